Background: an optimization exercise with open tools, aiming at small area. Do not read the settings as production practice. Function was checked by simulation only, so behaviour that the tests miss may differ from the original. The runs stand in the order in which they began. Some may have run side by side, so a run need not build on the results above it, and the first need not be the original design. The series may have gaps, and a smaller design here may also do less where the tests do not look. Power is estimated from default activity; no workload was simulated.

$ cat design/flow/config.mk
export PLATFORM = sky130hd
export DESIGN_NAME = dsp
export DESIGN_NICKNAME = dsp
export VERILOG_FILES = /design/flow/design.v
export SDC_FILE = /design/flow/constraint.sdc
export NUM_CORES = 4
export LEC_CHECK = 0
export CAP_MARGIN = 20
export CORE_MARGIN = 2
export CORE_UTILIZATION = 40
export SLEW_MARGIN = 20
$ cat design/flow/constraint.sdc
create_clock -name core_clock -period 12.0 [get_ports {clk}]
set_input_delay 2.4000 -clock core_clock [delete_from_list [all_inputs] [get_ports {clk}]]
set_output_delay 2.4000 -clock core_clock [all_outputs]
set_load 0.01 [all_outputs]
$ cat design/flow/design.v
`timescale 1ns/1ps
module control
  #(
    parameter N = 4  
  )
  (
    output  o_valid,  
    input   i_rst  ,  
    input   clk       
  );
  localparam NB_COUNTER = $clog2(N);
  reg  [NB_COUNTER-1:0]     counter;  
  reg                   inter_valid;  
  always @(posedge clk) begin : counter_calc
    if(i_rst) begin
      counter <= {NB_COUNTER{1'b0}};
    end
    else begin
      if (counter == (N-1)) begin
        counter <= {NB_COUNTER{1'b0}};
      end
      else begin
        counter <= counter + 1'b1;
      end
    end
  end
  always @(posedge clk) begin : inter_valid_calc
    if(i_rst) begin
      inter_valid <= 1'b0;
    end else begin
      if (counter == (N-1)) begin
        inter_valid <= 1'b1;
      end
      else begin
        inter_valid <= 1'b0;
      end
    end
  end
  assign o_valid = inter_valid;
endmodule
`timescale 1ns/1ps
module prbs9
  #(
    parameter SEED = 9'h1AA  
  )
  (
    output  o_data   ,  
    input   i_valid  ,  
    input   i_en     ,  
    input   i_rst    ,  
    input   clk         
  );
  reg  [8:0] register;  
  always @(posedge clk) begin : ShiftRegister
    if(i_rst) begin
      register <= SEED;
    end
    else begin
      if (i_en && i_valid) begin
          register <= {register[7:0], register[8]^register[4]};
      end
      else begin
        register <= register;
      end
    end
  end
  assign o_data = register[8];
endmodule
`timescale 1ns/1ps
module poly_fir_filter
  #(
    parameter NB_OUTPUT  = 8,  
    parameter NBF_OUTPUT = 7,  
    parameter NB_COEFF   = 8,  
    parameter NBF_COEFF  = 7   
  ) 
  (
    output signed [NB_OUTPUT-1:0] o_data ,    
    input                         i_data ,    
    input                         i_en   ,    
    input                         i_valid,    
    input                         i_rst  ,    
    input                         clk         
  );
  localparam NB_ADD     = NB_COEFF + 5;
  localparam NBF_ADD    = NBF_COEFF;
  localparam NBI_ADD    = NB_ADD - NBF_ADD;
  localparam NBI_OUTPUT = NB_OUTPUT - NBF_OUTPUT;
  localparam NB_SAT     = (NBI_ADD) - (NBI_OUTPUT);
  reg                  [1:0] counter             ;  
  reg                  [5:1] register            ;  
  wire signed [NB_COEFF-1:0] coeff         [23:0];  
  wire signed [NB_COEFF-1:0] set_coeff [3:0][5:0];  
  assign coeff [0] = 8'b0000_0000; assign coeff [1] = 8'b0000_0010;
  assign coeff [2] = 8'b0000_0010; assign coeff [3] = 8'b0000_0000;
  assign coeff [4] = 8'b1111_1000; assign coeff [5] = 8'b1111_0000;
  assign coeff [6] = 8'b1111_0000; assign coeff [7] = 8'b1111_1111;
  assign coeff [8] = 8'b0010_0001; assign coeff [9] = 8'b0100_1100;
  assign coeff[10] = 8'b0111_0001; assign coeff[11] = 8'b0111_1111;
  assign coeff[12] = 8'b0111_0001; assign coeff[13] = 8'b0100_1100;
  assign coeff[14] = 8'b0010_0001; assign coeff[15] = 8'b0000_0000;
  assign coeff[16] = 8'b1111_0000; assign coeff[17] = 8'b1111_0000;
  assign coeff[18] = 8'b1111_1000; assign coeff[19] = 8'b1111_1111;
  assign coeff[20] = 8'b0000_0010; assign coeff[21] = 8'b0000_0010;
  assign coeff[22] = 8'b0000_0000; assign coeff[23] = 8'b0000_0000;
  generate
    genvar ptr1, ptr2;
    for(ptr1=0;ptr1<4;ptr1=ptr1+1) begin
      for (ptr2=0;ptr2<6;ptr2=ptr2+1) begin
        assign set_coeff[ptr1][ptr2] = coeff[ptr1+ptr2*4];
      end
    end    
  endgenerate
  always @(posedge clk) begin:Counter
    if (i_rst == 1'b1) begin
      counter <= 2'b00;
    end
    else begin
      if (i_en) begin
        if (counter != 2'b00) begin
          if (counter == 2'b11) begin
            counter <= 2'b00;
          end
          else begin
            counter <= counter + 1'b1;
          end
        end
        else
          if (i_valid) begin
            counter <= counter + 1'b1;
        end
      end
    end
  end
  integer ptr3;
  integer ptr4;
  always @(posedge clk) begin:shiftRegister
    if (i_rst == 1'b1) begin
      for(ptr3=1;ptr3<6;ptr3=ptr3+1) begin:init
        register[ptr3] <= 1'b0;
      end
    end else begin
      if (counter == 2'b11 && i_en) begin
        for(ptr4=1;ptr4<6;ptr4=ptr4+1) begin:srmove
          if(ptr4==1)
            register[ptr4] <= i_data;
          else
            register[ptr4] <= register[ptr4-1];
         end   
      end
    end
  end
  reg signed [NB_COEFF-1:0] prod     [5:0];  
  integer ptr;
  always @(*) begin
    for (ptr = 0; ptr < 6; ptr=ptr+1) begin
      if (ptr==0) 
        prod[ptr] =        (i_data) ? -set_coeff[counter][ptr]
                                    :  set_coeff[counter][ptr];
      else
        prod[ptr] = (register[ptr]) ? -set_coeff[counter][ptr]
                                    :  set_coeff[counter][ptr];
    end
  end
  reg signed [NB_ADD-1:0] sum;
  always @(*) begin:accum
    sum = {NB_ADD{1'b0}};
    for(ptr3=0;ptr3<6;ptr3=ptr3+1) begin:adder 
      sum = sum + prod[ptr3];
    end
  end
  assign o_data = ( ~|sum[NB_ADD-1 -: NB_SAT+1] || &sum[NB_ADD-1 -: NB_SAT+1]) ? sum[NB_ADD-(NB_SAT) - 1 -: NB_OUTPUT] :
                    (sum[NB_ADD-1]) ? {{1'b1},{NB_OUTPUT-1{1'b0}}} : {{1'b0},{NB_OUTPUT-1{1'b1}}};
endmodule
`timescale 1ns/1ps
module BER
  #(
    parameter NB_INPUT   = 8,       
    parameter NBF_INPUT  = 7,       
    parameter N_SAMPLES  = 511,     
    parameter N_POS      = 511,     
    parameter N_PHASES   = 4,       
    parameter SEED       = 9'h1AA,  
    parameter NB_BER_CNT = 64       
  ) 
  (
    output                        o_ber_zero ,    
    output       [NB_BER_CNT-1:0] o_ber_samp ,    
    output       [NB_BER_CNT-1:0] o_ber_error,    
    input          [NB_INPUT-1:0] i_data     ,    
    input                         i_en       ,    
    input                         i_valid    ,    
    input          [N_PHASES-1:0] i_phase_sel,    
    input                         i_rst      ,    
    input                         clk             
  );
  localparam NB_STATE    = 2;
  localparam RESET_MODE  = 2'b00;
  localparam SYNCH_MODE  = 2'b01;
  localparam COUNT_MODE  = 2'b10;
  localparam STOP_MODE   = 2'b11;
  localparam NB_PHASES   = $clog2(N_PHASES);
  localparam NB_SAMPLES  = $clog2(N_SAMPLES);
  localparam NB_POS      = $clog2(N_POS);
  reg    [NB_INPUT-1:0]            phase       ;  
  reg    [NB_INPUT-1:0]   phase_register  [3:0];  
  reg   [NB_PHASES-1:0]        phase_cnt       ;  
  wire                       slice_value       ;  
  wire                   prbs9_rx_o_data       ;  
  reg       [N_POS-1:0]     dly_register       ;  
  reg  [NB_SAMPLES-1:0]      min_cnt_pos       ;  
  reg  [NB_SAMPLES-1:0]      min_err_cnt       ;  
  reg  [NB_BER_CNT-1:0]          err_cnt       ;  
  reg  [NB_BER_CNT-1:0]         samp_cnt       ;  
  reg      [NB_POS-1:0]          pos_cnt       ;  
  reg    [NB_STATE-1:0]            state       ;  
  reg    [NB_STATE-1:0]       next_state       ;  
  reg                     inter_ber_zero       ;  
  assign o_ber_samp  = samp_cnt;
  assign o_ber_error = err_cnt;
  prbs9
  #(
    .SEED(SEED)
  )
  prbs9_rx
  (
    .o_data(prbs9_rx_o_data),
    .i_valid(i_valid), 
    .i_en(i_en), 
    .i_rst(i_rst), 
    .clk(clk)      
  );
  always @(posedge clk) begin : phase_cnt_cal
    if(i_rst) begin
      phase_cnt <= {NB_POS{1'b0}};
    end
    else begin
      if (i_en) begin
        if (phase_cnt == (N_PHASES-1))
          phase_cnt <= {NB_POS{1'b0}};
        else
          phase_cnt <= phase_cnt + 1'b1;
      end
    end
  end
  integer ptr1;
  always @(posedge clk) begin : proc_phase_register
    if(i_rst) begin
      for (ptr1 = 0; ptr1 < N_PHASES; ptr1=ptr1+1) begin
        phase_register[ptr1] <= {NB_INPUT{1'b0}};
      end
    end
    else begin
      if (i_en) begin
        if (phase_cnt == 0) 
          phase_register[0] <= i_data;
        else if (phase_cnt == 1) 
          phase_register[1] <= i_data;
        else if (phase_cnt == 2) 
          phase_register[2] <= i_data;
        else
          phase_register[3] <= i_data;
      end
    end
  end
  always @(*) begin : downsampling
    case (i_phase_sel)
      2'b00:
      begin
        phase = phase_register[0];
      end
      2'b01:
      begin
        phase = phase_register[1];
      end
      2'b10:
      begin
        phase = phase_register[2];
      end
      2'b11:
      begin
        phase = phase_register[3];
      end
      default:
      begin
        phase = phase_register[0];
      end
    endcase
  end
  assign slice_value = phase[NB_INPUT-1];
  integer ptr2;
  always @(posedge clk) begin:delayShiftRegister
    if (i_rst == 1'b1) begin:init
      for (ptr2 = 0; ptr2 < N_POS; ptr2=ptr2+1)
        dly_register[ptr2] <= 1'b0;
    end
    else if (i_en && i_valid) begin :dsrmove
      dly_register <= {dly_register[N_POS-2:0],prbs9_rx_o_data}; 
    end
  end
  always @(posedge clk) begin : samp_cnt_cal
    if(i_rst) begin
      samp_cnt <= {NB_BER_CNT{1'b0}};
    end
    else if (state == RESET_MODE) begin
      samp_cnt <= {NB_BER_CNT{1'b0}};
    end
    else if(state == SYNCH_MODE) begin
      if (i_en && i_valid) begin
        if (samp_cnt == (N_SAMPLES-1))
          samp_cnt <= {NB_BER_CNT{1'b0}};
        else
          samp_cnt <= samp_cnt + 1'b1;
      end
    end
    else if(state == COUNT_MODE) begin
      if (i_en && i_valid) begin
        if (samp_cnt < (64'hFFFF_FFFF_FFFF_FFFF))  
          samp_cnt <= samp_cnt + 1'b1;
      end
    end
  end
  always @(posedge clk) begin : pos_cnt_cal
    if(i_rst) begin
      pos_cnt <= {NB_POS{1'b0}};
    end
    else if (state == RESET_MODE) begin
      pos_cnt <= {NB_POS{1'b0}};
    end
    else if(state == SYNCH_MODE) begin
      if (i_en && i_valid && (samp_cnt == (N_SAMPLES-1))) begin
        if (pos_cnt == (N_SAMPLES-1)) begin
          if (err_cnt > min_err_cnt)            
            pos_cnt <= min_cnt_pos;
        end
        else
          pos_cnt <= pos_cnt + 1'b1;
      end
    end
  end
  always @(posedge clk) begin : err_cnt_cal
    if(i_rst) begin
      err_cnt <= {NB_BER_CNT{1'b0}};
    end
    else if (state == RESET_MODE) begin
      err_cnt <= {NB_BER_CNT{1'b0}};
    end
    else if(state == SYNCH_MODE) begin
      if (i_en && i_valid) begin
        if (samp_cnt == (N_SAMPLES-1))
          err_cnt <= {NB_BER_CNT{1'b0}};
        else
          err_cnt <= err_cnt + (dly_register[pos_cnt] ^ slice_value);
      end
    end
    else if(state == COUNT_MODE) begin
      if (i_en && i_valid) begin
        if (err_cnt < (64'hFFFF_FFFF_FFFF_FFFF))  
          err_cnt <= err_cnt + (dly_register[pos_cnt] ^ slice_value);
      end
    end
  end
  always @(posedge clk) begin : min_err_cnt_cal
    if(i_rst) begin
      min_err_cnt <= {NB_SAMPLES{1'b1}};
    end
    else if (state == RESET_MODE) begin
      min_err_cnt <= {NB_SAMPLES{1'b1}};
    end
    else if(state == SYNCH_MODE) begin
      if (i_en && i_valid && samp_cnt == (N_SAMPLES-1)) begin
        if (err_cnt < min_err_cnt)
          min_err_cnt <= err_cnt;
      end
    end
  end
  always @(posedge clk) begin : min_cnt_pos_cal
    if(i_rst) begin
      min_cnt_pos <= {NB_SAMPLES{1'b0}};
    end
    else if (state == RESET_MODE) begin
      min_cnt_pos <= {NB_SAMPLES{1'b0}};
    end
    else if(state == SYNCH_MODE) begin
      if (i_en && i_valid && samp_cnt == (N_SAMPLES-1)) begin
        if (err_cnt < min_err_cnt)
          min_cnt_pos <= pos_cnt;
      end
    end
  end
  always @(posedge clk) begin : state_calc
    if(i_rst) begin
      state <= RESET_MODE;
    end else begin
      state <= next_state;
    end
  end
  always @(*) begin : next_state_calc
    case(state)
      RESET_MODE:
      begin
        if (i_en == 1)
          next_state = SYNCH_MODE;
        else
          next_state = RESET_MODE;
      end
      SYNCH_MODE:
      begin
        if ((i_en == 1) && (i_valid==1) && (pos_cnt == N_SAMPLES-1) && (samp_cnt == N_SAMPLES-1))
          next_state = COUNT_MODE;
        else
          next_state = state;
      end
      COUNT_MODE:
      begin
        if ((!i_en) || ((pos_cnt == 64'hFFFF_FFFF_FFFF_FFFE) && (samp_cnt == 64'hFFFF_FFFF_FFFF_FFFE) && i_en && i_valid))  
          next_state = STOP_MODE;
        else
          next_state = state;
      end
      STOP_MODE:
      begin
        if (i_en) 
          next_state = RESET_MODE;
        else
          next_state = state;
      end
      default:
      begin
        next_state = RESET_MODE;
      end
    endcase  
  end
  always @(posedge clk) begin : proc_inter_ber_zero
    if(i_rst) begin
      inter_ber_zero <= 1'b0;
    end else begin
      if (i_en && err_cnt == {NB_BER_CNT{1'b0}}) begin
        inter_ber_zero <= 1'b1;
      end
      else
        inter_ber_zero <= 1'b0;
    end
  end
  assign o_ber_zero = inter_ber_zero;
endmodule
`timescale 1ns/1ps
module dsp
  #(
    parameter SEED_I        = 9'h1AA,  
    parameter SEED_Q        = 9'h1FE,  
    parameter N_SAMPLES     = 511,    
    parameter N_POS         = 511,    
    parameter N_PHASES      = 4,      
    parameter NB_OUTPUT_TX  = 8,  
    parameter NBF_OUTPUT_TX = 7,  
    parameter NB_COEFF      = 8,  
    parameter NBF_COEFF     = 7,   
    parameter NB_SWITCH     = 4,   
    parameter NB_LEDS       = 4,   
    parameter NB_BER_CNT    = 64
  ) 
  (
    output [2*NB_OUTPUT_TX-1:0] o_filter_data,  
    output        [NB_LEDS-1:0] o_led        ,  
    output     [NB_BER_CNT-1:0] o_ber_samp_I ,  
    output     [NB_BER_CNT-1:0] o_ber_samp_Q ,  
    output     [NB_BER_CNT-1:0] o_ber_error_I,  
    output     [NB_BER_CNT-1:0] o_ber_error_Q,  
    input       [NB_SWITCH-1:0] i_sw         ,  
    input                       i_rstn       ,  
    input                       clk             
  );
  wire                    control_o_valid;           
  wire                    data_prbs9I_tx_to_RC_TxI;  
  wire                    data_prbs9Q_tx_to_RC_TxQ;  
  wire [NB_OUTPUT_TX-1:0] data_RC_TxI_to_BER_I;      
  wire [NB_OUTPUT_TX-1:0] data_RC_TxQ_to_BER_Q;      
  wire                    o_ber_zero_I;              
  wire                    o_ber_zero_Q;              
  wire    [NB_SWITCH-1:0] sw_from_vio;
  wire                    reset_from_vio;
  wire                    sel_mux;
  wire    [NB_SWITCH-1:0] sw_w;
  wire                    reset;
  assign  sw_w = i_sw;
  assign reset = ~i_rstn;
  assign o_filter_data = {data_RC_TxI_to_BER_I, data_RC_TxQ_to_BER_Q};
  assign o_led[0]      = reset; 
  assign o_led[1]      = sw_w[0]; 
  assign o_led[2]      = sw_w[1]; 
  assign o_led[3]      = o_ber_zero_I & o_ber_zero_Q; 
  control
  #(
    .N(N_PHASES)
  )
  u_control
  (
    .o_valid(control_o_valid),
    .i_rst(reset), 
    .clk(clk)      
  );
  prbs9
  #(
    .SEED(SEED_I)
  )
  u_prbs9I_tx
  (
    .o_data(data_prbs9I_tx_to_RC_TxI),
    .i_valid(control_o_valid), 
    .i_en(sw_w[0]), 
    .i_rst(reset), 
    .clk(clk)      
  );
  prbs9
  #(
    .SEED(SEED_Q)
  )
  u_prbs9Q_tx
  (
    .o_data(data_prbs9Q_tx_to_RC_TxQ),
    .i_valid(control_o_valid), 
    .i_en(sw_w[0]), 
    .i_rst(reset), 
    .clk(clk)      
  );
  poly_fir_filter
    #(
      .NB_OUTPUT  (NB_OUTPUT_TX),  
      .NBF_OUTPUT (NBF_OUTPUT_TX),  
      .NB_COEFF   (NB_COEFF),  
      .NBF_COEFF  (NBF_COEFF)   
    )
    u_RC_TxI
      (
        .o_data  (data_RC_TxI_to_BER_I),
        .i_data  (data_prbs9I_tx_to_RC_TxI),
        .i_en        (sw_w[0]),
        .i_valid  (control_o_valid),
        .i_rst      (reset),
        .clk        (clk)
      );
  poly_fir_filter
    #(
      .NB_OUTPUT  (NB_OUTPUT_TX),  
      .NBF_OUTPUT (NBF_OUTPUT_TX),  
      .NB_COEFF   (NB_COEFF),  
      .NBF_COEFF  (NBF_COEFF)   
    )
    u_RC_TxQ
      (
        .o_data  (data_RC_TxQ_to_BER_Q),
        .i_data  (data_prbs9Q_tx_to_RC_TxQ),
        .i_en        (sw_w[0]),
        .i_valid  (control_o_valid),
        .i_rst      (reset),
        .clk        (clk)
      );
  BER
    #(
      .NB_INPUT  (NB_OUTPUT_TX),
      .NBF_INPUT (NBF_OUTPUT_TX), 
      .N_SAMPLES   (N_SAMPLES),
      .N_POS  (N_POS),
      .N_PHASES  (N_PHASES),
      .SEED  (SEED_I)
    )
    u_BER_I 
      (
        .o_ber_zero (o_ber_zero_I),
        .o_ber_samp(o_ber_samp_I),
        .o_ber_error(o_ber_error_I),
        .i_data (data_RC_TxI_to_BER_I),
        .i_en   (sw_w[1]),
        .i_valid(control_o_valid),
        .i_phase_sel(sw_w[3:2]),
        .i_rst  (reset),
        .clk    (clk)
      );
  BER
    #(
      .NB_INPUT  (NB_OUTPUT_TX),
      .NBF_INPUT (NBF_OUTPUT_TX), 
      .N_SAMPLES   (N_SAMPLES),
      .N_POS  (N_POS),
      .N_PHASES  (N_PHASES),
      .SEED  (SEED_Q)
    )
    u_BER_Q 
      (
        .o_ber_zero (o_ber_zero_Q),
        .o_ber_samp(o_ber_samp_Q),
        .o_ber_error(o_ber_error_Q),
        .i_data (data_RC_TxQ_to_BER_Q),
        .i_en   (sw_w[1]),
        .i_valid(control_o_valid),
        .i_phase_sel(sw_w[3:2]),
        .i_rst  (reset),
        .clk    (clk)
      );
endmodule
$ cat design/flow/run.sh
#!/bin/bash
# synth_recipe.tcl (not shown) runs the flow's synth.tcl, then flattens the netlist and writes it again
# the make line also repeats each setting of config.mk as NAME=value (left out here)
make -C /OpenROAD-flow-scripts/flow DESIGN_CONFIG=/design/flow/config.mk WORK_HOME=/design/flow/orfs CLKGATE_MAP_FILE= SYNTH_SCRIPT=/design/flow/synth_recipe.tcl finish
==> results of run 1 <==
==> kinds of logic after synthesis <==
group                    share of synthesized area
buffers and inverters                      0.04293
flip-flops                                  0.4270
AO/OA/AOI/OAI                               0.1283
multiplexers                                0.1025
XOR/XNOR                                   0.03722
AND/OR/NAND/NOR                             0.2240
adder cells (fa/ha/maj)                    0.03815
==> sequential cells by signal, indices dropped and copies added, names as in the netlist, 64 cells and up <==
signal / count
u_BER_I.dly_register: 511
u_BER_I.err_cnt: 64
u_BER_Q.dly_register: 511
u_BER_I.samp_cnt: 64
u_BER_Q.err_cnt: 64
u_BER_Q.samp_cnt: 64
==> cell type report <==
| cell class | count | area share |
|---|---|---|
| sequential | 1403 | 0.3756 |
| tap | 2175 | 0.03636 |
| multi-input combinational | 5818 | 0.4668 |
| inverter | 167 | 0.008477 |
| timing repair buffer | 340 | 0.04504 |
| clock buffer | 221 | 0.05900 |
| clock inverter | 49 | 0.008778 |
==> final timing paths <==
kind / startpoint / to / slack [ns] / depth (start not counted)
max: u_RC_TxQ.counter[0]$_SDFFE_PN0P_ / o_filter_data[5] / 0.94 / 27
min: u_control.counter[0]$_SDFF_PP0_ / u_control.counter[0]$_SDFF_PP0_ / 0.43 / 1
max reg2reg: u_RC_TxI.counter[1]$_SDFFE_PN0P_ / u_BER_I.phase_register[1][7]$_SDFFE_PN0P_ / 5.20 / 26
min reg2reg: u_control.counter[0]$_SDFF_PP0_ / u_control.counter[0]$_SDFF_PP0_ / 0.43 / 1
==> routing by layer <==
layer / wire, µm / GRT usage / vias to the layer above
li1: - / - / 26960
met1: 79310 / 0.2749 / 26290
met2: 79680 / 0.3201 / 1259
met3: 8239 / 0.02976 / 211
met4: 3842 / 0.05572 / 0
met5: 0 / 0 / -
==> through the flow <==
stage	total power, mW	setup WS, ns	util	instances	cell area, µm²
floorplan	6.127	3.000	-	7939	65780
global placement	6.837	1.536	0.4279	9902	69720
detailed placement	6.864	1.452	0.4279	9902	69730
CTS	11.64	0.6125	0.4590	10170	74800
global route	12.05	0.1870	0.4592	10170	74840
finish	11.50	0.9414	0.4592	10170	74840
==> cells in the mapped netlist (21+ instances only) <==
| library cell | number |
|---|---|
| nand4_1 | 79 |
| and4_1 | 39 |
| and3_1 | 56 |
| buf_2 | 44 |
| mux4_2 | 253 |
| and2_1 | 25 |
| nor4_1 | 87 |
| mux2i_1 | 90 |
| nor3_1 | 91 |
| xor2_1 | 143 |
| xnor2_1 | 131 |
| fa_1 | 56 |
| ha_1 | 111 |
| dfxtp_1 | 1403 |
| inv_1 | 161 |
| a22oi_1 | 39 |
| nand2_1 | 2372 |
| clkbuf_1 | 468 |
| or3_1 | 33 |
| nor2_1 | 418 |
| nand3_1 | 170 |
| buf_1 | 21 |
| o21ai_0 | 109 |
| o21a_1 | 24 |
| a21oi_1 | 1163 |
| nor2b_1 | 32 |
==> where the power goes <==
part,switching (mW),internal [mW],total [mW]
sequential,0.0159,4.67,4.69
clock,1.95,2.78,4.73
combinational,1.14,0.929,2.07
total,3.11,8.38,11.5
==> timing repair <==
action                                  CTS  global route
endpoints found under the hold margin     0             0
hold buffers                              0             0
gates resized for setup                   0             1
endpoints found under the setup margin    0             2
==> worst register-to-register path: stages (launching register included) <==
cell and delay, ns:
dfxtp_1 0.42, inv_1 0.14, ha_1 0.42, ha_1 0.34, a211oi_1 0.51, a21oi_1 0.14, ha_1 0.34, o21ai_0 0.13
a21oi_1 0.12, o21ai_0 0.16, nand2b_1 0.10, a2111oi_0 0.40, a21oi_1 0.11, fa_1 0.61, inv_1 0.08, fa_1 0.53
inv_1 0.05, fa_1 0.49, inv_1 0.04, ha_1 0.30, a21oi_1 0.11, nand2b_1 0.20, nor2b_1 0.16, a211o_1 0.22
a31o_2 0.32, mux2i_1 0.16, nor2_1 0.05
==> metrics.yaml, run 1 <==
clock_tree:
  cts.clk_slew.worst_paths_ns: 0.06
  cts_root_buffer: "clkbuf_16"
  cts_sinks: 1403
  numCtsBuffers: 150
  cts_setup_buffers: 0
  tritoncts: "done"
  clock_path_buffers: 3
  clk_latency_ns: 0.79
  h-tree-depth: 4
synthesis:
  async_flop_share: 0
  yosys-top-cells-area: "dfxtp_1 (43%), nand2_1 (14%), a21oi_1 (8.8%)"
  synth_largest_area_cell: "dfxtp_1"
  synth-edff-count: 0
  ys_seq_area_frac: 0.4270
  synth_flop_cell: "dfxtp_1"
  avgSynthCellArea_um2: 8.286
  ys_ff_latch: 1403
  yosysTopAreaCellShare: 0.4270
  synth_fp_nets: 8112
  syn_inst: 7939
  syn-cell-area_um2: 65780
  synth.distinct_cells: 86
  yosysWarningCount: 11
global_routing:
  antenna_found_initial: 1
  grt_max_degree: 244
  gr-total-overflow: 0
  grt_pass1_wl_um: 277300
  grtUsageTotal: 0.1983
  first_global_vias: 51220
final_layout:
  multiInputGateArea_um2: 34930
  mostFrequentLayoutCell: "nand2_1"
  final_cell_mix: "nand2_1 (2371), dfxtp_1 (1397), a21oi_1 (1163)"
  drive_gt1_frac: 0.07702
  fillers: 15740
  n_antenna_cell: 0
  area_delta_synth_final_pct: 13.76
  seq_area_um2: 28100
  final_nets: 8053
worst_setup_path:
  cp.required_ns: 9.60
  crit_path_start_kind: "register"
  slowest_stage: "o31ai_1"
  cpMostUsedCell: "inv_1"
  path_buf_inv: 6
  slowest_delay_ns: 0.73
  crit_family: "adder cells"
  end_kind: "output pin"
  arrival_ns: 8.66
  crit_fanout: 9
  path_class: "reg -> out"
floorplan:
  die_x_um: 409.5
  initial_core_util: 0.4037
  die-area_um2: 167700
  ios: 282
  num_rows: 148
  chipHeight_um: 409.5
  core_area_um2: 163000
sta:
  timing.fmax_ghz: 0.09043
  hold_viol_final: 0
  drv_slew: 0
  slew_headroom: 0.1787
  worst_pin_slew_ns: 1.232
  hold_slack_ns: 0.4307
  rsz0062_at_grt: "no"
  tns_ns: 0
  setup_violations: 0
  finClkSkew_ns: 0.04227
  period_share: 0.9216
  fin_crit_ns: 11.06
min_path:
  hold_path_class: "reg -> reg"
place:
  io_buffer_count: 281
  routabilityCongestion: 0.8558
  dp_hpwl_um: 108300
route:
  wirelength_um: 171100
  drt_pre_antenna_iters: 5
  ant_nets: 0
  drc: 0
  vias: 54720
  routedWlPerCell_um: 16.82
  viasPerCell: 5.379
  drt_iter0_drc: 5143
power_and_ir_drop:
  leakage_nw: 24.30
  power_density_nw_per_um2: 153.6
  vdd_drop_max_v: 0.0005172
status:
  status: "no timing/DRC/antenna violations"
job:
  max-cap-violations: 0
==> inputs of run 2 (changes only) <==
==> design/flow/design.v (replaced) <==
`timescale 1ns/1ps
module control
  #(
    parameter N = 4
  )
  (
    output  o_valid,
    input   i_rst  ,
    input   clk
  );
  localparam NB_COUNTER = $clog2(N);
  reg  [NB_COUNTER-1:0] counter;
  reg                   inter_valid;
  always @(posedge clk) begin
    if (i_rst) begin
      counter     <= {NB_COUNTER{1'b0}};
      inter_valid <= 1'b0;
    end
    else begin
      counter     <= (counter == (N-1)) ? {NB_COUNTER{1'b0}} : counter + 1'b1;
      inter_valid <= (counter == (N-1));
    end
  end
  assign o_valid = inter_valid;
endmodule
`timescale 1ns/1ps
module prbs9
  #(
    parameter SEED = 9'h1AA
  )
  (
    output  o_data_I ,
    output  o_data_Q ,
    input   i_valid  ,
    input   i_en     ,
    input   i_rst    ,
    input   clk
  );
  reg [8:0] register;
  always @(posedge clk) begin
    if (i_rst)
      register <= SEED;
    else if (i_en && i_valid)
      register <= {register[7:0], register[8]^register[4]};
  end
  assign o_data_I = register[8];
  assign o_data_Q = register[5] ^ register[6];
endmodule
`timescale 1ns/1ps
module poly_fir_filter
  (
    output [7:0] o_data_I,
    output [7:0] o_data_Q,
    input        i_data_I,
    input        i_data_Q,
    input        i_en    ,
    input        i_valid ,
    input        i_rst   ,
    input        clk
  );
  reg [1:0] counter;
  reg [5:1] reg_I;
  reg [5:1] reg_Q;
  always @(posedge clk) begin
    if (i_rst)
      counter <= 2'b00;
    else if (i_en && (counter != 2'b00 || i_valid))
      counter <= counter + 1'b1;
  end
  always @(posedge clk) begin
    if (i_rst) begin
      reg_I <= 5'b0;
      reg_Q <= 5'b0;
    end
    else if (counter == 2'b11 && i_en) begin
      reg_I <= {reg_I[4:1], i_data_I};
      reg_Q <= {reg_Q[4:1], i_data_Q};
    end
  end
  fir_phase u_I (.o_data(o_data_I), .i_bits({reg_I, i_data_I}), .i_phase(counter));
  fir_phase u_Q (.o_data(o_data_Q), .i_bits({reg_Q, i_data_Q}), .i_phase(counter));
endmodule
module fir_phase
  (
    output [7:0] o_data ,
    input  [5:0] i_bits ,  
    input  [1:0] i_phase
  );
  wire signed [7:0] coeff [23:0];
  assign coeff [0] = 8'b0000_0000; assign coeff [1] = 8'b0000_0010;
  assign coeff [2] = 8'b0000_0010; assign coeff [3] = 8'b0000_0000;
  assign coeff [4] = 8'b1111_1000; assign coeff [5] = 8'b1111_0000;
  assign coeff [6] = 8'b1111_0000; assign coeff [7] = 8'b1111_1111;
  assign coeff [8] = 8'b0010_0001; assign coeff [9] = 8'b0100_1100;
  assign coeff[10] = 8'b0111_0001; assign coeff[11] = 8'b0111_1111;
  assign coeff[12] = 8'b0111_0001; assign coeff[13] = 8'b0100_1100;
  assign coeff[14] = 8'b0010_0001; assign coeff[15] = 8'b0000_0000;
  assign coeff[16] = 8'b1111_0000; assign coeff[17] = 8'b1111_0000;
  assign coeff[18] = 8'b1111_1000; assign coeff[19] = 8'b1111_1111;
  assign coeff[20] = 8'b0000_0010; assign coeff[21] = 8'b0000_0010;
  assign coeff[22] = 8'b0000_0000; assign coeff[23] = 8'b0000_0000;
  reg signed [12:0] sum;
  integer k;
  always @(*) begin
    sum = 13'sd0;
    for (k = 0; k < 6; k = k + 1)
      sum = sum + (i_bits[k] ? -coeff[i_phase + 4*k] : coeff[i_phase + 4*k]);
  end
  assign o_data = (~|sum[12:7] || &sum[12:7]) ? sum[7:0] :
                  (sum[12] ? 8'h80 : 8'h7F);
endmodule
`timescale 1ns/1ps
module BER
  (
    output        o_ber_zero   ,  
    output [63:0] o_ber_samp   ,  
    output [63:0] o_ber_error_I,  
    output [63:0] o_ber_error_Q,  
    input         i_sign_I     ,  
    input         i_sign_Q     ,  
    input         i_en         ,
    input         i_valid      ,
    input   [1:0] i_phase_sel  ,
    input         i_rst        ,
    input         clk
  );
  localparam [8:0] SEED = 9'h1AA;
  localparam [1:0] RESET_MODE = 2'b00;
  localparam [1:0] SYNCH_MODE = 2'b01;
  localparam [1:0] COUNT_MODE = 2'b10;
  localparam [1:0] STOP_MODE  = 2'b11;
  function [8:0] adv;
    input [8:0] x;
    adv = {x[7:0], x[8] ^ x[4]};
  endfunction
  reg  [1:0] state;
  reg  [1:0] phase_cnt;
  reg  [3:0] ph_I, ph_Q;
  reg  [8:0] prbs_st;          
  reg  [8:0] dly_st;           
  reg  [8:0] min_st_I, min_st_Q;  
  reg  [8:0] min_err_I, min_err_Q;
  reg        shifted;          
  reg        first_blk;        
  reg        zero_I, zero_Q;   
  reg        ber_zero;
  reg [63:0] samp_cnt, err_I, err_Q;
  wire adv_e  = i_en & i_valid;
  wire s_rst  = (state == RESET_MODE);
  wire s_sync = (state == SYNCH_MODE);
  wire s_cnt  = (state == COUNT_MODE);
  wire clr    = i_rst | s_rst;
  wire blk    = &samp_cnt[8:1];             
  wire last   = (dly_st == adv(prbs_st));   
  wire blk_end = s_sync & adv_e & blk;
  wire slice_I = ph_I[i_phase_sel];
  wire slice_Q = ph_Q[i_phase_sel];
  wire [8:0] d_st  = state[1] ? min_st_I : dly_st;
  wire [8:0] dq_st = state[1] ? min_st_Q : dly_st;
  wire dly_I = shifted & (d_st[0]  ^ d_st[5]);
  wire dly_Q = shifted & (dq_st[6] ^ dq_st[7]);
  wire e_I = dly_I ^ slice_I;
  wire e_Q = dly_Q ^ slice_Q;
  wire [8:0] prbs_nx = i_rst ? SEED : (adv_e ? adv(prbs_st) : prbs_st);
  always @(posedge clk) begin
    if (i_rst) begin
      phase_cnt <= 2'b00;
      ph_I <= 4'b0;
      ph_Q <= 4'b0;
    end
    else if (i_en) begin
      phase_cnt <= phase_cnt + 1'b1;
      ph_I[phase_cnt] <= i_sign_I;
      ph_Q[phase_cnt] <= i_sign_Q;
    end
  end
  always @(posedge clk) begin
    if (i_rst)
      state <= RESET_MODE;
    else case (state)
      RESET_MODE: if (i_en) state <= SYNCH_MODE;
      SYNCH_MODE: if (adv_e & blk & last) state <= COUNT_MODE;
      COUNT_MODE: if (!i_en) state <= STOP_MODE;
      default:    if (i_en) state <= RESET_MODE;
    endcase
  end
  always @(posedge clk) begin
    prbs_st <= prbs_nx;
    if (clr)
      dly_st <= prbs_nx;
    else if (adv_e & ~blk)
      dly_st <= adv(dly_st);
    if (i_rst)
      shifted <= 1'b0;
    else if (adv_e)
      shifted <= 1'b1;
    if (clr)
      first_blk <= 1'b1;
    else if (blk_end)
      first_blk <= 1'b0;
  end
  wire lt_I = err_I[8:0] < min_err_I;
  wire gt_I = err_I[8:0] > min_err_I;
  wire lt_Q = err_Q[8:0] < min_err_Q;
  wire gt_Q = err_Q[8:0] > min_err_Q;
  wire upd_I = first_blk | lt_I;
  wire upd_Q = first_blk | lt_Q;
  wire ld_I  = last ? ~gt_I : upd_I;
  wire ld_Q  = last ? ~gt_Q : upd_Q;
  always @(posedge clk) begin
    if (blk_end & upd_I) min_err_I <= err_I[8:0];
    if (blk_end & upd_Q) min_err_Q <= err_Q[8:0];
    if (blk_end & ld_I)  min_st_I <= adv(dly_st);
    else if (adv_e)      min_st_I <= adv(min_st_I);
    if (blk_end & ld_Q)  min_st_Q <= adv(dly_st);
    else if (adv_e)      min_st_Q <= adv(min_st_Q);
  end
  wire run = adv_e & (s_sync | s_cnt);
  always @(posedge clk) begin
    if (clr)
      samp_cnt <= 64'd0;
    else if (blk_end)
      samp_cnt <= 64'd0;
    else if (run & ~&samp_cnt)
      samp_cnt <= samp_cnt + 1'b1;
    if (clr)
      err_I <= 64'd0;
    else if (blk_end)
      err_I <= 64'd0;
    else if (run & ~&err_I)
      err_I <= err_I + e_I;
    if (clr)
      err_Q <= 64'd0;
    else if (blk_end)
      err_Q <= 64'd0;
    else if (run & ~&err_Q)
      err_Q <= err_Q + e_Q;
    if (clr | blk_end)
      zero_I <= 1'b1;
    else if (run & e_I)
      zero_I <= 1'b0;
    if (clr | blk_end)
      zero_Q <= 1'b1;
    else if (run & e_Q)
      zero_Q <= 1'b0;
    if (i_rst)
      ber_zero <= 1'b0;
    else
      ber_zero <= i_en & zero_I & zero_Q;
  end
  assign o_ber_zero    = ber_zero;
  assign o_ber_samp    = samp_cnt;
  assign o_ber_error_I = err_I;
  assign o_ber_error_Q = err_Q;
endmodule
`timescale 1ns/1ps
module dsp
  (
    output [15:0] o_filter_data,  
    output  [3:0] o_led        ,  
    output [63:0] o_ber_samp_I ,
    output [63:0] o_ber_samp_Q ,
    output [63:0] o_ber_error_I,
    output [63:0] o_ber_error_Q,
    input   [3:0] i_sw         ,  
    input         i_rstn       ,
    input         clk
  );
  wire        reset = ~i_rstn;
  wire        valid;
  wire        tx_I, tx_Q;
  wire  [7:0] fir_I, fir_Q;
  wire        ber_zero;
  wire [63:0] samp;
  assign o_filter_data = {fir_I, fir_Q};
  assign o_led         = {ber_zero, i_sw[1], i_sw[0], reset};
  assign o_ber_samp_I  = samp;
  assign o_ber_samp_Q  = samp;
  control #(.N(4)) u_control (.o_valid(valid), .i_rst(reset), .clk(clk));
  prbs9 #(.SEED(9'h1AA)) u_prbs9_tx
    (.o_data_I(tx_I), .o_data_Q(tx_Q), .i_valid(valid), .i_en(i_sw[0]), .i_rst(reset), .clk(clk));
  poly_fir_filter u_RC_Tx
    (.o_data_I(fir_I), .o_data_Q(fir_Q), .i_data_I(tx_I), .i_data_Q(tx_Q),
     .i_en(i_sw[0]), .i_valid(valid), .i_rst(reset), .clk(clk));
  BER u_BER
    (.o_ber_zero(ber_zero), .o_ber_samp(samp), .o_ber_error_I(o_ber_error_I), .o_ber_error_Q(o_ber_error_Q),
     .i_sign_I(fir_I[7]), .i_sign_Q(fir_Q[7]), .i_en(i_sw[1]), .i_valid(valid),
     .i_phase_sel(i_sw[3:2]), .i_rst(reset), .clk(clk));
endmodule
==> run 2 against run 1 <==
  * Total power decreased by 73%
  * Largest power group unchanged
  * First-iteration DRC count decreased by 85%
  * Global-route usage grew 0.094 points
  * Highest routed layer unchanged
  * Fmax is 10% higher
  * Final cell count down 72%
  * Combinational power decreased by 53%
  * Worst setup slack better by 1.0 ns
==> metrics.yaml, run 2 <==
route:
  routedWlPerCell_um: 16.56  # -1.5%
  vias: 14920  # -73%
  drt_pre_antenna_iters: 5  # unchanged
  drc: 0  # unchanged
  drt_iter0_drc: 769  # -85%
  ant_nets: 0  # unchanged
  wirelength_um: 47570  # -72%
  viasPerCell: 5.194  # -3.4%
synthesis:
  async_flop_share: 0  # unchanged
  synth-edff-count: 45  # +45
  synth_fp_nets: 2207  # -73%
  synth.distinct_cells: 72  # -16%
  ys_seq_area_frac: 0.3464  # -0.08054
  synth_flop_cell: "dfxtp_1"
  syn_inst: 2066  # -74%
  syn-cell-area_um2: 17890  # -73%
  yosysWarningCount: 5  # -6
  yosysMostFrequentCell: "dfxtp_1"
  avgSynthCellArea_um2: 8.657  # +4.5%
  synth_largest_area_cell: "dfxtp_1"
  yosys-top-cells-area: "dfxtp_1 (27%), fa_1 (8.1%), edfxtp_1 (7.6%)"
  synth_common_cells: "dfxtp_1 (242), nor2_1 (240), nand2_1 (187)"
  ys_ff_latch: 287  # -80%
  yosysTopAreaCellShare: 0.2709  # -0.1561
worst_setup_path:
  crit_fanout: 13  # +4
  path_class: "reg -> out"
  r2r_slack_ns: 5.66  # +0.46 ns
  crit_path_start_kind: "register"
  cp.required_ns: 9.60  # about the same
  end_kind: "output pin"
  arrival_ns: 7.62  # -1.04 ns
min_path:
  hold_path_class: "reg -> reg"
sta:
  rsz0062_at_grt: "no"
  finClkSkew_ns: 0.02770  # -0.01456 ns
  setup_violations: 0  # unchanged
  period_share: 0.8351  # -0.08641
  tns_ns: 0  # unchanged
  slew_headroom: 0.2603  # +0.08157
  worst_pin_slew_ns: 1.108  # -0.1235 ns
  timing.fmax_ghz: 0.09978  # +10%
  hold_viol_final: 0  # unchanged
  drv_slew: 0  # unchanged
  hold_slack_ns: 0.4373  # +0.006564 ns
  fin_crit_ns: 10.02  # -1.037 ns
global_routing:
  first_global_vias: 14340  # -72%
  antenna_found_initial: 0  # -1
  gr-total-overflow: 0  # unchanged
  grtUsageTotal: 0.1992  # +0.0009396
  grt_pass1_wl_um: 76310  # -72%
  grt_max_degree: 89  # -64%
clock_tree:
  cts_hold_buf: 0  # unchanged
  post_cts_resized: 0  # unchanged
  cts.clk_slew.worst_paths_ns: 0.06  # about the same
  cts_root_buffer: "clkbuf_16"
  cts_setup_buffers: 0  # unchanged
  cts_sinks: 287  # -80%
  numCtsBuffers: 34  # -77%
  h-tree-depth: 2  # -2
  clk_latency_ns: 0.52  # -0.27 ns
  clock_path_buffers: 3  # unchanged
  tritoncts: "done"
final_layout:
  mostFrequentLayoutCell: "clkdlybuf4s50_1"
  final_nets: 2396  # -70%
  area_delta_synth_final_pct: 22.53
  drive_gt1_frac: 0.04737  # -0.02965
  n_antenna_cell: 0  # unchanged
  final_cell_mix: "clkdlybuf4s50_1 (281), dfxtp_1 (242), nor2_1 (240)"
  top_regs: "u_BER.err_I x64, u_BER.err_Q x64, u_BER.samp_cnt x64"
  finalNonFillerCells: 2872  # -72%
power_and_ir_drop:
  power_density_nw_per_um2: 140.7  # -8.4%
  leakage_nw: 7.491  # -69%
  vdd_drop_max_v: 0.0002121  # -59%
floorplan:
  ios: 282  # unchanged
  core_area_um2: 44220  # -73%
  chipHeight_um: 215.5  # -47%
  num_rows: 77  # -48%
  initial_core_util: 0.4045  # +0.0007716
  die-area_um2: 46420  # -72%
  die_x_um: 215.5  # -47%
status:
  status: "no timing/DRC/antenna violations"
job:
  max-cap-violations: 0  # unchanged
place:
  dp_hpwl_um: 35140  # -68%
  routabilityCongestion: 0.8824  # +3.1%
  io_buffer_count: 281  # unchanged
  dp.cells: 2811  # -72%
-- run 2: cell type report --
class,instances,area (µm²)
Fill cell,4208,22310
Multi-Input combinational cell,1458,10220
Tap cell,592,740.7
Timing Repair Buffer,292,2895
Sequential cell,287,6196
Clock buffer,46,947.2
Clock inverter,15,227.7
Inverter,182,683.2
-- run 2: power by group --
part / leakage (nW) / internal [mW] / switching, mW
sequential: 2.40 / 1.00 / 0.0259
clock: 0.572 / 0.683 / 0.410
combinational: 4.52 / 0.434 / 0.531
-- run 2: kinds of logic after synthesis --
kind of cell,Yosys count,share of synthesized area
AO/OA/AOI/OAI,233,0.08332
XOR/XNOR,213,0.1043
adder cells (fa/ha/maj),139,0.1269
buffers and inverters,321,0.08255
flip-flops,287,0.3464
multiplexers,39,0.02462
AND/OR/NAND/NOR,834,0.2319
-- run 2: worst max-delay path, stage by stage (launching register included) --
cell             delay [ns]
dfxtp_1                0.41
inv_1                  0.19
ha_1                   0.41
nor2_1                 0.29
nand2_1                0.25
o21ai_0                0.50
inv_1                  0.22
fa_1                   0.52
inv_1                  0.05
fa_1                   0.47
inv_1                  0.06
fa_1                   0.54
inv_1                  0.05
ha_1                   0.20
inv_1                  0.07
fa_1                   0.22
nor2b_1                0.07
o31a_1                 0.28
o31a_1                 0.30
o41ai_2                0.27
xnor2_1                0.31
a41oi_1                0.68
o21a_1                 0.22
clkdlybuf4s50_1        0.53
-- run 2: path summary, 6_finish.rpt --
check / from / to / cells past startpoint
worst min register to register: u_control.counter[0]$_SDFF_PP0_ / u_control.counter[0]$_SDFF_PP0_ / 1
worst min-delay path: u_control.counter[0]$_SDFF_PP0_ / u_control.counter[0]$_SDFF_PP0_ / 1
worst max register to register: u_RC_Tx.counter[0]$_SDFFE_PN0P_ / u_BER.ph_I[1]$_SDFFE_PN0P_ / 22
worst max-delay path: u_RC_Tx.counter[0]$_SDFFE_PN0P_ / o_filter_data[4] / 23
-- run 2: metal layers --
metal | global-route usage | share of wire
met1 | 0.2618 | 0.45
met2 | 0.3398 | 0.48
met3 | 0.03763 | 0.050
met4 | 0.04414 | 0.016
met5 | 0 | 0
-- run 2: per-stage QoR --
step	total power, mW	utilization	cell area (µm²)	setup slack (ns)
6_report	3.083	0.4956	21910	1.978
2_1_floorplan	1.667	-	17890	3.742
3_5_place_dp	2.010	0.4690	20740	2.530
4_1_cts	3.115	0.4956	21910	1.972
3_3_place_gp	1.981	0.4690	20740	2.896
5_1_grt	3.247	0.4956	21910	1.412
==> inputs of run 3 (changes only) <==
--- a/design/flow/design.v
+++ b/design/flow/design.v
@@ -81,32 +81,207 @@
   fir_phase u_Q (.o_data(o_data_Q), .i_bits({reg_Q, i_data_Q}), .i_phase(counter));
 endmodule
-module fir_phase
-  (
-    output [7:0] o_data ,
-    input  [5:0] i_bits ,  
-    input  [1:0] i_phase
-  );
-  wire signed [7:0] coeff [23:0];
-  assign coeff [0] = 8'b0000_0000; assign coeff [1] = 8'b0000_0010;
-  assign coeff [2] = 8'b0000_0010; assign coeff [3] = 8'b0000_0000;
-  assign coeff [4] = 8'b1111_1000; assign coeff [5] = 8'b1111_0000;
-  assign coeff [6] = 8'b1111_0000; assign coeff [7] = 8'b1111_1111;
-  assign coeff [8] = 8'b0010_0001; assign coeff [9] = 8'b0100_1100;
-  assign coeff[10] = 8'b0111_0001; assign coeff[11] = 8'b0111_1111;
-  assign coeff[12] = 8'b0111_0001; assign coeff[13] = 8'b0100_1100;
-  assign coeff[14] = 8'b0010_0001; assign coeff[15] = 8'b0000_0000;
-  assign coeff[16] = 8'b1111_0000; assign coeff[17] = 8'b1111_0000;
-  assign coeff[18] = 8'b1111_1000; assign coeff[19] = 8'b1111_1111;
-  assign coeff[20] = 8'b0000_0010; assign coeff[21] = 8'b0000_0010;
-  assign coeff[22] = 8'b0000_0000; assign coeff[23] = 8'b0000_0000;
-  reg signed [12:0] sum;
-  integer k;
-  always @(*) begin
-    sum = 13'sd0;
-    for (k = 0; k < 6; k = k + 1)
-      sum = sum + (i_bits[k] ? -coeff[i_phase + 4*k] : coeff[i_phase + 4*k]);
-  end
-  assign o_data = (~|sum[12:7] || &sum[12:7]) ? sum[7:0] :
-                  (sum[12] ? 8'h80 : 8'h7F);
+module fir_phase(o_data, i_bits, i_phase);
+  output [7:0] o_data;
+  wire [7:0] o_data;
+  input [5:0] i_bits;
+  wire [5:0] i_bits;
+  input [1:0] i_phase;
+  wire [1:0] i_phase;
+  wire _000_;
+  wire _001_;
+  wire _002_;
+  wire _003_;
+  wire _004_;
+  wire _005_;
+  wire _006_;
+  wire _007_;
+  wire _008_;
+  wire _009_;
+  wire _010_;
+  wire _011_;
+  wire _012_;
+  wire _013_;
+  wire _014_;
+  wire _015_;
+  wire _016_;
+  wire _017_;
+  wire _018_;
+  wire _019_;
+  wire _020_;
+  wire _021_;
+  wire _022_;
+  wire _023_;
+  wire _024_;
+  wire _025_;
+  wire _026_;
+  wire _027_;
+  wire _028_;
+  wire _029_;
+  wire _030_;
+  wire _031_;
+  wire _032_;
+  wire _033_;
+  wire _034_;
+  wire _035_;
+  wire _036_;
+  wire _037_;
+  wire _038_;
+  wire _039_;
+  wire _040_;
+  wire _041_;
+  wire _042_;
+  wire _043_;
+  wire _044_;
+  wire _045_;
+  wire _046_;
+  wire _047_;
+  wire _048_;
+  wire _049_;
+  wire _050_;
+  wire _051_;
+  wire _052_;
+  wire _053_;
+  wire _054_;
+  wire _055_;
+  wire _056_;
+  wire _057_;
+  wire _058_;
+  wire _059_;
+  wire _060_;
+  wire _061_;
+  wire _062_;
+  wire _063_;
+  wire _064_;
+  wire _065_;
+  wire _066_;
+  wire _067_;
+  wire _068_;
+  wire _069_;
+  wire _070_;
+  wire _071_;
+  wire _072_;
+  wire _073_;
+  wire _074_;
+  wire _075_;
+  wire _076_;
+  wire _077_;
+  wire _078_;
+  wire _079_;
+  wire _080_;
+  wire _081_;
+  wire _082_;
+  wire _083_;
+  wire _084_;
+  wire _085_;
+  wire _086_;
+  wire _087_;
+  wire _088_;
+  wire _089_;
+  wire _090_;
+  wire _091_;
+  wire _092_;
+  wire _093_;
+  assign _015_ = ~i_phase[0];
+  assign _016_ = ~i_bits[2];
+  assign _017_ = ~i_bits[3];
+  assign _018_ = _017_ & _016_;
+  assign _019_ = ~_018_;
+  assign _020_ = _019_ & _015_;
+  assign _021_ = ~_020_;
+  assign _022_ = ~i_phase[1];
+  assign _023_ = _022_ & _017_;
+  assign _024_ = ~_023_;
+  assign _025_ = _024_ & i_bits[2];
+  assign _026_ = ~_025_;
+  assign _027_ = _026_ & _021_;
+  assign _028_ = i_phase[1] ? _016_ : _017_;
+  assign _029_ = i_phase[0] & i_bits[2];
+  assign _030_ = ~_029_;
+  assign _031_ = _030_ & _028_;
+  assign _032_ = ~_031_;
+  assign _033_ = i_phase[0] ? i_bits[0] : _019_;
+  assign _034_ = i_phase[1] ? i_bits[0] : i_bits[5];
+  assign _035_ = _034_ & _033_;
+  assign _036_ = ~_035_;
+  assign _037_ = _036_ & _027_;
+  assign _038_ = ~_037_;
+  assign _039_ = _038_ & _032_;
+  assign _040_ = i_bits[4] & i_bits[1];
+  assign _041_ = ~_040_;
+  assign _042_ = _041_ & _039_;
+  assign _043_ = ~_042_;
+  assign _044_ = _019_ & _022_;
+  assign _045_ = ~_044_;
+  assign _046_ = _045_ & _021_;
+  assign _047_ = ~_046_;
+  assign _048_ = i_bits[3] & i_bits[2];
+  assign _049_ = ~_048_;
+  assign _050_ = ~i_bits[1];
+  assign _051_ = ~i_bits[4];
+  assign _052_ = _051_ & _050_;
+  assign _053_ = ~_052_;
+  assign _054_ = _053_ & _049_;
+  assign _055_ = _054_ & _047_;
+  assign _056_ = _055_ & _043_;
+  assign o_data[6] = _056_ ^ _027_;
+  assign _057_ = _056_ & _041_;
+  assign _058_ = ~_057_;
+  assign _059_ = _048_ & _041_;
+  assign _060_ = ~_059_;
+  assign _061_ = _048_ & _022_;
+  assign _062_ = ~_061_;
+  assign _063_ = _062_ & i_phase[0];
+  assign _064_ = ~_063_;
+  assign _065_ = _064_ & _060_;
+  assign _066_ = ~_065_;
+  assign _067_ = _066_ & _025_;
+  assign _068_ = ~_067_;
+  assign _069_ = _053_ & _041_;
+  assign _070_ = _069_ & _068_;
+  assign _071_ = ~_070_;
+  assign _072_ = _071_ & _039_;
+  assign _073_ = ~_072_;
+  assign o_data[5] = _073_ & _058_;
+  assign _074_ = ~_039_;
+  assign _075_ = _053_ & _046_;
+  assign _076_ = ~_075_;
+  assign _077_ = i_phase[1] & _016_;
+  assign _078_ = _077_ & i_phase[0];
+  assign _079_ = ~_078_;
+  assign _080_ = _079_ & _076_;
+  assign _081_ = _080_ & _074_;
+  assign _082_ = ~_081_;
+  assign _083_ = _082_ & _027_;
+  assign _084_ = ~_083_;
+  assign _085_ = _066_ & _019_;
+  assign _086_ = ~_085_;
+  assign _087_ = _022_ ? _050_ : _051_;
+  assign _088_ = _087_ & _086_;
+  assign _089_ = ~_088_;
+  assign _090_ = _089_ & _084_;
+  assign o_data[4] = ~_090_;
+  assign _091_ = _086_ & _036_;
+  assign _092_ = ~_091_;
+  assign _093_ = _092_ & _084_;
+  assign o_data[3] = ~_093_;
+  assign _000_ = ~_033_;
+  assign _001_ = ~_034_;
+  assign _002_ = _001_ & _000_;
+  assign _003_ = ~_002_;
+  assign _004_ = _076_ & _036_;
+  assign _005_ = _004_ & _003_;
+  assign _006_ = ~_005_;
+  assign o_data[2] = _006_ & _068_;
+  assign _007_ = _041_ & _029_;
+  assign _008_ = ~_007_;
+  assign _009_ = _049_ & _020_;
+  assign _010_ = ~_009_;
+  assign _011_ = _010_ & _076_;
+  assign _012_ = ~_011_;
+  assign o_data[1] = _012_ & _008_;
+  assign o_data[0] = ~_080_;
+  assign _013_ = _056_ & _027_;
+  assign _014_ = ~_013_;
+  assign o_data[7] = _014_ & _032_;
 endmodule
 `timescale 1ns/1ps
@@ -145,5 +320,5 @@
   reg        zero_I, zero_Q;   
   reg        ber_zero;
-  reg [63:0] samp_cnt, err_I, err_Q;
+  wire [63:0] samp_cnt, err_I, err_Q;
   wire adv_e  = i_en & i_valid;
   wire s_rst  = (state == RESET_MODE);
@@ -200,15 +375,19 @@
       first_blk <= 1'b0;
   end
-  wire lt_I = err_I[8:0] < min_err_I;
-  wire gt_I = err_I[8:0] > min_err_I;
-  wire lt_Q = err_Q[8:0] < min_err_Q;
-  wire gt_Q = err_Q[8:0] > min_err_Q;
-  wire upd_I = first_blk | lt_I;
-  wire upd_Q = first_blk | lt_Q;
-  wire ld_I  = last ? ~gt_I : upd_I;
-  wire ld_Q  = last ? ~gt_Q : upd_Q;
+  function borrow;
+    input [8:0] a, b;
+    input       bin;
+    integer k;
+    begin
+      borrow = bin;
+      for (k = 0; k < 9; k = k + 1)
+        borrow = (~a[k] & b[k]) | (~(a[k] ^ b[k]) & borrow);
+    end
+  endfunction
+  wire ld_I = first_blk | ~borrow(min_err_I, err_I[8:0], ~last);
+  wire ld_Q = first_blk | ~borrow(min_err_Q, err_Q[8:0], ~last);
   always @(posedge clk) begin
-    if (blk_end & upd_I) min_err_I <= err_I[8:0];
-    if (blk_end & upd_Q) min_err_Q <= err_Q[8:0];
+    if (blk_end & ld_I) min_err_I <= err_I[8:0];
+    if (blk_end & ld_Q) min_err_Q <= err_Q[8:0];
     if (blk_end & ld_I)  min_st_I <= adv(dly_st);
     else if (adv_e)      min_st_I <= adv(min_st_I);
@@ -217,23 +396,9 @@
   end
   wire run = adv_e & (s_sync | s_cnt);
+  wire clr_cnt = clr | blk_end;
+  sat_cnt64 u_samp  (.q(samp_cnt), .i_clr(clr_cnt), .i_inc(run),       .clk(clk));
+  sat_cnt64 u_err_I (.q(err_I),    .i_clr(clr_cnt), .i_inc(run & e_I), .clk(clk));
+  sat_cnt64 u_err_Q (.q(err_Q),    .i_clr(clr_cnt), .i_inc(run & e_Q), .clk(clk));
   always @(posedge clk) begin
-    if (clr)
-      samp_cnt <= 64'd0;
-    else if (blk_end)
-      samp_cnt <= 64'd0;
-    else if (run & ~&samp_cnt)
-      samp_cnt <= samp_cnt + 1'b1;
-    if (clr)
-      err_I <= 64'd0;
-    else if (blk_end)
-      err_I <= 64'd0;
-    else if (run & ~&err_I)
-      err_I <= err_I + e_I;
-    if (clr)
-      err_Q <= 64'd0;
-    else if (blk_end)
-      err_Q <= 64'd0;
-    else if (run & ~&err_Q)
-      err_Q <= err_Q + e_Q;
     if (clr | blk_end)
       zero_I <= 1'b1;
@@ -254,4 +419,29 @@
   assign o_ber_error_Q = err_Q;
 endmodule
+module sat_cnt64
+  (
+    output reg [63:0] q    ,
+    input             i_clr,
+    input             i_inc,
+    input             clk
+  );
+  wire [7:0] ones;   
+  wire [8:0] bc;     
+  wire [63:0] t;     
+  genvar b, i;
+  generate
+    for (b = 0; b < 8; b = b + 1) begin : g_blk
+      assign ones[b] = &q[8*b+7:8*b];
+      assign bc[b+1] = bc[b] & ones[b];
+      assign t[8*b] = bc[b];
+      for (i = 1; i < 8; i = i + 1) begin : g_bit
+        assign t[8*b+i] = t[8*b+i-1] & q[8*b+i-1];
+      end
+    end
+  endgenerate
+  assign bc[0] = i_inc & ~&ones;
+  always @(posedge clk)
+    q <= i_clr ? 64'd0 : (q ^ t);
+endmodule
 `timescale 1ns/1ps
 module dsp
==> run 3 against run 2 <==
  * Largest power group is now sequential cells
  * Clock skew shrank 0.0028 ns
  * Combinational power is 86% lower
  * Largest cell class unchanged
  * Synthesized area is 20% lower
  * Synthesized cell count fell by 32%
  * Sequential share of layout area up 6.1 points
  * Worst setup slack improved by 3.0 ns
  * Utilization up 1.4 points
  * Die area shrank 20%
  * Final cell count decreased by 27%
  * Fmax increased by 43%
  * Sequential power hardly changed
  * Critical endpoint is now o_led[0]
  * Via count down 29%
  * Highest routed layer unchanged
==> metrics.yaml, run 3 <==
worst_setup_path:
  path_cells: "clkdlybuf4s50_1 > inv_2 > clkdlybuf4s50_1"
  crit_path_start_kind: "primary input"
  crit_fanout: 37  # +24
  cpMostUsedCell: "clkdlybuf4s50_1"
  cp.required_ns: 9.60  # about the same
  arrival_ns: 4.60  # -3.02 ns
  path_class: "in -> out"
  slowest_stage: "clkdlybuf4s50_1"
  slowest_delay_ns: 0.81  # +0.13 ns
  end_kind: "output pin"
power_and_ir_drop:
  swShare: 0.2441  # -0.06928
  internal_power_mw: 1.627  # -23%
  p_sw_mw: 0.5255  # -46%
  leakage_nw: 7.795  # +4.1%
  p_seq_frac: 0.477  # +0.144
  vdd_drop_max_v: 0.0001232  # -42%
  power_density_nw_per_um2: 119.3  # -15%
  power_frac_comb: 0.064  # -0.249
  clkPwrFrac: 0.460  # +0.106
sta:
  drv_slew: 0  # unchanged
  hold_slack_ns: 0.4271  # -0.01021 ns
  period_share: 0.5836  # -0.2516
  tns_ns: 0  # unchanged
  timing.fmax_ghz: 0.1428  # +43%
  worst_pin_slew_ns: 0.9107  # -0.1978 ns
  setup_violations: 0  # unchanged
  slew_headroom: 0.3929  # +0.1326
  finClkSkew_ns: 0.02493  # -0.002773 ns
  layout_setup_ws_ns: 4.997  # +3.019 ns
  hold_viol_final: 0  # unchanged
  fin_crit_ns: 7.003  # -3.019 ns
  rsz0062_at_grt: "no"
place:
  dp_hpwl_um: 26000  # -26%
  routabilityCongestion: 0.8258  # -6.4%
  io_buffer_count: 281  # unchanged
  dpl_cell_area_um2: 16970  # -18%
  pre_cts_slack_ns: 4.978  # +2.448 ns
  dp.cells: 2026  # -28%
synthesis:
  yosys.area_share.simple: 0.2023  # -0.02961
  synth-edff-count: 45  # unchanged
  yosysWarningCount: 5  # unchanged
  yosys-top-cells-area: "dfxtp_1 (34%), ha_1 (18%), edfxtp_1 (9.4%)"
  synth_common_cells: "dfxtp_1 (242), ha_1 (203), and2_1 (190)"
  yosysMostFrequentCell: "dfxtp_1"
  syn_inst: 1409  # -32%
  async_flop_share: 0  # unchanged
  muxShareOfSynthArea: 0.009433  # -0.01519
  synth_largest_area_cell: "dfxtp_1"
  synth_flop_cell: "dfxtp_1"
  synth_xor_area_frac: 0.02935  # -0.07495
  avgSynthCellArea_um2: 10.17  # +17%
  synth-compound-area-share: 0.08018  # -0.003134
  ys_ff_latch: 287  # unchanged
  synth_fp_nets: 1618  # -27%
  synth_top_family_by_area: "simple AND/OR/NAND/NOR gates"
  synth_fa_ha_area_frac: 0.1773  # +0.05041
  synth.distinct_cells: 71  # -1.4%
  ys_seq_area_frac: 0.4325  # +0.08611
  syn-cell-area_um2: 14320  # -20%
  yosysTopAreaCellShare: 0.3382  # +0.06733
route:
  ant_nets: 0  # unchanged
  wirelength_um: 35890  # -25%
  viasPerCell: 5.109  # -1.6%
  routedWlPerCell_um: 17.20  # +3.8%
  drc: 0  # unchanged
  drt_iter0_drc: 585  # -24%
  vias: 10660  # -29%
  drt_pre_antenna_iters: 5  # unchanged
final_layout:
  drive_gt1_frac: 0.04920  # +0.001832
  n_antenna_cell: 0  # unchanged
  finalNonFillerCells: 2087  # -27%
  fin_area_um2: 18050  # -18%
  final_nets: 1810  # -24%
  top_regs: "u_BER.u_err_I.q x64, u_BER.u_err_Q.q x64, u_BER.u_samp.q x64"
  area_delta_synth_final_pct: 26.00
  mostFrequentLayoutCell: "clkdlybuf4s50_1"
  final_cell_mix: "clkdlybuf4s50_1 (281), dfxtp_1 (242), ha_1 (203)"
clock_tree:
  cts_hold_buf: 0  # unchanged
  post_cts_resized: 0  # unchanged
  cts.clk_slew.worst_paths_ns: 0.05  # about the same
  h-tree-depth: 2  # unchanged
  numCtsBuffers: 34  # unchanged
  tritoncts: "done"
  clock_path_buffers: 3  # unchanged
  cts_root_buffer: "clkbuf_16"
  clk_latency_ns: 0.52  # about the same
  cts_setup_buffers: 0  # unchanged
  cts_sinks: 287  # unchanged
global_routing:
  first_global_vias: 10450  # -27%
  antenna_found_initial: 0  # unchanged
  grt_pass1_wl_um: 57080  # -25%
  gr-total-overflow: 0  # unchanged
  grt_max_degree: 140  # +57%
  grtUsageTotal: 0.1862  # -0.01304
floorplan:
  ios: 282  # unchanged
  core_area_um2: 35400  # -20%
  die-area_um2: 37340  # -20%
  die_x_um: 193.2  # -10%
  chipHeight_um: 193.2  # -10%
  num_rows: 69  # -10%
  initial_core_util: 0.4047  # about the same
min_path:
  hold_path_class: "reg -> reg"
job:
  max-cap-violations: 0  # unchanged
status:
  status: "no timing/DRC/antenna violations"
-- run 3: logic make-up after synthesis --
group	after synthesis
AND/OR/NAND/NOR	522
adder cells (fa/ha/maj)	203
multiplexers	11
flip-flops	287
XOR/XNOR	48
AO/OA/AOI/OAI	163
buffers and inverters	175
-- run 3: layer usage --
| metal | routed length, µm | vias to the layer above | track usage | part of all wire |
|---|---|---|---|---|
| met3 | 2150 | 45 | 0.04393 | 0.060 |
| met5 | 0 | - | 0 | 0 |
| met2 | 17080 | 252 | 0.3114 | 0.48 |
| li1 | - | 5302 | - | - |
| met4 | 685 | 0 | 0.04835 | 0.019 |
| met1 | 15970 | 5063 | 0.2416 | 0.45 |
-- run 3: worst max-delay path, delay by kind of cell --
kind                   cells  cell delay (ns)
buffers and inverters      3             2.19
-- run 3: metrics by stage --
| stage | power [mW] | util |
|---|---|---|
| after detailed placement | 1.186 | 0.4793 |
| after global placement | 1.184 | 0.4792 |
| after global routing | 2.235 | 0.5099 |
| after CTS | 2.181 | 0.5098 |
| after floorplan | 1.143 | - |
| final | 2.153 | 0.5099 |
-- run 3: layout make-up --
type / count / area, µm²
inverter: 45 / 182.7
sequential: 287 / 6196
tap: 461 / 576.8
clock buffer: 54 / 1037
timing repair buffer: 286 / 2854
fill: 3283 / 17350
clock inverter: 7 / 42.54
multi-input combinational: 947 / 7161
-- run 3: worst paths after layout --
path	from	endpoint	slack, ns	depth (start not counted)
worst max-delay path	i_rstn	o_led[0]	5.00	3
worst min-delay path	u_control.counter[0]$_SDFF_PP0_	u_control.counter[0]$_SDFF_PP0_	0.43	1
worst max register to register	u_control.inter_valid$_SDFF_PN0_	u_BER.u_samp.q[62]$_SDFF_PP0_	8.34	13
worst min register to register	u_control.counter[0]$_SDFF_PP0_	u_control.counter[0]$_SDFF_PP0_	0.43	1
-- run 3: power by group through the flow --
stage	combinational [mW]	clock [mW]	sequential, mW
after floorplan	0.119	0	1.02
after global routing	0.155	1.05	1.03
after global placement	0.138	0	1.05
after CTS	0.140	1.02	1.03
after detailed placement	0.139	0	1.05
final	0.137	0.989	1.03
==> inputs of run 4 (changes only) <==
==> design/flow/flow/run.sh (new file) <==
#!/bin/bash
# Standard ORFS layout with two changes: ports are buffered with the smallest
# buffer (buf_1) instead of the default choice, and clock tree synthesis uses
# small clock buffers without dummy loads.
set -e
export BUFFER_PORTS_ARGS="-buffer_cell sky130_fd_sc_hd__buf_1"
export CTS_ARGS="-sink_clustering_enable -repair_clock_nets -dont_use_dummy_load -buf_list sky130_fd_sc_hd__clkbuf_4"
bash standard.sh finish > standard_flow.log 2>&1
==> design/flow/standard.sh (new file) <==
#!/bin/bash
# synth_recipe.tcl (not shown) runs the flow's synth.tcl, then flattens the netlist and writes it again
# the make line also repeats each setting of config.mk as NAME=value (left out here)
make -C /OpenROAD-flow-scripts/flow DESIGN_CONFIG=/design/flow/config.mk WORK_HOME=/design/flow/orfs CLKGATE_MAP_FILE= SYNTH_SCRIPT=/design/flow/synth_recipe.tcl "${@:-finish}"
removed: design/flow/run.sh
==> run 4 against run 3 <==
  * Fmax grew 11%
  * Count of clock-buffer cells in the layout grew 25
  * Clock power is 35% lower
  * Worst hold slack better by 0.0084 ns
  * Via count grew 1.7%
  * Synthesized area unchanged
  * Register-to-register slack improved by 0.03 ns
  * Clock skew grew 0.060 ns
  * Sequential power about the same
  * Final cell count up 0.96%
  * Die area is the same
==> metrics.yaml, run 4 <==
synthesis:
  synth_top_family_by_area: "simple AND/OR/NAND/NOR gates"
  synth_fa_ha_area_frac: 0.1773  # unchanged
  syn-cell-area_um2: 14320  # unchanged
  yosysTopAreaCellShare: 0.3382  # unchanged
  yosysMostFrequentCell: "dfxtp_1"
  avgSynthCellArea_um2: 10.17  # unchanged
  synth-edff-count: 45  # unchanged
  ys_seq_area_frac: 0.4325  # unchanged
  synth_common_cells: "dfxtp_1 (242), ha_1 (203), and2_1 (190)"
  muxShareOfSynthArea: 0.009433  # unchanged
  synth_flop_cell: "dfxtp_1"
  synth-compound-area-share: 0.08018  # unchanged
  synth_largest_area_cell: "dfxtp_1"
  syn_inst: 1409  # unchanged
  synth.distinct_cells: 71  # unchanged
  yosys.area_share.simple: 0.2023  # unchanged
  yosysWarningCount: 5  # unchanged
  synth_fp_nets: 1618  # unchanged
  synth_xor_area_frac: 0.02935  # unchanged
  async_flop_share: 0  # unchanged
  ys_ff_latch: 287  # unchanged
  yosys-top-cells-area: "dfxtp_1 (34%), ha_1 (18%), edfxtp_1 (9.4%)"
place:
  dp_hpwl_um: 24810  # -4.6%
  pre_cts_slack_ns: 5.713  # +0.7356 ns
  routabilityCongestion: 0.8511  # +3.1%
  io_buffer_count: 281  # unchanged
  dpl_cell_area_um2: 15210  # -10%
sta:
  finClkSkew_ns: 0.08457  # +0.05964 ns
  fin_crit_ns: 6.307  # -0.6959 ns
  setup_violations: 0  # unchanged
  hold_viol_final: 0  # unchanged
  tns_ns: 0  # unchanged
  timing.fmax_ghz: 0.1586  # +11%
  rsz0062_at_grt: "no"
  layout_setup_ws_ns: 5.693  # +0.6959 ns
  period_share: 0.5256  # -0.05799
  worst_pin_slew_ns: 0.9705  # +0.05982 ns
  slew_headroom: 0.3530  # -0.03988
  drv_slew: 0  # unchanged
worst_setup_path:
  crit_path_start_kind: "primary input"
  cp.required_ns: 9.60  # about the same
  arrival_ns: 3.91  # -0.69 ns
  end_kind: "output pin"
  path_class: "in -> out"
  crit_fanout: 37  # unchanged
global_routing:
  gr-max-usage-layer: "met2"
  grt_max_degree: 135  # -3.6%
  met3_usage: 0.05248  # +0.008543
  use_met2: 0.2937  # -0.01772
  first_global_vias: 10360  # -0.83%
  antenna_found_initial: 1  # +1
  grt_pass1_wl_um: 55030  # -3.6%
  gr-total-overflow: 0  # unchanged
  grtUsageTotal: 0.1795  # -0.006679
  use_met1: 0.2254  # -0.01616
clock_tree:
  numCtsBuffers: 79  # +130%
  cts.clk_slew.worst_paths_ns: 0.05  # about the same
  post_cts_resized: 0  # unchanged
  cts_setup_buffers: 0  # unchanged
  clock_path_buffers: 3  # unchanged
  cts_root_buffer: "clkbuf_4"
  cts_sinks: 287  # unchanged
  tritoncts: "done"
  cts_hold_buf: 0  # unchanged
  clk_latency_ns: 0.70  # +0.18 ns
  h-tree-depth: 3  # +1
route:
  ant_nets: 0  # unchanged
  viasPerCell: 5.148  # +0.76%
  wirelength_um: 34210  # -4.7%
  vias: 10850  # +1.7%
  drt_pre_antenna_iters: 5  # unchanged
  routedWlPerCell_um: 16.24  # -5.6%
  drt_iter0_drc: 586  # +0.17%
  drc: 0  # unchanged
final_layout:
  utilization: 0.4467  # -0.06327
  final_nets: 1856  # +2.5%
  mostFrequentLayoutCell: "buf_1"
  fin_area_um2: 15810  # -12%
  top_regs: "u_BER.u_err_I.q x64, u_BER.u_err_Q.q x64, u_BER.u_samp.q x64"
  area_delta_synth_final_pct: 10.37
  final_cell_mix: "buf_1 (281), dfxtp_1 (242), ha_1 (203)"
  drive_gt1_frac: 0.06565  # +0.01645
floorplan:
  die-area_um2: 37340  # unchanged
  num_rows: 69  # unchanged
  chipHeight_um: 193.2  # unchanged
  ios: 282  # unchanged
  die_x_um: 193.2  # unchanged
  initial_core_util: 0.4047  # unchanged
  core_area_um2: 35400  # unchanged
job:
  max-cap-violations: 0  # unchanged
power_and_ir_drop:
  vdd_drop_max_v: 0.00005125  # -58%
  leakage_nw: 6.994  # -10%
  power_density_nw_per_um2: 114.4  # -4.1%
min_path:
  hold_path_class: "reg -> reg"
status:
  status: "no timing/DRC/antenna violations"
[run 4: cell counts after synthesis]
No cell type changed its count.
[run 4: routing by layer]
metal / share of wire / wire length (µm)
met4: 0.022 / 742
met3: 0.066 / 2245
met1: 0.44 / 14980
met2: 0.47 / 16240
met5: 0 / 0
[run 4: final timing paths]
kind / startpoint / to / slack [ns] / depth (start not counted)
hold reg to reg: u_control.counter[0]$_SDFF_PP0_ / u_control.counter[0]$_SDFF_PP0_ / 0.44 / 1
setup reg to reg: u_BER.u_samp.q[4]$_SDFF_PP0_ / u_BER.u_samp.q[6]$_SDFF_PP0_ / 8.37 / 13
hold / removal: u_control.counter[0]$_SDFF_PP0_ / u_control.counter[0]$_SDFF_PP0_ / 0.44 / 1
setup / recovery: i_rstn / o_led[0] / 5.69 / 3
[run 4: through the flow]
stage                     hold WS [ns]  power (mW)  std cells
after floorplan                 0.4043       1.143       1409
after global placement          0.4126       1.183       2027
after detailed placement        0.4285       1.184       2027
after CTS                       0.4360       1.845       2106
after global routing            0.4529       1.909       2107
final                           0.4355       1.809       2107
[run 4: final cells by class]
cell class | count | area, µm²
Multi-Input combinational cell | 947 | 7156
Inverter | 45 | 182.7
Tap cell | 461 | 576.8
Sequential cell | 287 | 6196
Timing Repair Buffer | 287 | 1104
Antenna cell | 1 | 2.502
Clock buffer | 79 | 593.1
Fill cell | 3454 | 19590
[run 4: power breakdown]
part           internal, mW  total (mW)  switching (mW)
Sequential            0.995        1.03          0.0326
Combinational        0.0372       0.136          0.0985
Clock                 0.298       0.645           0.347
[run 4: critical path: stages]
cell and delay [ns]:
buf_1 0.70, inv_2 0.54, buf_1 0.25
[run 4: logic make-up (layout without fill, tap and decap cells)]
logic type	Yosys count	count (layout)
simple gates	522	522
mux	11	11
other cells	0	1
flops	287	287
buf+inv	175	411
compound gates	163	163
xor+xnor	48	48
fa+ha+maj	203	203
==> inputs of run 5 (changes only) <==
==> design/flow/flow/run.sh (replaced) <==
#!/bin/bash
# Standard ORFS layout (standard.sh, unchanged synthesis, floorplan,
# power grid, placement and routing) with two settings changed:
#  - every port is buffered with the smallest buffer, buf_1, instead of the
#    default clkdlybuf4s50_1;
#  - clock tree synthesis uses clkbuf_8 leaf buffers on clusters of up to 15
#    flip-flops and inserts no dummy loads.
# All output goes to standard_flow.log (ORFS keeps per-step logs in orfs/logs).
set -e
export BUFFER_PORTS_ARGS="-buffer_cell sky130_fd_sc_hd__buf_1"
export CTS_ARGS="-sink_clustering_enable -repair_clock_nets -dont_use_dummy_load -buf_list sky130_fd_sc_hd__clkbuf_8 -sink_clustering_size 15 -sink_clustering_max_diameter 60"
bash standard.sh finish > standard_flow.log 2>&1
==> run 5 against run 4 <==
  * Design area down 1.5%
  * Still clean
  * Critical endpoint unchanged
  * Critical path type unchanged
  * Sequential power about the same
  * Largest cell class unchanged
  * Die area unchanged
  * Combinational power about the same
==> metrics.yaml, run 5 <==
synthesis:
  synth.distinct_cells: 71  # unchanged
  yosysWarningCount: 5  # unchanged
  synth_largest_area_cell: "dfxtp_1"
  synth-compound-area-share: 0.08018  # unchanged
  syn_inst: 1409  # unchanged
  yosysMostFrequentCell: "dfxtp_1"
  synth_xor_area_frac: 0.02935  # unchanged
  synth_top_family_by_area: "simple AND/OR/NAND/NOR gates"
  yosys-top-cells-area: "dfxtp_1 (34%), ha_1 (18%), edfxtp_1 (9.4%)"
  ys_seq_area_frac: 0.4325  # unchanged
  synth_fp_nets: 1618  # unchanged
  async_flop_share: 0  # unchanged
  yosys.area_share.simple: 0.2023  # unchanged
  ys_ff_latch: 287  # unchanged
  yosysTopAreaCellShare: 0.3382  # unchanged
  muxShareOfSynthArea: 0.009433  # unchanged
  synth_flop_cell: "dfxtp_1"
  synth-edff-count: 45  # unchanged
  avgSynthCellArea_um2: 10.17  # unchanged
  synth_fa_ha_area_frac: 0.1773  # unchanged
  syn-cell-area_um2: 14320  # unchanged
  synth_common_cells: "dfxtp_1 (242), ha_1 (203), and2_1 (190)"
power_and_ir_drop:
  leakage_nw: 6.818  # -2.5%
  power_density_nw_per_um2: 107.0  # -6.5%
  p_seq_frac: 0.616  # +0.048
  clkPwrFrac: 0.303  # -0.054
  power_frac_comb: 0.081  # +0.006
  power_mw: 1.666  # -7.9%
  internal_power_mw: 1.223  # -8.0%
  swShare: 0.2655  # +0.0009322
  vdd_drop_max_v: 0.00006731  # +31%
  p_sw_mw: 0.4422  # -7.6%
worst_setup_path:
  slowest_stage: "buf_1"
  cp.required_ns: 9.60  # about the same
  path_cells: "buf_1 > inv_2 > buf_1"
  path_class: "in -> out"
  crit_path_start_kind: "primary input"
  reg2regPathDepth: 13  # unchanged
  r2r_slack_ns: 8.39  # +0.02 ns
  setup.worst_path.start: "i_rstn"
  end_kind: "output pin"
  r2r-start: "u_control.inter_valid$_SDFF_PN0_"
  cpMostUsedCell: "buf_1"
  crit_fanout: 37  # unchanged
  r2r-end: "u_BER.u_samp.q[62]$_SDFF_PP0_"
  cp-endpoint: "o_led[0]"
  slowest_delay_ns: 0.69  # about the same
  arrival_ns: 3.90  # about the same
global_routing:
  grtUsageTotal: 0.1747  # -0.004839
  grt_max_degree: 135  # unchanged
  first_global_vias: 9902  # -4.4%
  gr-total-overflow: 0  # unchanged
  antenna_found_initial: 0  # -1
  grt_pass1_wl_um: 54050  # -1.8%
clock_tree:
  clock_path_buffers: 3  # unchanged
  cts_setup_buffers: 0  # unchanged
  tritoncts: "done"
  cts.clk_slew.worst_paths_ns: 0.09  # +0.04 ns
  numCtsBuffers: 26  # -67%
  post_cts_resized: 0  # unchanged
  cts_root_buffer: "clkbuf_8"
  cts_hold_buf: 0  # unchanged
  clk_latency_ns: 0.59  # -0.11 ns
  cts_sinks: 287  # unchanged
  h-tree-depth: 1  # -2
floorplan:
  chipHeight_um: 193.2  # unchanged
  ios: 282  # unchanged
  die_x_um: 193.2  # unchanged
  num_rows: 69  # unchanged
  initial_core_util: 0.4047  # unchanged
  core_area_um2: 35400  # unchanged
  die-area_um2: 37340  # unchanged
sta:
  rsz0062_at_grt: "no"
  setup_violations: 0  # unchanged
  hold_slack_ns: 0.4413  # +0.005780 ns
  period_share: 0.5246  # -0.0009358
  timing.fmax_ghz: 0.1588  # +0.18%
  fin_crit_ns: 6.296  # -0.01123 ns
  worst_pin_slew_ns: 0.9605  # -0.009972 ns
  slew_headroom: 0.3597  # +0.006648
  hold_viol_final: 0  # unchanged
  finClkSkew_ns: 0.05249  # -0.03208 ns
  drv_slew: 0  # unchanged
  tns_ns: 0  # unchanged
status:
  status: "no timing/DRC/antenna violations"
route:
  routedWlPerCell_um: 16.51  # +1.7%
  vias: 10560  # -2.6%
  ant_nets: 0  # unchanged
  wirelength_um: 33900  # -0.90%
  drt_pre_antenna_iters: 5  # unchanged
  drc: 0  # unchanged
  drt_iter0_drc: 646  # +10%
  viasPerCell: 5.145  # about the same
job:
  max-cap-violations: 0  # unchanged
min_path:
  hold_path_class: "reg -> reg"
final_layout:
  top_regs: "u_BER.u_err_I.q x64, u_BER.u_err_Q.q x64, u_BER.u_samp.q x64"
  drive_gt1_frac: 0.03455  # -0.03111
  final_nets: 1803  # -2.9%
  final_cell_mix: "buf_1 (281), dfxtp_1 (242), ha_1 (203)"
  area_delta_synth_final_pct: 8.708
  n_antenna_cell: 0  # -1
  mostFrequentLayoutCell: "buf_1"
place:
  dp_hpwl_um: 24810  # unchanged
  routabilityCongestion: 0.8511  # unchanged
  io_buffer_count: 281  # unchanged
[run 5: changes by cell type in the layout (fill, tap and decap cells not counted)]
| cell | change |
|---|---|
| clkbuf_8 | +26 |
| clkbuf_4 | -79 |
| diode_2 | -1 |
[run 5: power groups by stage]
stage | clock network [mW] | registers (mW) | logic, mW
floorplan | 0 | 1.02 | 0.119
global placement | 0 | 1.05 | 0.136
detailed placement | 0 | 1.05 | 0.137
CTS | 0.528 | 1.03 | 0.137
global route | 0.562 | 1.03 | 0.151
finish | 0.504 | 1.03 | 0.136
[run 5: worst min path at each step]
stage / depth (start not counted) / slack, ns / endpoint / from
3_5_place_dp: 1 / 0.43 / u_control.counter[0]$_SDFF_PP0_ / u_control.counter[0]$_SDFF_PP0_
5_1_grt: 1 / 0.46 / u_control.counter[0]$_SDFF_PP0_ / u_control.counter[0]$_SDFF_PP0_
4_1_cts: 1 / 0.44 / u_control.counter[0]$_SDFF_PP0_ / u_control.counter[0]$_SDFF_PP0_
2_1_floorplan: 1 / 0.40 / u_control.counter[0]$_SDFF_PP0_ / u_control.counter[0]$_SDFF_PP0_
6_report: 1 / 0.44 / u_control.counter[0]$_SDFF_PP0_ / u_control.counter[0]$_SDFF_PP0_
3_3_place_gp: 1 / 0.41 / u_control.counter[0]$_SDFF_PP0_ / u_control.counter[0]$_SDFF_PP0_
[run 5: layout make-up]
type	instances	area, µm²
Timing Repair Buffer	287	1104
Clock buffer	26	357.8
Multi-Input combinational cell	947	7156
Inverter	45	182.7
Tap cell	461	576.8
Sequential cell	287	6196
Fill cell	3446	19820
[run 5: routing by layer]
metal  part of all wire  GRT usage  wire length (µm)  vias to the layer above
li1                   -          -                 -                     5245
met2               0.47     0.2889             15820                      277
met3              0.064    0.03661              2183                       52
met1               0.45     0.2307             15120                     4989
met4              0.023    0.04919               773                        0
met5                  0          0                 0                        -
[run 5: logic make-up after synthesis]
family,Yosys count
AND/OR/NAND/NOR,522
flip-flops,287
adder cells (fa/ha/maj),203
buffers and inverters,175
AO/OA/AOI/OAI,163
XOR/XNOR,48
multiplexers,11
[run 5: critical path, delay by kind of cell]
| family | cells | cell delay [ns] |
|---|---|---|
| buffers and inverters | 3 | 1.48 |
[run 5: metrics by stage]
step	setup slack [ns]	area, µm²	cells	util
3_5_place_dp	5.713	15210	2027	0.4297
3_3_place_gp	5.798	15210	2027	0.4297
6_report	5.704	15570	2053	0.4399
4_1_cts	5.709	15570	2053	0.4398
5_1_grt	5.600	15570	2053	0.4399
2_1_floorplan	6.646	14330	1409	-
==> inputs of run 6 (changes only) <==
==> design/flow/design.v (replaced) <==
`timescale 1ns/1ps
module sat_cnt64
  (
    output reg [63:0] q    ,
    input             i_clr,
    input             i_inc,
    input             clk
  );
  wire [7:0] ones;   
  wire [8:0] bc;     
  wire [63:0] t;     
  genvar b, i;
  generate
    for (b = 0; b < 8; b = b + 1) begin : g_blk
      assign ones[b] = &q[8*b+7:8*b];
      assign bc[b+1] = bc[b] & ones[b];
      assign t[8*b] = bc[b];
      for (i = 1; i < 8; i = i + 1) begin : g_bit
        assign t[8*b+i] = t[8*b+i-1] & q[8*b+i-1];
      end
    end
  endgenerate
  assign bc[0] = i_inc & ~&ones;
  always @(posedge clk)
    q <= i_clr ? 64'd0 : (q ^ t);
endmodule
`timescale 1ns/1ps
module dsp(o_filter_data, o_led, o_ber_samp_I, o_ber_samp_Q, o_ber_error_I, o_ber_error_Q, i_sw, i_rstn, clk);
  output [15:0] o_filter_data;
  wire [15:0] o_filter_data;
  output [3:0] o_led;
  wire [3:0] o_led;
  output [63:0] o_ber_samp_I;
  wire [63:0] o_ber_samp_I;
  output [63:0] o_ber_samp_Q;
  wire [63:0] o_ber_samp_Q;
  output [63:0] o_ber_error_I;
  wire [63:0] o_ber_error_I;
  output [63:0] o_ber_error_Q;
  wire [63:0] o_ber_error_Q;
  input [3:0] i_sw;
  wire [3:0] i_sw;
  input i_rstn;
  wire i_rstn;
  input clk;
  wire clk;
  wire n0000;
  wire n0001;
  wire n0002;
  wire n0003;
  wire n0004;
  wire n0005;
  wire n0006;
  wire n0007;
  wire n0008;
  wire n0009;
  wire n0010;
  wire n0011;
  wire n0012;
  wire n0013;
  wire n0014;
  wire n0015;
  wire n0016;
  wire n0017;
  wire n0018;
  wire n0019;
  wire n0020;
  wire n0021;
  wire n0022;
  wire n0023;
  wire n0024;
  wire n0025;
  wire n0026;
  wire n0027;
  wire n0028;
  wire n0029;
  wire n0030;
  wire n0031;
  wire n0032;
  wire n0033;
  wire n0034;
  wire n0035;
  wire n0036;
  wire n0037;
  wire n0038;
  wire n0039;
  wire n0040;
  wire n0041;
  wire n0042;
  wire n0043;
  wire n0044;
  wire n0045;
  wire n0046;
  wire n0047;
  wire n0048;
  wire n0049;
  wire n0050;
  wire n0051;
  wire n0052;
  wire n0053;
  wire n0054;
  wire n0055;
  wire n0056;
  wire n0057;
  wire n0058;
  wire n0059;
  wire n0060;
  wire n0061;
  wire n0062;
  wire n0063;
  wire n0064;
  wire n0065;
  wire n0066;
  wire n0067;
  wire n0068;
  wire n0069;
  wire n0070;
  wire n0071;
  wire n0072;
  wire n0073;
  wire n0074;
  wire n0075;
  wire n0076;
  wire n0077;
  wire n0078;
  wire n0079;
  wire n0080;
  wire n0081;
  wire n0082;
  wire n0083;
  wire n0084;
  wire n0085;
  wire n0086;
  wire n0087;
  wire n0088;
  wire n0089;
  wire n0090;
  wire n0091;
  wire n0092;
  wire n0093;
  wire n0094;
  wire n0095;
  wire n0096;
  wire n0097;
  wire n0098;
  wire n0099;
  wire n0100;
  wire n0101;
  wire n0102;
  wire n0103;
  wire n0104;
  wire n0105;
  wire n0106;
  wire n0107;
  wire n0108;
  wire n0109;
  wire n0110;
  wire n0111;
  wire n0112;
  wire n0113;
  wire n0114;
  wire n0115;
  wire n0116;
  wire n0117;
  wire n0118;
  wire n0119;
  wire n0120;
  wire n0121;
  wire n0122;
  wire n0123;
  wire n0124;
  wire n0125;
  wire n0126;
  wire n0127;
  wire n0128;
  wire n0129;
  wire n0130;
  wire n0131;
  wire n0132;
  wire n0133;
  wire n0134;
  wire n0135;
  wire n0136;
  wire n0137;
  wire n0138;
  wire n0139;
  wire n0140;
  wire n0141;
  wire n0142;
  wire n0143;
  wire n0144;
  wire n0145;
  wire n0146;
  wire n0147;
  wire n0148;
  wire n0149;
  wire n0150;
  wire n0151;
  wire n0152;
  wire n0153;
  wire n0154;
  wire n0155;
  wire n0156;
  wire n0157;
  wire n0158;
  wire n0159;
  wire n0160;
  wire n0161;
  wire n0162;
  wire n0163;
  wire n0164;
  wire n0165;
  wire n0166;
  wire n0167;
  wire n0168;
  wire n0169;
  wire n0170;
  wire n0171;
  wire n0172;
  wire n0173;
  wire n0174;
  wire n0175;
  wire n0176;
  wire n0177;
  wire n0178;
  wire n0179;
  wire n0180;
  wire n0181;
  wire n0182;
  wire n0183;
  wire n0184;
  wire n0185;
  wire n0186;
  wire n0187;
  wire n0188;
  wire n0189;
  wire n0190;
  wire n0191;
  wire n0192;
  wire n0193;
  wire n0194;
  wire n0195;
  wire n0196;
  wire n0197;
  wire n0198;
  wire n0199;
  wire n0200;
  wire n0201;
  wire n0202;
  wire n0203;
  wire n0204;
  wire n0205;
  wire n0206;
  wire n0207;
  wire n0208;
  wire n0209;
  wire n0210;
  wire n0211;
  wire n0212;
  wire n0213;
  wire n0214;
  wire n0215;
  wire n0216;
  wire n0217;
  wire n0218;
  wire n0219;
  wire n0220;
  wire n0221;
  wire n0222;
  wire n0223;
  wire n0224;
  wire n0225;
  wire n0226;
  wire n0227;
  wire n0228;
  wire n0229;
  wire n0230;
  wire n0231;
  wire n0232;
  wire n0233;
  wire n0234;
  wire n0235;
  wire n0236;
  wire n0237;
  wire n0238;
  wire n0239;
  wire n0240;
  wire n0241;
  wire n0242;
  wire n0243;
  wire n0244;
  wire n0245;
  wire n0246;
  wire n0247;
  wire n0248;
  wire n0249;
  wire n0250;
  wire n0251;
  wire n0252;
  wire n0253;
  wire n0254;
  wire n0255;
  wire n0256;
  wire n0257;
  wire n0258;
  wire n0259;
  wire n0260;
  wire n0261;
  wire n0262;
  wire n0263;
  wire n0264;
  wire n0265;
  wire n0266;
  wire n0267;
  wire n0268;
  wire n0269;
  wire n0270;
  wire n0271;
  wire n0272;
  wire n0273;
  wire n0274;
  wire n0275;
  wire n0276;
  wire n0277;
  wire n0278;
  wire n0279;
  wire n0280;
  wire n0281;
  wire n0282;
  wire n0283;
  wire n0284;
  wire n0285;
  wire n0286;
  wire n0287;
  wire n0288;
  wire n0289;
  wire n0290;
  wire n0291;
  wire n0292;
  wire n0293;
  wire n0294;
  wire n0295;
  wire n0296;
  wire n0297;
  wire n0298;
  wire n0299;
  wire n0300;
  wire n0301;
  wire n0302;
  wire n0303;
  wire n0304;
  wire n0305;
  wire n0306;
  wire n0307;
  wire n0308;
  wire n0309;
  wire n0310;
  wire n0311;
  wire n0312;
  wire n0313;
  wire n0314;
  wire n0315;
  wire n0316;
  wire n0317;
  wire n0318;
  wire n0319;
  wire n0320;
  wire n0321;
  wire n0322;
  wire n0323;
  wire n0324;
  wire n0325;
  wire n0326;
  wire n0327;
  wire n0328;
  wire n0329;
  wire n0330;
  wire n0331;
  wire n0332;
  wire n0333;
  wire n0334;
  wire n0335;
  wire n0336;
  wire n0337;
  wire n0338;
  wire n0339;
  wire n0340;
  wire n0341;
  wire n0342;
  wire n0343;
  wire n0344;
  wire n0345;
  wire n0346;
  wire n0347;
  wire n0348;
  wire n0349;
  wire n0350;
  wire n0351;
  wire n0352;
  wire n0353;
  wire n0354;
  wire n0355;
  wire n0356;
  wire n0357;
  wire n0358;
  wire n0359;
  wire n0360;
  wire n0361;
  wire n0362;
  wire n0363;
  wire n0364;
  wire n0365;
  wire n0366;
  wire n0367;
  wire n0368;
  wire n0369;
  wire n0370;
  wire n0371;
  wire n0372;
  wire n0373;
  wire n0374;
  wire n0375;
  wire n0376;
  wire n0377;
  wire n0378;
  wire n0379;
  wire n0380;
  wire n0381;
  wire n0382;
  wire n0383;
  wire n0384;
  wire n0385;
  wire n0386;
  wire n0387;
  wire n0388;
  wire n0389;
  wire n0390;
  wire n0391;
  wire n0392;
  wire n0393;
  wire n0394;
  wire n0395;
  wire n0396;
  wire n0397;
  wire n0398;
  wire n0399;
  wire n0400;
  wire n0401;
  wire n0402;
  wire n0403;
  wire n0404;
  wire n0405;
  wire n0406;
  wire n0407;
  wire n0408;
  wire n0409;
  wire n0410;
  wire n0411;
  wire n0412;
  wire n0413;
  wire n0414;
  wire n0415;
  wire n0416;
  wire n0417;
  wire n0418;
  wire n0419;
  wire n0420;
  wire n0421;
  wire n0422;
  wire n0423;
  wire n0424;
  wire n0425;
  wire n0426;
  wire n0427;
  wire n0428;
  wire n0429;
  wire n0430;
  wire n0431;
  wire n0432;
  wire n0433;
  wire n0434;
  wire n0435;
  wire n0436;
  wire n0437;
  wire n0438;
  wire n0439;
  wire n0440;
  wire n0441;
  wire n0442;
  wire n0443;
  wire n0444;
  wire n0445;
  wire n0446;
  wire n0447;
  wire n0448;
  wire n0449;
  wire n0450;
  wire n0451;
  wire n0452;
  wire n0453;
  wire n0454;
  wire n0455;
  wire n0456;
  wire n0457;
  wire n0458;
  wire n0459;
  wire n0460;
  wire n0461;
  wire n0462;
  wire n0463;
  wire n0464;
  wire n0465;
  wire n0466;
  wire n0467;
  wire n0468;
  wire n0469;
  wire n0470;
  wire n0471;
  wire n0472;
  wire n0473;
  wire n0474;
  wire n0475;
  wire n0476;
  wire n0477;
  wire n0478;
  wire n0479;
  wire n0480;
  wire n0481;
  wire n0482;
  wire n0483;
  wire n0484;
  wire n0485;
  wire n0486;
  wire n0487;
  wire n0488;
  wire n0489;
  wire n0490;
  wire n0491;
  wire n0492;
  wire n0493;
  wire n0494;
  wire n0495;
  wire n0496;
  wire n0497;
  wire n0498;
  wire n0499;
  wire n0500;
  wire n0501;
  wire n0502;
  wire n0503;
  wire n0504;
  wire n0505;
  wire n0506;
  wire n0507;
  wire n0508;
  wire n0509;
  wire n0510;
  wire n0511;
  wire n0512;
  wire n0513;
  wire n0514;
  wire n0515;
  wire n0516;
  wire n0517;
  wire n0518;
  wire n0519;
  wire n0520;
  wire n0521;
  wire n0522;
  wire n0523;
  wire n0524;
  wire n0525;
  wire n0526;
  wire n0527;
  wire n0528;
  wire n0529;
  wire n0530;
  wire n0531;
  wire n0532;
  wire n0533;
  wire n0534;
  wire n0535;
  wire n0536;
  wire n0537;
  wire n0538;
  wire n0539;
  wire n0540;
  wire n0541;
  wire n0542;
  wire n0543;
  wire n0544;
  wire n0545;
  wire n0546;
  wire n0547;
  wire n0548;
  wire n0549;
  wire n0550;
  wire n0551;
  wire n0552;
  wire n0553;
  wire n0554;
  wire n0555;
  wire n0556;
  wire n0557;
  wire n0558;
  wire n0559;
  wire n0560;
  wire n0561;
  wire n0562;
  wire n0563;
  wire n0564;
  wire n0565;
  wire n0566;
  wire n0567;
  wire n0568;
  wire n0569;
  wire n0570;
  wire n0571;
  wire n0572;
  wire n0573;
  wire n0574;
  wire n0575;
  wire n0576;
  wire n0577;
  wire n0578;
  wire n0579;
  wire n0580;
  wire n0581;
  wire n0582;
  wire n0583;
  wire n0584;
  wire n0585;
  wire n0586;
  wire n0587;
  wire n0588;
  wire n0589;
  wire n0590;
  wire n0591;
  wire n0592;
  wire n0593;
  wire n0594;
  wire n0595;
  wire n0596;
  wire n0597;
  wire n0598;
  wire n0599;
  wire n0600;
  wire n0601;
  wire n0602;
  wire n0603;
  wire n0604;
  wire n0605;
  wire n0606;
  wire n0607;
  wire n0608;
  wire n0609;
  wire n0610;
  wire n0611;
  wire n0612;
  wire n0613;
  wire n0614;
  wire n0615;
  wire n0616;
  wire n0617;
  wire n0618;
  wire n0619;
  wire n0620;
  wire n0621;
  wire n0622;
  wire n0623;
  wire n0624;
  wire n0625;
  wire n0626;
  wire n0627;
  wire n0628;
  wire n0629;
  wire n0630;
  wire n0631;
  wire n0632;
  wire n0633;
  wire n0634;
  wire n0635;
  wire n0636;
  wire n0637;
  wire n0638;
  wire n0639;
  wire n0640;
  wire n0641;
  wire n0642;
  wire n0643;
  wire n0644;
  wire n0645;
  wire n0646;
  wire n0647;
  wire n0648;
  wire n0649;
  wire n0650;
  wire n0651;
  wire n0652;
  wire n0653;
  wire n0654;
  wire n0655;
  wire n0656;
  wire n0657;
  wire n0658;
  wire n0659;
  wire n0660;
  wire n0661;
  wire n0662;
  wire n0663;
  wire n0664;
  wire n0665;
  wire n0666;
  wire n0667;
  wire n0668;
  wire n0669;
  wire n0670;
  wire n0671;
  wire n0672;
  wire n0673;
  wire n0674;
  wire n0675;
  wire n0676;
  wire n0677;
  wire n0678;
  wire n0679;
  wire n0680;
  wire n0681;
  wire n0682;
  wire n0683;
  wire n0684;
  wire [1:0] n0685;
  wire [1:0] n0686;
  wire [1:0] n0687;
  wire [1:0] n0688;
  wire [1:0] n0689;
  wire [1:0] n0690;
  wire [1:0] n0691;
  reg ber_zero;
  wire reset;
  reg tx_I;
  wire tx_Q;
  wire u_BER_adv_e ;
  wire u_BER_blk_end ;
  wire u_BER_clr_cnt ;
  reg [8:0] u_BER_dly_st ;
  reg u_BER_first_blk ;
  wire u_BER_i_sign_I ;
  wire u_BER_i_sign_Q ;
  reg u_BER_i_valid ;
  reg [8:0] u_BER_min_err_I ;
  reg [8:0] u_BER_min_err_Q ;
  reg [8:0] u_BER_min_st_I ;
  reg [8:0] u_BER_min_st_Q ;
  reg [3:0] u_BER_ph_I ;
  reg [3:0] u_BER_ph_Q ;
  reg [1:0] u_BER_phase_cnt ;
  wire [8:0] u_BER_prbs_nx ;
  reg [8:0] u_BER_prbs_st ;
  wire u_BER_run ;
  reg u_BER_shifted ;
  reg [1:0] u_BER_state ;
  reg u_BER_zero_I ;
  reg u_BER_zero_Q ;
  reg [1:0] u_RC_Tx_counter ;
  reg [5:1] u_RC_Tx_reg_I ;
  reg [5:1] u_RC_Tx_reg_Q ;
  reg [1:0] u_control_counter ;
  wire [8:0] u_prbs9_tx_register ;
  assign u_BER_adv_e  = i_sw[1] & u_BER_i_valid ;
  assign reset = ~i_rstn;
  assign n0049 = ~u_BER_prbs_st [2];
  assign n0050 = u_BER_adv_e  & i_rstn;
  assign n0051 = n0050 & n0049;
  assign n0052 = ~n0051;
  assign n0053 = ~u_BER_prbs_st [3];
  assign n0054 = ~u_BER_adv_e ;
  assign n0055 = n0054 & i_rstn;
  assign n0056 = n0055 & n0053;
  assign n0057 = ~n0056;
  assign u_BER_prbs_nx [3] = n0057 & n0052;
  assign n0058 = ~u_BER_state [1];
  assign n0691[0] = ~u_BER_state [0];
  assign n0059 = n0691[0] & n0058;
  assign n0060 = ~n0059;
  assign n0048 = n0060 & i_rstn;
  assign n0006 = n0048 ? u_BER_dly_st [2] : u_BER_prbs_nx [3];
  assign n0061 = n0050 & u_BER_prbs_st [1];
  assign n0062 = ~n0061;
  assign n0063 = n0055 & u_BER_prbs_st [2];
  assign n0064 = ~n0063;
  assign n0065 = n0064 & n0062;
  assign u_BER_prbs_nx [2] = ~n0065;
  assign n0005 = n0048 ? u_BER_dly_st [1] : u_BER_prbs_nx [2];
  assign n0066 = ~u_BER_prbs_st [0];
  assign n0067 = n0050 & n0066;
  assign n0068 = ~n0067;
  assign n0069 = ~u_BER_prbs_st [1];
  assign n0070 = n0055 & n0069;
  assign n0071 = ~n0070;
  assign u_BER_prbs_nx [1] = n0071 & n0068;
  assign n0004 = n0048 ? u_BER_dly_st [0] : u_BER_prbs_nx [1];
  assign n0689[0] = ~u_control_counter [0];
  assign n0072 = n0055 & u_BER_prbs_st [4];
  assign n0073 = ~n0072;
  assign n0074 = n0050 & u_BER_prbs_st [3];
  assign n0075 = ~n0074;
  assign n0076 = n0075 & n0073;
  assign u_BER_prbs_nx [4] = ~n0076;
  assign n0077 = u_RC_Tx_reg_Q [2] & u_RC_Tx_reg_Q [3];
  assign n0078 = ~n0077;
  assign n0079 = ~u_RC_Tx_reg_Q [4];
  assign n0080 = ~u_RC_Tx_reg_Q [1];
  assign n0081 = n0080 & n0079;
  assign n0082 = ~n0081;
  assign tx_Q = u_prbs9_tx_register [5] ^ u_prbs9_tx_register [6];
  assign n0083 = tx_Q & u_RC_Tx_reg_Q [5];
  assign n0084 = ~n0083;
  assign n0085 = n0084 & n0082;
  assign n0086 = ~n0085;
  assign n0087 = ~u_RC_Tx_counter [1];
  assign n0088 = n0087 & u_RC_Tx_counter [0];
  assign n0089 = u_RC_Tx_reg_Q [1] & u_RC_Tx_reg_Q [4];
  assign n0090 = ~n0089;
  assign n0091 = n0090 & n0088;
  assign n0092 = n0091 & n0086;
  assign n0093 = ~n0092;
  assign n0094 = ~u_RC_Tx_reg_Q [2];
  assign n0687[0] = ~u_RC_Tx_counter [0];
  assign n0095 = n0087 & n0687[0];
  assign n0096 = ~n0095;
  assign n0097 = n0094 ? n0087 : n0096;
  assign n0098 = ~n0097;
  assign n0099 = n0098 & n0082;
  assign n0100 = ~n0099;
  assign n0101 = ~u_RC_Tx_reg_Q [3];
  assign n0102 = n0094 & n0101;
  assign n0103 = ~n0102;
  assign n0104 = u_RC_Tx_counter [1] & u_RC_Tx_counter [0];
  assign n0105 = n0104 & n0094;
  assign n0106 = ~n0105;
  assign n0107 = n0106 & n0103;
  assign n0108 = n0089 & n0687[0];
  assign n0109 = ~n0108;
  assign n0110 = n0109 & n0107;
  assign n0111 = n0110 & n0100;
  assign n0112 = n0111 & n0093;
  assign n0113 = ~n0112;
  assign o_filter_data[6] = n0113 & n0078;
  assign n0114 = n0088 & n0083;
  assign n0115 = ~n0114;
  assign n0116 = n0115 & u_RC_Tx_counter [0];
  assign n0117 = ~n0116;
  assign n0118 = n0090 & n0082;
  assign n0119 = n0118 & n0078;
  assign n0120 = n0119 & n0097;
  assign n0121 = n0120 & n0117;
  assign n0122 = ~n0121;
  assign n0123 = ~n0118;
  assign n0124 = n0096 & n0094;
  assign n0125 = ~n0124;
  assign n0126 = n0087 & n0101;
  assign n0127 = ~n0126;
  assign n0128 = n0127 & n0125;
  assign n0129 = ~n0128;
  assign n0130 = n0129 & n0123;
  assign n0131 = n0130 & n0115;
  assign n0132 = ~n0131;
  assign n0133 = n0132 & n0107;
  assign n0134 = n0133 & n0122;
  assign o_filter_data[5] = ~n0134;
  assign n0135 = n0090 & n0077;
  assign n0136 = ~n0135;
  assign n0137 = ~tx_Q;
  assign n0138 = u_RC_Tx_counter [1] & n0687[0];
  assign n0139 = n0138 & n0137;
  assign n0140 = ~n0139;
  assign n0141 = ~u_RC_Tx_reg_Q [5];
  assign n0142 = n0095 & n0141;
  assign n0143 = ~n0142;
  assign n0144 = n0143 & n0140;
  assign n0145 = n0088 & n0077;
  assign n0146 = ~n0145;
  assign n0147 = n0146 & n0107;
  assign n0148 = n0147 & n0144;
  assign n0149 = ~n0148;
  assign n0150 = n0149 & n0136;
  assign n0151 = ~n0150;
  assign n0152 = n0151 & n0115;
  assign n0153 = ~n0152;
  assign n0154 = n0106 & n0081;
  assign n0155 = ~n0154;
  assign n0156 = ~n0104;
  assign n0157 = n0156 & n0103;
  assign n0158 = ~n0157;
  assign o_filter_data[0] = n0158 & n0155;
  assign n0159 = ~o_filter_data[0];
  assign n0160 = n0159 & n0114;
  assign n0161 = n0160 & n0149;
  assign n0162 = ~n0161;
  assign o_filter_data[3] = n0162 & n0153;
  assign n0163 = ~o_filter_data[3];
  assign n0164 = n0163 & u_RC_Tx_counter [0];
  assign n0165 = ~n0164;
  assign n0166 = n0095 & u_RC_Tx_reg_Q [1];
  assign n0167 = ~n0166;
  assign n0168 = n0138 & u_RC_Tx_reg_Q [4];
  assign n0169 = ~n0168;
  assign n0170 = n0169 & n0167;
  assign n0171 = n0170 & n0165;
  assign n0172 = ~n0171;
  assign n0173 = n0172 & n0103;
  assign n0174 = ~n0173;
  assign o_filter_data[4] = n0174 & n0078;
  assign n0175 = ~n0107;
  assign n0176 = n0154 & n0144;
  assign n0177 = ~n0176;
  assign n0178 = n0177 & n0175;
  assign n0179 = ~n0178;
  assign n0180 = n0103 & n0687[0];
  assign n0181 = n0180 & n0144;
  assign n0182 = ~n0181;
  assign n0183 = tx_Q ^ n0141;
  assign n0184 = n0183 & n0088;
  assign n0185 = ~n0184;
  assign n0186 = n0185 & n0182;
  assign n0187 = n0186 & n0179;
  assign n0188 = ~n0187;
  assign o_filter_data[2] = n0188 & n0136;
  assign n0189 = u_RC_Tx_counter [1] & n0094;
  assign n0190 = ~n0189;
  assign n0191 = n0103 & n0190;
  assign n0192 = ~n0191;
  assign n0193 = n0192 & n0082;
  assign n0194 = ~n0193;
  assign n0195 = n0180 & n0078;
  assign n0196 = ~n0195;
  assign n0197 = n0104 & n0089;
  assign n0198 = ~n0197;
  assign n0199 = n0198 & n0196;
  assign n0200 = n0199 & n0194;
  assign o_filter_data[1] = ~n0200;
  assign n0201 = n0055 & u_BER_prbs_st [0];
  assign n0202 = ~n0201;
  assign n0203 = u_BER_prbs_st [4] ^ u_BER_prbs_st [8];
  assign n0204 = n0203 & n0050;
  assign n0205 = ~n0204;
  assign n0206 = n0205 & n0202;
  assign u_BER_prbs_nx [0] = ~n0206;
  assign n0207 = u_BER_dly_st [4] ^ u_BER_dly_st [8];
  assign n0003 = n0048 ? n0207 : u_BER_prbs_nx [0];
  assign n0686[1] = u_BER_phase_cnt [0] ^ u_BER_phase_cnt [1];
  assign n0208 = ~u_BER_prbs_st [6];
  assign n0209 = n0050 & n0208;
  assign n0210 = ~n0209;
  assign n0211 = ~u_BER_prbs_st [7];
  assign n0212 = n0055 & n0211;
  assign n0213 = ~n0212;
  assign u_BER_prbs_nx [7] = n0213 & n0210;
  assign n0214 = ~u_BER_prbs_st [5];
  assign n0215 = n0055 & n0214;
  assign n0216 = ~n0215;
  assign n0217 = ~u_BER_prbs_st [4];
  assign n0218 = n0050 & n0217;
  assign n0219 = ~n0218;
  assign u_BER_prbs_nx [5] = n0219 & n0216;
  assign n0685[0] = ~u_BER_phase_cnt [0];
  assign n0220 = n0685[0] & u_BER_phase_cnt [1];
  assign n0221 = ~n0220;
  assign n0222 = n0103 & n0092;
  assign n0223 = ~n0222;
  assign n0224 = n0223 & n0129;
  assign u_BER_i_sign_Q  = ~n0224;
  assign n0041 = n0221 ? u_BER_ph_Q [2] : u_BER_i_sign_Q ;
  assign n0225 = ~u_BER_phase_cnt [1];
  assign n0226 = u_BER_phase_cnt [0] & n0225;
  assign n0227 = ~n0226;
  assign n0040 = n0227 ? u_BER_ph_Q [1] : u_BER_i_sign_Q ;
  assign n0228 = n0685[0] & n0225;
  assign n0229 = ~n0228;
  assign n0039 = n0229 ? u_BER_ph_Q [0] : u_BER_i_sign_Q ;
  assign n0691[1] = u_BER_state [0] ^ u_BER_state [1];
  assign n0230 = u_RC_Tx_reg_I [3] & n0087;
  assign n0231 = ~n0230;
  assign n0232 = n0096 & u_RC_Tx_reg_I [2];
  assign n0233 = ~n0232;
  assign n0234 = n0233 & n0231;
  assign n0235 = ~n0234;
  assign n0236 = u_RC_Tx_reg_I [1] & u_RC_Tx_reg_I [4];
  assign n0237 = ~n0236;
  assign n0238 = tx_I & u_RC_Tx_reg_I [5];
  assign n0239 = ~n0238;
  assign n0240 = n0239 & u_RC_Tx_counter [0];
  assign n0241 = ~n0240;
  assign n0242 = u_RC_Tx_reg_I [3] ? n0087 : n0096;
  assign n0243 = n0242 & n0241;
  assign n0244 = ~n0243;
  assign n0245 = ~u_RC_Tx_reg_I [4];
  assign n0246 = ~u_RC_Tx_reg_I [1];
  assign n0247 = n0246 & n0245;
  assign n0248 = ~n0247;
  assign n0249 = n0248 & n0237;
  assign n0250 = n0249 & n0244;
  assign n0251 = ~n0250;
  assign n0252 = n0251 & n0237;
  assign n0253 = ~n0252;
  assign n0254 = ~u_RC_Tx_reg_I [3];
  assign n0255 = n0156 & n0254;
  assign n0256 = ~n0255;
  assign n0257 = n0256 & u_RC_Tx_reg_I [2];
  assign n0258 = ~n0257;
  assign n0259 = n0258 & u_RC_Tx_counter [0];
  assign n0260 = n0259 & n0253;
  assign n0261 = ~n0260;
  assign u_BER_i_sign_I  = n0261 & n0235;
  assign u_BER_run  = n0691[1] & u_BER_adv_e ;
  assign n0262 = o_ber_samp_I[5] & o_ber_samp_I[6];
  assign n0263 = o_ber_samp_I[7] & o_ber_samp_I[8];
  assign n0264 = n0263 & n0262;
  assign n0265 = o_ber_samp_I[1] & o_ber_samp_I[2];
  assign n0266 = o_ber_samp_I[3] & o_ber_samp_I[4];
  assign n0267 = n0266 & n0265;
  assign n0268 = n0267 & n0264;
  assign n0269 = n0268 & u_BER_state [0];
  assign u_BER_blk_end  = n0269 & u_BER_run ;
  assign n0270 = ~u_BER_min_err_I [6];
  assign n0271 = o_ber_error_I[6] & n0270;
  assign n0272 = ~n0271;
  assign n0273 = ~o_ber_error_I[5];
  assign n0274 = n0273 & u_BER_min_err_I [5];
  assign n0275 = ~n0274;
  assign n0276 = ~u_BER_min_err_I [3];
  assign n0277 = o_ber_error_I[3] & n0276;
  assign n0278 = ~n0277;
  assign n0279 = ~o_ber_error_I[2];
  assign n0280 = n0279 & u_BER_min_err_I [2];
  assign n0281 = ~n0280;
  assign n0282 = ~o_ber_error_I[1];
  assign n0283 = n0282 & u_BER_min_err_I [1];
  assign n0284 = ~n0283;
  assign n0285 = ~u_BER_min_err_I [0];
  assign n0286 = o_ber_error_I[0] & n0285;
  assign n0287 = ~n0286;
  assign n0288 = ~o_ber_error_I[0];
  assign n0289 = n0288 & u_BER_min_err_I [0];
  assign n0290 = ~n0289;
  assign n0291 = ~u_BER_prbs_st [8];
  assign n0292 = u_BER_dly_st [5] ^ u_BER_dly_st [0];
  assign n0293 = n0292 ^ n0291;
  assign n0294 = ~u_BER_dly_st [8];
  assign n0295 = u_BER_prbs_st [7] & n0294;
  assign n0296 = ~n0295;
  assign n0297 = n0066 & u_BER_dly_st [1];
  assign n0298 = ~n0297;
  assign n0299 = n0298 & n0296;
  assign n0300 = ~u_BER_dly_st [1];
  assign n0301 = u_BER_prbs_st [0] & n0300;
  assign n0302 = ~n0301;
  assign n0303 = ~u_BER_dly_st [5];
  assign n0304 = n0303 & u_BER_prbs_st [4];
  assign n0305 = ~n0304;
  assign n0306 = n0305 & n0302;
  assign n0307 = n0306 & n0299;
  assign n0308 = u_BER_dly_st [6] ^ n0214;
  assign n0309 = ~u_BER_dly_st [2];
  assign n0310 = u_BER_prbs_st [1] & n0309;
  assign n0311 = ~n0310;
  assign n0312 = n0211 & u_BER_dly_st [8];
  assign n0313 = ~n0312;
  assign n0314 = n0313 & n0311;
  assign n0315 = n0314 & n0308;
  assign n0316 = n0315 & n0307;
  assign n0317 = u_BER_dly_st [7] ^ n0208;
  assign n0318 = u_BER_dly_st [4] & n0053;
  assign n0319 = ~n0318;
  assign n0320 = n0069 & u_BER_dly_st [2];
  assign n0321 = ~n0320;
  assign n0322 = n0321 & n0319;
  assign n0323 = n0322 & n0317;
  assign n0324 = u_BER_dly_st [5] & n0217;
  assign n0325 = ~n0324;
  assign n0326 = ~u_BER_dly_st [3];
  assign n0327 = n0326 & u_BER_prbs_st [2];
  assign n0328 = ~n0327;
  assign n0329 = n0328 & n0325;
  assign n0330 = u_BER_dly_st [3] & n0049;
  assign n0331 = ~n0330;
  assign n0332 = ~u_BER_dly_st [4];
  assign n0333 = n0332 & u_BER_prbs_st [3];
  assign n0334 = ~n0333;
  assign n0335 = n0334 & n0331;
  assign n0336 = n0335 & n0329;
  assign n0337 = n0336 & n0323;
  assign n0338 = n0337 & n0316;
  assign n0339 = n0338 & n0293;
  assign n0340 = ~n0339;
  assign n0341 = n0340 & n0290;
  assign n0342 = ~n0341;
  assign n0343 = n0342 & n0287;
  assign n0344 = ~n0343;
  assign n0345 = n0344 & n0284;
  assign n0346 = ~n0345;
  assign n0347 = ~u_BER_min_err_I [2];
  assign n0348 = o_ber_error_I[2] & n0347;
  assign n0349 = ~n0348;
  assign n0350 = ~u_BER_min_err_I [1];
  assign n0351 = o_ber_error_I[1] & n0350;
  assign n0352 = ~n0351;
  assign n0353 = n0352 & n0349;
  assign n0354 = n0353 & n0346;
  assign n0355 = ~n0354;
  assign n0356 = n0355 & n0281;
  assign n0357 = ~n0356;
  assign n0358 = n0357 & n0278;
  assign n0359 = ~n0358;
  assign n0360 = ~o_ber_error_I[3];
  assign n0361 = n0360 & u_BER_min_err_I [3];
  assign n0362 = ~n0361;
  assign n0363 = ~o_ber_error_I[4];
  assign n0364 = n0363 & u_BER_min_err_I [4];
  assign n0365 = ~n0364;
  assign n0366 = n0365 & n0362;
  assign n0367 = n0366 & n0359;
  assign n0368 = ~n0367;
  assign n0369 = ~u_BER_min_err_I [5];
  assign n0370 = o_ber_error_I[5] & n0369;
  assign n0371 = ~n0370;
  assign n0372 = ~u_BER_min_err_I [4];
  assign n0373 = o_ber_error_I[4] & n0372;
  assign n0374 = ~n0373;
  assign n0375 = n0374 & n0371;
  assign n0376 = n0375 & n0368;
  assign n0377 = ~n0376;
  assign n0378 = n0377 & n0275;
  assign n0379 = ~n0378;
  assign n0380 = n0379 & n0272;
  assign n0381 = ~n0380;
  assign n0382 = ~o_ber_error_I[6];
  assign n0383 = n0382 & u_BER_min_err_I [6];
  assign n0384 = ~n0383;
  assign n0385 = ~o_ber_error_I[7];
  assign n0386 = n0385 & u_BER_min_err_I [7];
  assign n0387 = ~n0386;
  assign n0388 = n0387 & n0384;
  assign n0389 = n0388 & n0381;
  assign n0390 = ~n0389;
  assign n0391 = ~u_BER_min_err_I [8];
  assign n0392 = o_ber_error_I[8] & n0391;
  assign n0393 = ~n0392;
  assign n0394 = ~u_BER_min_err_I [7];
  assign n0395 = o_ber_error_I[7] & n0394;
  assign n0396 = ~n0395;
  assign n0397 = n0396 & n0393;
  assign n0398 = n0397 & n0390;
  assign n0399 = ~n0398;
  assign n0400 = ~u_BER_first_blk ;
  assign n0401 = ~o_ber_error_I[8];
  assign n0402 = n0401 & u_BER_min_err_I [8];
  assign n0403 = ~n0402;
  assign n0404 = n0403 & n0400;
  assign n0405 = n0404 & n0399;
  assign n0406 = ~n0405;
  assign n0030 = n0406 & u_BER_blk_end ;
  assign n0407 = u_BER_min_st_I [4] ^ u_BER_min_st_I [8];
  assign n0012 = n0030 ? n0207 : n0407;
  assign n0690[1] = u_control_counter [1] ^ u_control_counter [0];
  assign n0035 = n0229 ? u_BER_ph_I [0] : u_BER_i_sign_I ;
  assign n0688[1] = u_RC_Tx_counter [1] ^ u_RC_Tx_counter [0];
  assign n0036 = n0227 ? u_BER_ph_I [1] : u_BER_i_sign_I ;
  assign n0408 = ~u_RC_Tx_reg_I [2];
  assign n0409 = n0254 & n0408;
  assign n0410 = ~n0409;
  assign n0411 = n0252 & n0687[0];
  assign n0412 = ~n0411;
  assign n0413 = n0253 & n0088;
  assign n0414 = ~n0413;
  assign n0415 = n0414 & n0258;
  assign n0416 = n0415 & n0412;
  assign n0417 = ~n0416;
  assign n0418 = n0417 & n0410;
  assign o_filter_data[14] = ~n0418;
  assign n0007 = n0048 ? u_BER_dly_st [3] : u_BER_prbs_nx [4];
  assign n0419 = n0249 ^ n0243;
  assign n0420 = n0410 & n0687[0];
  assign n0421 = ~n0420;
  assign n0422 = n0421 & n0234;
  assign n0423 = ~n0422;
  assign n0424 = n0423 & n0419;
  assign n0425 = ~n0424;
  assign o_filter_data[13] = n0425 & n0258;
  assign n0037 = n0221 ? u_BER_ph_I [2] : u_BER_i_sign_I ;
  assign n0010 = n0048 ? u_BER_dly_st [6] : u_BER_prbs_nx [7];
  assign n0008 = n0048 ? u_BER_dly_st [4] : u_BER_prbs_nx [5];
  assign n0426 = n0236 & n0156;
  assign n0427 = ~n0426;
  assign n0428 = n0427 & n0257;
  assign n0429 = ~n0428;
  assign n0430 = u_RC_Tx_reg_I [3] & u_RC_Tx_reg_I [2];
  assign n0431 = ~n0430;
  assign n0432 = n0431 & n0410;
  assign n0433 = ~n0432;
  assign n0434 = n0409 & n0248;
  assign n0435 = ~n0434;
  assign n0436 = n0435 & n0238;
  assign n0437 = ~n0436;
  assign n0438 = n0437 & n0433;
  assign n0439 = ~n0438;
  assign n0440 = n0432 & n0238;
  assign n0441 = ~n0440;
  assign n0442 = n0441 & n0088;
  assign n0443 = n0442 & n0439;
  assign n0444 = ~n0443;
  assign n0445 = n0444 & n0429;
  assign n0446 = n0095 & u_RC_Tx_reg_I [1];
  assign n0447 = ~n0446;
  assign n0448 = n0138 & u_RC_Tx_reg_I [4];
  assign n0449 = ~n0448;
  assign n0450 = n0449 & n0431;
  assign n0451 = n0450 & n0447;
  assign n0452 = n0451 & n0445;
  assign n0453 = ~n0452;
  assign n0454 = n0453 & n0410;
  assign o_filter_data[12] = ~n0454;
  assign n0455 = ~u_RC_Tx_reg_I [5];
  assign n0456 = ~tx_I;
  assign n0457 = n0456 & n0455;
  assign n0458 = ~n0457;
  assign n0459 = n0239 & n0087;
  assign n0460 = n0459 & n0458;
  assign n0461 = ~n0460;
  assign n0462 = n0409 & n0456;
  assign n0463 = ~n0462;
  assign n0464 = n0410 & tx_I;
  assign n0465 = ~n0464;
  assign n0466 = n0465 & n0687[0];
  assign n0467 = n0466 & n0463;
  assign n0468 = n0467 ^ n0461;
  assign n0469 = n0468 & n0420;
  assign n0470 = ~n0469;
  assign o_filter_data[11] = n0470 & n0445;
  assign n0471 = n0050 & u_BER_prbs_st [5];
  assign n0472 = ~n0471;
  assign n0473 = n0055 & u_BER_prbs_st [6];
  assign n0474 = ~n0473;
  assign n0475 = n0474 & n0472;
  assign u_BER_prbs_nx [6] = ~n0475;
  assign n0476 = n0468 & n0429;
  assign n0477 = ~n0476;
  assign n0478 = n0477 & n0435;
  assign o_filter_data[10] = ~n0478;
  assign n0479 = n0248 & n0234;
  assign n0480 = ~n0479;
  assign n0481 = n0432 & n0687[0];
  assign n0482 = ~n0481;
  assign n0483 = n0236 & n0104;
  assign n0484 = ~n0483;
  assign n0485 = n0484 & n0482;
  assign n0486 = n0485 & n0480;
  assign o_filter_data[9] = ~n0486;
  assign n0487 = n0247 & u_RC_Tx_reg_I [2];
  assign n0488 = ~n0487;
  assign n0489 = n0435 & n0156;
  assign n0490 = ~n0489;
  assign o_filter_data[8] = n0490 & n0488;
  assign n0491 = ~u_BER_min_err_Q [6];
  assign n0492 = o_ber_error_Q[6] & n0491;
  assign n0493 = ~n0492;
  assign n0494 = ~o_ber_error_Q[5];
  assign n0495 = n0494 & u_BER_min_err_Q [5];
  assign n0496 = ~n0495;
  assign n0497 = ~o_ber_error_Q[2];
  assign n0498 = n0497 & u_BER_min_err_Q [2];
  assign n0499 = ~n0498;
  assign n0500 = ~u_BER_min_err_Q [1];
  assign n0501 = o_ber_error_Q[1] & n0500;
  assign n0502 = ~n0501;
  assign n0503 = ~u_BER_min_err_Q [0];
  assign n0504 = o_ber_error_Q[0] & n0503;
  assign n0505 = ~n0504;
  assign n0506 = n0505 & n0339;
  assign n0507 = ~n0506;
  assign n0508 = ~o_ber_error_Q[1];
  assign n0509 = n0508 & u_BER_min_err_Q [1];
  assign n0510 = ~n0509;
  assign n0511 = ~o_ber_error_Q[0];
  assign n0512 = n0511 & u_BER_min_err_Q [0];
  assign n0513 = ~n0512;
  assign n0514 = n0513 & n0510;
  assign n0515 = n0514 & n0507;
  assign n0516 = ~n0515;
  assign n0517 = n0516 & n0502;
  assign n0518 = ~n0517;
  assign n0519 = n0518 & n0499;
  assign n0520 = ~n0519;
  assign n0521 = ~u_BER_min_err_Q [2];
  assign n0522 = o_ber_error_Q[2] & n0521;
  assign n0523 = ~n0522;
  assign n0524 = ~u_BER_min_err_Q [3];
  assign n0525 = o_ber_error_Q[3] & n0524;
  assign n0526 = ~n0525;
  assign n0527 = n0526 & n0523;
  assign n0528 = n0527 & n0520;
  assign n0529 = ~n0528;
  assign n0530 = ~o_ber_error_Q[4];
  assign n0531 = n0530 & u_BER_min_err_Q [4];
  assign n0532 = ~n0531;
  assign n0533 = ~o_ber_error_Q[3];
  assign n0534 = n0533 & u_BER_min_err_Q [3];
  assign n0535 = ~n0534;
  assign n0536 = n0535 & n0532;
  assign n0537 = n0536 & n0529;
  assign n0538 = ~n0537;
  assign n0539 = ~u_BER_min_err_Q [4];
  assign n0540 = o_ber_error_Q[4] & n0539;
  assign n0541 = ~n0540;
  assign n0542 = ~u_BER_min_err_Q [5];
  assign n0543 = o_ber_error_Q[5] & n0542;
  assign n0544 = ~n0543;
  assign n0545 = n0544 & n0541;
  assign n0546 = n0545 & n0538;
  assign n0547 = ~n0546;
  assign n0548 = n0547 & n0496;
  assign n0549 = ~n0548;
  assign n0550 = n0549 & n0493;
  assign n0551 = ~n0550;
  assign n0552 = ~o_ber_error_Q[6];
  assign n0553 = n0552 & u_BER_min_err_Q [6];
  assign n0554 = ~n0553;
  assign n0555 = ~o_ber_error_Q[7];
  assign n0556 = n0555 & u_BER_min_err_Q [7];
  assign n0557 = ~n0556;
  assign n0558 = n0557 & n0554;
  assign n0559 = n0558 & n0551;
  assign n0560 = ~n0559;
  assign n0561 = ~u_BER_min_err_Q [8];
  assign n0562 = o_ber_error_Q[8] & n0561;
  assign n0563 = ~n0562;
  assign n0564 = ~u_BER_min_err_Q [7];
  assign n0565 = o_ber_error_Q[7] & n0564;
  assign n0566 = ~n0565;
  assign n0567 = n0566 & n0563;
  assign n0568 = n0567 & n0560;
  assign n0569 = ~n0568;
  assign n0570 = ~o_ber_error_Q[8];
  assign n0571 = n0570 & u_BER_min_err_Q [8];
  assign n0572 = ~n0571;
  assign n0573 = n0572 & n0400;
  assign n0574 = n0573 & n0569;
  assign n0575 = ~n0574;
  assign n0031 = n0575 & u_BER_blk_end ;
  assign n0028 = n0031 ? u_BER_dly_st [6] : u_BER_min_st_Q [6];
  assign n0027 = n0031 ? u_BER_dly_st [5] : u_BER_min_st_Q [5];
  assign n0026 = n0031 ? u_BER_dly_st [4] : u_BER_min_st_Q [4];
  assign n0025 = n0031 ? u_BER_dly_st [3] : u_BER_min_st_Q [3];
  assign n0024 = n0031 ? u_BER_dly_st [2] : u_BER_min_st_Q [2];
  assign n0023 = n0031 ? u_BER_dly_st [1] : u_BER_min_st_Q [1];
  assign n0022 = n0031 ? u_BER_dly_st [0] : u_BER_min_st_Q [0];
  assign n0576 = u_BER_min_st_Q [8] ^ u_BER_min_st_Q [4];
  assign n0021 = n0031 ? n0207 : n0576;
  assign n0019 = n0030 ? u_BER_dly_st [6] : u_BER_min_st_I [6];
  assign n0018 = n0030 ? u_BER_dly_st [5] : u_BER_min_st_I [5];
  assign n0577 = u_BER_zero_I  & i_sw[1];
  assign n0034 = n0577 & u_BER_zero_Q ;
  assign n0017 = n0030 ? u_BER_dly_st [4] : u_BER_min_st_I [4];
  assign n0578 = n0050 & n0211;
  assign n0579 = ~n0578;
  assign n0580 = n0055 & n0291;
  assign n0581 = ~n0580;
  assign u_BER_prbs_nx [8] = n0581 & n0579;
  assign n0582 = u_BER_phase_cnt [0] & u_BER_phase_cnt [1];
  assign n0583 = ~n0582;
  assign n0042 = n0583 ? u_BER_ph_Q [3] : u_BER_i_sign_Q ;
  assign n0029 = n0031 ? u_BER_dly_st [7] : u_BER_min_st_Q [7];
  assign n0020 = n0030 ? u_BER_dly_st [7] : u_BER_min_st_I [7];
  assign n0584 = i_sw[3] & u_BER_ph_Q [3];
  assign n0585 = ~n0584;
  assign n0586 = ~i_sw[3];
  assign n0587 = n0586 & u_BER_ph_Q [1];
  assign n0588 = ~n0587;
  assign n0589 = n0588 & i_sw[2];
  assign n0590 = n0589 & n0585;
  assign n0591 = ~n0590;
  assign n0592 = i_sw[3] & u_BER_ph_Q [2];
  assign n0593 = ~n0592;
  assign n0594 = ~i_sw[2];
  assign n0595 = n0586 & u_BER_ph_Q [0];
  assign n0596 = ~n0595;
  assign n0597 = n0596 & n0594;
  assign n0598 = n0597 & n0593;
  assign n0599 = ~n0598;
  assign n0600 = n0599 & n0591;
  assign n0601 = ~u_BER_dly_st [6];
  assign n0602 = ~u_BER_dly_st [7];
  assign n0603 = n0602 & n0601;
  assign n0604 = ~n0603;
  assign n0605 = u_BER_shifted  & n0058;
  assign n0606 = u_BER_dly_st [7] & u_BER_dly_st [6];
  assign n0607 = ~n0606;
  assign n0608 = n0607 & n0605;
  assign n0609 = n0608 & n0604;
  assign n0610 = ~n0609;
  assign n0611 = u_BER_min_st_Q [7] & u_BER_min_st_Q [6];
  assign n0612 = ~n0611;
  assign n0613 = u_BER_shifted  & u_BER_state [1];
  assign n0614 = ~u_BER_min_st_Q [6];
  assign n0615 = ~u_BER_min_st_Q [7];
  assign n0616 = n0615 & n0614;
  assign n0617 = ~n0616;
  assign n0618 = n0617 & n0613;
  assign n0619 = n0618 & n0612;
  assign n0620 = ~n0619;
  assign n0621 = n0620 & n0610;
  assign n0622 = ~n0621;
  assign n0623 = n0622 & n0600;
  assign n0624 = ~n0623;
  assign n0625 = ~n0600;
  assign n0626 = n0621 & n0625;
  assign n0627 = ~n0626;
  assign n0628 = n0627 & u_BER_run ;
  assign n0033 = n0628 & n0624;
  assign n0629 = n0605 & n0292;
  assign n0630 = ~n0629;
  assign n0631 = ~u_BER_min_st_I [5];
  assign n0632 = ~u_BER_min_st_I [0];
  assign n0633 = n0632 & n0631;
  assign n0634 = ~n0633;
  assign n0635 = u_BER_min_st_I [0] & u_BER_min_st_I [5];
  assign n0636 = ~n0635;
  assign n0637 = n0636 & n0613;
  assign n0638 = n0637 & n0634;
  assign n0639 = ~n0638;
  assign n0640 = n0639 & n0630;
  assign n0641 = ~n0640;
  assign n0642 = u_BER_ph_I [3] & i_sw[2];
  assign n0643 = ~n0642;
  assign n0644 = n0594 & u_BER_ph_I [2];
  assign n0645 = ~n0644;
  assign n0646 = n0645 & i_sw[3];
  assign n0647 = n0646 & n0643;
  assign n0648 = ~n0647;
  assign n0649 = i_sw[2] & u_BER_ph_I [1];
  assign n0650 = ~n0649;
  assign n0651 = n0594 & u_BER_ph_I [0];
  assign n0652 = ~n0651;
  assign n0653 = n0652 & n0586;
  assign n0654 = n0653 & n0650;
  assign n0655 = ~n0654;
  assign n0656 = n0655 & n0648;
  assign n0657 = n0656 & n0641;
  assign n0658 = ~n0657;
  assign n0659 = ~n0656;
  assign n0660 = n0659 & n0640;
  assign n0661 = ~n0660;
  assign n0662 = n0661 & u_BER_run ;
  assign n0032 = n0662 & n0658;
  assign n0011 = n0048 ? u_BER_dly_st [7] : u_BER_prbs_nx [8];
  assign n0663 = ~u_BER_blk_end ;
  assign n0664 = n0663 & n0048;
  assign u_BER_clr_cnt  = ~n0664;
  assign n0016 = n0030 ? u_BER_dly_st [3] : u_BER_min_st_I [3];
  assign n0015 = n0030 ? u_BER_dly_st [2] : u_BER_min_st_I [2];
  assign n0665 = ~u_BER_i_valid ;
  assign n0666 = n0095 & n0665;
  assign n0667 = ~n0666;
  assign n0043 = n0667 & i_sw[0];
  assign n0014 = n0030 ? u_BER_dly_st [1] : u_BER_min_st_I [1];
  assign n0044 = n0104 & i_sw[0];
  assign n0045 = u_control_counter [1] & u_control_counter [0];
  assign n0668 = ~n0045;
  assign n0669 = n0668 & i_rstn;
  assign n0002 = ~n0669;
  assign n0047 = u_prbs9_tx_register [4] ^ tx_I;
  assign n0670 = n0339 & u_BER_blk_end ;
  assign n0671 = ~n0670;
  assign n0672 = ~n0691[1];
  assign n0673 = n0672 & i_sw[1];
  assign n0674 = ~n0673;
  assign n0675 = ~i_sw[1];
  assign n0676 = u_BER_state [1] & n0675;
  assign n0677 = n0676 & n0691[0];
  assign n0678 = ~n0677;
  assign n0679 = n0678 & n0674;
  assign n0680 = n0679 & n0671;
  assign n0001 = ~n0680;
  assign n0013 = n0030 ? u_BER_dly_st [0] : u_BER_min_st_I [0];
  assign n0681 = ~n0268;
  assign n0682 = n0681 & u_BER_adv_e ;
  assign n0683 = ~n0682;
  assign n0684 = n0683 & n0048;
  assign n0000 = ~n0684;
  assign n0009 = n0048 ? u_BER_dly_st [5] : u_BER_prbs_nx [6];
  assign n0046 = i_sw[0] & u_BER_i_valid ;
  assign n0038 = n0583 ? u_BER_ph_I [3] : u_BER_i_sign_I ;
  always @(posedge clk)
    if (!i_rstn) ber_zero <= 1'h0;
    else ber_zero <= n0034;
  always @(posedge clk)
    if (u_BER_clr_cnt ) u_BER_zero_I  <= 1'h1;
    else if (n0032) u_BER_zero_I  <= 1'h0;
  always @(posedge clk)
    if (u_BER_clr_cnt ) u_BER_zero_Q  <= 1'h1;
    else if (n0033) u_BER_zero_Q  <= 1'h0;
  always @(posedge clk)
    if (u_BER_adv_e ) u_BER_min_st_I [0] <= n0012;
  always @(posedge clk)
    if (u_BER_adv_e ) u_BER_min_st_I [1] <= n0013;
  always @(posedge clk)
    if (u_BER_adv_e ) u_BER_min_st_I [2] <= n0014;
  always @(posedge clk)
    if (u_BER_adv_e ) u_BER_min_st_I [3] <= n0015;
  always @(posedge clk)
    if (u_BER_adv_e ) u_BER_min_st_I [4] <= n0016;
  always @(posedge clk)
    if (u_BER_adv_e ) u_BER_min_st_I [5] <= n0017;
  always @(posedge clk)
    if (u_BER_adv_e ) u_BER_min_st_I [6] <= n0018;
  always @(posedge clk)
    if (u_BER_adv_e ) u_BER_min_st_I [7] <= n0019;
  always @(posedge clk)
    if (u_BER_adv_e ) u_BER_min_st_I [8] <= n0020;
  always @(posedge clk)
    if (u_BER_adv_e ) u_BER_min_st_Q [0] <= n0021;
  always @(posedge clk)
    if (u_BER_adv_e ) u_BER_min_st_Q [1] <= n0022;
  always @(posedge clk)
    if (u_BER_adv_e ) u_BER_min_st_Q [2] <= n0023;
  always @(posedge clk)
    if (u_BER_adv_e ) u_BER_min_st_Q [3] <= n0024;
  always @(posedge clk)
    if (u_BER_adv_e ) u_BER_min_st_Q [4] <= n0025;
  always @(posedge clk)
    if (u_BER_adv_e ) u_BER_min_st_Q [5] <= n0026;
  always @(posedge clk)
    if (u_BER_adv_e ) u_BER_min_st_Q [6] <= n0027;
  always @(posedge clk)
    if (u_BER_adv_e ) u_BER_min_st_Q [7] <= n0028;
  always @(posedge clk)
    if (u_BER_adv_e ) u_BER_min_st_Q [8] <= n0029;
  always @(posedge clk)
    if (n0030) u_BER_min_err_I [0] <= o_ber_error_I[0];
  always @(posedge clk)
    if (n0030) u_BER_min_err_I [1] <= o_ber_error_I[1];
  always @(posedge clk)
    if (n0030) u_BER_min_err_I [2] <= o_ber_error_I[2];
  always @(posedge clk)
    if (n0030) u_BER_min_err_I [3] <= o_ber_error_I[3];
  always @(posedge clk)
    if (n0030) u_BER_min_err_I [4] <= o_ber_error_I[4];
  always @(posedge clk)
    if (n0030) u_BER_min_err_I [5] <= o_ber_error_I[5];
  always @(posedge clk)
    if (n0030) u_BER_min_err_I [6] <= o_ber_error_I[6];
  always @(posedge clk)
    if (n0030) u_BER_min_err_I [7] <= o_ber_error_I[7];
  always @(posedge clk)
    if (n0030) u_BER_min_err_I [8] <= o_ber_error_I[8];
  always @(posedge clk)
    if (n0031) u_BER_min_err_Q [0] <= o_ber_error_Q[0];
  always @(posedge clk)
    if (n0031) u_BER_min_err_Q [1] <= o_ber_error_Q[1];
  always @(posedge clk)
    if (n0031) u_BER_min_err_Q [2] <= o_ber_error_Q[2];
  always @(posedge clk)
    if (n0031) u_BER_min_err_Q [3] <= o_ber_error_Q[3];
  always @(posedge clk)
    if (n0031) u_BER_min_err_Q [4] <= o_ber_error_Q[4];
  always @(posedge clk)
    if (n0031) u_BER_min_err_Q [5] <= o_ber_error_Q[5];
  always @(posedge clk)
    if (n0031) u_BER_min_err_Q [6] <= o_ber_error_Q[6];
  always @(posedge clk)
    if (n0031) u_BER_min_err_Q [7] <= o_ber_error_Q[7];
  always @(posedge clk)
    if (n0031) u_BER_min_err_Q [8] <= o_ber_error_Q[8];
  always @(posedge clk)
    if (n0000) u_BER_dly_st [0] <= n0003;
  always @(posedge clk)
    if (n0000) u_BER_dly_st [1] <= n0004;
  always @(posedge clk)
    if (n0000) u_BER_dly_st [2] <= n0005;
  always @(posedge clk)
    if (n0000) u_BER_dly_st [3] <= n0006;
  always @(posedge clk)
    if (n0000) u_BER_dly_st [4] <= n0007;
  always @(posedge clk)
    if (n0000) u_BER_dly_st [5] <= n0008;
  always @(posedge clk)
    if (n0000) u_BER_dly_st [6] <= n0009;
  always @(posedge clk)
    if (n0000) u_BER_dly_st [7] <= n0010;
  always @(posedge clk)
    if (n0000) u_BER_dly_st [8] <= n0011;
  always @(posedge clk)
    if (!i_rstn) u_BER_shifted  <= 1'h0;
    else if (u_BER_adv_e ) u_BER_shifted  <= 1'h1;
  always @(posedge clk)
    if (!n0048) u_BER_first_blk  <= 1'h1;
    else if (u_BER_blk_end ) u_BER_first_blk  <= 1'h0;
  always @(posedge clk)
    if (!i_rstn) u_BER_state [0] <= 1'h0;
    else if (n0001) u_BER_state [0] <= n0691[0];
  always @(posedge clk)
    if (!i_rstn) u_BER_state [1] <= 1'h0;
    else if (n0001) u_BER_state [1] <= n0691[1];
  always @(posedge clk)
    if (!i_rstn) u_BER_phase_cnt [0] <= 1'h0;
    else if (i_sw[1]) u_BER_phase_cnt [0] <= n0685[0];
  always @(posedge clk)
    if (!i_rstn) u_BER_phase_cnt [1] <= 1'h0;
    else if (i_sw[1]) u_BER_phase_cnt [1] <= n0686[1];
  always @(posedge clk)
    if (!i_rstn) u_BER_ph_I [0] <= 1'h0;
    else if (i_sw[1]) u_BER_ph_I [0] <= n0035;
  always @(posedge clk)
    if (!i_rstn) u_BER_ph_I [1] <= 1'h0;
    else if (i_sw[1]) u_BER_ph_I [1] <= n0036;
  always @(posedge clk)
    if (!i_rstn) u_BER_ph_I [2] <= 1'h0;
    else if (i_sw[1]) u_BER_ph_I [2] <= n0037;
  always @(posedge clk)
    if (!i_rstn) u_BER_ph_I [3] <= 1'h0;
    else if (i_sw[1]) u_BER_ph_I [3] <= n0038;
  always @(posedge clk)
    if (!i_rstn) u_BER_ph_Q [0] <= 1'h0;
    else if (i_sw[1]) u_BER_ph_Q [0] <= n0039;
  always @(posedge clk)
    if (!i_rstn) u_BER_ph_Q [1] <= 1'h0;
    else if (i_sw[1]) u_BER_ph_Q [1] <= n0040;
  always @(posedge clk)
    if (!i_rstn) u_BER_ph_Q [2] <= 1'h0;
    else if (i_sw[1]) u_BER_ph_Q [2] <= n0041;
  always @(posedge clk)
    if (!i_rstn) u_BER_ph_Q [3] <= 1'h0;
    else if (i_sw[1]) u_BER_ph_Q [3] <= n0042;
  always @(posedge clk)
    if (!i_rstn) u_RC_Tx_reg_I [1] <= 1'h0;
    else if (n0044) u_RC_Tx_reg_I [1] <= tx_I;
  always @(posedge clk)
    if (!i_rstn) u_RC_Tx_reg_I [2] <= 1'h0;
    else if (n0044) u_RC_Tx_reg_I [2] <= u_RC_Tx_reg_I [1];
  always @(posedge clk)
    if (!i_rstn) u_RC_Tx_reg_I [3] <= 1'h0;
    else if (n0044) u_RC_Tx_reg_I [3] <= u_RC_Tx_reg_I [2];
  always @(posedge clk)
    if (!i_rstn) u_RC_Tx_reg_I [4] <= 1'h0;
    else if (n0044) u_RC_Tx_reg_I [4] <= u_RC_Tx_reg_I [3];
  always @(posedge clk)
    if (!i_rstn) u_RC_Tx_reg_I [5] <= 1'h0;
    else if (n0044) u_RC_Tx_reg_I [5] <= u_RC_Tx_reg_I [4];
  always @(posedge clk)
    if (!i_rstn) u_RC_Tx_reg_Q [1] <= 1'h0;
    else if (n0044) u_RC_Tx_reg_Q [1] <= tx_Q;
  always @(posedge clk)
    if (!i_rstn) u_RC_Tx_reg_Q [2] <= 1'h0;
    else if (n0044) u_RC_Tx_reg_Q [2] <= u_RC_Tx_reg_Q [1];
  always @(posedge clk)
    if (!i_rstn) u_RC_Tx_reg_Q [3] <= 1'h0;
    else if (n0044) u_RC_Tx_reg_Q [3] <= u_RC_Tx_reg_Q [2];
  always @(posedge clk)
    if (!i_rstn) u_RC_Tx_reg_Q [4] <= 1'h0;
    else if (n0044) u_RC_Tx_reg_Q [4] <= u_RC_Tx_reg_Q [3];
  always @(posedge clk)
    if (!i_rstn) u_RC_Tx_reg_Q [5] <= 1'h0;
    else if (n0044) u_RC_Tx_reg_Q [5] <= u_RC_Tx_reg_Q [4];
  always @(posedge clk)
    if (!i_rstn) u_RC_Tx_counter [0] <= 1'h0;
    else if (n0043) u_RC_Tx_counter [0] <= n0687[0];
  always @(posedge clk)
    if (!i_rstn) u_RC_Tx_counter [1] <= 1'h0;
    else if (n0043) u_RC_Tx_counter [1] <= n0688[1];
  reg u_prbs9_tx_register_reg_0 ;
  always @(posedge clk)
    if (!i_rstn) u_prbs9_tx_register_reg_0  <= 1'h0;
    else if (n0046) u_prbs9_tx_register_reg_0  <= n0047;
  assign u_prbs9_tx_register [0] = u_prbs9_tx_register_reg_0 ;
  reg u_prbs9_tx_register_reg_1 ;
  always @(posedge clk)
    if (!i_rstn) u_prbs9_tx_register_reg_1  <= 1'h1;
    else if (n0046) u_prbs9_tx_register_reg_1  <= u_prbs9_tx_register [0];
  assign u_prbs9_tx_register [1] = u_prbs9_tx_register_reg_1 ;
  reg u_prbs9_tx_register_reg_2 ;
  always @(posedge clk)
    if (!i_rstn) u_prbs9_tx_register_reg_2  <= 1'h0;
    else if (n0046) u_prbs9_tx_register_reg_2  <= u_prbs9_tx_register [1];
  assign u_prbs9_tx_register [2] = u_prbs9_tx_register_reg_2 ;
  reg u_prbs9_tx_register_reg_3 ;
  always @(posedge clk)
    if (!i_rstn) u_prbs9_tx_register_reg_3  <= 1'h1;
    else if (n0046) u_prbs9_tx_register_reg_3  <= u_prbs9_tx_register [2];
  assign u_prbs9_tx_register [3] = u_prbs9_tx_register_reg_3 ;
  reg u_prbs9_tx_register_reg_4 ;
  always @(posedge clk)
    if (!i_rstn) u_prbs9_tx_register_reg_4  <= 1'h0;
    else if (n0046) u_prbs9_tx_register_reg_4  <= u_prbs9_tx_register [3];
  assign u_prbs9_tx_register [4] = u_prbs9_tx_register_reg_4 ;
  reg u_prbs9_tx_register_reg_5 ;
  always @(posedge clk)
    if (!i_rstn) u_prbs9_tx_register_reg_5  <= 1'h1;
    else if (n0046) u_prbs9_tx_register_reg_5  <= u_prbs9_tx_register [4];
  assign u_prbs9_tx_register [5] = u_prbs9_tx_register_reg_5 ;
  reg u_prbs9_tx_register_reg_6 ;
  always @(posedge clk)
    if (!i_rstn) u_prbs9_tx_register_reg_6  <= 1'h0;
    else if (n0046) u_prbs9_tx_register_reg_6  <= u_prbs9_tx_register [5];
  assign u_prbs9_tx_register [6] = u_prbs9_tx_register_reg_6 ;
  reg u_prbs9_tx_register_reg_7 ;
  always @(posedge clk)
    if (!i_rstn) u_prbs9_tx_register_reg_7  <= 1'h1;
    else if (n0046) u_prbs9_tx_register_reg_7  <= u_prbs9_tx_register [6];
  assign u_prbs9_tx_register [7] = u_prbs9_tx_register_reg_7 ;
  always @(posedge clk)
    if (!i_rstn) tx_I <= 1'h1;
    else if (n0046) tx_I <= u_prbs9_tx_register [7];
  always @(posedge clk)
    if (n0002) u_control_counter [0] <= 1'h0;
    else u_control_counter [0] <= n0689[0];
  always @(posedge clk)
    if (n0002) u_control_counter [1] <= 1'h0;
    else u_control_counter [1] <= n0690[1];
  always @(posedge clk)
    if (!i_rstn) u_BER_i_valid  <= 1'h0;
    else u_BER_i_valid  <= n0045;
  always @(posedge clk)
    u_BER_prbs_st [0] <= u_BER_prbs_nx [0];
  always @(posedge clk)
    u_BER_prbs_st [1] <= u_BER_prbs_nx [1];
  always @(posedge clk)
    u_BER_prbs_st [2] <= u_BER_prbs_nx [2];
  always @(posedge clk)
    u_BER_prbs_st [3] <= u_BER_prbs_nx [3];
  always @(posedge clk)
    u_BER_prbs_st [4] <= u_BER_prbs_nx [4];
  always @(posedge clk)
    u_BER_prbs_st [5] <= u_BER_prbs_nx [5];
  always @(posedge clk)
    u_BER_prbs_st [6] <= u_BER_prbs_nx [6];
  always @(posedge clk)
    u_BER_prbs_st [7] <= u_BER_prbs_nx [7];
  always @(posedge clk)
    u_BER_prbs_st [8] <= u_BER_prbs_nx [8];
  sat_cnt64 u_BER_u_err_I  (
    .clk(clk),
    .i_clr(u_BER_clr_cnt ),
    .i_inc(n0032),
    .q(o_ber_error_I)
  );
  sat_cnt64 u_BER_u_err_Q  (
    .clk(clk),
    .i_clr(u_BER_clr_cnt ),
    .i_inc(n0033),
    .q(o_ber_error_Q)
  );
  sat_cnt64 u_BER_u_samp  (
    .clk(clk),
    .i_clr(u_BER_clr_cnt ),
    .i_inc(u_BER_run ),
    .q(o_ber_samp_I)
  );
  assign n0689[1] = u_control_counter [1];
  assign n0686[0] = n0685[0];
  assign n0688[0] = n0687[0];
  assign n0685[1] = u_BER_phase_cnt [1];
  assign n0687[1] = u_RC_Tx_counter [1];
  assign n0690[0] = n0689[0];
  assign u_prbs9_tx_register [8] = tx_I;
  assign o_ber_samp_Q = o_ber_samp_I;
  assign o_led = { ber_zero, i_sw[1:0], reset };
  assign { o_filter_data[15], o_filter_data[7] } = { u_BER_i_sign_I , u_BER_i_sign_Q  };
endmodule
--- a/design/flow/config.mk
+++ b/design/flow/config.mk
@@ -8,4 +8,5 @@
 export CAP_MARGIN = 20
 export CORE_MARGIN = 2
-export CORE_UTILIZATION = 40
+export CORE_UTILIZATION = 70
+export PLACE_DENSITY = 0.8
 export SLEW_MARGIN = 20
==> run 6 against run 5 <==
  * Still clean
  * Clock skew increased by 0.031 ns
  * Worst setup slack improved by 0.52 ns
  * Combinational power up 9%
  * Sequential power about the same
  * Critical path depth up 1
  * Final cell count fell by 12%
  * Worst hold slack got worse by 0.017 ns
  * Synthesized area shrank 4.4%
  * First-iteration DRC count is 15% lower
  * Critical path type unchanged
  * Critical endpoint unchanged
==> metrics.yaml, run 6 <==
worst_setup_path:
  arrival_ns: 3.37  # -0.53 ns
  crit_cells: 4  # +1
  r2r_slack_ns: 8.40  # about the same
  crit_path_start_kind: "primary input"
  crit_family: "buffers and inverters"
  r2r-end: "u_BER_u_err_Q.q[63]$_SDFF_PN0_"
  path_class: "in -> out"
  r2r-start: "u_BER_u_err_Q.q[8]$_SDFF_PN0_"
  path_cells: "buf_1 > buf_4 > inv_2 > buf_1"
  path_buf_inv: 4  # +1
  cp.required_ns: 9.60  # about the same
  crit_fanout: 37  # unchanged
  slowest_stage: "inv_2"
  slowest_delay_ns: 0.49  # -0.20 ns
  cpMostUsedCell: "buf_1"
  reg2regPathDepth: 15  # +2
  end_kind: "output pin"
sta:
  timing.fmax_ghz: 0.1732  # +9.1%
  finClkSkew_ns: 0.08344  # +0.03095 ns
  hold_viol_final: 0  # unchanged
  drv_slew: 0  # unchanged
  period_share: 0.4810  # -0.04363
  tns_ns: 0  # unchanged
  fin_crit_ns: 5.772  # -0.5235 ns
  setup_violations: 0  # unchanged
  worst_pin_slew_ns: 0.9445  # -0.01602 ns
  rsz0062_at_grt: "no"
  slew_headroom: 0.3689  # +0.009189
min_path:
  hold_path_class: "reg -> reg"
  holdPathEnd: "u_control_counter[0]$_SDFF_PN0_"
  hold_path.startpoint: "u_control_counter[0]$_SDFF_PN0_"
  whs_path_depth: 1  # unchanged
global_routing:
  grt_pass1_wl_um: 45620  # -16%
  gr-total-overflow: 0  # unchanged
  grtUsageTotal: 0.2727  # +0.09804
  antenna_found_initial: 0  # unchanged
  grt_max_degree: 120  # -11%
  first_global_vias: 9208  # -7.0%
status:
  status: "no timing/DRC/antenna violations"
place:
  dpl_cell_area_um2: 14450  # -5.0%
  dp_hpwl_um: 21560  # -13%
  routabilityCongestion: 0.8667  # +1.8%
  io_buffer_count: 281  # unchanged
route:
  drt_pre_antenna_iters: 5  # unchanged
  vias: 10080  # -4.5%
  wirelength_um: 28770  # -15%
  drc: 0  # unchanged
  drt_iter0_drc: 551  # -15%
  viasPerCell: 5.580  # +8.5%
  ant_nets: 0  # unchanged
  routedWlPerCell_um: 15.92  # -3.6%
power_and_ir_drop:
  leakage_nw: 6.466  # -5.2%
  power_mw: 1.648  # -1.0%
  vdd_drop_max_v: 0.0001176  # +75%
  power_density_nw_per_um2: 111.5  # +4.2%
floorplan:
  core_area_um2: 19330  # -45%
  num_rows: 51  # -26%
  initial_core_util: 0.7081  # +0.3034
  die-area_um2: 20690  # -45%
  ios: 282  # unchanged
  die_x_um: 143.9  # -26%
  chipHeight_um: 143.9  # -26%
final_layout:
  n_antenna_cell: 0  # unchanged
  drive_gt1_frac: 0.04150  # +0.006957
  seq_area_um2: 6196  # unchanged
  mostFrequentLayoutCell: "buf_1"
  final_nets: 1736  # -3.7%
  fillers: 1397  # -59%
  area_delta_synth_final_pct: 8.006
  fin_area_um2: 14790  # -5.0%
  top_regs: "u_BER_u_err_I.q x64, u_BER_u_err_Q.q x64, u_BER_u_samp.q x64"
  final_cell_mix: "buf_1 (281), dfxtp_1 (242), ha_1 (185)"
  multiInputGateArea_um2: 6656  # -7.0%
clock_tree:
  numCtsBuffers: 24  # -7.7%
  h-tree-depth: 1  # unchanged
  cts_setup_buffers: 0  # unchanged
  tritoncts: "done"
  cts.clk_slew.worst_paths_ns: 0.09  # about the same
  post_cts_resized: 0  # unchanged
  clock_path_buffers: 3  # unchanged
  cts_sinks: 287  # unchanged
  cts_hold_buf: 0  # unchanged
  clk_latency_ns: 0.58  # about the same
  cts_root_buffer: "clkbuf_8"
synthesis:
  ys_seq_area_frac: 0.4526  # +0.02004
  syn_inst: 1343  # -4.7%
  synth_flop_cell: "dfxtp_1"
  ys_ff_latch: 287  # unchanged
  async_flop_share: 0  # unchanged
  yosysWarningCount: 2  # -3
  synth_largest_area_cell: "dfxtp_1"
  synth_common_cells: "dfxtp_1 (242), ha_1 (185), and2_1 (179)"
  yosys-top-cells-area: "dfxtp_1 (35%), ha_1 (17%), edfxtp_1 (9.9%)"
  synth_fp_nets: 1535  # -5.1%
  synth-edff-count: 45  # unchanged
  synth.distinct_cells: 64  # -9.9%
  avgSynthCellArea_um2: 10.19  # +0.27%
  yosysTopAreaCellShare: 0.3539  # +0.01567
  yosysMostFrequentCell: "dfxtp_1"
  syn-cell-area_um2: 13690  # -4.4%
job:
  max-cap-violations: 0  # unchanged
## run 6: worst max-delay path by stage
stage               slack [ns]                             end                       startpoint
CTS                       6.23                        o_led[0]                           i_rstn
finish                    6.23                        o_led[0]                           i_rstn
floorplan                 6.65                        o_led[0]                           i_rstn
global placement          6.25                        o_led[0]                           i_rstn
global route              6.12                o_filter_data[4]  u_RC_Tx_counter[0]$_SDFFE_PN0P_
detailed placement        6.17  u_BER_u_err_I.q[63]$_SDFF_PN0_                          i_sw[1]
## run 6: stage by stage
step	std cells	hold WS, ns	utilization	worst slack (ns)
2_1_floorplan	1343	0.3952	-	6.654
3_3_place_gp	1783	0.4038	0.7475	6.254
3_5_place_dp	1783	0.4158	0.7475	6.174
4_1_cts	1807	0.4293	0.7646	6.232
5_1_grt	1807	0.4499	0.7648	6.117
6_report	1807	0.4241	0.7648	6.228
## run 6: layout make-up
cell class | instances | share of cell area
inverters | 42 | 0.01066
repair buffers | 289 | 0.07539
well taps | 265 | 0.02242
multi-input cells | 900 | 0.4502
flip-flops and latches | 287 | 0.4190
clock buffers | 24 | 0.02234
## run 6: logic make-up after synthesis
kind of cell / share of synthesized area
AND/OR/NAND/NOR: 0.1978
flip-flops: 0.4526
multiplexers: 0.01682
buffers and inverters: 0.06205
AO/OA/AOI/OAI: 0.06187
adder cells (fa/ha/maj): 0.1789
XOR/XNOR: 0.03007
## run 6: where the power goes
group | internal, mW | switching, mW
sequential | 0.997 | 0.0285
combinational | 0.0431 | 0.105
clock | 0.179 | 0.296
## run 6: worst register-to-register path: cells and delay by family (launching register included)
family / cells / cell delay [ns]
xor gates and xnor gates: 1 / 0.12
adders and majority gates: 7 / 1.03
DFF: 1 / 0.45
and+or+nand+nor: 7 / 1.90
## run 6: per-layer routing
| layer | track usage | up-vias | wire [µm] |
|---|---|---|---|
| met5 | 0 | - | 0 |
| met4 | 0.09030 | 0 | 877 |
| met3 | 0.07264 | 64 | 2119 |
| met2 | 0.4383 | 278 | 13180 |
| met1 | 0.3588 | 4776 | 12590 |
| li1 | - | 4965 | - |
==> inputs of run 7 (changes only) <==
==> design/flow/design.v (replaced) <==
`timescale 1ns/1ps
module sat_cnt64
  (
    output reg [63:0] q    ,
    input             i_clr,
    input             i_inc,
    input             clk
  );
  wire [7:0] ones;   
  wire [8:0] bc;     
  wire [63:0] t;     
  genvar b, i;
  generate
    for (b = 0; b < 8; b = b + 1) begin : g_blk
      assign ones[b] = &q[8*b+7:8*b];
      assign bc[b+1] = bc[b] & ones[b];
      assign t[8*b] = bc[b];
      for (i = 1; i < 8; i = i + 1) begin : g_bit
        assign t[8*b+i] = t[8*b+i-1] & q[8*b+i-1];
      end
    end
  endgenerate
  assign bc[0] = i_inc & ~&ones;
  always @(posedge clk)
    q <= i_clr ? 64'd0 : (q ^ t);
endmodule
`timescale 1ns/1ps
module dsp(o_filter_data, o_led, o_ber_samp_I, o_ber_samp_Q, o_ber_error_I, o_ber_error_Q, i_sw, i_rstn, clk);
  output [15:0] o_filter_data;
  wire [15:0] o_filter_data;
  output [3:0] o_led;
  wire [3:0] o_led;
  output [63:0] o_ber_samp_I;
  wire [63:0] o_ber_samp_I;
  output [63:0] o_ber_samp_Q;
  wire [63:0] o_ber_samp_Q;
  output [63:0] o_ber_error_I;
  wire [63:0] o_ber_error_I;
  output [63:0] o_ber_error_Q;
  wire [63:0] o_ber_error_Q;
  input [3:0] i_sw;
  wire [3:0] i_sw;
  input i_rstn;
  wire i_rstn;
  input clk;
  wire clk;
  wire n0000;
  wire n0001;
  wire n0002;
  wire n0003;
  wire n0004;
  wire n0005;
  wire n0006;
  wire n0007;
  wire n0008;
  wire n0009;
  wire n0010;
  wire n0011;
  wire n0012;
  wire n0013;
  wire n0014;
  wire n0015;
  wire n0016;
  wire n0017;
  wire n0018;
  wire n0019;
  wire n0020;
  wire n0021;
  wire n0022;
  wire n0023;
  wire n0024;
  wire n0025;
  wire n0026;
  wire n0027;
  wire n0028;
  wire n0029;
  wire n0030;
  wire n0031;
  wire n0032;
  wire n0033;
  wire n0034;
  wire n0035;
  wire n0036;
  wire n0037;
  wire n0038;
  wire n0039;
  wire n0040;
  wire n0041;
  wire n0042;
  wire n0043;
  wire n0044;
  wire n0045;
  wire n0046;
  wire n0047;
  wire n0048;
  wire n0049;
  wire n0050;
  wire n0051;
  wire n0052;
  wire n0053;
  wire n0054;
  wire n0055;
  wire n0056;
  wire n0057;
  wire n0058;
  wire n0059;
  wire n0060;
  wire n0061;
  wire n0062;
  wire n0063;
  wire n0064;
  wire n0065;
  wire n0066;
  wire n0067;
  wire n0068;
  wire n0069;
  wire n0070;
  wire n0071;
  wire n0072;
  wire n0073;
  wire n0074;
  wire n0075;
  wire n0076;
  wire n0077;
  wire n0078;
  wire n0079;
  wire n0080;
  wire n0081;
  wire n0082;
  wire n0083;
  wire n0084;
  wire n0085;
  wire n0086;
  wire n0087;
  wire n0088;
  wire n0089;
  wire n0090;
  wire n0091;
  wire n0092;
  wire n0093;
  wire n0094;
  wire n0095;
  wire n0096;
  wire n0097;
  wire n0098;
  wire n0099;
  wire n0100;
  wire n0101;
  wire n0102;
  wire n0103;
  wire n0104;
  wire n0105;
  wire n0106;
  wire n0107;
  wire n0108;
  wire n0109;
  wire n0110;
  wire n0111;
  wire n0112;
  wire n0113;
  wire n0114;
  wire n0115;
  wire n0116;
  wire n0117;
  wire n0118;
  wire n0119;
  wire n0120;
  wire n0121;
  wire n0122;
  wire n0123;
  wire n0124;
  wire n0125;
  wire n0126;
  wire n0127;
  wire n0128;
  wire n0129;
  wire n0130;
  wire n0131;
  wire n0132;
  wire n0133;
  wire n0134;
  wire n0135;
  wire n0136;
  wire n0137;
  wire n0138;
  wire n0139;
  wire n0140;
  wire n0141;
  wire n0142;
  wire n0143;
  wire n0144;
  wire n0145;
  wire n0146;
  wire n0147;
  wire n0148;
  wire n0149;
  wire n0150;
  wire n0151;
  wire n0152;
  wire n0153;
  wire n0154;
  wire n0155;
  wire n0156;
  wire n0157;
  wire n0158;
  wire n0159;
  wire n0160;
  wire n0161;
  wire n0162;
  wire n0163;
  wire n0164;
  wire n0165;
  wire n0166;
  wire n0167;
  wire n0168;
  wire n0169;
  wire n0170;
  wire n0171;
  wire n0172;
  wire n0173;
  wire n0174;
  wire n0175;
  wire n0176;
  wire n0177;
  wire n0178;
  wire n0179;
  wire n0180;
  wire n0181;
  wire n0182;
  wire n0183;
  wire n0184;
  wire n0185;
  wire n0186;
  wire n0187;
  wire n0188;
  wire n0189;
  wire n0190;
  wire n0191;
  wire n0192;
  wire n0193;
  wire n0194;
  wire n0195;
  wire n0196;
  wire n0197;
  wire n0198;
  wire n0199;
  wire n0200;
  wire n0201;
  wire n0202;
  wire n0203;
  wire n0204;
  wire n0205;
  wire n0206;
  wire n0207;
  wire n0208;
  wire n0209;
  wire n0210;
  wire n0211;
  wire n0212;
  wire n0213;
  wire n0214;
  wire n0215;
  wire n0216;
  wire n0217;
  wire n0218;
  wire n0219;
  wire n0220;
  wire n0221;
  wire n0222;
  wire n0223;
  wire n0224;
  wire n0225;
  wire n0226;
  wire n0227;
  wire n0228;
  wire n0229;
  wire n0230;
  wire n0231;
  wire n0232;
  wire n0233;
  wire n0234;
  wire n0235;
  wire n0236;
  wire n0237;
  wire n0238;
  wire n0239;
  wire n0240;
  wire n0241;
  wire n0242;
  wire n0243;
  wire n0244;
  wire n0245;
  wire n0246;
  wire n0247;
  wire n0248;
  wire n0249;
  wire n0250;
  wire n0251;
  wire n0252;
  wire n0253;
  wire n0254;
  wire n0255;
  wire n0256;
  wire n0257;
  wire n0258;
  wire n0259;
  wire n0260;
  wire n0261;
  wire n0262;
  wire n0263;
  wire n0264;
  wire n0265;
  wire n0266;
  wire n0267;
  wire n0268;
  wire n0269;
  wire n0270;
  wire n0271;
  wire n0272;
  wire n0273;
  wire n0274;
  wire n0275;
  wire n0276;
  wire n0277;
  wire n0278;
  wire n0279;
  wire n0280;
  wire n0281;
  wire n0282;
  wire n0283;
  wire n0284;
  wire n0285;
  wire n0286;
  wire n0287;
  wire n0288;
  wire n0289;
  wire n0290;
  wire n0291;
  wire n0292;
  wire n0293;
  wire n0294;
  wire n0295;
  wire n0296;
  wire n0297;
  wire n0298;
  wire n0299;
  wire n0300;
  wire n0301;
  wire n0302;
  wire n0303;
  wire n0304;
  wire n0305;
  wire n0306;
  wire n0307;
  wire n0308;
  wire n0309;
  wire n0310;
  wire n0311;
  wire n0312;
  wire n0313;
  wire n0314;
  wire n0315;
  wire n0316;
  wire n0317;
  wire n0318;
  wire n0319;
  wire n0320;
  wire n0321;
  wire n0322;
  wire n0323;
  wire n0324;
  wire n0325;
  wire n0326;
  wire n0327;
  wire n0328;
  wire n0329;
  wire n0330;
  wire n0331;
  wire n0332;
  wire n0333;
  wire n0334;
  wire n0335;
  wire n0336;
  wire n0337;
  wire n0338;
  wire n0339;
  wire n0340;
  wire n0341;
  wire n0342;
  wire n0343;
  wire n0344;
  wire n0345;
  wire n0346;
  wire n0347;
  wire n0348;
  wire n0349;
  wire n0350;
  wire n0351;
  wire n0352;
  wire n0353;
  wire n0354;
  wire n0355;
  wire n0356;
  wire n0357;
  wire n0358;
  wire n0359;
  wire n0360;
  wire n0361;
  wire n0362;
  wire n0363;
  wire n0364;
  wire n0365;
  wire n0366;
  wire n0367;
  wire n0368;
  wire n0369;
  wire n0370;
  wire n0371;
  wire n0372;
  wire n0373;
  wire n0374;
  wire n0375;
  wire n0376;
  wire n0377;
  wire n0378;
  wire n0379;
  wire n0380;
  wire n0381;
  wire n0382;
  wire n0383;
  wire n0384;
  wire n0385;
  wire n0386;
  wire n0387;
  wire n0388;
  wire n0389;
  wire n0390;
  wire n0391;
  wire n0392;
  wire n0393;
  wire n0394;
  wire n0395;
  wire n0396;
  wire n0397;
  wire n0398;
  wire n0399;
  wire n0400;
  wire n0401;
  wire n0402;
  wire n0403;
  wire n0404;
  wire n0405;
  wire n0406;
  wire n0407;
  wire n0408;
  wire n0409;
  wire n0410;
  wire n0411;
  wire n0412;
  wire n0413;
  wire n0414;
  wire n0415;
  wire n0416;
  wire n0417;
  wire n0418;
  wire n0419;
  wire n0420;
  wire n0421;
  wire n0422;
  wire n0423;
  wire n0424;
  wire n0425;
  wire n0426;
  wire n0427;
  wire n0428;
  wire n0429;
  wire n0430;
  wire n0431;
  wire n0432;
  wire n0433;
  wire n0434;
  wire n0435;
  wire n0436;
  wire n0437;
  wire n0438;
  wire n0439;
  wire n0440;
  wire n0441;
  wire n0442;
  wire n0443;
  wire n0444;
  wire n0445;
  wire n0446;
  wire n0447;
  wire n0448;
  wire n0449;
  wire n0450;
  wire n0451;
  wire n0452;
  wire n0453;
  wire n0454;
  wire n0455;
  wire n0456;
  wire n0457;
  wire n0458;
  wire n0459;
  wire n0460;
  wire n0461;
  wire n0462;
  wire n0463;
  wire n0464;
  wire n0465;
  wire n0466;
  wire n0467;
  wire n0468;
  wire n0469;
  wire n0470;
  wire n0471;
  wire n0472;
  wire n0473;
  wire n0474;
  wire n0475;
  wire n0476;
  wire n0477;
  wire n0478;
  wire n0479;
  wire n0480;
  wire n0481;
  wire n0482;
  wire n0483;
  wire n0484;
  wire n0485;
  wire n0486;
  wire n0487;
  wire n0488;
  wire n0489;
  wire n0490;
  wire n0491;
  wire n0492;
  wire n0493;
  wire n0494;
  wire n0495;
  wire n0496;
  wire n0497;
  wire n0498;
  wire n0499;
  wire n0500;
  wire n0501;
  wire n0502;
  wire n0503;
  wire n0504;
  wire n0505;
  wire n0506;
  wire n0507;
  wire n0508;
  wire n0509;
  wire n0510;
  wire n0511;
  wire n0512;
  wire n0513;
  wire n0514;
  wire n0515;
  wire n0516;
  wire n0517;
  wire n0518;
  wire n0519;
  wire n0520;
  wire n0521;
  wire n0522;
  wire n0523;
  wire n0524;
  wire n0525;
  wire n0526;
  wire n0527;
  wire n0528;
  wire n0529;
  wire n0530;
  wire n0531;
  wire n0532;
  wire n0533;
  wire n0534;
  wire n0535;
  wire n0536;
  wire n0537;
  wire n0538;
  wire n0539;
  wire n0540;
  wire n0541;
  wire n0542;
  wire n0543;
  wire n0544;
  wire n0545;
  wire n0546;
  wire n0547;
  wire n0548;
  wire n0549;
  wire n0550;
  wire n0551;
  wire n0552;
  wire n0553;
  wire n0554;
  wire n0555;
  wire n0556;
  wire n0557;
  wire n0558;
  wire n0559;
  wire n0560;
  wire n0561;
  wire n0562;
  wire n0563;
  wire n0564;
  wire n0565;
  wire n0566;
  wire n0567;
  wire n0568;
  wire n0569;
  wire n0570;
  wire n0571;
  wire n0572;
  wire n0573;
  wire n0574;
  wire n0575;
  wire n0576;
  wire n0577;
  wire n0578;
  wire n0579;
  wire n0580;
  wire n0581;
  wire n0582;
  wire n0583;
  wire n0584;
  wire n0585;
  wire n0586;
  wire n0587;
  wire n0588;
  wire n0589;
  wire n0590;
  wire n0591;
  wire n0592;
  wire n0593;
  wire n0594;
  wire n0595;
  wire n0596;
  wire n0597;
  wire n0598;
  wire n0599;
  wire n0600;
  wire n0601;
  wire n0602;
  wire [1:0] n0603;
  wire [1:0] n0604;
  wire [1:0] n0605;
  wire [1:0] n0606;
  wire [1:0] n0607;
  wire [1:0] n0608;
  wire [1:0] n0609;
  reg ber_zero;
  wire reset;
  reg tx_I;
  wire tx_Q;
  wire u_BER_adv_e ;
  wire u_BER_blk_end ;
  wire u_BER_clr_cnt ;
  reg [8:0] u_BER_dly_st ;
  reg u_BER_first_blk ;
  wire u_BER_i_sign_I ;
  wire u_BER_i_sign_Q ;
  reg u_BER_i_valid ;
  reg [8:0] u_BER_min_err_I ;
  reg [8:0] u_BER_min_err_Q ;
  reg [8:0] u_BER_min_st_I ;
  reg [8:0] u_BER_min_st_Q ;
  reg [3:0] u_BER_ph_I ;
  reg [3:0] u_BER_ph_Q ;
  reg [1:0] u_BER_phase_cnt ;
  wire [8:0] u_BER_prbs_nx ;
  reg [8:0] u_BER_prbs_st ;
  wire u_BER_run ;
  reg u_BER_shifted ;
  reg [1:0] u_BER_state ;
  reg u_BER_zero_IQ ;
  reg [1:0] u_RC_Tx_counter ;
  reg [5:1] u_RC_Tx_reg_I ;
  reg [5:1] u_RC_Tx_reg_Q ;
  reg [1:0] u_control_counter ;
  wire [8:0] u_prbs9_tx_register ;
  assign n0603[0] = ~u_BER_phase_cnt [0];
  assign n0050 = ~u_BER_phase_cnt [1];
  assign n0051 = n0050 & n0603[0];
  assign n0052 = ~n0051;
  assign n0053 = u_BER_phase_cnt [1] & u_BER_phase_cnt [0];
  assign n0054 = ~n0053;
  assign n0604[1] = n0054 & n0052;
  assign n0055 = u_BER_phase_cnt [1] & n0603[0];
  assign n0056 = ~n0055;
  assign n0057 = ~u_RC_Tx_reg_Q [2];
  assign n0605[0] = ~u_RC_Tx_counter [0];
  assign n0058 = ~u_RC_Tx_counter [1];
  assign n0059 = n0058 & n0605[0];
  assign n0060 = ~n0059;
  assign n0061 = n0060 & n0057;
  assign n0062 = ~n0061;
  assign n0063 = ~u_RC_Tx_reg_Q [3];
  assign n0064 = n0058 & n0063;
  assign n0065 = ~n0064;
  assign n0066 = n0065 & n0062;
  assign n0067 = ~n0066;
  assign n0068 = n0058 & u_RC_Tx_reg_Q [3];
  assign n0069 = ~n0068;
  assign n0070 = n0069 & n0057;
  assign n0071 = ~n0070;
  assign n0072 = n0071 & u_RC_Tx_counter [0];
  assign n0073 = n0063 & n0057;
  assign n0074 = ~n0073;
  assign n0075 = u_RC_Tx_reg_Q [3] & u_RC_Tx_reg_Q [2];
  assign n0076 = ~n0075;
  assign n0077 = n0076 & n0074;
  assign n0078 = u_RC_Tx_reg_Q [1] & u_RC_Tx_reg_Q [4];
  assign n0079 = ~n0078;
  assign n0080 = u_RC_Tx_counter [1] & u_RC_Tx_counter [0];
  assign n0081 = ~n0080;
  assign n0082 = n0081 & n0079;
  assign n0083 = n0082 & n0077;
  assign tx_Q = u_prbs9_tx_register [5] ^ u_prbs9_tx_register [6];
  assign n0084 = tx_Q & u_RC_Tx_reg_Q [5];
  assign n0085 = n0084 & n0072;
  assign n0086 = ~n0085;
  assign n0087 = n0086 & n0067;
  assign n0088 = ~u_RC_Tx_reg_Q [4];
  assign n0089 = ~u_RC_Tx_reg_Q [1];
  assign n0090 = n0089 & n0088;
  assign n0091 = ~n0090;
  assign n0092 = n0091 & n0087;
  assign n0093 = ~n0092;
  assign n0094 = n0093 & n0083;
  assign n0095 = n0094 & n0072;
  assign n0096 = ~n0095;
  assign n0097 = n0096 & n0067;
  assign u_BER_i_sign_Q  = ~n0097;
  assign n0042 = n0056 ? u_BER_ph_Q [2] : u_BER_i_sign_Q ;
  assign u_BER_adv_e  = i_sw[1] & u_BER_i_valid ;
  assign n0098 = ~u_BER_adv_e ;
  assign n0099 = n0098 & i_rstn;
  assign n0100 = n0099 & u_BER_prbs_st [0];
  assign n0101 = ~n0100;
  assign n0102 = u_BER_adv_e  & i_rstn;
  assign n0103 = u_BER_prbs_st [4] ^ u_BER_prbs_st [8];
  assign n0104 = n0103 & n0102;
  assign n0105 = ~n0104;
  assign n0106 = n0105 & n0101;
  assign u_BER_prbs_nx [0] = ~n0106;
  assign n0107 = ~u_BER_state [1];
  assign n0609[0] = ~u_BER_state [0];
  assign n0108 = n0609[0] & n0107;
  assign n0109 = ~n0108;
  assign n0049 = n0109 & i_rstn;
  assign n0110 = u_BER_dly_st [4] ^ u_BER_dly_st [8];
  assign n0003 = n0049 ? n0110 : u_BER_prbs_nx [0];
  assign n0111 = n0050 & u_BER_phase_cnt [0];
  assign n0112 = ~n0111;
  assign n0041 = n0112 ? u_BER_ph_Q [1] : u_BER_i_sign_Q ;
  assign reset = ~i_rstn;
  assign n0040 = n0052 ? u_BER_ph_Q [0] : u_BER_i_sign_Q ;
  assign n0607[0] = ~u_control_counter [0];
  assign n0113 = ~n0072;
  assign n0114 = n0076 & n0113;
  assign o_filter_data[6] = n0094 ? n0072 : n0114;
  assign n0115 = n0091 & n0083;
  assign o_filter_data[5] = n0115 ^ n0087;
  assign n0116 = n0099 & u_BER_prbs_st [2];
  assign n0117 = ~n0116;
  assign n0118 = n0102 & u_BER_prbs_st [1];
  assign n0119 = ~n0118;
  assign n0120 = n0119 & n0117;
  assign u_BER_prbs_nx [2] = ~n0120;
  assign n0121 = n0080 & n0057;
  assign n0122 = ~n0121;
  assign n0123 = n0081 & n0074;
  assign n0124 = ~n0123;
  assign n0125 = n0124 & n0091;
  assign n0126 = ~n0125;
  assign n0127 = n0126 & n0122;
  assign n0128 = n0127 & u_RC_Tx_counter [0];
  assign n0129 = n0084 ^ n0077;
  assign n0130 = n0129 & n0128;
  assign n0131 = ~n0130;
  assign n0132 = n0059 & u_RC_Tx_reg_Q [1];
  assign n0133 = ~n0132;
  assign n0134 = n0133 & n0076;
  assign n0135 = n0080 & u_RC_Tx_reg_Q [2];
  assign n0136 = ~n0135;
  assign n0137 = u_RC_Tx_counter [1] & n0605[0];
  assign n0138 = n0137 & u_RC_Tx_reg_Q [4];
  assign n0139 = ~n0138;
  assign n0140 = n0139 & n0136;
  assign n0141 = n0140 & n0134;
  assign n0142 = n0141 & n0131;
  assign n0143 = ~n0142;
  assign n0144 = n0143 & n0074;
  assign o_filter_data[4] = ~n0144;
  assign n0145 = n0079 & n0075;
  assign n0146 = ~n0145;
  assign n0147 = n0146 & n0136;
  assign n0148 = n0074 & n0605[0];
  assign n0149 = n0058 ? u_RC_Tx_reg_Q [5] : tx_Q;
  assign n0150 = n0149 & n0148;
  assign n0151 = ~n0150;
  assign n0152 = n0151 & n0147;
  assign o_filter_data[3] = n0152 & n0131;
  assign n0153 = n0605[0] ? n0074 : tx_Q;
  assign n0154 = n0153 & n0149;
  assign n0155 = ~n0154;
  assign n0156 = ~n0149;
  assign n0157 = ~n0153;
  assign n0158 = n0157 & n0156;
  assign n0159 = ~n0158;
  assign n0160 = n0159 & n0127;
  assign n0161 = n0160 & n0155;
  assign n0162 = ~n0161;
  assign o_filter_data[2] = n0162 & n0147;
  assign n0163 = n0077 & n0605[0];
  assign n0164 = ~n0163;
  assign n0165 = n0080 & n0078;
  assign n0166 = ~n0165;
  assign n0167 = n0091 & n0070;
  assign n0168 = ~n0167;
  assign n0169 = n0168 & n0166;
  assign n0170 = n0169 & n0164;
  assign o_filter_data[1] = ~n0170;
  assign o_filter_data[0] = ~n0127;
  assign n0171 = n0060 & u_RC_Tx_reg_I [2];
  assign n0172 = ~n0171;
  assign n0173 = u_RC_Tx_reg_I [3] & n0058;
  assign n0174 = ~n0173;
  assign n0175 = n0174 & n0172;
  assign n0176 = ~n0175;
  assign n0177 = ~u_RC_Tx_reg_I [2];
  assign n0178 = ~u_RC_Tx_reg_I [3];
  assign n0179 = n0178 & n0177;
  assign n0180 = ~n0179;
  assign n0181 = u_RC_Tx_reg_I [3] & u_RC_Tx_reg_I [2];
  assign n0182 = ~n0181;
  assign n0183 = n0182 & u_RC_Tx_counter [0];
  assign n0184 = n0183 & n0180;
  assign n0185 = n0184 & n0058;
  assign n0186 = u_RC_Tx_reg_I [1] & u_RC_Tx_reg_I [4];
  assign n0187 = ~n0186;
  assign n0188 = tx_I & u_RC_Tx_reg_I [5];
  assign n0189 = ~n0188;
  assign n0190 = n0189 & n0185;
  assign n0191 = ~n0190;
  assign n0192 = n0191 & n0176;
  assign n0193 = ~n0192;
  assign n0194 = ~u_RC_Tx_reg_I [4];
  assign n0195 = ~u_RC_Tx_reg_I [1];
  assign n0196 = n0195 & n0194;
  assign n0197 = ~n0196;
  assign n0198 = n0197 & n0187;
  assign n0199 = n0198 & n0193;
  assign n0200 = ~n0199;
  assign n0201 = n0200 & n0187;
  assign n0202 = ~n0201;
  assign n0203 = n0202 & n0185;
  assign n0204 = ~n0203;
  assign u_BER_i_sign_I  = n0204 & n0176;
  assign n0609[1] = u_BER_state [0] ^ u_BER_state [1];
  assign n0038 = n0056 ? u_BER_ph_I [2] : u_BER_i_sign_I ;
  assign n0205 = ~u_BER_prbs_st [7];
  assign n0206 = n0099 & n0205;
  assign n0207 = ~n0206;
  assign n0208 = ~u_BER_prbs_st [6];
  assign n0209 = n0102 & n0208;
  assign n0210 = ~n0209;
  assign u_BER_prbs_nx [7] = n0210 & n0207;
  assign n0211 = n0099 & u_BER_prbs_st [6];
  assign n0212 = ~n0211;
  assign n0213 = n0102 & u_BER_prbs_st [5];
  assign n0214 = ~n0213;
  assign n0215 = n0214 & n0212;
  assign u_BER_prbs_nx [6] = ~n0215;
  assign n0216 = ~u_BER_prbs_st [4];
  assign n0217 = n0102 & n0216;
  assign n0218 = ~n0217;
  assign n0219 = ~u_BER_prbs_st [5];
  assign n0220 = n0099 & n0219;
  assign n0221 = ~n0220;
  assign u_BER_prbs_nx [5] = n0221 & n0218;
  assign n0222 = n0099 & u_BER_prbs_st [4];
  assign n0223 = ~n0222;
  assign n0224 = n0102 & u_BER_prbs_st [3];
  assign n0225 = ~n0224;
  assign n0226 = n0225 & n0223;
  assign u_BER_prbs_nx [4] = ~n0226;
  assign n0227 = ~u_BER_prbs_st [2];
  assign n0228 = n0102 & n0227;
  assign n0229 = ~n0228;
  assign n0230 = ~u_BER_prbs_st [3];
  assign n0231 = n0099 & n0230;
  assign n0232 = ~n0231;
  assign u_BER_prbs_nx [3] = n0232 & n0229;
  assign n0233 = n0180 & n0605[0];
  assign n0234 = n0233 & n0201;
  assign n0235 = ~n0234;
  assign n0236 = u_RC_Tx_reg_I [2] & u_RC_Tx_counter [0];
  assign n0237 = n0236 & u_RC_Tx_counter [1];
  assign n0238 = ~n0237;
  assign n0239 = n0238 & n0182;
  assign n0240 = n0239 & n0204;
  assign o_filter_data[14] = n0240 & n0235;
  assign n0005 = n0049 ? u_BER_dly_st [1] : u_BER_prbs_nx [2];
  assign n0241 = ~n0233;
  assign n0242 = n0241 & n0191;
  assign n0243 = ~n0242;
  assign n0244 = n0243 & n0199;
  assign n0245 = ~n0244;
  assign n0246 = ~n0198;
  assign n0247 = n0246 & n0192;
  assign n0248 = ~n0247;
  assign n0249 = n0248 & n0239;
  assign o_filter_data[13] = n0249 & n0245;
  assign n0250 = ~u_BER_prbs_st [0];
  assign n0251 = n0102 & n0250;
  assign n0252 = ~n0251;
  assign n0253 = ~u_BER_prbs_st [1];
  assign n0254 = n0099 & n0253;
  assign n0255 = ~n0254;
  assign u_BER_prbs_nx [1] = n0255 & n0252;
  assign n0256 = n0194 & u_RC_Tx_counter [1];
  assign n0257 = ~n0256;
  assign n0258 = n0059 & n0195;
  assign n0259 = ~n0258;
  assign n0260 = n0259 & n0257;
  assign n0261 = n0260 & n0243;
  assign n0262 = ~n0261;
  assign o_filter_data[12] = n0262 & n0239;
  assign n0004 = n0049 ? u_BER_dly_st [0] : u_BER_prbs_nx [1];
  assign n0263 = ~tx_I;
  assign n0264 = n0060 & n0263;
  assign n0265 = ~n0264;
  assign n0266 = ~u_RC_Tx_reg_I [5];
  assign n0267 = n0266 & n0058;
  assign n0268 = ~n0267;
  assign n0269 = n0268 & n0265;
  assign n0270 = ~n0183;
  assign n0271 = n0179 ? u_RC_Tx_counter [0] : n0270;
  assign n0272 = n0271 & n0269;
  assign n0273 = n0180 & n0081;
  assign n0274 = ~n0273;
  assign n0275 = n0274 & n0197;
  assign n0276 = ~n0275;
  assign n0277 = n0080 & n0177;
  assign n0278 = ~n0277;
  assign n0279 = n0278 & n0276;
  assign n0280 = n0279 & n0272;
  assign n0281 = ~n0280;
  assign n0282 = ~n0239;
  assign n0283 = n0238 & n0186;
  assign n0284 = ~n0283;
  assign n0285 = n0284 & n0282;
  assign n0286 = ~n0285;
  assign n0287 = n0286 & n0191;
  assign o_filter_data[11] = n0287 & n0281;
  assign n0288 = ~n0269;
  assign n0289 = n0179 & n0605[0];
  assign n0290 = n0289 & n0288;
  assign n0291 = ~n0290;
  assign n0292 = ~n0272;
  assign n0293 = tx_I ^ n0266;
  assign n0294 = n0293 & u_RC_Tx_counter [0];
  assign n0295 = ~n0294;
  assign n0296 = n0295 & n0279;
  assign n0297 = n0296 & n0292;
  assign n0298 = ~n0297;
  assign n0299 = n0298 & n0286;
  assign n0300 = ~n0299;
  assign n0301 = n0300 & n0291;
  assign o_filter_data[10] = ~n0301;
  assign n0302 = n0233 & n0182;
  assign n0303 = ~n0302;
  assign n0304 = n0303 & n0276;
  assign n0305 = ~n0304;
  assign n0306 = n0236 & n0187;
  assign n0307 = ~n0306;
  assign o_filter_data[9] = n0307 & n0305;
  assign o_filter_data[8] = ~n0279;
  assign n0308 = o_ber_samp_I[5] & o_ber_samp_I[6];
  assign n0309 = o_ber_samp_I[7] & o_ber_samp_I[8];
  assign n0310 = n0309 & n0308;
  assign n0311 = o_ber_samp_I[1] & o_ber_samp_I[2];
  assign n0312 = o_ber_samp_I[3] & o_ber_samp_I[4];
  assign n0313 = n0312 & n0311;
  assign n0314 = n0313 & n0310;
  assign n0315 = u_BER_state [0] & n0107;
  assign n0316 = n0315 & u_BER_adv_e ;
  assign u_BER_blk_end  = n0316 & n0314;
  assign n0317 = ~u_BER_prbs_st [8];
  assign n0318 = u_BER_dly_st [5] ^ u_BER_dly_st [0];
  assign n0319 = n0318 ^ n0317;
  assign n0320 = n0205 ^ u_BER_dly_st [8];
  assign n0321 = n0230 ^ u_BER_dly_st [4];
  assign n0322 = n0321 & n0320;
  assign n0323 = u_BER_dly_st [1] ^ n0250;
  assign n0324 = u_BER_dly_st [6] ^ n0219;
  assign n0325 = n0324 & n0323;
  assign n0326 = n0325 & n0322;
  assign n0327 = u_BER_dly_st [2] ^ n0253;
  assign n0328 = u_BER_dly_st [7] ^ n0208;
  assign n0329 = n0328 & n0327;
  assign n0330 = u_BER_dly_st [5] ^ n0216;
  assign n0331 = u_BER_dly_st [3] ^ n0227;
  assign n0332 = n0331 & n0330;
  assign n0333 = n0332 & n0329;
  assign n0334 = n0333 & n0326;
  assign n0335 = n0334 & n0319;
  assign n0336 = ~u_BER_min_err_Q [0];
  assign n0337 = o_ber_error_Q[0] & n0336;
  assign n0338 = ~n0337;
  assign n0339 = n0338 & n0335;
  assign n0340 = ~n0339;
  assign n0341 = ~o_ber_error_Q[0];
  assign n0342 = n0341 & u_BER_min_err_Q [0];
  assign n0343 = ~n0342;
  assign n0344 = ~o_ber_error_Q[1];
  assign n0345 = n0344 & u_BER_min_err_Q [1];
  assign n0346 = ~n0345;
  assign n0347 = n0346 & n0343;
  assign n0348 = n0347 & n0340;
  assign n0349 = ~n0348;
  assign n0350 = ~u_BER_min_err_Q [1];
  assign n0351 = o_ber_error_Q[1] & n0350;
  assign n0352 = ~n0351;
  assign n0353 = ~u_BER_min_err_Q [2];
  assign n0354 = o_ber_error_Q[2] & n0353;
  assign n0355 = ~n0354;
  assign n0356 = n0355 & n0352;
  assign n0357 = n0356 & n0349;
  assign n0358 = ~n0357;
  assign n0359 = ~o_ber_error_Q[2];
  assign n0360 = n0359 & u_BER_min_err_Q [2];
  assign n0361 = ~n0360;
  assign n0362 = n0361 & n0358;
  assign n0363 = ~n0362;
  assign n0364 = ~u_BER_min_err_Q [3];
  assign n0365 = o_ber_error_Q[3] & n0364;
  assign n0366 = ~n0365;
  assign n0367 = n0366 & n0363;
  assign n0368 = ~n0367;
  assign n0369 = ~o_ber_error_Q[4];
  assign n0370 = n0369 & u_BER_min_err_Q [4];
  assign n0371 = ~n0370;
  assign n0372 = ~o_ber_error_Q[3];
  assign n0373 = n0372 & u_BER_min_err_Q [3];
  assign n0374 = ~n0373;
  assign n0375 = n0374 & n0371;
  assign n0376 = n0375 & n0368;
  assign n0377 = ~n0376;
  assign n0378 = ~u_BER_min_err_Q [4];
  assign n0379 = o_ber_error_Q[4] & n0378;
  assign n0380 = ~n0379;
  assign n0381 = n0380 & n0377;
  assign n0382 = ~n0381;
  assign n0383 = ~o_ber_error_Q[5];
  assign n0384 = n0383 & u_BER_min_err_Q [5];
  assign n0385 = ~n0384;
  assign n0386 = n0385 & n0382;
  assign n0387 = ~n0386;
  assign n0388 = ~u_BER_min_err_Q [6];
  assign n0389 = o_ber_error_Q[6] & n0388;
  assign n0390 = ~n0389;
  assign n0391 = ~u_BER_min_err_Q [5];
  assign n0392 = o_ber_error_Q[5] & n0391;
  assign n0393 = ~n0392;
  assign n0394 = n0393 & n0390;
  assign n0395 = n0394 & n0387;
  assign n0396 = ~n0395;
  assign n0397 = ~o_ber_error_Q[6];
  assign n0398 = n0397 & u_BER_min_err_Q [6];
  assign n0399 = ~n0398;
  assign n0400 = ~o_ber_error_Q[7];
  assign n0401 = n0400 & u_BER_min_err_Q [7];
  assign n0402 = ~n0401;
  assign n0403 = n0402 & n0399;
  assign n0404 = n0403 & n0396;
  assign n0405 = ~n0404;
  assign n0406 = ~u_BER_min_err_Q [7];
  assign n0407 = o_ber_error_Q[7] & n0406;
  assign n0408 = ~n0407;
  assign n0409 = ~u_BER_min_err_Q [8];
  assign n0410 = o_ber_error_Q[8] & n0409;
  assign n0411 = ~n0410;
  assign n0412 = n0411 & n0408;
  assign n0413 = n0412 & n0405;
  assign n0414 = ~n0413;
  assign n0415 = ~u_BER_first_blk ;
  assign n0416 = ~o_ber_error_Q[8];
  assign n0417 = n0416 & u_BER_min_err_Q [8];
  assign n0418 = ~n0417;
  assign n0419 = n0418 & n0415;
  assign n0420 = n0419 & n0414;
  assign n0421 = ~n0420;
  assign n0031 = n0421 & u_BER_blk_end ;
  assign n0028 = n0031 ? u_BER_dly_st [6] : u_BER_min_st_Q [6];
  assign n0027 = n0031 ? u_BER_dly_st [5] : u_BER_min_st_Q [5];
  assign n0026 = n0031 ? u_BER_dly_st [4] : u_BER_min_st_Q [4];
  assign n0025 = n0031 ? u_BER_dly_st [3] : u_BER_min_st_Q [3];
  assign n0024 = n0031 ? u_BER_dly_st [2] : u_BER_min_st_Q [2];
  assign n0023 = n0031 ? u_BER_dly_st [1] : u_BER_min_st_Q [1];
  assign n0022 = n0031 ? u_BER_dly_st [0] : u_BER_min_st_Q [0];
  assign n0422 = u_BER_min_st_Q [8] ^ u_BER_min_st_Q [4];
  assign n0021 = n0031 ? n0110 : n0422;
  assign n0423 = ~u_BER_min_err_I [2];
  assign n0424 = o_ber_error_I[2] & n0423;
  assign n0425 = ~n0424;
  assign n0426 = ~o_ber_error_I[1];
  assign n0427 = n0426 & u_BER_min_err_I [1];
  assign n0428 = ~n0427;
  assign n0429 = ~u_BER_min_err_I [1];
  assign n0430 = o_ber_error_I[1] & n0429;
  assign n0431 = ~n0430;
  assign n0432 = ~o_ber_error_I[0];
  assign n0433 = n0432 & u_BER_min_err_I [0];
  assign n0434 = ~n0433;
  assign n0435 = ~u_BER_min_err_I [0];
  assign n0436 = o_ber_error_I[0] & n0435;
  assign n0437 = ~n0436;
  assign n0438 = n0437 & n0335;
  assign n0439 = ~n0438;
  assign n0440 = n0439 & n0434;
  assign n0441 = ~n0440;
  assign n0442 = n0441 & n0431;
  assign n0443 = ~n0442;
  assign n0444 = n0443 & n0428;
  assign n0445 = ~n0444;
  assign n0446 = n0445 & n0425;
  assign n0447 = ~n0446;
  assign n0448 = ~o_ber_error_I[2];
  assign n0449 = n0448 & u_BER_min_err_I [2];
  assign n0450 = ~n0449;
  assign n0451 = ~o_ber_error_I[3];
  assign n0452 = n0451 & u_BER_min_err_I [3];
  assign n0453 = ~n0452;
  assign n0454 = n0453 & n0450;
  assign n0455 = n0454 & n0447;
  assign n0456 = ~n0455;
  assign n0457 = ~u_BER_min_err_I [3];
  assign n0458 = o_ber_error_I[3] & n0457;
  assign n0459 = ~n0458;
  assign n0460 = ~u_BER_min_err_I [4];
  assign n0461 = o_ber_error_I[4] & n0460;
  assign n0462 = ~n0461;
  assign n0463 = n0462 & n0459;
  assign n0464 = n0463 & n0456;
  assign n0465 = ~n0464;
  assign n0466 = ~o_ber_error_I[4];
  assign n0467 = n0466 & u_BER_min_err_I [4];
  assign n0468 = ~n0467;
  assign n0469 = ~o_ber_error_I[5];
  assign n0470 = n0469 & u_BER_min_err_I [5];
  assign n0471 = ~n0470;
  assign n0472 = n0471 & n0468;
  assign n0473 = n0472 & n0465;
  assign n0474 = ~n0473;
  assign n0475 = ~u_BER_min_err_I [5];
  assign n0476 = o_ber_error_I[5] & n0475;
  assign n0477 = ~n0476;
  assign n0478 = ~u_BER_min_err_I [6];
  assign n0479 = o_ber_error_I[6] & n0478;
  assign n0480 = ~n0479;
  assign n0481 = n0480 & n0477;
  assign n0482 = n0481 & n0474;
  assign n0483 = ~n0482;
  assign n0484 = ~o_ber_error_I[6];
  assign n0485 = n0484 & u_BER_min_err_I [6];
  assign n0486 = ~n0485;
  assign n0487 = ~o_ber_error_I[7];
  assign n0488 = n0487 & u_BER_min_err_I [7];
  assign n0489 = ~n0488;
  assign n0490 = n0489 & n0486;
  assign n0491 = n0490 & n0483;
  assign n0492 = ~n0491;
  assign n0493 = ~u_BER_min_err_I [7];
  assign n0494 = o_ber_error_I[7] & n0493;
  assign n0495 = ~n0494;
  assign n0496 = ~u_BER_min_err_I [8];
  assign n0497 = o_ber_error_I[8] & n0496;
  assign n0498 = ~n0497;
  assign n0499 = n0498 & n0495;
  assign n0500 = n0499 & n0492;
  assign n0501 = ~n0500;
  assign n0502 = ~o_ber_error_I[8];
  assign n0503 = n0502 & u_BER_min_err_I [8];
  assign n0504 = ~n0503;
  assign n0505 = n0504 & n0415;
  assign n0506 = n0505 & n0501;
  assign n0507 = ~n0506;
  assign n0030 = n0507 & u_BER_blk_end ;
  assign n0019 = n0030 ? u_BER_dly_st [6] : u_BER_min_st_I [6];
  assign n0018 = n0030 ? u_BER_dly_st [5] : u_BER_min_st_I [5];
  assign n0007 = n0049 ? u_BER_dly_st [3] : u_BER_prbs_nx [4];
  assign n0608[1] = u_control_counter [1] ^ u_control_counter [0];
  assign n0017 = n0030 ? u_BER_dly_st [4] : u_BER_min_st_I [4];
  assign n0006 = n0049 ? u_BER_dly_st [2] : u_BER_prbs_nx [3];
  assign n0606[1] = u_RC_Tx_counter [1] ^ u_RC_Tx_counter [0];
  assign n0016 = n0030 ? u_BER_dly_st [3] : u_BER_min_st_I [3];
  assign n0036 = n0052 ? u_BER_ph_I [0] : u_BER_i_sign_I ;
  assign n0015 = n0030 ? u_BER_dly_st [2] : u_BER_min_st_I [2];
  assign n0014 = n0030 ? u_BER_dly_st [1] : u_BER_min_st_I [1];
  assign n0037 = n0112 ? u_BER_ph_I [1] : u_BER_i_sign_I ;
  assign n0013 = n0030 ? u_BER_dly_st [0] : u_BER_min_st_I [0];
  assign n0508 = u_BER_min_st_I [8] ^ u_BER_min_st_I [4];
  assign n0012 = n0030 ? n0110 : n0508;
  assign n0009 = n0049 ? u_BER_dly_st [5] : u_BER_prbs_nx [6];
  assign n0008 = n0049 ? u_BER_dly_st [4] : u_BER_prbs_nx [5];
  assign n0010 = n0049 ? u_BER_dly_st [6] : u_BER_prbs_nx [7];
  assign n0509 = n0609[1] & i_sw[1];
  assign u_BER_run  = n0509 & u_BER_i_valid ;
  assign n0510 = u_BER_shifted  & u_BER_state [1];
  assign n0511 = u_BER_min_st_Q [7] ^ u_BER_min_st_Q [6];
  assign n0512 = n0511 & n0510;
  assign n0513 = ~n0512;
  assign n0514 = u_BER_dly_st [7] & u_BER_dly_st [6];
  assign n0515 = ~n0514;
  assign n0516 = ~u_BER_dly_st [6];
  assign n0517 = ~u_BER_dly_st [7];
  assign n0518 = n0517 & n0516;
  assign n0519 = ~n0518;
  assign n0520 = u_BER_shifted  & n0107;
  assign n0521 = n0520 & n0519;
  assign n0522 = n0521 & n0515;
  assign n0523 = ~n0522;
  assign n0524 = n0523 & n0513;
  assign n0525 = ~u_BER_ph_Q [3];
  assign n0526 = n0525 & i_sw[2];
  assign n0527 = ~n0526;
  assign n0528 = ~i_sw[2];
  assign n0529 = ~u_BER_ph_Q [2];
  assign n0530 = n0529 & n0528;
  assign n0531 = ~n0530;
  assign n0532 = n0531 & i_sw[3];
  assign n0533 = n0532 & n0527;
  assign n0534 = ~n0533;
  assign n0535 = ~u_BER_ph_Q [1];
  assign n0536 = i_sw[2] & n0535;
  assign n0537 = ~n0536;
  assign n0538 = ~i_sw[3];
  assign n0539 = ~u_BER_ph_Q [0];
  assign n0540 = n0528 & n0539;
  assign n0541 = ~n0540;
  assign n0542 = n0541 & n0538;
  assign n0543 = n0542 & n0537;
  assign n0544 = ~n0543;
  assign n0545 = n0544 & n0534;
  assign n0546 = n0545 ^ n0524;
  assign n0033 = n0546 & u_BER_run ;
  assign n0039 = n0054 ? u_BER_ph_I [3] : u_BER_i_sign_I ;
  assign n0547 = n0099 & n0317;
  assign n0548 = ~n0547;
  assign n0549 = n0102 & n0205;
  assign n0550 = ~n0549;
  assign u_BER_prbs_nx [8] = n0550 & n0548;
  assign n0551 = n0520 & n0318;
  assign n0552 = ~n0551;
  assign n0553 = u_BER_min_st_I [0] & u_BER_min_st_I [5];
  assign n0554 = ~n0553;
  assign n0555 = ~u_BER_min_st_I [5];
  assign n0556 = ~u_BER_min_st_I [0];
  assign n0557 = n0556 & n0555;
  assign n0558 = ~n0557;
  assign n0559 = n0558 & n0510;
  assign n0560 = n0559 & n0554;
  assign n0561 = ~n0560;
  assign n0562 = n0561 & n0552;
  assign n0563 = ~u_BER_ph_I [3];
  assign n0564 = n0563 & i_sw[3];
  assign n0565 = ~n0564;
  assign n0566 = ~u_BER_ph_I [1];
  assign n0567 = n0538 & n0566;
  assign n0568 = ~n0567;
  assign n0569 = n0568 & i_sw[2];
  assign n0570 = n0569 & n0565;
  assign n0571 = ~n0570;
  assign n0572 = ~u_BER_ph_I [2];
  assign n0573 = i_sw[3] & n0572;
  assign n0574 = ~n0573;
  assign n0575 = ~u_BER_ph_I [0];
  assign n0576 = n0538 & n0575;
  assign n0577 = ~n0576;
  assign n0578 = n0577 & n0528;
  assign n0579 = n0578 & n0574;
  assign n0580 = ~n0579;
  assign n0581 = n0580 & n0571;
  assign n0582 = n0581 ^ n0562;
  assign n0032 = n0582 & u_BER_run ;
  assign n0029 = n0031 ? u_BER_dly_st [7] : u_BER_min_st_Q [7];
  assign n0020 = n0030 ? u_BER_dly_st [7] : u_BER_min_st_I [7];
  assign n0583 = ~u_BER_blk_end ;
  assign n0584 = n0583 & n0049;
  assign u_BER_clr_cnt  = ~n0584;
  assign n0011 = n0049 ? u_BER_dly_st [7] : u_BER_prbs_nx [8];
  assign n0043 = n0054 ? u_BER_ph_Q [3] : u_BER_i_sign_Q ;
  assign n0585 = ~u_BER_i_valid ;
  assign n0586 = n0059 & n0585;
  assign n0587 = ~n0586;
  assign n0044 = n0587 & i_sw[0];
  assign n0045 = n0080 & i_sw[0];
  assign n0046 = u_control_counter [1] & u_control_counter [0];
  assign n0588 = ~n0046;
  assign n0589 = n0588 & i_rstn;
  assign n0002 = ~n0589;
  assign n0035 = u_BER_zero_IQ  & i_sw[1];
  assign n0048 = u_prbs9_tx_register [4] ^ tx_I;
  assign n0590 = n0335 & u_BER_blk_end ;
  assign n0591 = ~n0590;
  assign n0592 = n0609[0] & u_BER_state [1];
  assign n0593 = ~n0592;
  assign n0594 = i_sw[1] ? n0609[1] : n0593;
  assign n0595 = n0594 & n0591;
  assign n0001 = ~n0595;
  assign n0596 = ~n0314;
  assign n0597 = n0596 & u_BER_adv_e ;
  assign n0598 = ~n0597;
  assign n0599 = n0598 & n0049;
  assign n0000 = ~n0599;
  assign n0047 = i_sw[0] & u_BER_i_valid ;
  assign n0600 = ~n0033;
  assign n0601 = ~n0032;
  assign n0602 = n0601 & n0600;
  assign n0034 = ~n0602;
  always @(posedge clk)
    if (!i_rstn) ber_zero <= 1'h0;
    else ber_zero <= n0035;
  always @(posedge clk)
    if (u_BER_clr_cnt ) u_BER_zero_IQ  <= 1'h1;
    else if (n0034) u_BER_zero_IQ  <= 1'h0;
  always @(posedge clk)
    if (u_BER_adv_e ) u_BER_min_st_I [0] <= n0012;
  always @(posedge clk)
    if (u_BER_adv_e ) u_BER_min_st_I [1] <= n0013;
  always @(posedge clk)
    if (u_BER_adv_e ) u_BER_min_st_I [2] <= n0014;
  always @(posedge clk)
    if (u_BER_adv_e ) u_BER_min_st_I [3] <= n0015;
  always @(posedge clk)
    if (u_BER_adv_e ) u_BER_min_st_I [4] <= n0016;
  always @(posedge clk)
    if (u_BER_adv_e ) u_BER_min_st_I [5] <= n0017;
  always @(posedge clk)
    if (u_BER_adv_e ) u_BER_min_st_I [6] <= n0018;
  always @(posedge clk)
    if (u_BER_adv_e ) u_BER_min_st_I [7] <= n0019;
  always @(posedge clk)
    if (u_BER_adv_e ) u_BER_min_st_I [8] <= n0020;
  always @(posedge clk)
    if (u_BER_adv_e ) u_BER_min_st_Q [0] <= n0021;
  always @(posedge clk)
    if (u_BER_adv_e ) u_BER_min_st_Q [1] <= n0022;
  always @(posedge clk)
    if (u_BER_adv_e ) u_BER_min_st_Q [2] <= n0023;
  always @(posedge clk)
    if (u_BER_adv_e ) u_BER_min_st_Q [3] <= n0024;
  always @(posedge clk)
    if (u_BER_adv_e ) u_BER_min_st_Q [4] <= n0025;
  always @(posedge clk)
    if (u_BER_adv_e ) u_BER_min_st_Q [5] <= n0026;
  always @(posedge clk)
    if (u_BER_adv_e ) u_BER_min_st_Q [6] <= n0027;
  always @(posedge clk)
    if (u_BER_adv_e ) u_BER_min_st_Q [7] <= n0028;
  always @(posedge clk)
    if (u_BER_adv_e ) u_BER_min_st_Q [8] <= n0029;
  always @(posedge clk)
    if (n0030) u_BER_min_err_I [0] <= o_ber_error_I[0];
  always @(posedge clk)
    if (n0030) u_BER_min_err_I [1] <= o_ber_error_I[1];
  always @(posedge clk)
    if (n0030) u_BER_min_err_I [2] <= o_ber_error_I[2];
  always @(posedge clk)
    if (n0030) u_BER_min_err_I [3] <= o_ber_error_I[3];
  always @(posedge clk)
    if (n0030) u_BER_min_err_I [4] <= o_ber_error_I[4];
  always @(posedge clk)
    if (n0030) u_BER_min_err_I [5] <= o_ber_error_I[5];
  always @(posedge clk)
    if (n0030) u_BER_min_err_I [6] <= o_ber_error_I[6];
  always @(posedge clk)
    if (n0030) u_BER_min_err_I [7] <= o_ber_error_I[7];
  always @(posedge clk)
    if (n0030) u_BER_min_err_I [8] <= o_ber_error_I[8];
  always @(posedge clk)
    if (n0031) u_BER_min_err_Q [0] <= o_ber_error_Q[0];
  always @(posedge clk)
    if (n0031) u_BER_min_err_Q [1] <= o_ber_error_Q[1];
  always @(posedge clk)
    if (n0031) u_BER_min_err_Q [2] <= o_ber_error_Q[2];
  always @(posedge clk)
    if (n0031) u_BER_min_err_Q [3] <= o_ber_error_Q[3];
  always @(posedge clk)
    if (n0031) u_BER_min_err_Q [4] <= o_ber_error_Q[4];
  always @(posedge clk)
    if (n0031) u_BER_min_err_Q [5] <= o_ber_error_Q[5];
  always @(posedge clk)
    if (n0031) u_BER_min_err_Q [6] <= o_ber_error_Q[6];
  always @(posedge clk)
    if (n0031) u_BER_min_err_Q [7] <= o_ber_error_Q[7];
  always @(posedge clk)
    if (n0031) u_BER_min_err_Q [8] <= o_ber_error_Q[8];
  always @(posedge clk)
    if (n0000) u_BER_dly_st [0] <= n0003;
  always @(posedge clk)
    if (n0000) u_BER_dly_st [1] <= n0004;
  always @(posedge clk)
    if (n0000) u_BER_dly_st [2] <= n0005;
  always @(posedge clk)
    if (n0000) u_BER_dly_st [3] <= n0006;
  always @(posedge clk)
    if (n0000) u_BER_dly_st [4] <= n0007;
  always @(posedge clk)
    if (n0000) u_BER_dly_st [5] <= n0008;
  always @(posedge clk)
    if (n0000) u_BER_dly_st [6] <= n0009;
  always @(posedge clk)
    if (n0000) u_BER_dly_st [7] <= n0010;
  always @(posedge clk)
    if (n0000) u_BER_dly_st [8] <= n0011;
  always @(posedge clk)
    if (!i_rstn) u_BER_shifted  <= 1'h0;
    else if (u_BER_adv_e ) u_BER_shifted  <= 1'h1;
  always @(posedge clk)
    if (!n0049) u_BER_first_blk  <= 1'h1;
    else if (u_BER_blk_end ) u_BER_first_blk  <= 1'h0;
  always @(posedge clk)
    if (!i_rstn) u_BER_state [0] <= 1'h0;
    else if (n0001) u_BER_state [0] <= n0609[0];
  always @(posedge clk)
    if (!i_rstn) u_BER_state [1] <= 1'h0;
    else if (n0001) u_BER_state [1] <= n0609[1];
  always @(posedge clk)
    if (!i_rstn) u_BER_phase_cnt [0] <= 1'h0;
    else if (i_sw[1]) u_BER_phase_cnt [0] <= n0603[0];
  always @(posedge clk)
    if (!i_rstn) u_BER_phase_cnt [1] <= 1'h0;
    else if (i_sw[1]) u_BER_phase_cnt [1] <= n0604[1];
  always @(posedge clk)
    if (!i_rstn) u_BER_ph_I [0] <= 1'h0;
    else if (i_sw[1]) u_BER_ph_I [0] <= n0036;
  always @(posedge clk)
    if (!i_rstn) u_BER_ph_I [1] <= 1'h0;
    else if (i_sw[1]) u_BER_ph_I [1] <= n0037;
  always @(posedge clk)
    if (!i_rstn) u_BER_ph_I [2] <= 1'h0;
    else if (i_sw[1]) u_BER_ph_I [2] <= n0038;
  always @(posedge clk)
    if (!i_rstn) u_BER_ph_I [3] <= 1'h0;
    else if (i_sw[1]) u_BER_ph_I [3] <= n0039;
  always @(posedge clk)
    if (!i_rstn) u_BER_ph_Q [0] <= 1'h0;
    else if (i_sw[1]) u_BER_ph_Q [0] <= n0040;
  always @(posedge clk)
    if (!i_rstn) u_BER_ph_Q [1] <= 1'h0;
    else if (i_sw[1]) u_BER_ph_Q [1] <= n0041;
  always @(posedge clk)
    if (!i_rstn) u_BER_ph_Q [2] <= 1'h0;
    else if (i_sw[1]) u_BER_ph_Q [2] <= n0042;
  always @(posedge clk)
    if (!i_rstn) u_BER_ph_Q [3] <= 1'h0;
    else if (i_sw[1]) u_BER_ph_Q [3] <= n0043;
  always @(posedge clk)
    if (!i_rstn) u_RC_Tx_reg_I [1] <= 1'h0;
    else if (n0045) u_RC_Tx_reg_I [1] <= tx_I;
  always @(posedge clk)
    if (!i_rstn) u_RC_Tx_reg_I [2] <= 1'h0;
    else if (n0045) u_RC_Tx_reg_I [2] <= u_RC_Tx_reg_I [1];
  always @(posedge clk)
    if (!i_rstn) u_RC_Tx_reg_I [3] <= 1'h0;
    else if (n0045) u_RC_Tx_reg_I [3] <= u_RC_Tx_reg_I [2];
  always @(posedge clk)
    if (!i_rstn) u_RC_Tx_reg_I [4] <= 1'h0;
    else if (n0045) u_RC_Tx_reg_I [4] <= u_RC_Tx_reg_I [3];
  always @(posedge clk)
    if (!i_rstn) u_RC_Tx_reg_I [5] <= 1'h0;
    else if (n0045) u_RC_Tx_reg_I [5] <= u_RC_Tx_reg_I [4];
  always @(posedge clk)
    if (!i_rstn) u_RC_Tx_reg_Q [1] <= 1'h0;
    else if (n0045) u_RC_Tx_reg_Q [1] <= tx_Q;
  always @(posedge clk)
    if (!i_rstn) u_RC_Tx_reg_Q [2] <= 1'h0;
    else if (n0045) u_RC_Tx_reg_Q [2] <= u_RC_Tx_reg_Q [1];
  always @(posedge clk)
    if (!i_rstn) u_RC_Tx_reg_Q [3] <= 1'h0;
    else if (n0045) u_RC_Tx_reg_Q [3] <= u_RC_Tx_reg_Q [2];
  always @(posedge clk)
    if (!i_rstn) u_RC_Tx_reg_Q [4] <= 1'h0;
    else if (n0045) u_RC_Tx_reg_Q [4] <= u_RC_Tx_reg_Q [3];
  always @(posedge clk)
    if (!i_rstn) u_RC_Tx_reg_Q [5] <= 1'h0;
    else if (n0045) u_RC_Tx_reg_Q [5] <= u_RC_Tx_reg_Q [4];
  always @(posedge clk)
    if (!i_rstn) u_RC_Tx_counter [0] <= 1'h0;
    else if (n0044) u_RC_Tx_counter [0] <= n0605[0];
  always @(posedge clk)
    if (!i_rstn) u_RC_Tx_counter [1] <= 1'h0;
    else if (n0044) u_RC_Tx_counter [1] <= n0606[1];
  reg u_prbs9_tx_register_reg_0 ;
  always @(posedge clk)
    if (!i_rstn) u_prbs9_tx_register_reg_0  <= 1'h0;
    else if (n0047) u_prbs9_tx_register_reg_0  <= n0048;
  assign u_prbs9_tx_register [0] = u_prbs9_tx_register_reg_0 ;
  reg u_prbs9_tx_register_reg_1 ;
  always @(posedge clk)
    if (!i_rstn) u_prbs9_tx_register_reg_1  <= 1'h1;
    else if (n0047) u_prbs9_tx_register_reg_1  <= u_prbs9_tx_register [0];
  assign u_prbs9_tx_register [1] = u_prbs9_tx_register_reg_1 ;
  reg u_prbs9_tx_register_reg_2 ;
  always @(posedge clk)
    if (!i_rstn) u_prbs9_tx_register_reg_2  <= 1'h0;
    else if (n0047) u_prbs9_tx_register_reg_2  <= u_prbs9_tx_register [1];
  assign u_prbs9_tx_register [2] = u_prbs9_tx_register_reg_2 ;
  reg u_prbs9_tx_register_reg_3 ;
  always @(posedge clk)
    if (!i_rstn) u_prbs9_tx_register_reg_3  <= 1'h1;
    else if (n0047) u_prbs9_tx_register_reg_3  <= u_prbs9_tx_register [2];
  assign u_prbs9_tx_register [3] = u_prbs9_tx_register_reg_3 ;
  reg u_prbs9_tx_register_reg_4 ;
  always @(posedge clk)
    if (!i_rstn) u_prbs9_tx_register_reg_4  <= 1'h0;
    else if (n0047) u_prbs9_tx_register_reg_4  <= u_prbs9_tx_register [3];
  assign u_prbs9_tx_register [4] = u_prbs9_tx_register_reg_4 ;
  reg u_prbs9_tx_register_reg_5 ;
  always @(posedge clk)
    if (!i_rstn) u_prbs9_tx_register_reg_5  <= 1'h1;
    else if (n0047) u_prbs9_tx_register_reg_5  <= u_prbs9_tx_register [4];
  assign u_prbs9_tx_register [5] = u_prbs9_tx_register_reg_5 ;
  reg u_prbs9_tx_register_reg_6 ;
  always @(posedge clk)
    if (!i_rstn) u_prbs9_tx_register_reg_6  <= 1'h0;
    else if (n0047) u_prbs9_tx_register_reg_6  <= u_prbs9_tx_register [5];
  assign u_prbs9_tx_register [6] = u_prbs9_tx_register_reg_6 ;
  reg u_prbs9_tx_register_reg_7 ;
  always @(posedge clk)
    if (!i_rstn) u_prbs9_tx_register_reg_7  <= 1'h1;
    else if (n0047) u_prbs9_tx_register_reg_7  <= u_prbs9_tx_register [6];
  assign u_prbs9_tx_register [7] = u_prbs9_tx_register_reg_7 ;
  always @(posedge clk)
    if (!i_rstn) tx_I <= 1'h1;
    else if (n0047) tx_I <= u_prbs9_tx_register [7];
  always @(posedge clk)
    if (n0002) u_control_counter [0] <= 1'h0;
    else u_control_counter [0] <= n0607[0];
  always @(posedge clk)
    if (n0002) u_control_counter [1] <= 1'h0;
    else u_control_counter [1] <= n0608[1];
  always @(posedge clk)
    if (!i_rstn) u_BER_i_valid  <= 1'h0;
    else u_BER_i_valid  <= n0046;
  always @(posedge clk)
    u_BER_prbs_st [0] <= u_BER_prbs_nx [0];
  always @(posedge clk)
    u_BER_prbs_st [1] <= u_BER_prbs_nx [1];
  always @(posedge clk)
    u_BER_prbs_st [2] <= u_BER_prbs_nx [2];
  always @(posedge clk)
    u_BER_prbs_st [3] <= u_BER_prbs_nx [3];
  always @(posedge clk)
    u_BER_prbs_st [4] <= u_BER_prbs_nx [4];
  always @(posedge clk)
    u_BER_prbs_st [5] <= u_BER_prbs_nx [5];
  always @(posedge clk)
    u_BER_prbs_st [6] <= u_BER_prbs_nx [6];
  always @(posedge clk)
    u_BER_prbs_st [7] <= u_BER_prbs_nx [7];
  always @(posedge clk)
    u_BER_prbs_st [8] <= u_BER_prbs_nx [8];
  sat_cnt64 u_BER_u_err_I  (
    .clk(clk),
    .i_clr(u_BER_clr_cnt ),
    .i_inc(n0032),
    .q(o_ber_error_I)
  );
  sat_cnt64 u_BER_u_err_Q  (
    .clk(clk),
    .i_clr(u_BER_clr_cnt ),
    .i_inc(n0033),
    .q(o_ber_error_Q)
  );
  sat_cnt64 u_BER_u_samp  (
    .clk(clk),
    .i_clr(u_BER_clr_cnt ),
    .i_inc(u_BER_run ),
    .q(o_ber_samp_I)
  );
  assign n0607[1] = u_control_counter [1];
  assign n0604[0] = n0603[0];
  assign n0606[0] = n0605[0];
  assign n0603[1] = u_BER_phase_cnt [1];
  assign n0605[1] = u_RC_Tx_counter [1];
  assign n0608[0] = n0607[0];
  assign u_prbs9_tx_register [8] = tx_I;
  assign o_ber_samp_Q = o_ber_samp_I;
  assign o_led = { ber_zero, i_sw[1:0], reset };
  assign { o_filter_data[15], o_filter_data[7] } = { u_BER_i_sign_I , u_BER_i_sign_Q  };
endmodule
==> run 7 against run 6 <==
  * Still clean
  * Synthesized area fell by 1.2%
  * Wire length rose by 4.8%
  * Count of clock-buffer cells in the layout did not move
  * Global-route usage rose by 1.4 points
  * Worst setup slack got worse by 0.64 ns
  * Synthesized cell count fell by 2.7%
  * Via count rose by 0.87%
  * Combinational power barely moved
  * Clock skew fell by 0.044 ns
  * Fmax fell by 10%
  * Die area fell by 1.1%
  * Largest cell class unchanged
  * Highest routed layer unchanged
==> metrics.yaml, run 7 <==
sta:
  rsz0062_at_grt: "no"
  hold_viol_final: 0  # unchanged
  layout_setup_ws_ns: 5.587  # -0.6403 ns
  slew_headroom: 0.3424  # -0.02643
  finClkSkew_ns: 0.03912  # -0.04432 ns
  tns_ns: 0  # unchanged
  period_share: 0.5344  # +0.05336
  fin_crit_ns: 6.413  # +0.6403 ns
  drv_slew: 0  # unchanged
  timing.fmax_ghz: 0.1559  # -10%
  setup_violations: 0  # unchanged
  worst_pin_slew_ns: 0.9853  # +0.04080 ns
worst_setup_path:
  reg2regPathDepth: 15  # unchanged
  crit_fanout: 29  # -22%
  crit_path_start_kind: "primary input"
  r2r_slack_ns: 7.84  # -0.56 ns
  r2r-start: "u_BER_u_err_I.q[3]$_SDFF_PN0_"
  path_class: "in -> out"
  setup.worst_path.start: "i_rstn"
  end_kind: "output pin"
  arrival_ns: 4.01  # +0.64 ns
  r2r-end: "u_BER_u_err_I.q[7]$_SDFF_PN0_"
  cp.required_ns: 9.60  # about the same
final_layout:
  fillers: 1323  # -5.3%
  n_antenna_cell: 0  # unchanged
  final_nets: 1682  # -3.1%
  top_regs: "u_BER_u_err_I.q x64, u_BER_u_err_Q.q x64, u_BER_u_samp.q x64"
  mostFrequentLayoutCell: "buf_1"
  final_cell_mix: "buf_1 (281), dfxtp_1 (241), ha_1 (184)"
  utilization: 0.7730  # +0.008186
  area_delta_synth_final_pct: 7.573
  drive_gt1_frac: 0.04161  # +0.0001062
  fin_area_um2: 14560  # -1.6%
place:
  dpl_cell_area_um2: 14220  # -1.6%
  pre_cts_slack_ns: 5.619  # -0.5547 ns
  routabilityCongestion: 0.9019  # +4.1%
  io_buffer_count: 281  # unchanged
  dp_hpwl_um: 21780  # +1.1%
global_routing:
  antenna_found_initial: 0  # unchanged
  use_met1: 0.3770  # +0.01814
  grt_pass1_wl_um: 47220  # +3.5%
  first_global_vias: 9189  # -0.21%
  grt_max_degree: 101  # -16%
  gr-max-usage-layer: "met2"
  gr-total-overflow: 0  # unchanged
  use_met2: 0.4858  # +0.04743
  grtUsageTotal: 0.2865  # +0.01383
  met3_usage: 0.05701  # -0.01563
power_and_ir_drop:
  vdd_drop_max_v: 0.0001096  # -6.8%
  p_seq_frac: 0.622  # about the same
  clkPwrFrac: 0.287  # about the same
  swShare: 0.2596  # -0.0006441
  power_mw: 1.643  # -0.29%
  p_sw_mw: 0.4267  # -0.54%
  power_density_nw_per_um2: 112.9  # +1.3%
  leakage_nw: 6.976  # +7.9%
  power_frac_comb: 0.091  # about the same
  internal_power_mw: 1.217  # -0.21%
synthesis:
  ys_seq_area_frac: 0.4564  # +0.003877
  yosysWarningCount: 2  # unchanged
  yosys-top-cells-area: "dfxtp_1 (36%), ha_1 (17%), edfxtp_1 (10%)"
  async_flop_share: 0  # unchanged
  synth-edff-count: 45  # unchanged
  synth_largest_area_cell: "dfxtp_1"
  synth_common_cells: "dfxtp_1 (241), ha_1 (184), and3_1 (171)"
  synth_fp_nets: 1497  # -2.5%
  syn-cell-area_um2: 13530  # -1.2%
  ys_ff_latch: 286  # -0.35%
  synth.distinct_cells: 64  # unchanged
  avgSynthCellArea_um2: 10.35  # +1.6%
  yosysMostFrequentCell: "dfxtp_1"
  synth_flop_cell: "dfxtp_1"
  syn_inst: 1307  # -2.7%
  yosysTopAreaCellShare: 0.3566  # +0.002709
floorplan:
  ios: 282  # unchanged
  num_rows: 50  # -2.0%
  core_area_um2: 18830  # -2.6%
  die_x_um: 143.0  # -0.57%
  initial_core_util: 0.7185  # +0.01046
  chipHeight_um: 143.0  # -0.57%
  die-area_um2: 20460  # -1.1%
route:
  drt_pre_antenna_iters: 5  # unchanged
  wirelength_um: 30160  # +4.8%
  viasPerCell: 5.812  # +4.2%
  ant_nets: 0  # unchanged
  vias: 10170  # +0.87%
  routedWlPerCell_um: 17.23  # +8.2%
  drt_iter0_drc: 640  # +16%
  drc: 0  # unchanged
job:
  max-cap-violations: 0  # unchanged
min_path:
  hold_path_class: "reg -> reg"
  hold_path.startpoint: "u_control_counter[0]$_SDFF_PN0_"
  whs_path_depth: 1  # unchanged
  holdPathEnd: "u_control_counter[0]$_SDFF_PN0_"
clock_tree:
  cts_setup_buffers: 0  # unchanged
  post_cts_resized: 0  # unchanged
  tritoncts: "done"
  cts.clk_slew.worst_paths_ns: 0.09  # about the same
  cts_root_buffer: "clkbuf_8"
  h-tree-depth: 1  # unchanged
  cts_sinks: 286  # -0.35%
  cts_hold_buf: 0  # unchanged
  clock_path_buffers: 3  # unchanged
  numCtsBuffers: 24  # unchanged
  clk_latency_ns: 0.56  # -0.02 ns
status:
  status: "no timing/DRC/antenna violations"
run 7: layer usage:
layer  wire length (µm)  share of wire
met1              12640           0.42
met2              14930           0.49
met3               1875          0.062
met4                721          0.024
met5                  0              0
run 7: how the worst max path moves through the flow:
stage                     slack (ns)       end  depth (start not counted)
after global placement          5.68  o_led[0]                          3
after global routing            5.45  o_led[0]                          3
after floorplan                 6.42  o_led[0]                          4
after CTS                       5.61  o_led[0]                          3
after detailed placement        5.62  o_led[0]                          3
final                           5.59  o_led[0]                          3
run 7: final cells by class:
cell class              count  area, µm²  share of cell area
well taps                 260      325.3             0.02235
flip-flops and latches    286       6176              0.4243
multi-input cells         853       6474              0.4448
clock buffers              24      330.3             0.02269
repair buffers            287       1100             0.07556
inverters                  40      150.1             0.01032
run 7: power groups by stage:
stage | combinational [mW] | clock [mW] | sequential (mW)
after CTS | 0.148 | 0.481 | 1.02
after global placement | 0.146 | 0 | 1.04
final | 0.150 | 0.471 | 1.02
after global routing | 0.164 | 0.514 | 1.02
after detailed placement | 0.147 | 0 | 1.04
after floorplan | 0.109 | 0 | 1.03
run 7: cells by family (layout without fill, tap and decap cells):
group / after synthesis / count (layout) / synth area share
simple gates: 462 / 462 / 0.1886
compound gates: 124 / 124 / 0.05844
fa+ha+maj: 186 / 186 / 0.1716
buf+inv: 168 / 351 / 0.06602
mux: 30 / 30 / 0.02589
flops: 286 / 286 / 0.4564
xor+xnor: 51 / 51 / 0.03301
run 7: through the flow:
step           std cells  hold slack [ns]
4_1_cts             1750           0.4421
3_3_place_gp        1726           0.4039
3_5_place_dp        1726           0.4324
5_1_grt             1750           0.4462
6_report            1750           0.4417
2_1_floorplan       1307           0.3952
run 7: worst max-delay path: stages:
cell	delay, ns
buf_1	0.62
inv_1	0.70
buf_1	0.28
==> inputs of run 8 (changes only) <==
--- a/design/flow/config.mk
+++ b/design/flow/config.mk
@@ -9,4 +9,6 @@
 export CORE_MARGIN = 2
 export CORE_UTILIZATION = 70
+export GPL_ROUTABILITY_DRIVEN = 0
+export GPL_TIMING_DRIVEN = 0
 export PLACE_DENSITY = 0.8
 export SLEW_MARGIN = 20
==> run 8 against run 7 <==
  * Flip-flop and latch count did not move
  * Utilization rose by 3.6 points
  * Critical path depth rose by 3
  * Synthesized area did not move
  * Combinational power rose by 8%
  * Total power rose by 0.25%
  * Worst setup slack improved by 0.13 ns
  * Clock power fell by 1%
  * Still clean
  * Worst hold slack got worse by 0.013 ns
  * Via count rose by 4.0%
  * Sequential share of layout area fell by 1.9 points
  * Critical endpoint unchanged
  * Largest cell class unchanged
  * Design area rose by 4.7%
==> metrics.yaml, run 8 <==
clock_tree:
  cts_root_buffer: "clkbuf_8"
  clock_path_buffers: 3  # unchanged
  cts_setup_buffers: 0  # unchanged
  post_cts_resized: 0  # unchanged
  clk_latency_ns: 0.57  # about the same
  numCtsBuffers: 23  # -4.2%
  cts_hold_buf: 0  # unchanged
  cts.clk_slew.worst_paths_ns: 0.08  # about the same
  h-tree-depth: 1  # unchanged
  cts_sinks: 286  # unchanged
  tritoncts: "done"
final_layout:
  final_nets: 1803  # +7.2%
  n_antenna_cell: 0  # unchanged
  finalNonFillerCells: 1871  # +6.9%
  top_regs: "u_BER_u_err_I.q x64, u_BER_u_err_Q.q x64, u_BER_u_samp.q x64"
  area_delta_synth_final_pct: 12.59
  fillers: 1281  # -3.2%
  final_cell_mix: "buf_1 (284), dfxtp_1 (241), ha_1 (184)"
  seq_area_um2: 6176  # unchanged
  fin_area_um2: 15230  # +4.7%
  drive_gt1_frac: 0.07759  # +0.03598
  multiInputGateArea_um2: 6466  # -0.12%
  mostFrequentLayoutCell: "buf_1"
power_and_ir_drop:
  power_density_nw_per_um2: 108.2  # -4.2%
  vdd_drop_max_v: 0.00008415  # -23%
  leakage_nw: 7.392  # +6.0%
  p_sw_mw: 0.4324  # +1.4%
  power_mw: 1.648  # +0.25%
  swShare: 0.2625  # +0.002862
  p_seq_frac: 0.619  # -0.003
  clkPwrFrac: 0.283  # -0.004
  internal_power_mw: 1.215  # -0.14%
  power_frac_comb: 0.098  # +0.007
global_routing:
  antenna_found_initial: 0  # unchanged
  grtUsageTotal: 0.3058  # +0.01925
  grt_max_degree: 28  # -72%
  grt_pass1_wl_um: 50250  # +6.4%
  first_global_vias: 10130  # +10%
  gr-total-overflow: 0  # unchanged
worst_setup_path:
  reg2regPathDepth: 15  # unchanged
  path_class: "in -> out"
  end_kind: "output pin"
  arrival_ns: 3.88  # -0.13 ns
  cp.required_ns: 9.60  # about the same
  r2r-start: "u_BER_u_err_I.q[5]$_SDFF_PN0_"
  r2r-end: "u_BER_u_err_I.q[31]$_SDFF_PN0_"
  crit_fanout: 10  # -66%
  r2r_slack_ns: 7.81  # -0.03 ns
  crit_path_start_kind: "primary input"
sta:
  drv_slew: 0  # unchanged
  hold_viol_final: 0  # unchanged
  finClkSkew_ns: 0.05528  # +0.01616 ns
  rsz0062_at_grt: "no"
  tns_ns: 0  # unchanged
  period_share: 0.5233  # -0.01109
  worst_pin_slew_ns: 0.9338  # -0.05145 ns
  fin_crit_ns: 6.280  # -0.1330 ns
  timing.fmax_ghz: 0.1592  # +2.1%
  slew_headroom: 0.3774  # +0.03494
  setup_violations: 0  # unchanged
status:
  status: "no timing/DRC/antenna violations"
synthesis:
  ys_ff_latch: 286  # unchanged
  synth_largest_area_cell: "dfxtp_1"
  avgSynthCellArea_um2: 10.35  # unchanged
  synth.distinct_cells: 64  # unchanged
  synth_fp_nets: 1497  # unchanged
  yosysMostFrequentCell: "dfxtp_1"
  yosys-top-cells-area: "dfxtp_1 (36%), ha_1 (17%), edfxtp_1 (10%)"
  ys_seq_area_frac: 0.4564  # unchanged
  synth_flop_cell: "dfxtp_1"
  synth-edff-count: 45  # unchanged
  synth_common_cells: "dfxtp_1 (241), ha_1 (184), and3_1 (171)"
  async_flop_share: 0  # unchanged
  syn_inst: 1307  # unchanged
  syn-cell-area_um2: 13530  # unchanged
  yosysWarningCount: 2  # unchanged
  yosysTopAreaCellShare: 0.3566  # unchanged
place:
  dp.cells: 1848  # +7.1%
  dp_hpwl_um: 24510  # +13%
  io_buffer_count: 281  # unchanged
  dpl_cell_area_um2: 14910  # +4.8%
floorplan:
  die_x_um: 143.0  # unchanged
  die-area_um2: 20460  # unchanged
  initial_core_util: 0.7185  # unchanged
  ios: 282  # unchanged
  core_area_um2: 18830  # unchanged
  num_rows: 50  # unchanged
  chipHeight_um: 143.0  # unchanged
min_path:
  whs_path_depth: 1  # unchanged
  hold_path.startpoint: "u_control_counter[0]$_SDFF_PN0_"
  hold_path_class: "reg -> reg"
  holdPathEnd: "u_control_counter[0]$_SDFF_PN0_"
route:
  drt_iter0_drc: 524  # -18%
  vias: 10580  # +4.0%
  wirelength_um: 32010  # +6.1%
  viasPerCell: 5.654  # -2.7%
  ant_nets: 0  # unchanged
  drt_pre_antenna_iters: 5  # unchanged
  drc: 0  # unchanged
  routedWlPerCell_um: 17.11  # -0.74%
job:
  max-cap-violations: 0  # unchanged
run 8: stage by stage:
| stage | setup WS [ns] | util | hold WS [ns] |
|---|---|---|---|
| final | 5.721 | 0.8090 | 0.4285 |
| after global routing | 5.588 | 0.8090 | 0.4489 |
| after CTS | 5.718 | 0.8087 | 0.4268 |
| after detailed placement | 5.723 | 0.7919 | 0.4127 |
| after global placement | 5.753 | 0.7918 | 0.4073 |
| after floorplan | 6.424 | - | 0.3952 |
run 8: final cells by class:
cell class / instances / area share
plain buffers: 128 / 0.04887
clock buffers: 23 / 0.02078
inverters: 40 / 0.009856
multi-input cells: 853 / 0.4245
flip-flops and latches: 286 / 0.4054
well taps: 260 / 0.02136
repair buffers: 281 / 0.06924
run 8: worst max-delay path, cell delays in order:
cell and delay, ns:
buf_1 0.13, inv_1 0.09, clkbuf_1 0.41, buf_1 0.51
buf_4 0.20, buf_1 0.14
run 8: kinds of logic after synthesis:
kind of cell | after synthesis | synth area share
AND/OR/NAND/NOR | 462 | 0.1886
XOR/XNOR | 51 | 0.03301
multiplexers | 30 | 0.02589
flip-flops | 286 | 0.4564
AO/OA/AOI/OAI | 124 | 0.05844
buffers and inverters | 168 | 0.06602
adder cells (fa/ha/maj) | 186 | 0.1716
run 8: power by group through the flow:
stage	clock network, mW	logic, mW	registers, mW
finish	0.466	0.162	1.02
detailed placement	0	0.159	1.04
global route	0.502	0.179	1.02
floorplan	0	0.109	1.03
CTS	0.470	0.160	1.02
global placement	0	0.154	1.04
run 8: layer usage:
layer | share of wire | track usage | up-vias
li1 | - | - | 5184
met1 | 0.42 | 0.3823 | 5023
met2 | 0.49 | 0.5334 | 303
met3 | 0.062 | 0.06170 | 68
met4 | 0.031 | 0.09380 | 0
met5 | 0 | 0 | -
run 8: worst max path at each step:
stage            from       end  slack [ns]  cells past startpoint
3_5_place_dp   i_rstn  o_led[0]        5.72                      6
5_1_grt        i_rstn  o_led[0]        5.59                      6
4_1_cts        i_rstn  o_led[0]        5.72                      6
2_1_floorplan  i_rstn  o_led[0]        6.42                      4
3_3_place_gp   i_rstn  o_led[0]        5.75                      6
6_report       i_rstn  o_led[0]        5.72                      6
==> inputs of run 9 (changes only) <==
--- a/design/flow/config.mk
+++ b/design/flow/config.mk
@@ -8,7 +8,5 @@
 export CAP_MARGIN = 20
 export CORE_MARGIN = 2
-export CORE_UTILIZATION = 70
-export GPL_ROUTABILITY_DRIVEN = 0
-export GPL_TIMING_DRIVEN = 0
-export PLACE_DENSITY = 0.8
+export CORE_UTILIZATION = 85
+export PLACE_DENSITY = 0.9
 export SLEW_MARGIN = 20
==> run 9 against run 8 <==
  * Still clean
  * Global-route usage is 12 points higher
  * Flip-flop and latch count did not move
  * Worst hold slack lost 0.0079 ns
  * Sequential share of layout area grew 2.1 points
  * First-iteration DRC count grew 150%
  * Synthesized cell count unchanged
  * Total power grew 0.38%
  * Utilization rose by 11 points
  * Via count increased by 7.9%
  * Design area fell by 5.0%
  * Die area shrank 17%
  * Final cell count fell by 9.0%
  * Largest cell class unchanged
==> metrics.yaml, run 9 <==
route:
  routedWlPerCell_um: 22.17  # +30%
  ant_nets: 0  # unchanged
  viasPerCell: 6.701  # +19%
  drt_pre_antenna_iters: 6  # +1
  wirelength_um: 37750  # +18%
  drc: 0  # unchanged
  vias: 11410  # +7.9%
  drt_iter0_drc: 1285  # +150%
synthesis:
  syn-cell-area_um2: 13530  # unchanged
  yosysWarningCount: 2  # unchanged
  synth_fa_ha_area_frac: 0.1716  # unchanged
  yosysTopAreaCellShare: 0.3566  # unchanged
  syn_inst: 1307  # unchanged
  synth_flop_cell: "dfxtp_1"
  synth_top_family_by_area: "simple AND/OR/NAND/NOR gates"
  synth_common_cells: "dfxtp_1 (241), ha_1 (184), and3_1 (171)"
  synth_xor_area_frac: 0.03301  # unchanged
  synth-edff-count: 45  # unchanged
  yosys.area_share.simple: 0.1886  # unchanged
  muxShareOfSynthArea: 0.02589  # unchanged
  synth.distinct_cells: 64  # unchanged
  yosys-top-cells-area: "dfxtp_1 (36%), ha_1 (17%), edfxtp_1 (10%)"
  ys_seq_area_frac: 0.4564  # unchanged
  synth_fp_nets: 1497  # unchanged
  synth_largest_area_cell: "dfxtp_1"
  avgSynthCellArea_um2: 10.35  # unchanged
  ys_ff_latch: 286  # unchanged
  synth-compound-area-share: 0.05844  # unchanged
  yosysMostFrequentCell: "dfxtp_1"
  async_flop_share: 0  # unchanged
global_routing:
  grt_pass1_wl_um: 56730  # +13%
  grtUsageTotal: 0.4292  # +0.1234
  gr-total-overflow: 0  # unchanged
  first_global_vias: 10800  # +6.6%
  grt_max_degree: 132  # +370%
  antenna_found_initial: 0  # unchanged
floorplan:
  num_rows: 46  # -8.0%
  chipHeight_um: 130.2  # -9.0%
  core_area_um2: 15710  # -17%
  ios: 282  # unchanged
  initial_core_util: 0.8611  # +0.1426
  die-area_um2: 16940  # -17%
  die_x_um: 130.2  # -9.0%
final_layout:
  final_nets: 1679  # -6.9%
  fin_area_um2: 14480  # -5.0%
  top_regs: "u_BER_u_err_I.q x64, u_BER_u_err_Q.q x64, u_BER_u_samp.q x64"
  mostFrequentLayoutCell: "buf_1"
  final_cell_mix: "buf_1 (281), dfxtp_1 (241), ha_1 (184)"
  area_delta_synth_final_pct: 6.991
  drive_gt1_frac: 0.04035  # -0.03724
  n_antenna_cell: 0  # unchanged
sta:
  timing.fmax_ghz: 0.1562  # -1.9%
  period_share: 0.5336  # +0.01030
  setup_violations: 0  # unchanged
  rsz0062_at_grt: "no"
  fin_crit_ns: 6.403  # +0.1236 ns
  worst_pin_slew_ns: 1.114  # +0.1803 ns
  hold_viol_final: 0  # unchanged
  slew_headroom: 0.2573  # -0.1201
  finClkSkew_ns: 0.06126  # +0.005986 ns
  hold_slack_ns: 0.4205  # -0.007937 ns
  drv_slew: 0  # unchanged
  tns_ns: 0  # unchanged
clock_tree:
  cts_sinks: 286  # unchanged
  tritoncts: "done"
  clock_path_buffers: 3  # unchanged
  cts_hold_buf: 0  # unchanged
  cts_root_buffer: "clkbuf_8"
  cts_setup_buffers: 0  # unchanged
  post_cts_resized: 0  # unchanged
  clk_latency_ns: 0.57  # about the same
  h-tree-depth: 1  # unchanged
  numCtsBuffers: 23  # unchanged
  cts.clk_slew.worst_paths_ns: 0.09  # about the same
worst_setup_path:
  cp.required_ns: 9.60  # about the same
  end_kind: "output pin"
  arrival_ns: 4.00  # +0.12 ns
  crit_path_start_kind: "primary input"
  crit_fanout: 29  # +19
  path_class: "in -> out"
place:
  routabilityCongestion: 0.9170
  dp_hpwl_um: 24100  # -1.7%
  io_buffer_count: 281  # unchanged
  dpl_cell_area_um2: 14160  # -5.0%
power_and_ir_drop:
  p_sw_mw: 0.4447  # +2.8%
  power_frac_comb: 0.093  # -0.005
  internal_power_mw: 1.209  # -0.50%
  power_density_nw_per_um2: 114.2  # +5.6%
  swShare: 0.2689  # +0.006428
  clkPwrFrac: 0.286  # +0.003
  leakage_nw: 6.961  # -5.8%
  vdd_drop_max_v: 0.0001106  # +31%
  p_seq_frac: 0.621  # +0.002
min_path:
  hold_path_class: "reg -> reg"
status:
  status: "no timing/DRC/antenna violations"
job:
  max-cap-violations: 0  # unchanged
[run 9: cells by family after synthesis]
logic type,after synthesis
buffers and inverters,168
multiplexers,30
XOR/XNOR,51
adder cells (fa/ha/maj),186
flip-flops,286
AO/OA/AOI/OAI,124
AND/OR/NAND/NOR,462
[run 9: layout make-up]
| type | count | area, µm² |
|---|---|---|
| clock buffer | 23 | 316.6 |
| fill | 602 | 1236 |
| inverter | 40 | 150.1 |
| multi-input combinational | 853 | 6479 |
| sequential | 286 | 6176 |
| tap | 216 | 270.3 |
| timing repair buffer | 285 | 1085 |
[run 9: worst max-delay path, stage by stage]
cell and delay, ns:
buf_1 0.61, inv_1 0.69, buf_1 0.30
[run 9: path summary, 6_finish.rpt]
kind                                   startpoint                         endpoint  slack (ns)  cells after the start
setup reg to reg    u_BER_u_err_I.q[6]$_SDFF_PN0_   u_BER_u_err_I.q[15]$_SDFF_PN0_        7.58                     15
setup / recovery                           i_rstn                         o_led[0]        5.60                      3
hold reg to reg   u_control_counter[0]$_SDFF_PN0_  u_control_counter[0]$_SDFF_PN0_        0.42                      1
hold / removal    u_control_counter[0]$_SDFF_PN0_  u_control_counter[0]$_SDFF_PN0_        0.42                      1
[run 9: metal layers]
metal	vias to the layer above	wire length [µm]	GRT usage	share of wire
li1	4935	-	-	-
met1	5335	13200	0.5065	0.35
met2	878	17930	0.7247	0.47
met3	264	3770	0.08323	0.10
met4	0	2857	0.2669	0.076
met5	-	0	0	0
[run 9: power by group through the flow]
stage	combinational, mW	sequential, mW	clock (mW)
2_1_floorplan	0.109	1.03	0
3_3_place_gp	0.139	1.04	0
3_5_place_dp	0.144	1.05	0
4_1_cts	0.147	1.02	0.465
5_1_grt	0.161	1.03	0.501
6_report	0.153	1.03	0.473
[run 9: stage by stage]
| stage | worst slack [ns] | instances | total power [mW] | utilization |
|---|---|---|---|---|
| after floorplan | 6.424 | 1307 | 1.142 | - |
| after global placement | 5.641 | 1680 | 1.183 | 0.9009 |
| after detailed placement | 5.581 | 1680 | 1.190 | 0.9012 |
| after CTS | 5.635 | 1703 | 1.636 | 0.9213 |
| after global routing | 5.432 | 1703 | 1.690 | 0.9213 |
| final | 5.597 | 1703 | 1.654 | 0.9213 |

-- separate check: timing with driven ports --
How much do the figures lean on ideal ports? The routed layouts below were timed once more, with nothing changed but the port constraints.
Step 1 (the two cells are an assumption about what drives the block):
set clk [get_ports {clk}]
set_driving_cell -lib_cell sky130_fd_sc_hd__clkbuf_16 $clk
set_driving_cell -lib_cell sky130_fd_sc_hd__buf_2 [delete_from_list [all_inputs] $clk]
Step 2, shift: input delay + t, output delay - t, t = (earliest + latest rising clock arrival at the registers) / 2. This alone moves slack from input paths to output paths.
Slacks: ideal ports / drivers / drivers and shift; pairs: ideal ports / drivers.
run	t (ns)	slack for setup (ns)	cell pins on the clock port's net
run 1	0.853	0.941 / 0.861 / 1.714	1
run 2	0.563	1.978 / 1.922 / 2.485	1
run 3	0.556	4.997 / 4.969 / 4.969	1
run 4	0.703	5.693 / 5.656 / 5.656	1
run 5	0.609	5.704 / 5.668 / 5.668	1
run 6	0.581	6.228 / 6.208 / 6.171	1
run 7	0.572	5.587 / 5.560 / 5.560	1
run 8	0.583	5.720 / 5.701 / 5.701	1
run 9	0.585	5.597 / 5.569 / 5.375	1
After both steps setup and hold are still met in every run listed. The setup slack of run 9, which loses most, moves by -0.028 ns with the drivers and by -0.222 ns with both steps.
